Context: an optimization exercise on an open-source flow, tuned for small area, a short achievable clock period and few clock cycles per item. The choices shown serve that exercise and are no tape-out recipe.
RTL that was checked went through simulation tests only; none was proved equivalent to the original.
Runs are listed by start time; runs that overlapped did not see each other's results, and the first one shown may already differ from the original design.
Not every run is shown, and edits may drop behaviour that the tests do not exercise.
Only the layout flow was run in runs 5 to 10; the RTL was not checked for function there.
Power is estimated from default activity; no workload was simulated.

[flow/run.sh]
#!/bin/bash
# synth_recipe.tcl (not shown) runs the flow's synth.tcl, then flattens the netlist and writes it again
# the make line also repeats each setting of config.mk as NAME=value (left out here)
make -C /OpenROAD-flow-scripts/flow DESIGN_CONFIG=/design/flow/config.mk WORK_HOME=/design/flow/orfs CLKGATE_MAP_FILE= SYNTH_SCRIPT=/design/flow/synth_recipe.tcl finish
[flow/config.mk]
export PLATFORM = sky130hd
export DESIGN_NAME = TopModule
export DESIGN_NICKNAME = TopModule
export VERILOG_FILES = /design/flow/design.v
export SDC_FILE = /design/flow/constraint.sdc
export NUM_CORES = 4
export LEC_CHECK = 0
export CAP_MARGIN = 20
export CORE_MARGIN = 2
export CORE_UTILIZATION = 40
export PLACE_DENSITY = 0.6
export SLEW_MARGIN = 20
[flow/constraint.sdc]
create_clock -name core_clock -period 10.0 [get_ports {Clk}]
set_input_delay 2.0000 -clock core_clock [delete_from_list [all_inputs] [get_ports {Clk}]]
set_output_delay 2.0000 -clock core_clock [all_outputs]
set_load 0.01 [all_outputs]
[flow/design.v]
module vector_multiplier #(
    parameter BITWIDTH = 16,
    parameter MATSIZE  = 8
  )(
    input  logic clk,
    input  logic rstn,
    input  logic valid,
    input  logic [MATSIZE-1:0][BITWIDTH-1:0] k,
    input  logic [MATSIZE-1:0][BITWIDTH-1:0] x,
    output logic Flag,
    output logic [BITWIDTH-1:0] y
  );
  localparam CW = $clog2(MATSIZE/2) + 1;
  logic [MATSIZE-1:0][BITWIDTH-1:0] mul_vector;
  logic [BITWIDTH-1:0] sum1, sum2;
  logic [CW-1:0] counter;
  logic busy;
  always_ff @(posedge clk) begin
    if (valid)
      for (int c = 0; c < MATSIZE; c = c + 1)
        mul_vector[c] <= k[c] * x[c];
  end
  always_ff @(posedge clk) begin
    if (!rstn) begin
      busy <= 1'b0;
      Flag <= 1'b0;
    end else begin
      Flag <= 1'b0;
      if (valid) begin
        busy <= 1'b1;
      end else if (busy && counter == MATSIZE/2) begin
        busy <= 1'b0;
        Flag <= 1'b1;
      end
    end
  end
  always_ff @(posedge clk) begin
    if (valid) begin
      sum1    <= '0;
      sum2    <= '0;
      counter <= '0;
    end else if (busy) begin
      if (counter < MATSIZE/2) begin
        sum1    <= sum1 + mul_vector[counter];
        sum2    <= sum2 + mul_vector[counter + MATSIZE/2];
        counter <= counter + 1'b1;
      end else begin
        y <= sum1 + sum2;
      end
    end
  end
endmodule
module CacheBuffer #(
    parameter BITWIDTH = 16,
    parameter MATSIZE  = 8,
    parameter NPE      = 4
  )(
    input  logic Clk,
    input  logic WriteB,
    input  logic WriteA,
    input  logic [$clog2(MATSIZE)-1:0] Row,
    input  logic [$clog2(MATSIZE)-1:0] Col,
    input  logic [BITWIDTH-1:0] dataIn,
    input  logic [$clog2(MATSIZE/NPE+1)-1:0] Round,
    input  logic WriteOut,
    input  logic [NPE-1:0][BITWIDTH-1:0] PEData_In,
    output logic [MATSIZE-1:0][BITWIDTH-1:0] dataOutA,
    output logic [NPE-1:0][MATSIZE-1:0][BITWIDTH-1:0] dataOutB,
    output logic [MATSIZE-1:0][BITWIDTH-1:0] dataOut
  );
  logic [MATSIZE-1:0][MATSIZE-1:0][BITWIDTH-1:0] CacheB;
  always_ff @(posedge Clk) begin
    if (WriteB) CacheB[Col][Row] <= dataIn;
    if (WriteA) dataOutA[Col] <= dataIn;
    if (WriteOut)
      for (int p = 0; p < NPE; p = p + 1)
        dataOut[Round*NPE + p] <= PEData_In[p];
  end
  always_comb
    for (int p = 0; p < NPE; p = p + 1)
      dataOutB[p] = CacheB[Round*NPE + p];
endmodule
module AXIoutput #(
    parameter BITWIDTH = 16,
    parameter MATSIZE  = 8
  )(
    input  logic clk,
    input  logic rstn,
    input  logic [MATSIZE-1:0][BITWIDTH-1:0] data_in,
    output logic [BITWIDTH-1:0] data_out,
    output logic valid,
    input  logic data_ready,
    input  logic o_ready,
    output logic last_sent
  );
  logic [$clog2(MATSIZE+1)-1:0] counter;
  assign last_sent = valid && o_ready && (counter == MATSIZE);
  always_ff @(posedge clk) begin
    if (!rstn) begin
      valid   <= 1'b0;
      counter <= '0;
    end else begin
      if (!valid) begin
        if (data_ready) begin
          valid    <= 1'b1;
          data_out <= data_in[0];
          counter  <= 1;
        end
      end else if (o_ready) begin
        if (counter < MATSIZE) begin
          data_out <= data_in[counter];
          counter  <= counter + 1'b1;
        end else begin
          valid   <= 1'b0;
          counter <= '0;
        end
      end
    end
  end
endmodule
module PLcontroller #(
    parameter MATSIZE = 8,
    parameter NPE     = 4
  )(
    input  logic clk,
    input  logic rstn,
    input  logic i_valid,
    output logic i_ready,
    output logic WriteB,
    output logic WriteA,
    output logic [$clog2(MATSIZE)-1:0] Row,
    output logic [$clog2(MATSIZE)-1:0] Col,
    output logic [$clog2(MATSIZE/NPE+1)-1:0] Round,
    output logic mul_ready,
    input  logic flag,
    output logic WriteOut,
    output logic AXI_out,
    input  logic last_sent,
    output logic o_intr
  );
  localparam AW = $clog2(MATSIZE);
  localparam ROUNDS = MATSIZE / NPE;
  localparam [1:0] LOAD_B = 2'd0, LOAD_A = 2'd1, COMPUTE = 2'd2, SEND = 2'd3;
  logic [1:0] state;
  logic [AW-1:0] rowA;
  logic started;
  assign i_ready  = (state == LOAD_B) || (state == LOAD_A);
  assign WriteB   = (state == LOAD_B) && i_valid;
  assign WriteA   = (state == LOAD_A) && i_valid;
  assign WriteOut = (state == COMPUTE) && started && flag;
  always_ff @(posedge clk) begin
    if (!rstn) begin
      state     <= LOAD_B;
      Row       <= '0;
      Col       <= '0;
      rowA      <= '0;
      Round     <= '0;
      started   <= 1'b0;
      mul_ready <= 1'b0;
      AXI_out   <= 1'b0;
      o_intr    <= 1'b0;
    end else begin
      mul_ready <= 1'b0;
      AXI_out   <= 1'b0;
      o_intr    <= 1'b0;
      case (state)
        LOAD_B: if (i_valid) begin
          Col <= Col + 1'b1;
          if (Col == AW'(MATSIZE-1)) begin
            Row <= Row + 1'b1;
            if (Row == AW'(MATSIZE-1)) state <= LOAD_A;
          end
        end
        LOAD_A: if (i_valid) begin
          Col <= Col + 1'b1;
          if (Col == AW'(MATSIZE-1)) begin
            state   <= COMPUTE;
            Round   <= '0;
            started <= 1'b0;
          end
        end
        COMPUTE: begin
          if (!started) begin
            mul_ready <= 1'b1;
            started   <= 1'b1;
          end else if (flag) begin
            started <= 1'b0;
            Round   <= Round + 1'b1;
            if (Round == ROUNDS-1) begin
              state   <= SEND;
              AXI_out <= 1'b1;
            end
          end
        end
        SEND: if (last_sent) begin
          rowA <= rowA + 1'b1;
          if (rowA == AW'(MATSIZE-1)) begin
            state  <= LOAD_B;
            o_intr <= 1'b1;
          end else begin
            state <= LOAD_A;
          end
        end
      endcase
    end
  end
endmodule
module TopModule #(
    parameter BITWIDTH = 16,
    parameter MATSIZE  = 8
  )(
    input  logic rstn,
    input  logic [BITWIDTH-1:0] i_data,
    input  logic i_valid,
    output logic i_ready,
    output logic o_valid,
    input  logic o_ready,
    output logic [BITWIDTH-1:0] o_data,
    input  logic Clk,
    output logic o_intr
  );
  localparam NPE = 4;
  localparam AW  = $clog2(MATSIZE);
  logic [MATSIZE-1:0][BITWIDTH-1:0] dataOutA;
  logic [NPE-1:0][MATSIZE-1:0][BITWIDTH-1:0] dataOutB;
  logic [MATSIZE-1:0][BITWIDTH-1:0] outBus;
  logic [NPE-1:0][BITWIDTH-1:0] PEData_In;
  logic [NPE-1:0] flag;
  logic WriteB, WriteA, WriteOut, mul_ready, AXI_out, last_sent;
  logic [AW-1:0] Row, Col;
  logic [$clog2(MATSIZE/NPE+1)-1:0] Round;
  CacheBuffer #(.BITWIDTH(BITWIDTH), .MATSIZE(MATSIZE), .NPE(NPE)) CacheUnit (
    .Clk(Clk),
    .WriteB(WriteB),
    .WriteA(WriteA),
    .Row(Row),
    .Col(Col),
    .dataIn(i_data),
    .Round(Round),
    .WriteOut(WriteOut),
    .PEData_In(PEData_In),
    .dataOutA(dataOutA),
    .dataOutB(dataOutB),
    .dataOut(outBus)
  );
  genvar p;
  generate
    for (p = 0; p < NPE; p = p + 1) begin : PE
      vector_multiplier #(.BITWIDTH(BITWIDTH), .MATSIZE(MATSIZE)) u_pe (
        .clk(Clk),
        .rstn(rstn),
        .valid(mul_ready),
        .k(dataOutA),
        .x(dataOutB[p]),
        .Flag(flag[p]),
        .y(PEData_In[p])
      );
    end
  endgenerate
  PLcontroller #(.MATSIZE(MATSIZE), .NPE(NPE)) contoller (
    .clk(Clk),
    .rstn(rstn),
    .i_valid(i_valid),
    .i_ready(i_ready),
    .WriteB(WriteB),
    .WriteA(WriteA),
    .Row(Row),
    .Col(Col),
    .Round(Round),
    .mul_ready(mul_ready),
    .flag(flag[0]),
    .WriteOut(WriteOut),
    .AXI_out(AXI_out),
    .last_sent(last_sent),
    .o_intr(o_intr)
  );
  AXIoutput #(.BITWIDTH(BITWIDTH), .MATSIZE(MATSIZE)) AXIout (
    .clk(Clk),
    .rstn(rstn),
    .data_in(outBus),
    .data_out(o_data),
    .valid(o_valid),
    .data_ready(AXI_out),
    .o_ready(o_ready),
    .last_sent(last_sent)
  );
endmodule
==> summary.txt, run 1 <==
hold_ws 0.468 ns; grt met3 use 0.0495; H-Tree Depth 5; Reg area 59600 um^2; port bufs 38; Pre-antenna DRT Iters 6; met2 global-route usage 0.385; Area Overhead vs Synth 7.40%; Die Span Y 755 um; Max Cap Viol 0; Synth Flop Type edfxtp_1; total track usage 0.240; CTS Root Cell clkbuf_16; first-pass GRT wire length 1030 mm; Hold Path Origin PE[1].u_pe.counter[2]; Post-Route Setup TNS 0 ns; fin crit period 7.84 ns; post-synthesis cell area 226000 um^2; net count after synthesis 26700; flops & latches, synth 2039; Crit Path Category register to register; final WL 689 mm; Crit. path cell count 22; Final ANT Viol Nets 0; Least-Margin Pin Slew 1.20 ns; WL/cell 23.3 um; CP max FO 59; area occupied by multi-input gates 146000 um^2; buffer and inverter count on the worst path 7; busiest grt layer met2; # fillers 53600; total CTS buffers 268; cell breakdown of the critical path buf_12, buf_12, mux2i_1, nor2_1, nand2_1, fa_1, inv_1, fa_1, inv_1, fa_1, fa_1, inv_1, fa_1, inv_1, fa_1, inv_1, ha_1, and3_1, a21oi_1, o21ai_0, o41ai_1, xnor2_1; Avg Inst Size Synth 10.1 um^2; Critical Path Sink Type register; worst reg-to-reg path cell count 22; RSZ-0062 raised after global routing no; Final setup viols 0; period utilisation layout 0.784; # DRC 0; Yosys warning count 4; final net count 26200; die area 570000 um^2; Worst-Skew Late Latency 1.01 ns; Critical Path Start Type register; Seq/Total Area, Yosys 0.264; Starting Density 0.402; pre-CTS WS 2.25 ns; met1 usage 0.315; CP Launch Point contoller.Round[0]; vias per cell 5.30; slowest stage cell, crit path nor2_1; final worst slack 2.16 ns; max-slew violations 0; main area contributors after synthesis edfxtp_1 (25%), fa_1 (23%), ha_1 (9.8%); fraction of registers with async set/reset 0; Post-CTS Setup Bufs 0; Post-synth EDFFs 1872; GPL Wtd Cong 0.935; CTS tree built; Max Buffers Root-to-Sink 4; Cells after Synth 22300; Resized Gates After CTS 0; hold path cells 2; initial antenna violation count 71; clk slew on worst S/H paths 0.06 ns; R2R Setup Slk 2.16 ns; Highest Clock Rate 128 MHz; vias in the first global route 160000; share of the synthesized area in the top cell type 0.249; largest net degree at the start of global routing 146; Min-Delay Path Class register to register; Floorplan Core Area 562000 um^2; Largest stage delay, worst path 0.81 ns; share of cells above drive strength 1 0.0989; I/O pin count 39; Iter 0 DRT Violations 13400; CP arrival 8.56 ns; final hold viol count 0; cts hold-fix bufs 0; post-layout util 0.432; Worst EP required 10.72 ns; post-detail-place hpwl 502 mm; Die W 755 um; CP dominant cell by count fa_1; Cell Rows 275; status timing/DRC/antenna clean; Slew headroom 0.196; Distinct cells, synth 86; CP delay by family, top adder cells; clk sinks 2039; Fin Clk Skew 0.0883 ns; Via Count 157000; Remaining Overflow, GRT 0; RR Startpoint contoller.Round[0]; Yosys top cell by area edfxtp_1
==> synthesized netlist by cell type (all sizes together), types with 302 or more instances <==
cell type and n:
xor2 302, ha 1776, mux2 1087, inv 4077, and2 1853, clkbuf 903
o21ai 303, nand2 2807, a21oi 385, mux2i 538, nor2 913, xnor2 1025
fa 2572, edfxtp 1872
==> per-layer routing <==
metal  wire [um]  up-vias
met5         212        -
met4       35300       30
met1      284000    80400
met3       55400     1195
li1            -    69600
met2      315000     5482
==> flip-flops by register name (all words and copies together), names as in the netlist <==
name and cells:
PE.u_pe.counter 12, PE.u_pe.sum2 64, PE.u_pe.mul_vector 512, contoller.state 2
contoller.mul_ready 1, contoller.started 1, contoller.o_intr 1, AXIout.counter 4
contoller.rowA 3, CacheUnit.dataOutA 128, PE.u_pe.busy 4, contoller.AXI_out 1
contoller.Row 3, CacheUnit.CacheB 1024, PE.u_pe.Flag 1, contoller.Col 3
CacheUnit.dataOut 128, PE.u_pe.sum1 64, PE.u_pe.y 64, AXIout.data_out 16
AXIout.valid 1, contoller.Round 2
==> through the flow <==
stage / instances / instance area [um^2]
after floorplan: 22300 / 226000
after global placement: 29000 / 233000
after detailed placement: 29000 / 233000
after CTS: 29500 / 242000
after global routing: 29500 / 242000
final: 29600 / 242000
==> cell families after synthesis <==
| kind of cell | share of synthesized area |
|---|---|
| AOI/OAI and AO/OA | 0.0388 |
| xor gates and xnor gates | 0.0548 |
| adders and majority gates | 0.327 |
| buffers and inverters | 0.0892 |
| DFF | 0.264 |
| muxes | 0.0944 |
| and+or+nand+nor | 0.132 |
==> cells in the final DEF, fill, tap and decap left out, drive strengths merged, types with 538 or more instances in the layout <==
master	instances
nand2	2807
edfxtp	1872
mux2	1087
fa	2572
and2	1853
inv	4092
mux2i	538
nor2	913
xnor2	1025
ha	1776
==> worst paths after layout <==
| path | to |
|---|---|
| setup / recovery | PE[3].u_pe.mul_vector[63] |
| hold / removal | PE[1].u_pe.counter[2] |
| setup reg to reg | PE[3].u_pe.mul_vector[63] |
| hold reg to reg | PE[1].u_pe.counter[2] |
==> cell type report <==
cell class | instances | share of cell area
inverters | 4077 | 0.0631
flip-flops and latches | 2039 | 0.246
repair buffers | 369 | 0.0127
multi-input cells | 15100 | 0.603
well taps | 7479 | 0.0386
clock inverters | 152 | 0.00723
clock buffers | 322 | 0.0291
diodes | 48 | 0.000495
==> worst min-delay path, delay by kind of cell (launching register included) <==
family	cells	cell delay, ns
AO/OA/AOI/OAI	1	0.04
flip-flops	1	0.32
AND/OR/NAND/NOR	1	0.07
Testbench counts, summed over its fixed seeds: cycles 7,872, items 1,536.
Power of run 1 is not shown: the default activity estimate is doubtful for this run.
## Run 2: large edit since run 1, in outline
flow/design.v: 287 -> 4262 lines; modules unchanged: 0
  vector_multiplier: edited, 52 -> 4048 lines, shown in part
  CacheBuffer: edited, 30 -> 35 lines
  AXIoutput: edited, 38 -> 32 lines
  PLcontroller: edited, 87 -> 83 lines
  TopModule: edited, 80 -> 64 lines
==> module vector_multiplier, changes in run 2, first 97 of 4094 lines <==
@@ -1,52 +1,4048 @@
-module vector_multiplier #(
-    parameter BITWIDTH = 16,
-    parameter MATSIZE  = 8
-  )(
+module vector_multiplier (
     input  logic clk,
-    input  logic rstn,
-    input  logic valid,
-    input  logic [MATSIZE-1:0][BITWIDTH-1:0] k,
-    input  logic [MATSIZE-1:0][BITWIDTH-1:0] x,
-    output logic Flag,
-    output logic [BITWIDTH-1:0] y
+    input  logic [7:0][15:0] a,
+    input  logic [7:0][15:0] b,
+    output logic [15:0] y
   );
-  localparam CW = $clog2(MATSIZE/2) + 1;
-  logic [MATSIZE-1:0][BITWIDTH-1:0] mul_vector;
-  logic [BITWIDTH-1:0] sum1, sum2;
-  logic [CW-1:0] counter;
-  logic busy;
+  logic one0_0, two0_0, neg0_0;
+  logic p1;
+  logic p2;
+  logic p3;
+  logic p4;
+  logic p5;
+  logic p6;
+  logic p7;
+  logic p8;
+  logic p9;
+  logic p10;
+  logic p11;
+  logic p12;
+  logic p13;
+  logic p14;
+  logic p15;
+  logic p16;
+  logic p17;
+  logic one0_1, two0_1, neg0_1;
+  logic p18;
+  logic p19;
+  logic p20;
+  logic p21;
+  logic p22;
+  logic p23;
+  logic p24;
+  logic p25;
+  logic p26;
+  logic p27;
+  logic p28;
+  logic p29;
+  logic p30;
+  logic p31;
+  logic p32;
+  logic one0_2, two0_2, neg0_2;
+  logic p33;
+  logic p34;
+  logic p35;
+  logic p36;
+  logic p37;
+  logic p38;
+  logic p39;
+  logic p40;
+  logic p41;
+  logic p42;
+  logic p43;
+  logic p44;
+  logic p45;
+  logic one0_3, two0_3, neg0_3;
+  logic p46;
+  logic p47;
+  logic p48;
+  logic p49;
+  logic p50;
+  logic p51;
+  logic p52;
+  logic p53;
+  logic p54;
+  logic p55;
+  logic p56;
+  logic one0_4, two0_4, neg0_4;
+  logic p57;
+  logic p58;
+  logic p59;
+  logic p60;
+  logic p61;
+  logic p62;
+  logic p63;
+  logic p64;
+  logic p65;
+  logic one0_5, two0_5, neg0_5;
+  logic p66;
+  logic p67;
+  logic p68;
+  logic p69;
==> module CacheBuffer as of run 2 <==
module CacheBuffer #(
    parameter BITWIDTH = 16,
    parameter MATSIZE  = 8
  )(
    input  logic Clk,
    input  logic [BITWIDTH-1:0] dataIn,
    input  logic WriteB,
    input  logic [$clog2(MATSIZE)-1:0] RowB,
    input  logic WriteA,
    input  logic LoadCR,
    input  logic LoadDirect,
    output logic [MATSIZE-1:0][BITWIDTH-1:0] rowA,
    output logic [MATSIZE-1:0][BITWIDTH-1:0] colB
  );
  logic [MATSIZE-1:0][MATSIZE-1:0][BITWIDTH-1:0] ringB;
  logic [MATSIZE-1:0][BITWIDTH-1:0] ringA;
  always_ff @(posedge Clk) begin
    for (int k = 0; k < MATSIZE; k++) begin
      for (int m = 0; m < MATSIZE-1; m++)
        ringB[k][m] <= ringB[k][m+1];
      ringB[k][MATSIZE-1] <= (WriteB && RowB == k) ? dataIn : ringB[k][0];
    end
    for (int m = 0; m < MATSIZE-1; m++)
      ringA[m] <= ringA[m+1];
    ringA[MATSIZE-1] <= WriteA ? dataIn : ringA[0];
    if (LoadCR) begin
      for (int k = 0; k < MATSIZE-1; k++)
        rowA[k] <= ringA[k+1];
      rowA[MATSIZE-1] <= LoadDirect ? dataIn : ringA[0];
    end
  end
  always_comb
    for (int k = 0; k < MATSIZE; k++)
      colB[k] = ringB[k][0];
endmodule
==> module AXIoutput as of run 2 <==
module AXIoutput #(
    parameter BITWIDTH = 16,
    parameter DEPTH    = 4
  )(
    input  logic clk,
    input  logic rstn,
    input  logic push,
    input  logic [BITWIDTH-1:0] data_in,
    output logic [BITWIDTH-1:0] data_out,
    output logic valid,
    input  logic o_ready,
    output logic pop
  );
  localparam CW = $clog2(DEPTH+1);
  logic [DEPTH-1:0][BITWIDTH-1:0] q;
  logic [CW-1:0] count;
  assign valid    = (count != 0);
  assign pop      = valid && o_ready;
  assign data_out = q[0];
  always_ff @(posedge clk) begin
    for (int e = 0; e < DEPTH; e++) begin
      if (pop) begin
        if (push && count == CW'(e+1)) q[e] <= data_in;
        else if (e < DEPTH-1)          q[e] <= q[(e < DEPTH-1) ? e+1 : e];
      end else if (push && count == CW'(e)) begin
        q[e] <= data_in;
      end
    end
    if (!rstn) count <= '0;
    else count <= count + CW'(push) - CW'(pop);
  end
endmodule
==> module PLcontroller as of run 2 <==
module PLcontroller #(
    parameter BITWIDTH = 16,
    parameter MATSIZE  = 8,
    parameter LAT      = 2,
    parameter DEPTH    = LAT + 2
  )(
    input  logic clk,
    input  logic rstn,
    input  logic [BITWIDTH-1:0] i_data,
    input  logic i_valid,
    output logic i_ready,
    output logic [BITWIDTH-1:0] word,
    output logic WriteB,
    output logic [$clog2(MATSIZE)-1:0] RowB,
    output logic WriteA,
    output logic LoadCR,
    output logic LoadDirect,
    output logic push,
    input  logic pop,
    output logic o_intr
  );
  localparam AW = $clog2(MATSIZE);
  localparam CW = $clog2(DEPTH+1);
  logic [AW-1:0] ph;
  logic in_v, in_isA;
  logic [AW-1:0] in_hi, in_lo;
  logic [2*AW:0] w;
  logic fr_pend, cr_act;
  logic [AW-1:0] nextcol;
  logic [CW-1:0] resv;
  logic [LAT-1:0] vpipe;
  logic [2*AW-1:0] ocnt;
  logic [AW-1:0] colnow;
  logic commit, phok, colfree, wr, release_cr;
  assign colnow  = ph - 1'b1;
  assign commit  = cr_act && colnow == nextcol && resv < CW'(DEPTH);
  assign phok    = ph == in_lo + 1'b1;
  assign colfree = !cr_act || nextcol > in_lo || (nextcol == in_lo && commit);
  assign WriteB  = in_v && !in_isA && phok && !fr_pend && colfree;
  assign WriteA  = in_v && in_isA && phok && !fr_pend;
  assign wr      = WriteB || WriteA;
  assign RowB    = in_hi;
  assign i_ready = !in_v || wr;
  assign LoadDirect = WriteA && in_lo == AW'(MATSIZE-1);
  assign release_cr = !cr_act || (nextcol == AW'(MATSIZE-1) && commit);
  assign LoadCR  = ph == '0 && (LoadDirect || fr_pend) && release_cr;
  assign push    = vpipe[LAT-1];
  always_ff @(posedge clk) begin
    if (i_ready) begin
      word <= i_data;
      {in_isA, in_hi, in_lo} <= w;
    end
    if (!rstn) begin
      ph      <= '0;
      in_v    <= 1'b0;
      w       <= '0;
      fr_pend <= 1'b0;
      cr_act  <= 1'b0;
      nextcol <= '0;
      resv    <= '0;
      vpipe   <= '0;
      ocnt    <= '0;
      o_intr  <= 1'b0;
    end else begin
      ph <= ph + 1'b1;
      if (i_ready) in_v <= i_valid;
      if (i_valid && i_ready) w <= w + 1'b1;
      if (LoadCR) fr_pend <= 1'b0;
      else if (LoadDirect) fr_pend <= 1'b1;
      if (LoadCR) begin
        cr_act  <= 1'b1;
        nextcol <= '0;
      end else if (commit) begin
        nextcol <= nextcol + 1'b1;
        if (nextcol == AW'(MATSIZE-1)) cr_act <= 1'b0;
      end
      resv  <= resv + CW'(commit) - CW'(pop);
      vpipe <= {vpipe, commit};
      if (pop) ocnt <= ocnt + 1'b1;
      o_intr <= pop && ocnt == '1;
    end
  end
endmodule
==> module TopModule as of run 2 <==
module TopModule #(
    parameter BITWIDTH = 16,
    parameter MATSIZE  = 8
  )(
    input  logic rstn,
    input  logic [BITWIDTH-1:0] i_data,
    input  logic i_valid,
    output logic i_ready,
    output logic o_valid,
    input  logic o_ready,
    output logic [BITWIDTH-1:0] o_data,
    input  logic Clk,
    output logic o_intr
  );
  localparam AW  = $clog2(MATSIZE);
  localparam LAT = 2;    
  logic [BITWIDTH-1:0] word, product;
  logic WriteB, WriteA, LoadCR, LoadDirect, push, pop;
  logic [AW-1:0] RowB;
  logic [MATSIZE-1:0][BITWIDTH-1:0] rowA, colB;
  PLcontroller #(.BITWIDTH(BITWIDTH), .MATSIZE(MATSIZE), .LAT(LAT)) controller (
    .clk(Clk),
    .rstn(rstn),
    .i_data(i_data),
    .i_valid(i_valid),
    .i_ready(i_ready),
    .word(word),
    .WriteB(WriteB),
    .RowB(RowB),
    .WriteA(WriteA),
    .LoadCR(LoadCR),
    .LoadDirect(LoadDirect),
    .push(push),
    .pop(pop),
    .o_intr(o_intr)
  );
  CacheBuffer #(.BITWIDTH(BITWIDTH), .MATSIZE(MATSIZE)) CacheUnit (
    .Clk(Clk),
    .dataIn(word),
    .WriteB(WriteB),
    .RowB(RowB),
    .WriteA(WriteA),
    .LoadCR(LoadCR),
    .LoadDirect(LoadDirect),
    .rowA(rowA),
    .colB(colB)
  );
  vector_multiplier u_mul (
    .clk(Clk),
    .a(rowA),
    .b(colB),
    .y(product)
  );
  AXIoutput #(.BITWIDTH(BITWIDTH), .DEPTH(LAT+2)) AXIout (
    .clk(Clk),
    .rstn(rstn),
    .push(push),
    .data_in(product),
    .data_out(o_data),
    .valid(o_valid),
    .o_ready(o_ready),
    .pop(pop)
  );
endmodule
==> summary.txt, run 2 <==
clk slew on worst S/H paths 0.06 ns (about the same); die area 189000 um^2 (was 570000 um^2); placed cells 9050 (was 29000); final WL 221 mm (was 689 mm); CP delay by family, top simple AND/OR/NAND/NOR gates (was adder cells); R2R Setup Slk 5.45 ns (was 2.16 ns); share of the synthesized area in the top cell type 0.422 (was 0.249); hold path cells 0 (was 2); Seq/Total Area, Yosys 0.495 (was 0.264); CP max FO 17 (was 59); share of cells above drive strength 1 0.0842 (was 0.0989); Top Registers CacheUnit.ringB x1024, u_mul.r1 x287 (was CacheUnit.CacheB x1024, PE.u_pe.mul_vector x512); vias per cell 5.40 (was 5.30); CTS tree built (unchanged); Max Buffers Root-to-Sink 3 (was 4); first-pass GRT wire length 319 mm (was 1030 mm); Max Cap Viol 0 (unchanged); Die Span Y 435 um (was 755 um); Power per Cell Area 242 nW/um^2; Fin Clk Skew 0.0775 ns (was 0.0883 ns); met1 usage 0.321 (was 0.315); Remaining Overflow, GRT 0 (unchanged); clk sinks 1749 (was 2039); Post-synth EDFFs 183 (was 1872); Post-CTS Setup Bufs 0 (unchanged); Cell Rows 158 (was 275); Pre-antenna DRT Iters 8 (was 6); Die W 435 um (was 755 um); Distinct cells, synth 69 (was 86); Synth Flop Type dfxtp_1 (was edfxtp_1); RR Startpoint controller.ph[0] (was contoller.Round[0]); Worst-Skew Late Latency 0.86 ns (was 1.01 ns); fraction of registers with async set/reset 0 (unchanged); cell breakdown of the critical path ha_1, ha_1, xor2_1, nor4_1, nand2_1, nand2_1, a21o_1, clkdlybuf4s50_1 (was buf_12, buf_12, mux2i_1, nor2_1, nand2_1, fa_1, inv_1, fa_1, inv_1, fa_1, fa_1, inv_1, fa_1, inv_1, fa_1, inv_1, ha_1, and3_1, a21oi_1, o21ai_0, o41ai_1, xnor2_1); flops & latches, synth 1749 (was 2039); synth cell count leaders dfxtp_1 (1566), a21oi_1 (615), inv_1 (558) (was inv_1 (4077), nand2_1 (2801), fa_1 (2572)); post-synthesis cell area 74400 um^2 (was 226000 um^2); CTS Root Cell clkbuf_16 (unchanged); # DRC 0 (unchanged); Area Overhead vs Synth 10.9% (was 7.40%); grt met3 use 0.0413 (was 0.0495); port bufs 38 (unchanged); net count after synthesis 7567 (was 26700); slowest stage cell, crit path nand2_1 (was nor2_1); RSZ-0062 raised after global routing no (unchanged); Critical Path Sink Type primary output (was register); Iter 0 DRT Violations 6379 (was 13400); Post-Route Setup TNS 0 ns (unchanged); hold_ws 0.272 ns (was 0.468 ns); Starting Density 0.402 (about the same); Critical Path Start Type register (unchanged); Reg area 36800 um^2 (was 59600 um^2); post-detail-place hpwl 159 mm (was 502 mm); period utilisation layout 0.621 (was 0.784); Avg Inst Size Synth 10.6 um^2 (was 10.1 um^2); area occupied by multi-input gates 33100 um^2 (was 146000 um^2); # fillers 17200 (was 53600); Highest Clock Rate 161 MHz (was 128 MHz); main area contributors after synthesis dfxtp_1 (42%), fa_1 (13%), edfxtp_1 (7.4%) (was edfxtp_1 (25%), fa_1 (23%), ha_1 (9.8%)); busiest grt layer met2 (unchanged); most frequent cells in the layout dfxtp_1 (1566), a21oi_1 (614), inv_1 (558) (was inv_1 (4076), nand2_1 (2801), fa_1 (2572)); met2 global-route usage 0.341 (was 0.385); pre-CTS WS 4.58 ns (was 2.25 ns); placed cell area 76400 um^2 (was 233000 um^2); Cells after Synth 7017 (was 22300); Largest stage delay, worst path 0.76 ns (was 0.81 ns); final net count 7293 (was 26200); final instance area 82500 um^2 (was 242000 um^2); Yosys top cell by area dfxtp_1 (was edfxtp_1); final worst slack 3.79 ns (was 2.16 ns); buffer and inverter count on the worst path 1 (was 7); fin crit period 6.21 ns (was 7.84 ns); I/O pin count 39 (unchanged); vias in the first global route 46600 (was 160000); commonest non-fill, non-tap cell in the layout dfxtp_1 (was inv_1); CP arrival 4.21 ns (was 8.56 ns); Peak VDD IR 0.409 mV; worst reg-to-reg path cell count 8 (was 22); Hold Path Origin CacheUnit.ringB[757] (was PE[1].u_pe.counter[2]); Biggest register CacheUnit.ringB (was CacheUnit.CacheB); max-slew violations 0 (unchanged); Worst EP required 8.00 ns (was 10.72 ns); final hold viol count 0 (unchanged); most frequent cell after synthesis dfxtp_1 (was inv_1); WL/cell 23.5 um (was 23.3 um); Worst R2R End CacheUnit.rowA[96] (was PE[3].u_pe.mul_vector[63]); Final setup viols 0 (unchanged); Least-Margin Pin Slew 1.11 ns (was 1.20 ns); Final ANT Viol Nets 0 (unchanged); Non-Filler Instances 9391 (was 29600); total track usage 0.228 (was 0.240); Resized Gates After CTS 0 (unchanged); Hold Crit Endpoint CacheUnit.ringB[741] (was PE[1].u_pe.counter[2]); initial antenna violation count 29 (was 71); Via Count 50700 (was 157000); cts hold-fix bufs 0 (unchanged); H-Tree Depth 4 (was 5); Slew headroom 0.263 (was 0.196); Min-Delay Path Class register to register (unchanged); total CTS buffers 171 (was 268); status timing/DRC/antenna clean (unchanged); Leakage 31.9 nW; Floorplan Core Area 185000 um^2 (was 562000 um^2); GPL Wtd Cong 0.958 (was 0.935); Crit Path Category register to primary output (was register to register); largest net degree at the start of global routing 69 (was 146); max reg flops 1024 (unchanged); Yosys warning count 4 (unchanged)
run 2: area by class of cell:
| class | instances | share of cell area |
|---|---|---|
| flip-flops and latches | 1749 | 0.447 |
| multi-input cells | 4101 | 0.401 |
| clock buffers | 239 | 0.0606 |
| well taps | 2480 | 0.0376 |
| inverters | 574 | 0.0261 |
| repair buffers | 146 | 0.0144 |
| clock inverters | 78 | 0.0125 |
| diodes | 24 | 0.000728 |
run 2: how the worst max path moves through the flow:
| stage | endpoint | cells after the start | startpoint | slack (ns) |
|---|---|---|---|---|
| after floorplan | controller.nextcol[0] | 8 | controller.in_lo[0] | 0.56 |
| after global placement | i_ready | 8 | controller.in_lo[0] | 4.54 |
| after detailed placement | i_ready | 8 | controller.in_lo[0] | 4.58 |
| after CTS | i_ready | 8 | controller.in_lo[0] | 3.66 |
| after global routing | i_ready | 8 | controller.in_lo[0] | 3.51 |
| final | i_ready | 8 | controller.in_lo[0] | 3.79 |
run 2: power by group:
group	total (mW)	internal [mW]	switching, mW
Clock	6.71	3.84	2.87
Sequential	8.17	7.83	0.339
Combinational	5.09	1.98	3.11
run 2: stage by stage:
step / power [mW] / util
finish: 20.0 / 0.446
global route: 21.0 / 0.445
CTS: 20.1 / 0.445
detailed placement: 13.4 / 0.413
global placement: 13.2 / 0.413
floorplan: 11.7 / -
run 2: kinds of logic after synthesis:
| kind of cell | after synthesis | synth area share |
|---|---|---|
| multiplexers | 202 | 0.0310 |
| buffers and inverters | 1167 | 0.0600 |
| AND/OR/NAND/NOR | 1225 | 0.0768 |
| AO/OA/AOI/OAI | 1665 | 0.141 |
| adder cells (fa/ha/maj) | 623 | 0.150 |
| flip-flops | 1749 | 0.495 |
| XOR/XNOR | 386 | 0.0458 |
run 2: worst reg2reg max path, cell delays in order (launching register included):
cell	delay [ns]
dfxtp_1	0.44
inv_1	0.10
ha_1	0.20
xor3_1	0.39
nor4_4	0.45
a21boi_0	0.32
nor4b_4	0.30
buf_4	0.75
buf_4	1.08
run 2: per-layer routing:
metal,part of all wire,vias to the layer above
met2,0.44,2392
met5,0.00018,-
met4,0.049,6
met1,0.43,24800
li1,-,23100
met3,0.087,406
Testbench counts for the RTL of run 2, summed over its fixed seeds: cycles 3,168, items 1,536.
==> run 3, diff against run 2 <==
--- a/flow/config.mk
+++ b/flow/config.mk
@@ -5,8 +5,10 @@
 export SDC_FILE = /design/flow/constraint.sdc
 export NUM_CORES = 4
 export LEC_CHECK = 0
+export ABC_CLOCK_PERIOD_IN_PS = 3000
 export CAP_MARGIN = 20
 export CORE_MARGIN = 2
 export CORE_UTILIZATION = 40
 export PLACE_DENSITY = 0.6
+export SETUP_SLACK_MARGIN = 5
 export SLEW_MARGIN = 20
==> summary.txt, run 3 <==
Post-Route Setup TNS 0 ns (unchanged); CTS tree built (unchanged); CP max FO 4 (was 17); Clk pwr share 0.331 (was 0.336); period utilisation layout 0.482 (was 0.621); Via Count 50900 (was 50700); CP delay by family, top compound AO/OA/AOI/OAI gates (was simple AND/OR/NAND/NOR gates); Pre-antenna DRT Iters 8 (unchanged); status timing/DRC/antenna clean (unchanged); initial antenna violation count 29 (unchanged); max reg flops 1024 (unchanged); Max Cap Viol 0 (unchanged); Seq/Total Area, Yosys 0.495 (unchanged); Crit Path Category register to primary output (unchanged); port bufs 38 (unchanged); Least-Margin Pin Slew 1.11 ns (about the same); Min-Delay Path Class register to register (unchanged); Slew headroom 0.255 (was 0.263); Logic pwr share 0.258 (was 0.255); GPL Wtd Cong 0.973 (was 0.958); Final setup viols 0 (unchanged); Reg power frac 0.412 (was 0.409); commonest non-fill, non-tap cell in the layout dfxtp_1 (unchanged); synth cell count leaders dfxtp_1 (1566), a21oi_1 (615), inv_1 (558) (unchanged); Critical Path Sink Type primary output (unchanged); Tot Pwr 19.9 mW (was 20.0 mW); Area Overhead vs Synth 10.8% (was 10.9%); Cell Rows 158 (unchanged); Leakage 31.9 nW (about the same); fraction of registers with async set/reset 0 (unchanged); die area 189000 um^2 (unchanged); final hold viol count 0 (unchanged); share of the synthesized area in the top cell type 0.422 (unchanged); first-pass GRT wire length 322 mm (was 319 mm); Distinct cells, synth 69 (unchanged); Iter 0 DRT Violations 6035 (was 6379); CTS Root Cell clkbuf_16 (unchanged); Sw Share 0.317 (about the same); Die Span Y 435 um (unchanged); # DRC 0 (unchanged); main area contributors after synthesis dfxtp_1 (42%), fa_1 (13%), edfxtp_1 (7.4%) (unchanged); Biggest register CacheUnit.ringB (unchanged); Worst-Skew Late Latency 0.83 ns (was 0.86 ns); CP arrival 2.82 ns (was 4.21 ns); Highest Clock Rate 207 MHz (was 161 MHz); Yosys warning count 4 (unchanged); Int Power 13.6 mW (was 13.7 mW); largest net degree at the start of global routing 131 (was 69); most frequent cell after synthesis dfxtp_1 (unchanged); max-slew violations 0 (unchanged); fin crit period 4.82 ns (was 6.21 ns); net count after synthesis 7567 (unchanged); WL/cell 23.7 um (was 23.5 um); Cells after Synth 7017 (unchanged); total track usage 0.230 (was 0.228); final WL 223 mm (was 221 mm); Post-synth EDFFs 183 (unchanged); post-synthesis cell area 74400 um^2 (unchanged); clk sinks 1749 (unchanged); Avg Inst Size Synth 10.6 um^2 (unchanged); RSZ-0062 raised after global routing no (unchanged); vias in the first global route 46800 (was 46600); total CTS buffers 170 (was 171); Top Registers CacheUnit.ringB x1024, u_mul.r1 x287 (unchanged); Final ANT Viol Nets 0 (unchanged); H-Tree Depth 4 (unchanged); final net count 7297 (was 7293); most frequent cells in the layout dfxtp_1 (1563), a21oi_1 (615), inv_1 (556) (was dfxtp_1 (1566), a21oi_1 (614), inv_1 (558)); Starting Density 0.402 (unchanged); clk slew on worst S/H paths 0.07 ns (was 0.06 ns); hold_ws 0.317 ns (was 0.272 ns); I/O pin count 39 (unchanged); switching power 6.32 mW (about the same); Worst EP required 8.00 ns (about the same); Fin Clk Skew 0.0334 ns (was 0.0775 ns); Largest stage delay, worst path 0.39 ns (was 0.76 ns); post-layout util 0.445 (was 0.446); Yosys top cell by area dfxtp_1 (unchanged); Die W 435 um (unchanged); Critical Path Start Type register (unchanged); Power per Cell Area 242 nW/um^2 (about the same); slowest stage cell, crit path edfxtp_1 (was nand2_1); flops & latches, synth 1749 (unchanged); Floorplan Core Area 185000 um^2 (unchanged); cell breakdown of the critical path buf_4, ha_1, nand2b_1, a21o_1, a21oi_1, o21ai_2, a21o_1, buf_12, clkdlybuf4s15_2 (was ha_1, ha_1, xor2_1, nor4_1, nand2_1, nand2_1, a21o_1, clkdlybuf4s50_1); CP dominant cell by count a21o_1; Max Buffers Root-to-Sink 3 (unchanged); post-detail-place hpwl 159 mm (about the same); share of cells above drive strength 1 0.0875 (was 0.0842); Peak VDD IR 0.294 mV (was 0.409 mV); vias per cell 5.42 (was 5.40); buffer and inverter count on the worst path 3 (was 1); Remaining Overflow, GRT 0 (unchanged); Synth Flop Type dfxtp_1 (unchanged)
==> run 3: worst paths after layout <==
path,to,slack [ns],startpoint,depth (start not counted)
hold reg to reg,CacheUnit.ringB[225],0.32,CacheUnit.ringB[241],0
setup reg to reg,u_mul.r1[283],5.67,CacheUnit.rowA[113],15
hold / removal,CacheUnit.ringB[225],0.32,CacheUnit.ringB[241],0
setup / recovery,i_ready,5.18,controller.in_lo[0],9
==> run 3: what timing repair did <==
| action | CTS | global route |
|---|---|---|
| pin swaps | 3 | 1 |
| cloned | 1 | 0 |
| endpoints found under the hold margin | 0 | 0 |
| buffers inserted | 8 | 0 |
| resized for setup | 11 | 0 |
| hold buffers | 0 | 0 |
| endpoints found under the setup margin | 1 | 1 |
==> run 3: layout make-up <==
type / instances / area (um^2)
fill: 17200 / 103000
sequential: 1749 / 36900
multi-input combinational: 4101 / 33200
clock buffer: 235 / 4930
tap: 2480 / 3100
inverter: 574 / 2160
timing repair buffer: 151 / 1280
clock inverter: 81 / 882
antenna: 19 / 47.5
==> run 3: logic make-up after synthesis <==
family,count (synthesis),synth area share
flip-flops,1749,0.495
AO/OA/AOI/OAI,1665,0.141
AND/OR/NAND/NOR,1225,0.0768
buffers and inverters,1167,0.0600
adder cells (fa/ha/maj),623,0.150
XOR/XNOR,386,0.0458
multiplexers,202,0.0310
==> run 3: power groups by stage <==
stage	Clock (mW)	Sequential, mW	Combinational, mW
floorplan	0	8.14	3.52
global placement	0	8.34	4.93
detailed placement	0	8.35	5.05
CTS	6.72	8.20	5.09
global route	6.98	8.24	5.70
finish	6.59	8.20	5.14
==> run 3: per-stage QoR <==
step | std cells | setup slack [ns] | area [um^2]
2_1_floorplan | 7017 | 3.88 | 74500
3_3_place_gp | 9046 | 4.66 | 76400
3_5_place_dp | 9046 | 4.68 | 76400
4_1_cts | 9371 | 5.06 | 82400
5_1_grt | 9376 | 5.03 | 82400
6_report | 9390 | 5.18 | 82400
==> run 3: layer usage <==
metal  routed length [um]  GRT usage  vias up
li1                     -          -    23100
met1                92900      0.312    24900
met2                99100      0.350     2488
met3                19900     0.0492      433
met4                10900      0.113        8
met5                   69          0        -
==> run 4, diff against run 3 <==
--- a/flow/config.mk
+++ b/flow/config.mk
@@ -5,7 +5,6 @@
 export SDC_FILE = /design/flow/constraint.sdc
 export NUM_CORES = 4
 export LEC_CHECK = 0
-export ABC_CLOCK_PERIOD_IN_PS = 3000
 export CAP_MARGIN = 20
 export CORE_MARGIN = 2
 export CORE_UTILIZATION = 40
==> summary.txt, run 4 <==
CP arrival 2.82 ns (about the same); total track usage 0.230 (unchanged); Worst-Skew Late Latency 0.83 ns (about the same); Final ANT Viol Nets 0 (unchanged); Die W 435 um (unchanged); Highest Clock Rate 207 MHz (unchanged); share of the synthesized area in the top cell type 0.422 (unchanged); first-pass GRT wire length 322 mm (unchanged); most frequent cells in the layout dfxtp_1 (1563), a21oi_1 (615), inv_1 (556) (unchanged); most frequent cell after synthesis dfxtp_1 (unchanged); Clk pwr share 0.331 (about the same); die area 189000 um^2 (unchanged); Area Overhead vs Synth 10.8% (unchanged); WL/cell 23.7 um (unchanged); largest net degree at the start of global routing 131 (unchanged); Reg power frac 0.412 (about the same); share of cells above drive strength 1 0.0875 (unchanged); I/O pin count 39 (unchanged); net count after synthesis 7567 (unchanged); final worst slack 5.18 ns (unchanged); clk sinks 1749 (unchanged); CTS tree built (unchanged); Biggest register CacheUnit.ringB (unchanged); Fin Clk Skew 0.0334 ns (unchanged); cts hold-fix bufs 0 (unchanged); Hold Path Origin CacheUnit.ringB[241] (unchanged); period utilisation layout 0.482 (unchanged); Crit Path Category register to primary output (unchanged); pre-CTS WS 4.68 ns (unchanged); Worst EP required 8.00 ns (about the same); commonest non-fill, non-tap cell in the layout dfxtp_1 (unchanged); Starting Density 0.402 (unchanged); Max Buffers Root-to-Sink 3 (unchanged); Die Span Y 435 um (unchanged); vias per cell 5.42 (unchanged); Post-synth EDFFs 183 (unchanged); Slew headroom 0.255 (unchanged); CTS Root Cell clkbuf_16 (unchanged); Min-Delay Path Class register to register (unchanged); worst reg-to-reg path cell count 15 (unchanged); final net count 7297 (unchanged); hold path cells 0 (unchanged); post-synthesis cell area 74400 um^2 (unchanged); Critical Path Sink Type primary output (unchanged); max reg flops 1024 (unchanged); H-Tree Depth 4 (unchanged); R2R Setup Slk 5.67 ns (about the same); fraction of registers with async set/reset 0 (unchanged); Top Registers CacheUnit.ringB x1024, u_mul.r1 x287 (unchanged); Tot Pwr 19.9 mW (unchanged); Post-Route Setup TNS 0 ns (unchanged); Remaining Overflow, GRT 0 (unchanged); Cell Rows 158 (unchanged); Final setup viols 0 (unchanged); Via Count 50900 (unchanged); # DRC 0 (unchanged); RR Startpoint CacheUnit.rowA[113] (unchanged); Max Cap Viol 0 (unchanged); Power per Cell Area 242 nW/um^2 (unchanged); GPL Wtd Cong 0.973 (unchanged); Distinct cells, synth 69 (unchanged); RSZ-0062 raised after global routing no (unchanged); final WL 223 mm (unchanged); clk slew on worst S/H paths 0.07 ns (about the same); hold_ws 0.317 ns (unchanged); Floorplan Core Area 185000 um^2 (unchanged); Least-Margin Pin Slew 1.11 ns (unchanged); status timing/DRC/antenna clean (unchanged); Yosys top cell by area dfxtp_1 (unchanged); Pre-antenna DRT Iters 8 (unchanged); Worst R2R End u_mul.r1[283] (unchanged); max-slew violations 0 (unchanged); Peak VDD IR 0.294 mV (unchanged); vias in the first global route 46800 (unchanged); port bufs 38 (unchanged); post-detail-place hpwl 159 mm (unchanged); Hold Crit Endpoint CacheUnit.ringB[225] (unchanged); Avg Inst Size Synth 10.6 um^2 (unchanged); Critical Path Start Type register (unchanged); Cells after Synth 7017 (unchanged); post-layout util 0.445 (unchanged); final hold viol count 0 (unchanged); Yosys warning count 4 (unchanged); main area contributors after synthesis dfxtp_1 (42%), fa_1 (13%), edfxtp_1 (7.4%) (unchanged); Iter 0 DRT Violations 6035 (unchanged); flops & latches, synth 1749 (unchanged); Synth Flop Type dfxtp_1 (unchanged); CP max FO 4 (unchanged); Logic pwr share 0.258 (about the same); synth cell count leaders dfxtp_1 (1566), a21oi_1 (615), inv_1 (558) (unchanged); switching power 6.32 mW (unchanged); Seq/Total Area, Yosys 0.495 (unchanged); initial antenna violation count 29 (unchanged); Sw Share 0.317 (unchanged); total CTS buffers 170 (unchanged); Leakage 31.9 nW (unchanged); Int Power 13.6 mW (unchanged); fin crit period 4.82 ns (unchanged)
run 4: area by class of cell:
cell class,instances,area (um^2)
Sequential cell,1749,36900
Antenna cell,19,47.5
Timing Repair Buffer,151,1280
Inverter,574,2160
Tap cell,2480,3100
Clock buffer,235,4930
Multi-Input combinational cell,4101,33200
Clock inverter,81,882
Fill cell,17200,103000
run 4: worst max-delay path by stage:
| stage | slack [ns] | end | depth (start not counted) | start |
|---|---|---|---|---|
| global route | 5.03 | i_ready | 9 | controller.in_lo[0] |
| detailed placement | 4.68 | i_ready | 9 | controller.in_lo[0] |
| floorplan | 3.88 | controller.fr_pend | 8 | controller.in_lo[0] |
| finish | 5.18 | i_ready | 9 | controller.in_lo[0] |
| CTS | 5.06 | i_ready | 10 | controller.in_lo[1] |
| global placement | 4.66 | i_ready | 9 | controller.in_lo[0] |
run 4: per-layer routing:
layer | share of wire | global-route usage | wire [um] | vias to the layer above
met3 | 0.089 | 0.0492 | 19900 | 433
met1 | 0.42 | 0.312 | 92900 | 24900
met4 | 0.049 | 0.113 | 10900 | 8
li1 | - | - | - | 23100
met5 | 0.00031 | 0 | 69 | -
met2 | 0.44 | 0.350 | 99100 | 2488
run 4: logic make-up (layout without fill, tap and decap cells):
group,count (synthesis),after routing,synth area share
AO/OA/AOI/OAI,1665,1665,0.141
XOR/XNOR,386,386,0.0458
adder cells (fa/ha/maj),623,623,0.150
buffers and inverters,1167,1041,0.0600
flip-flops,1749,1749,0.495
multiplexers,202,202,0.0310
other,0,19,0
AND/OR/NAND/NOR,1225,1225,0.0768
run 4: power groups by stage:
stage                     combinational [mW]  sequential, mW  clock, mW
after global placement                  4.93            8.34          0
after global routing                    5.70            8.24       6.98
after detailed placement                5.05            8.35          0
final                                   5.14            8.20       6.59
after floorplan                         3.52            8.14          0
after CTS                               5.09            8.20       6.72
run 4: critical path, cell delays in order (launching register included):
cell and delay, ns:
edfxtp_1 0.39, buf_4 0.16, ha_1 0.28, nand2b_1 0.15, a21o_1 0.17, a21oi_1 0.18, o21ai_2 0.12, a21o_1 0.21
buf_12 0.14, clkdlybuf4s15_2 0.21
run 4: what timing repair did:
item / in CTS / in global routing
resized for setup: 11 / 0
gates cloned: 1 / 0
setup endpoints to repair: 1 / 1
pin swaps: 3 / 1
setup buffers: 8 / 0
run 4: through the flow:
step                cell area [um^2]  cells
floorplan                      74500   7017
global placement               76400   9046
detailed placement             76400   9046
CTS                            82400   9371
global route                   82400   9376
finish                         82400   9390
==> run 5, diff against run 4 <==
--- a/flow/design.v
+++ b/flow/design.v
@@ -4094,23 +4094,36 @@
     input  logic o_ready,
     output logic pop
   );
-  localparam CW = $clog2(DEPTH+1);
-  logic [DEPTH-1:0][BITWIDTH-1:0] q;
-  logic [CW-1:0] count;
-  assign valid    = (count != 0);
-  assign pop      = valid && o_ready;
-  assign data_out = q[0];
+  localparam NF = DEPTH - 1;
+  localparam PW = (NF > 1) ? $clog2(NF) : 1;
+  localparam CW = $clog2(NF+1);
+  logic [NF-1:0][BITWIDTH-1:0] fifo;
+  logic [PW-1:0] wp, rp;
+  logic [CW-1:0] fc;
+  logic take, fnext, bypass, fwrite;
+  assign pop    = valid && o_ready;
+  assign take   = !valid || o_ready;         
+  assign fnext  = fc != '0;
+  assign bypass = take && !fnext;            
+  assign fwrite = push && !bypass;
+  function automatic logic [PW-1:0] inc(input logic [PW-1:0] p);
+    inc = p + 1'b1;
+    if (p == PW'(NF-1)) inc = {PW{1'b0}};
+  endfunction
   always_ff @(posedge clk) begin
-    for (int e = 0; e < DEPTH; e++) begin
-      if (pop) begin
-        if (push && count == CW'(e+1)) q[e] <= data_in;
-        else if (e < DEPTH-1)          q[e] <= q[(e < DEPTH-1) ? e+1 : e];
-      end else if (push && count == CW'(e)) begin
-        q[e] <= data_in;
-      end
+    if (push) fifo[wp] <= data_in;
+    if (take) data_out <= fnext ? fifo[rp] : data_in;
+    if (!rstn) begin
+      valid <= 1'b0;
+      wp    <= '0;
+      rp    <= '0;
+      fc    <= '0;
+    end else begin
+      if (take) valid <= fnext || push;
+      if (fwrite) wp <= inc(wp);
+      if (take && fnext) rp <= inc(rp);
+      fc <= fc + CW'(fwrite) - CW'(take && fnext);
     end
-    if (!rstn) count <= '0;
-    else count <= count + CW'(push) - CW'(pop);
   end
 endmodule
 module PLcontroller #(
@@ -4136,60 +4149,90 @@
   );
   localparam AW = $clog2(MATSIZE);
   localparam CW = $clog2(DEPTH+1);
+  typedef struct packed {
+    logic isA;
+    logic [AW-1:0] hi;
+    logic [AW-1:0] lo;
+    logic [AW-1:0] ph;
+  } tag_t;
   logic [AW-1:0] ph;
-  logic in_v, in_isA;
-  logic [AW-1:0] in_hi, in_lo;
-  logic [2*AW:0] w;
+  logic ph0;                        
+  logic h_v, s_v;                   
+  tag_t h_t, s_t, w_t;
+  logic [BITWIDTH-1:0] s_d;
+  logic phok;                       
+  logic [2*AW:0] w;                 
   logic fr_pend, cr_act;
-  logic [AW-1:0] nextcol;
-  logic [CW-1:0] resv;
+  logic [AW-1:0] nextcol, nextph;   
+  logic [CW-1:0] resv;              
+  logic room;                       
   logic [LAT-1:0] vpipe;
   logic [2*AW-1:0] ocnt;
-  logic [AW-1:0] colnow;
-  logic commit, phok, colfree, wr, release_cr;
-  assign colnow  = ph - 1'b1;
-  assign commit  = cr_act && colnow == nextcol && resv < CW'(DEPTH);
-  assign phok    = ph == in_lo + 1'b1;
-  assign colfree = !cr_act || nextcol > in_lo || (nextcol == in_lo && commit);
-  assign WriteB  = in_v && !in_isA && phok && !fr_pend && colfree;
-  assign WriteA  = in_v && in_isA && phok && !fr_pend;
+  logic accept, commit, colfree, wr, hfree, release_cr;
+  logic [CW-1:0] resv_n;
+  tag_t h_t_n;
+  assign w_t     = {w[2*AW], w[2*AW-1:AW], w[AW-1:0], AW'(w[AW-1:0] + 1'b1)};
+  assign accept  = i_valid && i_ready;
+  assign commit  = cr_act && ph == nextph && room;
+  assign colfree = !cr_act || h_t.lo < nextcol || (h_t.lo == nextcol && room);
+  assign WriteB  = h_v && phok && !fr_pend && !h_t.isA && colfree;
+  assign WriteA  = h_v && phok && !fr_pend && h_t.isA;
   assign wr      = WriteB || WriteA;
-  assign RowB    = in_hi;
-  assign i_ready = !in_v || wr;
-  assign LoadDirect = WriteA && in_lo == AW'(MATSIZE-1);
-  assign release_cr = !cr_act || (nextcol == AW'(MATSIZE-1) && commit);
-  assign LoadCR  = ph == '0 && (LoadDirect || fr_pend) && release_cr;
+  assign hfree   = !h_v || wr;
+  assign RowB    = h_t.hi;
+  assign LoadDirect = WriteA && h_t.lo == AW'(MATSIZE-1);
+  assign release_cr = !cr_act || (nextph == '0 && room);
+  assign LoadCR  = ph0 && (LoadDirect || fr_pend) && release_cr;
   assign push    = vpipe[LAT-1];
+  assign resv_n  = resv + CW'(commit) - CW'(pop);
+  assign h_t_n   = !hfree ? h_t : s_v ? s_t : w_t;
   always_ff @(posedge clk) begin
-    if (i_ready) begin
-      word <= i_data;
-      {in_isA, in_hi, in_lo} <= w;
+    if (hfree) begin
+      word <= s_v ? s_d : i_data;
+      h_t  <= h_t_n;
+    end
+    if (!hfree && accept) begin
+      s_d <= i_data;
+      s_t <= w_t;
     end
     if (!rstn) begin
       ph      <= '0;
-      in_v    <= 1'b0;
+      ph0     <= 1'b0;
+      phok    <= 1'b0;
+      h_v     <= 1'b0;
+      s_v     <= 1'b0;
+      i_ready <= 1'b1;
       w       <= '0;
       fr_pend <= 1'b0;
       cr_act  <= 1'b0;
       nextcol <= '0;
+      nextph  <= '0;
       resv    <= '0;
+      room    <= 1'b0;
       vpipe   <= '0;
       ocnt    <= '0;
       o_intr  <= 1'b0;
     end else begin
-      ph <= ph + 1'b1;
-      if (i_ready) in_v <= i_valid;
-      if (i_valid && i_ready) w <= w + 1'b1;
+      ph   <= ph + 1'b1;
+      ph0  <= ph == AW'(MATSIZE-1);
+      phok <= ph + 1'b1 == h_t_n.ph;
+      if (hfree) h_v <= s_v || i_valid;
+      s_v     <= !hfree && (s_v || accept);
+      i_ready <= hfree || !(s_v || accept);
+      if (accept) w <= w + 1'b1;
       if (LoadCR) fr_pend <= 1'b0;
       else if (LoadDirect) fr_pend <= 1'b1;
       if (LoadCR) begin
         cr_act  <= 1'b1;
         nextcol <= '0;
+        nextph  <= AW'(1);
       end else if (commit) begin
         nextcol <= nextcol + 1'b1;
+        nextph  <= nextph + 1'b1;
         if (nextcol == AW'(MATSIZE-1)) cr_act <= 1'b0;
       end
-      resv  <= resv + CW'(commit) - CW'(pop);
+      resv  <= resv_n;
+      room  <= resv_n < CW'(DEPTH);
       vpipe <= {vpipe, commit};
       if (pop) ocnt <= ocnt + 1'b1;
       o_intr <= pop && ocnt == '1;
--- a/flow/config.mk
+++ b/flow/config.mk
@@ -5,9 +5,10 @@
 export SDC_FILE = /design/flow/constraint.sdc
 export NUM_CORES = 4
 export LEC_CHECK = 0
+export ABC_AREA = 1
 export CAP_MARGIN = 20
 export CORE_MARGIN = 2
-export CORE_UTILIZATION = 40
-export PLACE_DENSITY = 0.6
+export CORE_UTILIZATION = 60
+export PLACE_DENSITY = 0.7
 export SETUP_SLACK_MARGIN = 5
 export SLEW_MARGIN = 20
==> summary.txt, run 5 <==
net count after synthesis 6737 (was 7567); first-pass GRT wire length 267 mm (was 322 mm); RSZ-0062 raised after global routing no (unchanged); Reg area 38300 um^2 (was 36900 um^2); placed cell area 69900 um^2 (was 76400 um^2); Yosys warning count 4 (unchanged); Biggest register CacheUnit.ringB (unchanged); Max Buffers Root-to-Sink 3 (unchanged); largest net degree at the start of global routing 64 (was 131); area occupied by multi-input gates 25600 um^2 (was 33200 um^2); final WL 182 mm (was 223 mm); worst reg-to-reg path cell count 11 (was 15); total track usage 0.315 (was 0.230); max-slew violations 0 (unchanged); R2R Setup Slk 5.90 ns (was 5.67 ns); Critical Path Start Type register (unchanged); # fillers 8391 (was 17200); most frequent cell after synthesis dfxtp_1 (unchanged); Leakage 33.1 nW (was 31.9 nW); cts hold-fix bufs 0 (unchanged); Int Power 12.6 mW (was 13.6 mW); total CTS buffers 167 (was 170); CTS Root Cell clkbuf_16 (unchanged); final net count 6773 (was 7297); post-synthesis cell area 68400 um^2 (was 74400 um^2); Post-CTS Setup Bufs 0 (was 8); Fin Clk Skew 0.0270 ns (was 0.0334 ns); Top Registers CacheUnit.ringB x1024, u_mul.r1 x287 (unchanged); hold_ws 0.320 ns (was 0.317 ns); vias in the first global route 41600 (was 46800); Critical Path Sink Type register (was primary output); Cell Rows 123 (was 158); Tot Pwr 17.6 mW (was 19.9 mW); Peak VDD IR 0.283 mV (was 0.294 mV); Remaining Overflow, GRT 0 (unchanged); Min-Delay Path Class register to register (unchanged); H-Tree Depth 4 (unchanged); Logic pwr share 0.185 (was 0.258); pre-CTS WS 5.80 ns (was 4.68 ns); Max Cap Viol 0 (unchanged); clk slew on worst S/H paths 0.06 ns (was 0.07 ns); Final ANT Viol Nets 0 (unchanged); period utilisation layout 0.410 (was 0.482); Reg power frac 0.453 (was 0.412); Iter 0 DRT Violations 4386 (was 6035); fin crit period 4.10 ns (was 4.82 ns); Worst EP required 10.65 ns (was 8.00 ns); GPL Wtd Cong 1.01 (was 0.973); vias per cell 5.50 (was 5.42); placed cells 7552 (was 9046); Slew headroom 0.240 (was 0.255); Cells after Synth 6186 (was 7017); fraction of registers with async set/reset 0 (unchanged); CP arrival 4.76 ns (was 2.82 ns); most frequent cells in the layout dfxtp_1 (1544), nand2_1 (935), inv_1 (872) (was dfxtp_1 (1563), a21oi_1 (615), inv_1 (556)); Resized Gates After CTS 0 (was 11); Yosys top cell by area dfxtp_1 (unchanged); Final setup viols 0 (unchanged); Area Overhead vs Synth 10.5% (was 10.8%); final worst slack 5.90 ns (was 5.18 ns); Avg Inst Size Synth 11.1 um^2 (was 10.6 um^2); Worst-Skew Late Latency 0.78 ns (was 0.83 ns); final instance area 75500 um^2 (was 82400 um^2); Non-Filler Instances 7872 (was 9390); I/O pin count 39 (unchanged); Seq/Total Area, Yosys 0.560 (was 0.495); post-layout util 0.669 (was 0.445); share of cells above drive strength 1 0.0605 (was 0.0875); CTS tree built (unchanged); port bufs 38 (unchanged); Clk pwr share 0.362 (was 0.331); final hold viol count 0 (unchanged); commonest non-fill, non-tap cell in the layout dfxtp_1 (unchanged); die area 117000 um^2 (was 189000 um^2); clk sinks 1790 (was 1749); Hold Crit Endpoint CacheUnit.ringB[440] (was CacheUnit.ringB[225]); Least-Margin Pin Slew 1.14 ns (was 1.11 ns); RR Startpoint CacheUnit.rowA[1] (was CacheUnit.rowA[113]); Sw Share 0.284 (was 0.317); WL/cell 23.2 um (was 23.7 um); max reg flops 1024 (unchanged); Post-Route Setup TNS 0 ns (unchanged); hold path cells 0 (unchanged); # DRC 0 (unchanged); Die Span Y 342 um (was 435 um); main area contributors after synthesis dfxtp_1 (45%), fa_1 (14%), edfxtp_1 (11%) (was dfxtp_1 (42%), fa_1 (13%), edfxtp_1 (7.4%)); post-detail-place hpwl 137 mm (was 159 mm); Crit Path Category register to register (was register to primary output); Die W 342 um (was 435 um); status timing/DRC/antenna clean (unchanged); flops & latches, synth 1790 (was 1749); switching power 5.00 mW (was 6.32 mW); Via Count 43300 (was 50900); Highest Clock Rate 244 MHz (was 207 MHz); Pre-antenna DRT Iters 7 (was 8); initial antenna violation count 27 (was 29); Distinct cells, synth 49 (was 69); synth cell count leaders dfxtp_1 (1546), nand2_1 (935), inv_1 (874) (was dfxtp_1 (1566), a21oi_1 (615), inv_1 (558)); Power per Cell Area 233 nW/um^2 (was 242 nW/um^2); Floorplan Core Area 113000 um^2 (was 185000 um^2); Synth Flop Type dfxtp_1 (unchanged); Hold Path Origin CacheUnit.ringB[456] (was CacheUnit.ringB[241]); CP Launch Point CacheUnit.rowA[1] (was controller.in_lo[0]); Starting Density 0.606 (was 0.402); share of the synthesized area in the top cell type 0.453 (was 0.422); Post-synth EDFFs 244 (was 183); Worst R2R End u_mul.r1[264] (was u_mul.r1[283]); CP max FO 14 (was 4)
[run 5: layout make-up]
class	instances	area share
clock buffers	245	0.0654
multi-input cells	3254	0.339
well taps	1500	0.0249
clock inverters	62	0.00876
inverters	942	0.0471
repair buffers	67	0.00792
diodes	12	0.000398
flip-flops and latches	1790	0.507
[run 5: cells by family after synthesis]
logic type	synth area share
flops	0.560
xor+xnor	0.0709
buf+inv	0.0662
simple gates	0.0783
compound gates	0.0748
fa+ha+maj	0.150
[run 5: routing by layer]
metal,wire length [um],GRT usage,vias to the layer above
met5,53,0,-
met4,8500,0.143,8
met3,15100,0.0490,363
met2,79900,0.471,1933
met1,78700,0.456,21200
li1,-,-,19700
[run 5: power groups by stage]
stage | registers, mW | logic (mW) | clock network [mW]
floorplan | 8.06 | 2.18 | 0
global placement | 8.12 | 3.12 | 0
detailed placement | 8.13 | 3.21 | 0
CTS | 7.98 | 3.23 | 6.44
global route | 8.00 | 3.62 | 6.73
finish | 7.98 | 3.26 | 6.37
[run 5: critical path, stage by stage, from the launching register on]
cell      delay [ns]
edfxtp_1        0.75
inv_2           0.19
nand2_1         0.14
nand2_1         0.06
nand2_1         0.35
o22ai_1         0.15
xor2_1          0.18
fa_1            0.53
inv_1           0.06
fa_1            0.63
fa_1            0.48
fa_1            0.47
[run 5: worst max path at each step]
stage / end
finish: u_mul.r1[264]
global route: u_mul.r1[264]
CTS: u_mul.r1[264]
detailed placement: AXIout.fc[1]
global placement: controller.room
floorplan: controller.nextph[0]
==> run 6, diff against run 5 <==
--- a/flow/config.mk
+++ b/flow/config.mk
@@ -8,7 +8,7 @@
 export ABC_AREA = 1
 export CAP_MARGIN = 20
 export CORE_MARGIN = 2
-export CORE_UTILIZATION = 60
-export PLACE_DENSITY = 0.7
+export CORE_UTILIZATION = 40
+export PLACE_DENSITY = 0.6
 export SETUP_SLACK_MARGIN = 5
 export SLEW_MARGIN = 20
==> summary.txt, run 6 <==
Biggest register CacheUnit.ringB (unchanged); synth cell count leaders dfxtp_1 (1546), nand2_1 (935), inv_1 (874) (unchanged); Crit Path Category register to register (unchanged); CP max FO 14 (unchanged); post-detail-place hpwl 143 mm (was 137 mm); final net count 6784 (was 6773); Worst-Skew Late Latency 0.82 ns (was 0.78 ns); Max Cap Viol 0 (unchanged); # fillers 15600 (was 8391); H-Tree Depth 4 (unchanged); total track usage 0.214 (was 0.315); Largest stage delay, worst path 0.80 ns (was 0.75 ns); share of cells above drive strength 1 0.0663 (was 0.0605); Area Overhead vs Synth 12.6% (was 10.5%); pre-CTS WS 5.21 ns (was 5.80 ns); Synth Flop Type dfxtp_1 (unchanged); Cell Rows 151 (was 123); Floorplan Core Area 170000 um^2 (was 113000 um^2); Seq/Total Area, Yosys 0.560 (unchanged); Fin Clk Skew 0.0585 ns (was 0.0270 ns); RSZ-0062 raised after global routing no (unchanged); clk slew on worst S/H paths 0.07 ns (was 0.06 ns); flops & latches, synth 1790 (unchanged); Highest Clock Rate 235 MHz (was 244 MHz); post-synthesis cell area 68400 um^2 (unchanged); vias per cell 4.91 (was 5.50); Min-Delay Path Class register to register (unchanged); Critical Path Start Type register (unchanged); clk sinks 1790 (unchanged); die area 174000 um^2 (was 117000 um^2); compound-cell area share of the yosys netlist 0.0748 (unchanged); WL/cell 21.8 um (was 23.2 um); Final setup viols 0 (unchanged); Leakage 33.4 nW (was 33.1 nW); met1 wire length 84.0 mm (was 78.7 mm); Avg Inst Size Synth 11.1 um^2 (unchanged); Die Span Y 417 um (was 342 um); most frequent cell after synthesis dfxtp_1 (unchanged); CP Launch Point CacheUnit.rowA[1] (unchanged); CTS Root Cell clkbuf_16 (unchanged); Least-Margin Pin Slew 1.12 ns (was 1.14 ns); Post-Route Setup TNS 0 ns (unchanged); period utilisation layout 0.425 (was 0.410); Iter 0 DRT Violations 4238 (was 4386); Hold Path Origin CacheUnit.ringB[296] (was CacheUnit.ringB[456]); share of the synthesized area in the top cell type 0.453 (unchanged); met3 routed WL 13.4 mm (was 15.1 mm); final worst slack 5.75 ns (was 5.90 ns); Post-CTS Setup Bufs 0 (unchanged); initial antenna violation count 17 (was 27); xor and xnor area share after synthesis 0.0709 (unchanged); Die W 417 um (was 342 um); Crit. path cell count 11 (unchanged); Simple-Gate Fraction of Synth Area 0.0783 (unchanged); Via Count 42200 (was 43300); worst reg-to-reg path cell count 11 (unchanged); most frequent cells in the layout dfxtp_1 (1544), nand2_1 (935), inv_1 (870) (was dfxtp_1 (1544), nand2_1 (935), inv_1 (872)); met2 routed WL 83.4 mm (was 79.9 mm); Cells after Synth 6186 (unchanged); net count after synthesis 6737 (unchanged); Post-synth EDFFs 244 (unchanged); port bufs 38 (unchanged); CP arrival 4.93 ns (was 4.76 ns); CP dominant cell by count fa_1 (unchanged); largest net degree at the start of global routing 73 (was 64); status timing/DRC/antenna clean (unchanged); Yosys top cell by area dfxtp_1 (unchanged); vias in the first global route 40700 (was 41600); Worst EP required 10.67 ns (was 10.65 ns); first-pass GRT wire length 272 mm (was 267 mm); hold_ws 0.294 ns (was 0.320 ns); highest metal used met5 (unchanged); fraction of registers with async set/reset 0 (unchanged); slowest stage cell, crit path edfxtp_1 (unchanged); max reg flops 1024 (unchanged); max-slew violations 0 (unchanged); GPL Wtd Cong 0.959 (was 1.01); CTS tree built (unchanged); Max Buffers Root-to-Sink 3 (unchanged); final hold viol count 0 (unchanged); Distinct cells, synth 49 (unchanged); # DRC 0 (unchanged); cts hold-fix bufs 0 (unchanged); total CTS buffers 175 (was 167); Peak VDD IR 0.195 mV (was 0.283 mV); Slew headroom 0.250 (was 0.240); RR Startpoint CacheUnit.rowA[1] (unchanged); largest family of logic cells by synthesized area adder cells (unchanged); buffer and inverter count on the worst path 2 (unchanged); Critical Path Sink Type register (unchanged); Remaining Overflow, GRT 0 (unchanged); Final ANT Viol Nets 0 (unchanged); cell breakdown of the critical path inv_2, nand2_1, nand2_1, nand2_1, o22ai_1, xor2_1, fa_1, inv_1, fa_1, fa_1, fa_1 (unchanged); fin crit period 4.25 ns (was 4.10 ns); Synth Area in Adders 0.150 (unchanged); Yosys warning count 4 (unchanged); final WL 187 mm (was 182 mm); hold path cells 0 (unchanged); Top Registers CacheUnit.ringB x1024, u_mul.r1 x287 (unchanged); post-layout util 0.454 (was 0.669); Power per Cell Area 235 nW/um^2 (was 233 nW/um^2); main area contributors after synthesis dfxtp_1 (45%), fa_1 (14%), edfxtp_1 (11%) (unchanged); I/O pin count 39 (unchanged); mux contribution to synthesized area 0 (unchanged); Pre-antenna DRT Iters 6 (was 7); CP delay by family, top adder cells (unchanged); Tot Pwr 18.1 mW (was 17.6 mW); Resized Gates After CTS 0 (unchanged); commonest non-fill, non-tap cell in the layout dfxtp_1 (unchanged); Starting Density 0.403 (was 0.606)
[run 6: cell counts after synthesis]
Identical to the previous run, type by type.
[run 6: layer usage]
metal | vias to the layer above | GRT usage
li1 | 19800 | -
met1 | 20700 | 0.302
met2 | 1498 | 0.329
met3 | 287 | 0.0414
met4 | 4 | 0.0755
met5 | - | 0
[run 6: cells by family (layout without fill, tap and decap cells)]
kind of cell | Yosys count | after routing
flip-flops | 1790 | 1790
AND/OR/NAND/NOR | 1305 | 1305
buffers and inverters | 1142 | 1337
AO/OA/AOI/OAI | 866 | 866
XOR/XNOR | 552 | 552
adder cells (fa/ha/maj) | 531 | 531
other | 0 | 5
[run 6: path summary, 6_finish.rpt]
kind	endpoint	slack (ns)
worst max-delay path	u_mul.r1[264]	5.75
worst min-delay path	CacheUnit.ringB[280]	0.29
worst min register to register	CacheUnit.ringB[280]	0.29
worst max register to register	u_mul.r1[264]	5.75
[run 6: layout make-up]
class / count / area (um^2) / area share
timing repair buffer: 70 / 628 / 0.00816
antenna: 5 / 12.5 / 0.000162
tap: 2218 / 2780 / 0.0360
multi-input combinational: 3254 / 25600 / 0.332
sequential: 1790 / 38300 / 0.497
inverter: 942 / 3560 / 0.0462
clock buffer: 247 / 5240 / 0.0681
clock inverter: 78 / 930 / 0.0121
[run 6: per-stage QoR]
stage / cell area [um^2] / std cells
after floorplan: 68400 / 6186
after global placement: 70800 / 8272
after detailed placement: 70800 / 8272
after CTS: 77000 / 8597
after global routing: 77000 / 8599
final: 77000 / 8604
[run 6: report_power, final]
group / leakage [nW] / internal [mW] / total [mW] / switching, mW
registers: 14.9 / 7.79 / 7.97 / 0.182
clock network: 3.02 / 3.97 / 6.84 / 2.88
logic: 15.4 / 1.22 / 3.28 / 2.06
==> run 7, diff against run 6 <==
--- a/flow/design.v
+++ b/flow/design.v
@@ -1091,6 +1091,7 @@
   logic s1021;
   logic s1022;
   logic s1023;
+  logic [395:0] r1;
   logic s1024;
   logic c1025;
   logic s1026;
@@ -1288,7 +1289,6 @@
   logic s1218;
   logic s1219;
   logic s1220;
-  logic [286:0] r1;
   logic s1221;
   logic c1222;
   logic s1223;
@@ -2983,203 +2983,203 @@
   assign s1021 = s796 ^ s797 ^ s798;
   assign s1022 = s799 ^ s800 ^ s801;
   assign s1023 = p637 ^ p639 ^ p640;
-  assign s1024 = p5 ^ p19 ^ p20;
-  assign c1025 = (p5 & p19) | (p5 & p20) | (p19 & p20);
-  assign s1026 = p85 ^ p99 ^ p100;
-  assign c1027 = (p85 & p99) | (p85 & p100) | (p99 & p100);
-  assign s1028 = p165 ^ p179;
-  assign c1029 = p165 & p179;
-  assign s1030 = p6 ^ p21 ^ p33;
-  assign c1031 = (p6 & p21) | (p6 & p33) | (p21 & p33);
-  assign s1032 = p86 ^ p101 ^ p113;
-  assign c1033 = (p86 & p101) | (p86 & p113) | (p101 & p113);
-  assign s1034 = p166 ^ p181 ^ p193;
-  assign c1035 = (p166 & p181) | (p166 & p193) | (p181 & p193);
-  assign s1036 = p246 ^ p261 ^ p273;
-  assign c1037 = (p246 & p261) | (p246 & p273) | (p261 & p273);
-  assign s1038 = s802 ^ s804 ^ p114;
-  assign c1039 = (s802 & s804) | (s802 & p114) | (s804 & p114);
-  assign s1040 = p115 ^ p167 ^ p182;
-  assign c1041 = (p115 & p167) | (p115 & p182) | (p167 & p182);
-  assign s1042 = p194 ^ p195 ^ p247;
-  assign c1043 = (p194 & p195) | (p194 & p247) | (p195 & p247);
-  assign s1044 = p262 ^ p274 ^ p275;
-  assign c1045 = (p262 & p274) | (p262 & p275) | (p274 & p275);
-  assign s1046 = p327 ^ p342 ^ p354;
-  assign c1047 = (p327 & p342) | (p327 & p354) | (p342 & p354);
-  assign s1048 = p355 ^ p407 ^ p422;
-  assign c1049 = (p355 & p407) | (p355 & p422) | (p407 & p422);
-  assign s1050 = p434 ^ p435;
-  assign c1051 = p434 & p435;
-  assign s1052 = c803 ^ c805 ^ s806;
-  assign c1053 = (c803 & c805) | (c803 & s806) | (c805 & s806);
-  assign s1054 = s808 ^ s810 ^ p183;
-  assign c1055 = (s808 & s810) | (s808 & p183) | (s810 & p183);
-  assign s1056 = p196 ^ p206 ^ p248;
-  assign c1057 = (p196 & p206) | (p196 & p248) | (p206 & p248);
-  assign s1058 = p263 ^ p276 ^ p286;
-  assign c1059 = (p263 & p276) | (p263 & p286) | (p276 & p286);
-  assign s1060 = p328 ^ p343 ^ p356;
-  assign c1061 = (p328 & p343) | (p328 & p356) | (p343 & p356);
-  assign s1062 = p366 ^ p408 ^ p423;
-  assign c1063 = (p366 & p408) | (p366 & p423) | (p408 & p423);
-  assign s1064 = p436 ^ p446 ^ p488;
-  assign c1065 = (p436 & p446) | (p436 & p488) | (p446 & p488);
-  assign s1066 = p503 ^ p516 ^ p526;
-  assign c1067 = (p503 & p516) | (p503 & p526) | (p516 & p526);
-  assign s1068 = c807 ^ c809 ^ c811;
-  assign c1069 = (c807 & c809) | (c807 & c811) | (c809 & c811);
-  assign s1070 = s812 ^ s814 ^ s816;
-  assign c1071 = (s812 & s814) | (s812 & s816) | (s814 & s816);
-  assign s1072 = s818 ^ s820 ^ s822;
-  assign c1073 = (s818 & s820) | (s818 & s822) | (s820 & s822);
-  assign s1074 = s824 ^ s826 ^ p367;
-  assign c1075 = (s824 & s826) | (s824 & p367) | (s826 & p367);
-  assign s1076 = p368 ^ p409 ^ p424;
-  assign c1077 = (p368 & p409) | (p368 & p424) | (p409 & p424);
-  assign s1078 = p437 ^ p447 ^ p448;
-  assign c1079 = (p437 & p447) | (p437 & p448) | (p447 & p448);
-  assign s1080 = p489 ^ p504 ^ p517;
-  assign c1081 = (p489 & p504) | (p489 & p517) | (p504 & p517);
-  assign s1082 = p527 ^ p528 ^ p569;
-  assign c1083 = (p527 & p528) | (p527 & p569) | (p528 & p569);
-  assign s1084 = p584 ^ p597;
-  assign c1085 = p584 & p597;
-  assign s1086 = c813 ^ c815 ^ c817;
-  assign c1087 = (c813 & c815) | (c813 & c817) | (c815 & c817);
-  assign s1088 = c819 ^ c821 ^ c823;
-  assign c1089 = (c819 & c821) | (c819 & c823) | (c821 & c823);
-  assign s1090 = c825 ^ c827 ^ s828;
-  assign c1091 = (c825 & c827) | (c825 & s828) | (c827 & s828);
-  assign s1092 = s830 ^ s832 ^ s834;
-  assign c1093 = (s830 & s832) | (s830 & s834) | (s832 & s834);
-  assign s1094 = s836 ^ s838 ^ s840;
-  assign c1095 = (s836 & s838) | (s836 & s840) | (s838 & s840);
-  assign s1096 = s842 ^ s844 ^ s846;
-  assign c1097 = (s842 & s844) | (s842 & s846) | (s844 & s846);
-  assign s1098 = p490 ^ p505 ^ p518;
-  assign c1099 = (p490 & p505) | (p490 & p518) | (p505 & p518);
-  assign s1100 = p529 ^ p537 ^ p570;
-  assign c1101 = (p529 & p537) | (p529 & p570) | (p537 & p570);
-  assign s1102 = p585 ^ p598 ^ p609;
-  assign c1103 = (p585 & p598) | (p585 & p609) | (p598 & p609);
-  assign s1104 = c829 ^ c831 ^ c833;
-  assign c1105 = (c829 & c831) | (c829 & c833) | (c831 & c833);
-  assign s1106 = c835 ^ c837 ^ c839;
-  assign c1107 = (c835 & c837) | (c835 & c839) | (c837 & c839);
-  assign s1108 = c841 ^ c843 ^ c845;
-  assign c1109 = (c841 & c843) | (c841 & c845) | (c843 & c845);
-  assign s1110 = c847 ^ s848 ^ s850;
-  assign c1111 = (c847 & s848) | (c847 & s850) | (s848 & s850);
-  assign s1112 = s852 ^ s854 ^ s856;
-  assign c1113 = (s852 & s854) | (s852 & s856) | (s854 & s856);
-  assign s1114 = s858 ^ s860 ^ s862;
-  assign c1115 = (s858 & s860) | (s858 & s862) | (s860 & s862);
-  assign s1116 = s864 ^ s866 ^ s868;
-  assign c1117 = (s864 & s866) | (s864 & s868) | (s866 & s868);
-  assign s1118 = s870 ^ p571 ^ p586;
-  assign c1119 = (s870 & p571) | (s870 & p586) | (p571 & p586);
-  assign s1120 = p599 ^ p610 ^ p618;
-  assign c1121 = (p599 & p610) | (p599 & p618) | (p610 & p618);
-  assign s1122 = c849 ^ c851 ^ c853;
-  assign c1123 = (c849 & c851) | (c849 & c853) | (c851 & c853);
-  assign s1124 = c855 ^ c857 ^ c859;
-  assign c1125 = (c855 & c857) | (c855 & c859) | (c857 & c859);
-  assign s1126 = c861 ^ c863 ^ c865;
-  assign c1127 = (c861 & c863) | (c861 & c865) | (c863 & c865);
-  assign s1128 = c867 ^ c869 ^ c871;
-  assign c1129 = (c867 & c869) | (c867 & c871) | (c869 & c871);
-  assign s1130 = s872 ^ s874 ^ s876;
-  assign c1131 = (s872 & s874) | (s872 & s876) | (s874 & s876);
-  assign s1132 = s878 ^ s880 ^ s882;
-  assign c1133 = (s878 & s880) | (s878 & s882) | (s880 & s882);
-  assign s1134 = s884 ^ s886 ^ s888;
-  assign c1135 = (s884 & s886) | (s884 & s888) | (s886 & s888);
-  assign s1136 = s890 ^ s892 ^ s894;
-  assign c1137 = (s890 & s892) | (s890 & s894) | (s892 & s894);
-  assign s1138 = s896 ^ p611 ^ p620;
-  assign c1139 = (s896 & p611) | (s896 & p620) | (p611 & p620);
-  assign s1140 = c873 ^ c875 ^ c877;
-  assign c1141 = (c873 & c875) | (c873 & c877) | (c875 & c877);
-  assign s1142 = c879 ^ c881 ^ c883;
-  assign c1143 = (c879 & c881) | (c879 & c883) | (c881 & c883);
-  assign s1144 = c885 ^ c887 ^ c889;
-  assign c1145 = (c885 & c887) | (c885 & c889) | (c887 & c889);
-  assign s1146 = c891 ^ c893 ^ c895;
-  assign c1147 = (c891 & c893) | (c891 & c895) | (c893 & c895);
-  assign s1148 = c897 ^ s898 ^ s900;
-  assign c1149 = (c897 & s898) | (c897 & s900) | (s898 & s900);
-  assign s1150 = s902 ^ s904 ^ s906;
-  assign c1151 = (s902 & s904) | (s902 & s906) | (s904 & s906);
-  assign s1152 = s908 ^ s910 ^ s912;
-  assign c1153 = (s908 & s910) | (s908 & s912) | (s910 & s912);
-  assign s1154 = s914 ^ s916 ^ s918;
-  assign c1155 = (s914 & s916) | (s914 & s918) | (s916 & s918);
-  assign s1156 = s920 ^ s922 ^ s924;
-  assign c1157 = (s920 & s922) | (s920 & s924) | (s922 & s924);
-  assign s1158 = c899 ^ c901 ^ c903;
-  assign c1159 = (c899 & c901) | (c899 & c903) | (c901 & c903);
-  assign s1160 = c905 ^ c907 ^ c909;
-  assign c1161 = (c905 & c907) | (c905 & c909) | (c907 & c909);
-  assign s1162 = c911 ^ c913 ^ c915;
-  assign c1163 = (c911 & c913) | (c911 & c915) | (c913 & c915);
-  assign s1164 = c917 ^ c919 ^ c921;
-  assign c1165 = (c917 & c919) | (c917 & c921) | (c919 & c921);
-  assign s1166 = c923 ^ c925 ^ s926;
-  assign c1167 = (c923 & c925) | (c923 & s926) | (c925 & s926);
-  assign s1168 = s928 ^ s930 ^ s932;
-  assign c1169 = (s928 & s930) | (s928 & s932) | (s930 & s932);
-  assign s1170 = s934 ^ s936 ^ s938;
-  assign c1171 = (s934 & s936) | (s934 & s938) | (s936 & s938);
-  assign s1172 = s940 ^ s942 ^ s944;
-  assign c1173 = (s940 & s942) | (s940 & s944) | (s942 & s944);
-  assign s1174 = s946 ^ s948 ^ s950;
-  assign c1175 = (s946 & s948) | (s946 & s950) | (s948 & s950);
-  assign s1176 = c927 ^ c929 ^ c931;
-  assign c1177 = (c927 & c929) | (c927 & c931) | (c929 & c931);
-  assign s1178 = c933 ^ c935 ^ c937;
-  assign c1179 = (c933 & c935) | (c933 & c937) | (c935 & c937);
-  assign s1180 = c939 ^ c941 ^ c943;
-  assign c1181 = (c939 & c941) | (c939 & c943) | (c941 & c943);
-  assign s1182 = c945 ^ c947 ^ c949;
-  assign c1183 = (c945 & c947) | (c945 & c949) | (c947 & c949);
-  assign s1184 = c951 ^ c953 ^ s954;
-  assign c1185 = (c951 & c953) | (c951 & s954) | (c953 & s954);
-  assign s1186 = s956 ^ s958 ^ s960;
-  assign c1187 = (s956 & s958) | (s956 & s960) | (s958 & s960);
-  assign s1188 = s962 ^ s964 ^ s966;
-  assign c1189 = (s962 & s964) | (s962 & s966) | (s964 & s966);
-  assign s1190 = s968 ^ s970 ^ s972;
-  assign c1191 = (s968 & s970) | (s968 & s972) | (s970 & s972);
-  assign s1192 = s974 ^ s976 ^ s978;
-  assign c1193 = (s974 & s976) | (s974 & s978) | (s976 & s978);
-  assign s1194 = c955 ^ c957 ^ c959;
-  assign c1195 = (c955 & c957) | (c955 & c959) | (c957 & c959);
-  assign s1196 = c961 ^ c963 ^ c965;
-  assign c1197 = (c961 & c963) | (c961 & c965) | (c963 & c965);
-  assign s1198 = c967 ^ c969 ^ c971;
-  assign c1199 = (c967 & c969) | (c967 & c971) | (c969 & c971);
-  assign s1200 = c973 ^ c975 ^ c977;
-  assign c1201 = (c973 & c975) | (c973 & c977) | (c975 & c977);
-  assign s1202 = c979 ^ c981 ^ s982;
-  assign c1203 = (c979 & c981) | (c979 & s982) | (c981 & s982);
-  assign s1204 = s984 ^ s986 ^ s988;
-  assign c1205 = (s984 & s986) | (s984 & s988) | (s986 & s988);
-  assign s1206 = s990 ^ s992 ^ s994;
-  assign c1207 = (s990 & s992) | (s990 & s994) | (s992 & s994);
-  assign s1208 = s996 ^ s998 ^ s1000;
-  assign c1209 = (s996 & s998) | (s996 & s1000) | (s998 & s1000);
-  assign s1210 = s1002 ^ s1004 ^ s1006;
-  assign c1211 = (s1002 & s1004) | (s1002 & s1006) | (s1004 & s1006);
-  assign s1212 = c983 ^ c985 ^ c987;
-  assign s1213 = c989 ^ c991 ^ c993;
-  assign s1214 = c995 ^ c997 ^ c999;
-  assign s1215 = c1001 ^ c1003 ^ c1005;
-  assign s1216 = c1007 ^ c1009 ^ s1010;
-  assign s1217 = s1011 ^ s1012 ^ s1013;
-  assign s1218 = s1014 ^ s1015 ^ s1016;
-  assign s1219 = s1017 ^ s1018 ^ s1019;
-  assign s1220 = s1020 ^ s1021 ^ s1022;
+  assign s1024 = r1[40] ^ r1[41] ^ r1[42];
+  assign c1025 = (r1[40] & r1[41]) | (r1[40] & r1[42]) | (r1[41] & r1[42]);
+  assign s1026 = r1[43] ^ r1[44] ^ r1[45];
+  assign c1027 = (r1[43] & r1[44]) | (r1[43] & r1[45]) | (r1[44] & r1[45]);
+  assign s1028 = r1[46] ^ r1[47];
+  assign c1029 = r1[46] & r1[47];
+  assign s1030 = r1[64] ^ r1[65] ^ r1[66];
+  assign c1031 = (r1[64] & r1[65]) | (r1[64] & r1[66]) | (r1[65] & r1[66]);
+  assign s1032 = r1[67] ^ r1[68] ^ r1[69];
+  assign c1033 = (r1[67] & r1[68]) | (r1[67] & r1[69]) | (r1[68] & r1[69]);
+  assign s1034 = r1[70] ^ r1[71] ^ r1[72];
+  assign c1035 = (r1[70] & r1[71]) | (r1[70] & r1[72]) | (r1[71] & r1[72]);
+  assign s1036 = r1[73] ^ r1[74] ^ r1[75];
+  assign c1037 = (r1[73] & r1[74]) | (r1[73] & r1[75]) | (r1[74] & r1[75]);
+  assign s1038 = r1[88] ^ r1[89] ^ r1[90];
+  assign c1039 = (r1[88] & r1[89]) | (r1[88] & r1[90]) | (r1[89] & r1[90]);
+  assign s1040 = r1[91] ^ r1[92] ^ r1[93];
+  assign c1041 = (r1[91] & r1[92]) | (r1[91] & r1[93]) | (r1[92] & r1[93]);
+  assign s1042 = r1[94] ^ r1[95] ^ r1[96];
+  assign c1043 = (r1[94] & r1[95]) | (r1[94] & r1[96]) | (r1[95] & r1[96]);
+  assign s1044 = r1[97] ^ r1[98] ^ r1[99];
+  assign c1045 = (r1[97] & r1[98]) | (r1[97] & r1[99]) | (r1[98] & r1[99]);
+  assign s1046 = r1[100] ^ r1[101] ^ r1[102];
+  assign c1047 = (r1[100] & r1[101]) | (r1[100] & r1[102]) | (r1[101] & r1[102]);
+  assign s1048 = r1[103] ^ r1[104] ^ r1[105];
+  assign c1049 = (r1[103] & r1[104]) | (r1[103] & r1[105]) | (r1[104] & r1[105]);
+  assign s1050 = r1[106] ^ r1[107];
+  assign c1051 = r1[106] & r1[107];
+  assign s1052 = r1[116] ^ r1[117] ^ r1[118];
+  assign c1053 = (r1[116] & r1[117]) | (r1[116] & r1[118]) | (r1[117] & r1[118]);
+  assign s1054 = r1[119] ^ r1[120] ^ r1[121];
+  assign c1055 = (r1[119] & r1[120]) | (r1[119] & r1[121]) | (r1[120] & r1[121]);
+  assign s1056 = r1[122] ^ r1[123] ^ r1[124];
+  assign c1057 = (r1[122] & r1[123]) | (r1[122] & r1[124]) | (r1[123] & r1[124]);
+  assign s1058 = r1[125] ^ r1[126] ^ r1[127];
+  assign c1059 = (r1[125] & r1[126]) | (r1[125] & r1[127]) | (r1[126] & r1[127]);
+  assign s1060 = r1[128] ^ r1[129] ^ r1[130];
+  assign c1061 = (r1[128] & r1[129]) | (r1[128] & r1[130]) | (r1[129] & r1[130]);
+  assign s1062 = r1[131] ^ r1[132] ^ r1[133];
+  assign c1063 = (r1[131] & r1[132]) | (r1[131] & r1[133]) | (r1[132] & r1[133]);
+  assign s1064 = r1[134] ^ r1[135] ^ r1[136];
+  assign c1065 = (r1[134] & r1[135]) | (r1[134] & r1[136]) | (r1[135] & r1[136]);
+  assign s1066 = r1[137] ^ r1[138] ^ r1[139];
+  assign c1067 = (r1[137] & r1[138]) | (r1[137] & r1[139]) | (r1[138] & r1[139]);
+  assign s1068 = r1[144] ^ r1[145] ^ r1[146];
+  assign c1069 = (r1[144] & r1[145]) | (r1[144] & r1[146]) | (r1[145] & r1[146]);
+  assign s1070 = r1[147] ^ r1[148] ^ r1[149];
+  assign c1071 = (r1[147] & r1[148]) | (r1[147] & r1[149]) | (r1[148] & r1[149]);
+  assign s1072 = r1[150] ^ r1[151] ^ r1[152];
+  assign c1073 = (r1[150] & r1[151]) | (r1[150] & r1[152]) | (r1[151] & r1[152]);
+  assign s1074 = r1[153] ^ r1[154] ^ r1[155];
+  assign c1075 = (r1[153] & r1[154]) | (r1[153] & r1[155]) | (r1[154] & r1[155]);
+  assign s1076 = r1[156] ^ r1[157] ^ r1[158];
+  assign c1077 = (r1[156] & r1[157]) | (r1[156] & r1[158]) | (r1[157] & r1[158]);
+  assign s1078 = r1[159] ^ r1[160] ^ r1[161];
+  assign c1079 = (r1[159] & r1[160]) | (r1[159] & r1[161]) | (r1[160] & r1[161]);
+  assign s1080 = r1[162] ^ r1[163] ^ r1[164];
+  assign c1081 = (r1[162] & r1[163]) | (r1[162] & r1[164]) | (r1[163] & r1[164]);
+  assign s1082 = r1[165] ^ r1[166] ^ r1[167];
+  assign c1083 = (r1[165] & r1[166]) | (r1[165] & r1[167]) | (r1[166] & r1[167]);
+  assign s1084 = r1[168] ^ r1[169];
+  assign c1085 = r1[168] & r1[169];
+  assign s1086 = r1[172] ^ r1[173] ^ r1[174];
+  assign c1087 = (r1[172] & r1[173]) | (r1[172] & r1[174]) | (r1[173] & r1[174]);
+  assign s1088 = r1[175] ^ r1[176] ^ r1[177];
+  assign c1089 = (r1[175] & r1[176]) | (r1[175] & r1[177]) | (r1[176] & r1[177]);
+  assign s1090 = r1[178] ^ r1[179] ^ r1[180];
+  assign c1091 = (r1[178] & r1[179]) | (r1[178] & r1[180]) | (r1[179] & r1[180]);
+  assign s1092 = r1[181] ^ r1[182] ^ r1[183];
+  assign c1093 = (r1[181] & r1[182]) | (r1[181] & r1[183]) | (r1[182] & r1[183]);
+  assign s1094 = r1[184] ^ r1[185] ^ r1[186];
+  assign c1095 = (r1[184] & r1[185]) | (r1[184] & r1[186]) | (r1[185] & r1[186]);
+  assign s1096 = r1[187] ^ r1[188] ^ r1[189];
+  assign c1097 = (r1[187] & r1[188]) | (r1[187] & r1[189]) | (r1[188] & r1[189]);
+  assign s1098 = r1[190] ^ r1[191] ^ r1[192];
+  assign c1099 = (r1[190] & r1[191]) | (r1[190] & r1[192]) | (r1[191] & r1[192]);
+  assign s1100 = r1[193] ^ r1[194] ^ r1[195];
+  assign c1101 = (r1[193] & r1[194]) | (r1[193] & r1[195]) | (r1[194] & r1[195]);
+  assign s1102 = r1[196] ^ r1[197] ^ r1[198];
+  assign c1103 = (r1[196] & r1[197]) | (r1[196] & r1[198]) | (r1[197] & r1[198]);
+  assign s1104 = r1[200] ^ r1[201] ^ r1[202];
+  assign c1105 = (r1[200] & r1[201]) | (r1[200] & r1[202]) | (r1[201] & r1[202]);
+  assign s1106 = r1[203] ^ r1[204] ^ r1[205];
+  assign c1107 = (r1[203] & r1[204]) | (r1[203] & r1[205]) | (r1[204] & r1[205]);
+  assign s1108 = r1[206] ^ r1[207] ^ r1[208];
+  assign c1109 = (r1[206] & r1[207]) | (r1[206] & r1[208]) | (r1[207] & r1[208]);
+  assign s1110 = r1[209] ^ r1[210] ^ r1[211];
+  assign c1111 = (r1[209] & r1[210]) | (r1[209] & r1[211]) | (r1[210] & r1[211]);
+  assign s1112 = r1[212] ^ r1[213] ^ r1[214];
+  assign c1113 = (r1[212] & r1[213]) | (r1[212] & r1[214]) | (r1[213] & r1[214]);
+  assign s1114 = r1[215] ^ r1[216] ^ r1[217];
+  assign c1115 = (r1[215] & r1[216]) | (r1[215] & r1[217]) | (r1[216] & r1[217]);
+  assign s1116 = r1[218] ^ r1[219] ^ r1[220];
+  assign c1117 = (r1[218] & r1[219]) | (r1[218] & r1[220]) | (r1[219] & r1[220]);
+  assign s1118 = r1[221] ^ r1[222] ^ r1[223];
+  assign c1119 = (r1[221] & r1[222]) | (r1[221] & r1[223]) | (r1[222] & r1[223]);
+  assign s1120 = r1[224] ^ r1[225] ^ r1[226];
+  assign c1121 = (r1[224] & r1[225]) | (r1[224] & r1[226]) | (r1[225] & r1[226]);
+  assign s1122 = r1[228] ^ r1[229] ^ r1[230];
+  assign c1123 = (r1[228] & r1[229]) | (r1[228] & r1[230]) | (r1[229] & r1[230]);
+  assign s1124 = r1[231] ^ r1[232] ^ r1[233];
+  assign c1125 = (r1[231] & r1[232]) | (r1[231] & r1[233]) | (r1[232] & r1[233]);
+  assign s1126 = r1[234] ^ r1[235] ^ r1[236];
+  assign c1127 = (r1[234] & r1[235]) | (r1[234] & r1[236]) | (r1[235] & r1[236]);
+  assign s1128 = r1[237] ^ r1[238] ^ r1[239];
+  assign c1129 = (r1[237] & r1[238]) | (r1[237] & r1[239]) | (r1[238] & r1[239]);
+  assign s1130 = r1[240] ^ r1[241] ^ r1[242];
+  assign c1131 = (r1[240] & r1[241]) | (r1[240] & r1[242]) | (r1[241] & r1[242]);
+  assign s1132 = r1[243] ^ r1[244] ^ r1[245];
+  assign c1133 = (r1[243] & r1[244]) | (r1[243] & r1[245]) | (r1[244] & r1[245]);
+  assign s1134 = r1[246] ^ r1[247] ^ r1[248];
+  assign c1135 = (r1[246] & r1[247]) | (r1[246] & r1[248]) | (r1[247] & r1[248]);
+  assign s1136 = r1[249] ^ r1[250] ^ r1[251];
+  assign c1137 = (r1[249] & r1[250]) | (r1[249] & r1[251]) | (r1[250] & r1[251]);
+  assign s1138 = r1[252] ^ r1[253] ^ r1[254];
+  assign c1139 = (r1[252] & r1[253]) | (r1[252] & r1[254]) | (r1[253] & r1[254]);
+  assign s1140 = r1[256] ^ r1[257] ^ r1[258];
+  assign c1141 = (r1[256] & r1[257]) | (r1[256] & r1[258]) | (r1[257] & r1[258]);
+  assign s1142 = r1[259] ^ r1[260] ^ r1[261];
+  assign c1143 = (r1[259] & r1[260]) | (r1[259] & r1[261]) | (r1[260] & r1[261]);
+  assign s1144 = r1[262] ^ r1[263] ^ r1[264];
+  assign c1145 = (r1[262] & r1[263]) | (r1[262] & r1[264]) | (r1[263] & r1[264]);
+  assign s1146 = r1[265] ^ r1[266] ^ r1[267];
+  assign c1147 = (r1[265] & r1[266]) | (r1[265] & r1[267]) | (r1[266] & r1[267]);
+  assign s1148 = r1[268] ^ r1[269] ^ r1[270];
+  assign c1149 = (r1[268] & r1[269]) | (r1[268] & r1[270]) | (r1[269] & r1[270]);
+  assign s1150 = r1[271] ^ r1[272] ^ r1[273];
+  assign c1151 = (r1[271] & r1[272]) | (r1[271] & r1[273]) | (r1[272] & r1[273]);
+  assign s1152 = r1[274] ^ r1[275] ^ r1[276];
+  assign c1153 = (r1[274] & r1[275]) | (r1[274] & r1[276]) | (r1[275] & r1[276]);
+  assign s1154 = r1[277] ^ r1[278] ^ r1[279];
+  assign c1155 = (r1[277] & r1[278]) | (r1[277] & r1[279]) | (r1[278] & r1[279]);
+  assign s1156 = r1[280] ^ r1[281] ^ r1[282];
+  assign c1157 = (r1[280] & r1[281]) | (r1[280] & r1[282]) | (r1[281] & r1[282]);
+  assign s1158 = r1[284] ^ r1[285] ^ r1[286];
+  assign c1159 = (r1[284] & r1[285]) | (r1[284] & r1[286]) | (r1[285] & r1[286]);
+  assign s1160 = r1[287] ^ r1[288] ^ r1[289];
+  assign c1161 = (r1[287] & r1[288]) | (r1[287] & r1[289]) | (r1[288] & r1[289]);
+  assign s1162 = r1[290] ^ r1[291] ^ r1[292];
+  assign c1163 = (r1[290] & r1[291]) | (r1[290] & r1[292]) | (r1[291] & r1[292]);
+  assign s1164 = r1[293] ^ r1[294] ^ r1[295];
+  assign c1165 = (r1[293] & r1[294]) | (r1[293] & r1[295]) | (r1[294] & r1[295]);
+  assign s1166 = r1[296] ^ r1[297] ^ r1[298];
+  assign c1167 = (r1[296] & r1[297]) | (r1[296] & r1[298]) | (r1[297] & r1[298]);
+  assign s1168 = r1[299] ^ r1[300] ^ r1[301];
+  assign c1169 = (r1[299] & r1[300]) | (r1[299] & r1[301]) | (r1[300] & r1[301]);
+  assign s1170 = r1[302] ^ r1[303] ^ r1[304];
+  assign c1171 = (r1[302] & r1[303]) | (r1[302] & r1[304]) | (r1[303] & r1[304]);
+  assign s1172 = r1[305] ^ r1[306] ^ r1[307];
+  assign c1173 = (r1[305] & r1[306]) | (r1[305] & r1[307]) | (r1[306] & r1[307]);
+  assign s1174 = r1[308] ^ r1[309] ^ r1[310];
+  assign c1175 = (r1[308] & r1[309]) | (r1[308] & r1[310]) | (r1[309] & r1[310]);
+  assign s1176 = r1[312] ^ r1[313] ^ r1[314];
+  assign c1177 = (r1[312] & r1[313]) | (r1[312] & r1[314]) | (r1[313] & r1[314]);
+  assign s1178 = r1[315] ^ r1[316] ^ r1[317];
+  assign c1179 = (r1[315] & r1[316]) | (r1[315] & r1[317]) | (r1[316] & r1[317]);
+  assign s1180 = r1[318] ^ r1[319] ^ r1[320];
+  assign c1181 = (r1[318] & r1[319]) | (r1[318] & r1[320]) | (r1[319] & r1[320]);
+  assign s1182 = r1[321] ^ r1[322] ^ r1[323];
+  assign c1183 = (r1[321] & r1[322]) | (r1[321] & r1[323]) | (r1[322] & r1[323]);
+  assign s1184 = r1[324] ^ r1[325] ^ r1[326];
+  assign c1185 = (r1[324] & r1[325]) | (r1[324] & r1[326]) | (r1[325] & r1[326]);
+  assign s1186 = r1[327] ^ r1[328] ^ r1[329];
+  assign c1187 = (r1[327] & r1[328]) | (r1[327] & r1[329]) | (r1[328] & r1[329]);
+  assign s1188 = r1[330] ^ r1[331] ^ r1[332];
+  assign c1189 = (r1[330] & r1[331]) | (r1[330] & r1[332]) | (r1[331] & r1[332]);
+  assign s1190 = r1[333] ^ r1[334] ^ r1[335];
+  assign c1191 = (r1[333] & r1[334]) | (r1[333] & r1[335]) | (r1[334] & r1[335]);
+  assign s1192 = r1[336] ^ r1[337] ^ r1[338];
+  assign c1193 = (r1[336] & r1[337]) | (r1[336] & r1[338]) | (r1[337] & r1[338]);
+  assign s1194 = r1[340] ^ r1[341] ^ r1[342];
+  assign c1195 = (r1[340] & r1[341]) | (r1[340] & r1[342]) | (r1[341] & r1[342]);
+  assign s1196 = r1[343] ^ r1[344] ^ r1[345];
+  assign c1197 = (r1[343] & r1[344]) | (r1[343] & r1[345]) | (r1[344] & r1[345]);
+  assign s1198 = r1[346] ^ r1[347] ^ r1[348];
+  assign c1199 = (r1[346] & r1[347]) | (r1[346] & r1[348]) | (r1[347] & r1[348]);
+  assign s1200 = r1[349] ^ r1[350] ^ r1[351];
+  assign c1201 = (r1[349] & r1[350]) | (r1[349] & r1[351]) | (r1[350] & r1[351]);
+  assign s1202 = r1[352] ^ r1[353] ^ r1[354];
+  assign c1203 = (r1[352] & r1[353]) | (r1[352] & r1[354]) | (r1[353] & r1[354]);
+  assign s1204 = r1[355] ^ r1[356] ^ r1[357];
+  assign c1205 = (r1[355] & r1[356]) | (r1[355] & r1[357]) | (r1[356] & r1[357]);
+  assign s1206 = r1[358] ^ r1[359] ^ r1[360];
+  assign c1207 = (r1[358] & r1[359]) | (r1[358] & r1[360]) | (r1[359] & r1[360]);
+  assign s1208 = r1[361] ^ r1[362] ^ r1[363];
+  assign c1209 = (r1[361] & r1[362]) | (r1[361] & r1[363]) | (r1[362] & r1[363]);
+  assign s1210 = r1[364] ^ r1[365] ^ r1[366];
+  assign c1211 = (r1[364] & r1[365]) | (r1[364] & r1[366]) | (r1[365] & r1[366]);
+  assign s1212 = r1[368] ^ r1[369] ^ r1[370];
+  assign s1213 = r1[371] ^ r1[372] ^ r1[373];
+  assign s1214 = r1[374] ^ r1[375] ^ r1[376];
+  assign s1215 = r1[377] ^ r1[378] ^ r1[379];
+  assign s1216 = r1[380] ^ r1[381] ^ r1[382];
+  assign s1217 = r1[383] ^ r1[384] ^ r1[385];
+  assign s1218 = r1[386] ^ r1[387] ^ r1[388];
+  assign s1219 = r1[389] ^ r1[390] ^ r1[391];
+  assign s1220 = r1[392] ^ r1[393] ^ r1[394];
   assign s1221 = r1[8] ^ r1[9] ^ r1[10];
   assign c1222 = (r1[8] & r1[9]) | (r1[8] & r1[10]) | (r1[9] & r1[10]);
   assign s1223 = r1[11] ^ r1[12];
@@ -3190,154 +3190,154 @@
   assign c1228 = (r1[27] & r1[28]) | (r1[27] & r1[29]) | (r1[28] & r1[29]);
   assign s1229 = r1[30] ^ r1[31];
   assign c1230 = r1[30] & r1[31];
-  assign s1231 = r1[40] ^ r1[41] ^ r1[42];
-  assign c1232 = (r1[40] & r1[41]) | (r1[40] & r1[42]) | (r1[41] & r1[42]);
-  assign s1233 = r1[43] ^ r1[44] ^ r1[45];
-  assign c1234 = (r1[43] & r1[44]) | (r1[43] & r1[45]) | (r1[44] & r1[45]);
-  assign s1235 = r1[46] ^ r1[47] ^ r1[48];
-  assign c1236 = (r1[46] & r1[47]) | (r1[46] & r1[48]) | (r1[47] & r1[48]);
-  assign s1237 = r1[49] ^ r1[50] ^ r1[51];
-  assign c1238 = (r1[49] & r1[50]) | (r1[49] & r1[51]) | (r1[50] & r1[51]);
-  assign s1239 = r1[52] ^ r1[53];
-  assign c1240 = r1[52] & r1[53];
-  assign s1241 = r1[59] ^ r1[60] ^ r1[61];
-  assign c1242 = (r1[59] & r1[60]) | (r1[59] & r1[61]) | (r1[60] & r1[61]);
-  assign s1243 = r1[62] ^ r1[63] ^ r1[64];
-  assign c1244 = (r1[62] & r1[63]) | (r1[62] & r1[64]) | (r1[63] & r1[64]);
-  assign s1245 = r1[65] ^ r1[66] ^ r1[67];
-  assign c1246 = (r1[65] & r1[66]) | (r1[65] & r1[67]) | (r1[66] & r1[67]);
-  assign s1247 = r1[68] ^ r1[69] ^ r1[70];
-  assign c1248 = (r1[68] & r1[69]) | (r1[68] & r1[70]) | (r1[69] & r1[70]);
-  assign s1249 = r1[71] ^ r1[72] ^ r1[73];
-  assign c1250 = (r1[71] & r1[72]) | (r1[71] & r1[73]) | (r1[72] & r1[73]);
-  assign s1251 = r1[74] ^ r1[75];
-  assign c1252 = r1[74] & r1[75];
-  assign s1253 = r1[78] ^ r1[79] ^ r1[80];
-  assign c1254 = (r1[78] & r1[79]) | (r1[78] & r1[80]) | (r1[79] & r1[80]);
-  assign s1255 = r1[81] ^ r1[82] ^ r1[83];
-  assign c1256 = (r1[81] & r1[82]) | (r1[81] & r1[83]) | (r1[82] & r1[83]);
-  assign s1257 = r1[84] ^ r1[85] ^ r1[86];
-  assign c1258 = (r1[84] & r1[85]) | (r1[84] & r1[86]) | (r1[85] & r1[86]);
-  assign s1259 = r1[87] ^ r1[88] ^ r1[89];
-  assign c1260 = (r1[87] & r1[88]) | (r1[87] & r1[89]) | (r1[88] & r1[89]);
-  assign s1261 = r1[90] ^ r1[91] ^ r1[92];
-  assign c1262 = (r1[90] & r1[91]) | (r1[90] & r1[92]) | (r1[91] & r1[92]);
-  assign s1263 = r1[93] ^ r1[94] ^ r1[95];
-  assign c1264 = (r1[93] & r1[94]) | (r1[93] & r1[95]) | (r1[94] & r1[95]);
-  assign s1265 = r1[97] ^ r1[98] ^ r1[99];
-  assign c1266 = (r1[97] & r1[98]) | (r1[97] & r1[99]) | (r1[98] & r1[99]);
-  assign s1267 = r1[100] ^ r1[101] ^ r1[102];
-  assign c1268 = (r1[100] & r1[101]) | (r1[100] & r1[102]) | (r1[101] & r1[102]);
-  assign s1269 = r1[103] ^ r1[104] ^ r1[105];
-  assign c1270 = (r1[103] & r1[104]) | (r1[103] & r1[105]) | (r1[104] & r1[105]);
-  assign s1271 = r1[106] ^ r1[107] ^ r1[108];
-  assign c1272 = (r1[106] & r1[107]) | (r1[106] & r1[108]) | (r1[107] & r1[108]);
-  assign s1273 = r1[109] ^ r1[110] ^ r1[111];
-  assign c1274 = (r1[109] & r1[110]) | (r1[109] & r1[111]) | (r1[110] & r1[111]);
-  assign s1275 = r1[112] ^ r1[113] ^ r1[114];
-  assign c1276 = (r1[112] & r1[113]) | (r1[112] & r1[114]) | (r1[113] & r1[114]);
-  assign s1277 = r1[116] ^ r1[117] ^ r1[118];
-  assign c1278 = (r1[116] & r1[117]) | (r1[116] & r1[118]) | (r1[117] & r1[118]);
-  assign s1279 = r1[119] ^ r1[120] ^ r1[121];
-  assign c1280 = (r1[119] & r1[120]) | (r1[119] & r1[121]) | (r1[120] & r1[121]);
-  assign s1281 = r1[122] ^ r1[123] ^ r1[124];
-  assign c1282 = (r1[122] & r1[123]) | (r1[122] & r1[124]) | (r1[123] & r1[124]);
-  assign s1283 = r1[125] ^ r1[126] ^ r1[127];
-  assign c1284 = (r1[125] & r1[126]) | (r1[125] & r1[127]) | (r1[126] & r1[127]);
-  assign s1285 = r1[128] ^ r1[129] ^ r1[130];
-  assign c1286 = (r1[128] & r1[129]) | (r1[128] & r1[130]) | (r1[129] & r1[130]);
-  assign s1287 = r1[131] ^ r1[132] ^ r1[133];
-  assign c1288 = (r1[131] & r1[132]) | (r1[131] & r1[133]) | (r1[132] & r1[133]);
-  assign s1289 = r1[135] ^ r1[136] ^ r1[137];
-  assign c1290 = (r1[135] & r1[136]) | (r1[135] & r1[137]) | (r1[136] & r1[137]);
-  assign s1291 = r1[138] ^ r1[139] ^ r1[140];
-  assign c1292 = (r1[138] & r1[139]) | (r1[138] & r1[140]) | (r1[139] & r1[140]);
-  assign s1293 = r1[141] ^ r1[142] ^ r1[143];
-  assign c1294 = (r1[141] & r1[142]) | (r1[141] & r1[143]) | (r1[142] & r1[143]);
-  assign s1295 = r1[144] ^ r1[145] ^ r1[146];
-  assign c1296 = (r1[144] & r1[145]) | (r1[144] & r1[146]) | (r1[145] & r1[146]);
-  assign s1297 = r1[147] ^ r1[148] ^ r1[149];
-  assign c1298 = (r1[147] & r1[148]) | (r1[147] & r1[149]) | (r1[148] & r1[149]);
-  assign s1299 = r1[150] ^ r1[151] ^ r1[152];
-  assign c1300 = (r1[150] & r1[151]) | (r1[150] & r1[152]) | (r1[151] & r1[152]);
-  assign s1301 = r1[154] ^ r1[155] ^ r1[156];
-  assign c1302 = (r1[154] & r1[155]) | (r1[154] & r1[156]) | (r1[155] & r1[156]);
-  assign s1303 = r1[157] ^ r1[158] ^ r1[159];
-  assign c1304 = (r1[157] & r1[158]) | (r1[157] & r1[159]) | (r1[158] & r1[159]);
-  assign s1305 = r1[160] ^ r1[161] ^ r1[162];
-  assign c1306 = (r1[160] & r1[161]) | (r1[160] & r1[162]) | (r1[161] & r1[162]);
-  assign s1307 = r1[163] ^ r1[164] ^ r1[165];
-  assign c1308 = (r1[163] & r1[164]) | (r1[163] & r1[165]) | (r1[164] & r1[165]);
-  assign s1309 = r1[166] ^ r1[167] ^ r1[168];
-  assign c1310 = (r1[166] & r1[167]) | (r1[166] & r1[168]) | (r1[167] & r1[168]);
-  assign s1311 = r1[169] ^ r1[170] ^ r1[171];
-  assign c1312 = (r1[169] & r1[170]) | (r1[169] & r1[171]) | (r1[170] & r1[171]);
-  assign s1313 = r1[173] ^ r1[174] ^ r1[175];
-  assign c1314 = (r1[173] & r1[174]) | (r1[173] & r1[175]) | (r1[174] & r1[175]);
-  assign s1315 = r1[176] ^ r1[177] ^ r1[178];
-  assign c1316 = (r1[176] & r1[177]) | (r1[176] & r1[178]) | (r1[177] & r1[178]);
-  assign s1317 = r1[179] ^ r1[180] ^ r1[181];
-  assign c1318 = (r1[179] & r1[180]) | (r1[179] & r1[181]) | (r1[180] & r1[181]);
-  assign s1319 = r1[182] ^ r1[183] ^ r1[184];
-  assign c1320 = (r1[182] & r1[183]) | (r1[182] & r1[184]) | (r1[183] & r1[184]);
-  assign s1321 = r1[185] ^ r1[186] ^ r1[187];
-  assign c1322 = (r1[185] & r1[186]) | (r1[185] & r1[187]) | (r1[186] & r1[187]);
-  assign s1323 = r1[188] ^ r1[189] ^ r1[190];
-  assign c1324 = (r1[188] & r1[189]) | (r1[188] & r1[190]) | (r1[189] & r1[190]);
-  assign s1325 = r1[192] ^ r1[193] ^ r1[194];
-  assign c1326 = (r1[192] & r1[193]) | (r1[192] & r1[194]) | (r1[193] & r1[194]);
-  assign s1327 = r1[195] ^ r1[196] ^ r1[197];
-  assign c1328 = (r1[195] & r1[196]) | (r1[195] & r1[197]) | (r1[196] & r1[197]);
-  assign s1329 = r1[198] ^ r1[199] ^ r1[200];
-  assign c1330 = (r1[198] & r1[199]) | (r1[198] & r1[200]) | (r1[199] & r1[200]);
-  assign s1331 = r1[201] ^ r1[202] ^ r1[203];
-  assign c1332 = (r1[201] & r1[202]) | (r1[201] & r1[203]) | (r1[202] & r1[203]);
-  assign s1333 = r1[204] ^ r1[205] ^ r1[206];
-  assign c1334 = (r1[204] & r1[205]) | (r1[204] & r1[206]) | (r1[205] & r1[206]);
-  assign s1335 = r1[207] ^ r1[208] ^ r1[209];
-  assign c1336 = (r1[207] & r1[208]) | (r1[207] & r1[209]) | (r1[208] & r1[209]);
-  assign s1337 = r1[211] ^ r1[212] ^ r1[213];
-  assign c1338 = (r1[211] & r1[212]) | (r1[211] & r1[213]) | (r1[212] & r1[213]);
-  assign s1339 = r1[214] ^ r1[215] ^ r1[216];
-  assign c1340 = (r1[214] & r1[215]) | (r1[214] & r1[216]) | (r1[215] & r1[216]);
-  assign s1341 = r1[217] ^ r1[218] ^ r1[219];
-  assign c1342 = (r1[217] & r1[218]) | (r1[217] & r1[219]) | (r1[218] & r1[219]);
-  assign s1343 = r1[220] ^ r1[221] ^ r1[222];
-  assign c1344 = (r1[220] & r1[221]) | (r1[220] & r1[222]) | (r1[221] & r1[222]);
-  assign s1345 = r1[223] ^ r1[224] ^ r1[225];
-  assign c1346 = (r1[223] & r1[224]) | (r1[223] & r1[225]) | (r1[224] & r1[225]);
-  assign s1347 = r1[226] ^ r1[227] ^ r1[228];
-  assign c1348 = (r1[226] & r1[227]) | (r1[226] & r1[228]) | (r1[227] & r1[228]);
-  assign s1349 = r1[230] ^ r1[231] ^ r1[232];
-  assign c1350 = (r1[230] & r1[231]) | (r1[230] & r1[232]) | (r1[231] & r1[232]);
-  assign s1351 = r1[233] ^ r1[234] ^ r1[235];
-  assign c1352 = (r1[233] & r1[234]) | (r1[233] & r1[235]) | (r1[234] & r1[235]);
-  assign s1353 = r1[236] ^ r1[237] ^ r1[238];
-  assign c1354 = (r1[236] & r1[237]) | (r1[236] & r1[238]) | (r1[237] & r1[238]);
-  assign s1355 = r1[239] ^ r1[240] ^ r1[241];
-  assign c1356 = (r1[239] & r1[240]) | (r1[239] & r1[241]) | (r1[240] & r1[241]);
-  assign s1357 = r1[242] ^ r1[243] ^ r1[244];
-  assign c1358 = (r1[242] & r1[243]) | (r1[242] & r1[244]) | (r1[243] & r1[244]);
-  assign s1359 = r1[245] ^ r1[246] ^ r1[247];
-  assign c1360 = (r1[245] & r1[246]) | (r1[245] & r1[247]) | (r1[246] & r1[247]);
-  assign s1361 = r1[249] ^ r1[250] ^ r1[251];
-  assign c1362 = (r1[249] & r1[250]) | (r1[249] & r1[251]) | (r1[250] & r1[251]);
-  assign s1363 = r1[252] ^ r1[253] ^ r1[254];
-  assign c1364 = (r1[252] & r1[253]) | (r1[252] & r1[254]) | (r1[253] & r1[254]);
-  assign s1365 = r1[255] ^ r1[256] ^ r1[257];
-  assign c1366 = (r1[255] & r1[256]) | (r1[255] & r1[257]) | (r1[256] & r1[257]);
-  assign s1367 = r1[258] ^ r1[259] ^ r1[260];
-  assign c1368 = (r1[258] & r1[259]) | (r1[258] & r1[260]) | (r1[259] & r1[260]);
-  assign s1369 = r1[261] ^ r1[262] ^ r1[263];
-  assign c1370 = (r1[261] & r1[262]) | (r1[261] & r1[263]) | (r1[262] & r1[263]);
-  assign s1371 = r1[264] ^ r1[265] ^ r1[266];
-  assign c1372 = (r1[264] & r1[265]) | (r1[264] & r1[266]) | (r1[265] & r1[266]);
-  assign s1373 = r1[268] ^ r1[269] ^ r1[270];
-  assign s1374 = r1[271] ^ r1[272] ^ r1[273];
-  assign s1375 = r1[274] ^ r1[275] ^ r1[276];
-  assign s1376 = r1[277] ^ r1[278] ^ r1[279];
-  assign s1377 = r1[280] ^ r1[281] ^ r1[282];
-  assign s1378 = r1[283] ^ r1[284] ^ r1[285];
+  assign s1231 = s1024 ^ s1026 ^ s1028;
+  assign c1232 = (s1024 & s1026) | (s1024 & s1028) | (s1026 & s1028);
+  assign s1233 = r1[48] ^ r1[49] ^ r1[50];
+  assign c1234 = (r1[48] & r1[49]) | (r1[48] & r1[50]) | (r1[49] & r1[50]);
+  assign s1235 = r1[51] ^ r1[52] ^ r1[53];
+  assign c1236 = (r1[51] & r1[52]) | (r1[51] & r1[53]) | (r1[52] & r1[53]);
+  assign s1237 = r1[54] ^ r1[55] ^ r1[56];
+  assign c1238 = (r1[54] & r1[55]) | (r1[54] & r1[56]) | (r1[55] & r1[56]);
+  assign s1239 = r1[57] ^ r1[58];
+  assign c1240 = r1[57] & r1[58];
+  assign s1241 = c1025 ^ c1027 ^ c1029;
+  assign c1242 = (c1025 & c1027) | (c1025 & c1029) | (c1027 & c1029);
+  assign s1243 = s1030 ^ s1032 ^ s1034;
+  assign c1244 = (s1030 & s1032) | (s1030 & s1034) | (s1032 & s1034);
+  assign s1245 = s1036 ^ r1[76] ^ r1[77];
+  assign c1246 = (s1036 & r1[76]) | (s1036 & r1[77]) | (r1[76] & r1[77]);
+  assign s1247 = r1[78] ^ r1[79] ^ r1[80];
+  assign c1248 = (r1[78] & r1[79]) | (r1[78] & r1[80]) | (r1[79] & r1[80]);
+  assign s1249 = r1[81] ^ r1[82] ^ r1[83];
+  assign c1250 = (r1[81] & r1[82]) | (r1[81] & r1[83]) | (r1[82] & r1[83]);
+  assign s1251 = r1[84] ^ r1[85];
+  assign c1252 = r1[84] & r1[85];
+  assign s1253 = c1031 ^ c1033 ^ c1035;
+  assign c1254 = (c1031 & c1033) | (c1031 & c1035) | (c1033 & c1035);
+  assign s1255 = c1037 ^ s1038 ^ s1040;
+  assign c1256 = (c1037 & s1038) | (c1037 & s1040) | (s1038 & s1040);
+  assign s1257 = s1042 ^ s1044 ^ s1046;
+  assign c1258 = (s1042 & s1044) | (s1042 & s1046) | (s1044 & s1046);
+  assign s1259 = s1048 ^ s1050 ^ r1[108];
+  assign c1260 = (s1048 & s1050) | (s1048 & r1[108]) | (s1050 & r1[108]);
+  assign s1261 = r1[109] ^ r1[110] ^ r1[111];
+  assign c1262 = (r1[109] & r1[110]) | (r1[109] & r1[111]) | (r1[110] & r1[111]);
+  assign s1263 = r1[112] ^ r1[113] ^ r1[114];
+  assign c1264 = (r1[112] & r1[113]) | (r1[112] & r1[114]) | (r1[113] & r1[114]);
+  assign s1265 = c1039 ^ c1041 ^ c1043;
+  assign c1266 = (c1039 & c1041) | (c1039 & c1043) | (c1041 & c1043);
+  assign s1267 = c1045 ^ c1047 ^ c1049;
+  assign c1268 = (c1045 & c1047) | (c1045 & c1049) | (c1047 & c1049);
+  assign s1269 = c1051 ^ s1052 ^ s1054;
+  assign c1270 = (c1051 & s1052) | (c1051 & s1054) | (s1052 & s1054);
+  assign s1271 = s1056 ^ s1058 ^ s1060;
+  assign c1272 = (s1056 & s1058) | (s1056 & s1060) | (s1058 & s1060);
+  assign s1273 = s1062 ^ s1064 ^ s1066;
+  assign c1274 = (s1062 & s1064) | (s1062 & s1066) | (s1064 & s1066);
+  assign s1275 = r1[140] ^ r1[141] ^ r1[142];
+  assign c1276 = (r1[140] & r1[141]) | (r1[140] & r1[142]) | (r1[141] & r1[142]);
+  assign s1277 = c1053 ^ c1055 ^ c1057;
+  assign c1278 = (c1053 & c1055) | (c1053 & c1057) | (c1055 & c1057);
+  assign s1279 = c1059 ^ c1061 ^ c1063;
+  assign c1280 = (c1059 & c1061) | (c1059 & c1063) | (c1061 & c1063);
+  assign s1281 = c1065 ^ c1067 ^ s1068;
+  assign c1282 = (c1065 & c1067) | (c1065 & s1068) | (c1067 & s1068);
+  assign s1283 = s1070 ^ s1072 ^ s1074;
+  assign c1284 = (s1070 & s1072) | (s1070 & s1074) | (s1072 & s1074);
+  assign s1285 = s1076 ^ s1078 ^ s1080;
+  assign c1286 = (s1076 & s1078) | (s1076 & s1080) | (s1078 & s1080);
+  assign s1287 = s1082 ^ s1084 ^ r1[170];
+  assign c1288 = (s1082 & s1084) | (s1082 & r1[170]) | (s1084 & r1[170]);
+  assign s1289 = c1069 ^ c1071 ^ c1073;
+  assign c1290 = (c1069 & c1071) | (c1069 & c1073) | (c1071 & c1073);
+  assign s1291 = c1075 ^ c1077 ^ c1079;
+  assign c1292 = (c1075 & c1077) | (c1075 & c1079) | (c1077 & c1079);
+  assign s1293 = c1081 ^ c1083 ^ c1085;
+  assign c1294 = (c1081 & c1083) | (c1081 & c1085) | (c1083 & c1085);
+  assign s1295 = s1086 ^ s1088 ^ s1090;
+  assign c1296 = (s1086 & s1088) | (s1086 & s1090) | (s1088 & s1090);
+  assign s1297 = s1092 ^ s1094 ^ s1096;
+  assign c1298 = (s1092 & s1094) | (s1092 & s1096) | (s1094 & s1096);
+  assign s1299 = s1098 ^ s1100 ^ s1102;
+  assign c1300 = (s1098 & s1100) | (s1098 & s1102) | (s1100 & s1102);
+  assign s1301 = c1087 ^ c1089 ^ c1091;
+  assign c1302 = (c1087 & c1089) | (c1087 & c1091) | (c1089 & c1091);
+  assign s1303 = c1093 ^ c1095 ^ c1097;
+  assign c1304 = (c1093 & c1095) | (c1093 & c1097) | (c1095 & c1097);
+  assign s1305 = c1099 ^ c1101 ^ c1103;
+  assign c1306 = (c1099 & c1101) | (c1099 & c1103) | (c1101 & c1103);
+  assign s1307 = s1104 ^ s1106 ^ s1108;
+  assign c1308 = (s1104 & s1106) | (s1104 & s1108) | (s1106 & s1108);
+  assign s1309 = s1110 ^ s1112 ^ s1114;
+  assign c1310 = (s1110 & s1112) | (s1110 & s1114) | (s1112 & s1114);
+  assign s1311 = s1116 ^ s1118 ^ s1120;
+  assign c1312 = (s1116 & s1118) | (s1116 & s1120) | (s1118 & s1120);
+  assign s1313 = c1105 ^ c1107 ^ c1109;
+  assign c1314 = (c1105 & c1107) | (c1105 & c1109) | (c1107 & c1109);
+  assign s1315 = c1111 ^ c1113 ^ c1115;
+  assign c1316 = (c1111 & c1113) | (c1111 & c1115) | (c1113 & c1115);
+  assign s1317 = c1117 ^ c1119 ^ c1121;
+  assign c1318 = (c1117 & c1119) | (c1117 & c1121) | (c1119 & c1121);
+  assign s1319 = s1122 ^ s1124 ^ s1126;
+  assign c1320 = (s1122 & s1124) | (s1122 & s1126) | (s1124 & s1126);
+  assign s1321 = s1128 ^ s1130 ^ s1132;
+  assign c1322 = (s1128 & s1130) | (s1128 & s1132) | (s1130 & s1132);
+  assign s1323 = s1134 ^ s1136 ^ s1138;
+  assign c1324 = (s1134 & s1136) | (s1134 & s1138) | (s1136 & s1138);
+  assign s1325 = c1123 ^ c1125 ^ c1127;
+  assign c1326 = (c1123 & c1125) | (c1123 & c1127) | (c1125 & c1127);
+  assign s1327 = c1129 ^ c1131 ^ c1133;
+  assign c1328 = (c1129 & c1131) | (c1129 & c1133) | (c1131 & c1133);
+  assign s1329 = c1135 ^ c1137 ^ c1139;
+  assign c1330 = (c1135 & c1137) | (c1135 & c1139) | (c1137 & c1139);
+  assign s1331 = s1140 ^ s1142 ^ s1144;
+  assign c1332 = (s1140 & s1142) | (s1140 & s1144) | (s1142 & s1144);
+  assign s1333 = s1146 ^ s1148 ^ s1150;
+  assign c1334 = (s1146 & s1148) | (s1146 & s1150) | (s1148 & s1150);
+  assign s1335 = s1152 ^ s1154 ^ s1156;
+  assign c1336 = (s1152 & s1154) | (s1152 & s1156) | (s1154 & s1156);
+  assign s1337 = c1141 ^ c1143 ^ c1145;
+  assign c1338 = (c1141 & c1143) | (c1141 & c1145) | (c1143 & c1145);
+  assign s1339 = c1147 ^ c1149 ^ c1151;
+  assign c1340 = (c1147 & c1149) | (c1147 & c1151) | (c1149 & c1151);
+  assign s1341 = c1153 ^ c1155 ^ c1157;
+  assign c1342 = (c1153 & c1155) | (c1153 & c1157) | (c1155 & c1157);
+  assign s1343 = s1158 ^ s1160 ^ s1162;
+  assign c1344 = (s1158 & s1160) | (s1158 & s1162) | (s1160 & s1162);
+  assign s1345 = s1164 ^ s1166 ^ s1168;
+  assign c1346 = (s1164 & s1166) | (s1164 & s1168) | (s1166 & s1168);
+  assign s1347 = s1170 ^ s1172 ^ s1174;
+  assign c1348 = (s1170 & s1172) | (s1170 & s1174) | (s1172 & s1174);
+  assign s1349 = c1159 ^ c1161 ^ c1163;
+  assign c1350 = (c1159 & c1161) | (c1159 & c1163) | (c1161 & c1163);
+  assign s1351 = c1165 ^ c1167 ^ c1169;
+  assign c1352 = (c1165 & c1167) | (c1165 & c1169) | (c1167 & c1169);
+  assign s1353 = c1171 ^ c1173 ^ c1175;
+  assign c1354 = (c1171 & c1173) | (c1171 & c1175) | (c1173 & c1175);
+  assign s1355 = s1176 ^ s1178 ^ s1180;
+  assign c1356 = (s1176 & s1178) | (s1176 & s1180) | (s1178 & s1180);
+  assign s1357 = s1182 ^ s1184 ^ s1186;
+  assign c1358 = (s1182 & s1184) | (s1182 & s1186) | (s1184 & s1186);
+  assign s1359 = s1188 ^ s1190 ^ s1192;
+  assign c1360 = (s1188 & s1190) | (s1188 & s1192) | (s1190 & s1192);
+  assign s1361 = c1177 ^ c1179 ^ c1181;
+  assign c1362 = (c1177 & c1179) | (c1177 & c1181) | (c1179 & c1181);
+  assign s1363 = c1183 ^ c1185 ^ c1187;
+  assign c1364 = (c1183 & c1185) | (c1183 & c1187) | (c1185 & c1187);
+  assign s1365 = c1189 ^ c1191 ^ c1193;
+  assign c1366 = (c1189 & c1191) | (c1189 & c1193) | (c1191 & c1193);
+  assign s1367 = s1194 ^ s1196 ^ s1198;
+  assign c1368 = (s1194 & s1196) | (s1194 & s1198) | (s1196 & s1198);
+  assign s1369 = s1200 ^ s1202 ^ s1204;
+  assign c1370 = (s1200 & s1202) | (s1200 & s1204) | (s1202 & s1204);
+  assign s1371 = s1206 ^ s1208 ^ s1210;
+  assign c1372 = (s1206 & s1208) | (s1206 & s1210) | (s1208 & s1210);
+  assign s1373 = c1195 ^ c1197 ^ c1199;
+  assign s1374 = c1201 ^ c1203 ^ c1205;
+  assign s1375 = c1207 ^ c1209 ^ c1211;
+  assign s1376 = s1212 ^ s1213 ^ s1214;
+  assign s1377 = s1215 ^ s1216 ^ s1217;
+  assign s1378 = s1218 ^ s1219 ^ s1220;
   assign s1379 = s1221 ^ s1223 ^ r1[13];
   assign c1380 = (s1221 & s1223) | (s1221 & r1[13]) | (s1223 & r1[13]);
   assign s1381 = r1[14] ^ r1[15] ^ r1[16];
@@ -3352,18 +3352,18 @@
   assign c1390 = (c1226 & c1228) | (c1226 & c1230) | (c1228 & c1230);
   assign s1391 = s1231 ^ s1233 ^ s1235;
   assign c1392 = (s1231 & s1233) | (s1231 & s1235) | (s1233 & s1235);
-  assign s1393 = s1237 ^ s1239 ^ r1[54];
-  assign c1394 = (s1237 & s1239) | (s1237 & r1[54]) | (s1239 & r1[54]);
-  assign s1395 = r1[55] ^ r1[56];
-  assign c1396 = r1[55] & r1[56];
+  assign s1393 = s1237 ^ s1239 ^ r1[59];
+  assign c1394 = (s1237 & s1239) | (s1237 & r1[59]) | (s1239 & r1[59]);
+  assign s1395 = r1[60] ^ r1[61];
+  assign c1396 = r1[60] & r1[61];
   assign s1397 = c1232 ^ c1234 ^ c1236;
   assign c1398 = (c1232 & c1234) | (c1232 & c1236) | (c1234 & c1236);
   assign s1399 = c1238 ^ c1240 ^ s1241;
   assign c1400 = (c1238 & c1240) | (c1238 & s1241) | (c1240 & s1241);
   assign s1401 = s1243 ^ s1245 ^ s1247;
   assign c1402 = (s1243 & s1245) | (s1243 & s1247) | (s1245 & s1247);
-  assign s1403 = s1249 ^ s1251 ^ r1[76];
-  assign c1404 = (s1249 & s1251) | (s1249 & r1[76]) | (s1251 & r1[76]);
+  assign s1403 = s1249 ^ s1251 ^ r1[86];
+  assign c1404 = (s1249 & s1251) | (s1249 & r1[86]) | (s1251 & r1[86]);
   assign s1405 = c1242 ^ c1244 ^ c1246;
   assign c1406 = (c1242 & c1244) | (c1242 & c1246) | (c1244 & c1246);
   assign s1407 = c1248 ^ c1250 ^ c1252;
@@ -3464,77 +3464,77 @@
   assign c1502 = (c1384 & c1386) | (c1384 & c1388) | (c1386 & c1388);
   assign s1503 = s1389 ^ s1391 ^ s1393;
   assign c1504 = (s1389 & s1391) | (s1389 & s1393) | (s1391 & s1393);
-  assign s1505 = s1395 ^ r1[57] ^ r1[58];
-  assign c1506 = (s1395 & r1[57]) | (s1395 & r1[58]) | (r1[57] & r1[58]);
+  assign s1505 = s1395 ^ r1[62] ^ r1[63];
+  assign c1506 = (s1395 & r1[62]) | (s1395 & r1[63]) | (r1[62] & r1[63]);
   assign s1507 = c1390 ^ c1392 ^ c1394;
   assign c1508 = (c1390 & c1392) | (c1390 & c1394) | (c1392 & c1394);
   assign s1509 = c1396 ^ s1397 ^ s1399;
   assign c1510 = (c1396 & s1397) | (c1396 & s1399) | (s1397 & s1399);
-  assign s1511 = s1401 ^ s1403 ^ r1[77];
-  assign c1512 = (s1401 & s1403) | (s1401 & r1[77]) | (s1403 & r1[77]);
+  assign s1511 = s1401 ^ s1403 ^ r1[87];
+  assign c1512 = (s1401 & s1403) | (s1401 & r1[87]) | (s1403 & r1[87]);
   assign s1513 = c1398 ^ c1400 ^ c1402;
   assign c1514 = (c1398 & c1400) | (c1398 & c1402) | (c1400 & c1402);
   assign s1515 = c1404 ^ s1405 ^ s1407;
   assign c1516 = (c1404 & s1405) | (c1404 & s1407) | (s1405 & s1407);
-  assign s1517 = s1409 ^ s1411 ^ r1[96];
-  assign c1518 = (s1409 & s1411) | (s1409 & r1[96]) | (s1411 & r1[96]);
+  assign s1517 = s1409 ^ s1411 ^ r1[115];
+  assign c1518 = (s1409 & s1411) | (s1409 & r1[115]) | (s1411 & r1[115]);
   assign s1519 = c1406 ^ c1408 ^ c1410;
   assign c1520 = (c1406 & c1408) | (c1406 & c1410) | (c1408 & c1410);
   assign s1521 = c1412 ^ s1413 ^ s1415;
   assign c1522 = (c1412 & s1413) | (c1412 & s1415) | (s1413 & s1415);
-  assign s1523 = s1417 ^ s1419 ^ r1[115];
-  assign c1524 = (s1417 & s1419) | (s1417 & r1[115]) | (s1419 & r1[115]);
+  assign s1523 = s1417 ^ s1419 ^ r1[143];
+  assign c1524 = (s1417 & s1419) | (s1417 & r1[143]) | (s1419 & r1[143]);
   assign s1525 = c1414 ^ c1416 ^ c1418;
   assign c1526 = (c1414 & c1416) | (c1414 & c1418) | (c1416 & c1418);
   assign s1527 = c1420 ^ s1421 ^ s1423;
   assign c1528 = (c1420 & s1421) | (c1420 & s1423) | (s1421 & s1423);
-  assign s1529 = s1425 ^ s1427 ^ r1[134];
-  assign c1530 = (s1425 & s1427) | (s1425 & r1[134]) | (s1427 & r1[134]);
+  assign s1529 = s1425 ^ s1427 ^ r1[171];
+  assign c1530 = (s1425 & s1427) | (s1425 & r1[171]) | (s1427 & r1[171]);
   assign s1531 = c1422 ^ c1424 ^ c1426;
   assign c1532 = (c1422 & c1424) | (c1422 & c1426) | (c1424 & c1426);
   assign s1533 = c1428 ^ s1429 ^ s1431;
   assign c1534 = (c1428 & s1429) | (c1428 & s1431) | (s1429 & s1431);
-  assign s1535 = s1433 ^ s1435 ^ r1[153];
-  assign c1536 = (s1433 & s1435) | (s1433 & r1[153]) | (s1435 & r1[153]);
+  assign s1535 = s1433 ^ s1435 ^ r1[199];
+  assign c1536 = (s1433 & s1435) | (s1433 & r1[199]) | (s1435 & r1[199]);
   assign s1537 = c1430 ^ c1432 ^ c1434;
   assign c1538 = (c1430 & c1432) | (c1430 & c1434) | (c1432 & c1434);
   assign s1539 = c1436 ^ s1437 ^ s1439;
   assign c1540 = (c1436 & s1437) | (c1436 & s1439) | (s1437 & s1439);
-  assign s1541 = s1441 ^ s1443 ^ r1[172];
-  assign c1542 = (s1441 & s1443) | (s1441 & r1[172]) | (s1443 & r1[172]);
+  assign s1541 = s1441 ^ s1443 ^ r1[227];
+  assign c1542 = (s1441 & s1443) | (s1441 & r1[227]) | (s1443 & r1[227]);
   assign s1543 = c1438 ^ c1440 ^ c1442;
   assign c1544 = (c1438 & c1440) | (c1438 & c1442) | (c1440 & c1442);
   assign s1545 = c1444 ^ s1445 ^ s1447;
   assign c1546 = (c1444 & s1445) | (c1444 & s1447) | (s1445 & s1447);
-  assign s1547 = s1449 ^ s1451 ^ r1[191];
-  assign c1548 = (s1449 & s1451) | (s1449 & r1[191]) | (s1451 & r1[191]);
+  assign s1547 = s1449 ^ s1451 ^ r1[255];
+  assign c1548 = (s1449 & s1451) | (s1449 & r1[255]) | (s1451 & r1[255]);
   assign s1549 = c1446 ^ c1448 ^ c1450;
   assign c1550 = (c1446 & c1448) | (c1446 & c1450) | (c1448 & c1450);
   assign s1551 = c1452 ^ s1453 ^ s1455;
   assign c1552 = (c1452 & s1453) | (c1452 & s1455) | (s1453 & s1455);
-  assign s1553 = s1457 ^ s1459 ^ r1[210];
-  assign c1554 = (s1457 & s1459) | (s1457 & r1[210]) | (s1459 & r1[210]);
+  assign s1553 = s1457 ^ s1459 ^ r1[283];
+  assign c1554 = (s1457 & s1459) | (s1457 & r1[283]) | (s1459 & r1[283]);
   assign s1555 = c1454 ^ c1456 ^ c1458;
   assign c1556 = (c1454 & c1456) | (c1454 & c1458) | (c1456 & c1458);
   assign s1557 = c1460 ^ s1461 ^ s1463;
   assign c1558 = (c1460 & s1461) | (c1460 & s1463) | (s1461 & s1463);
-  assign s1559 = s1465 ^ s1467 ^ r1[229];
-  assign c1560 = (s1465 & s1467) | (s1465 & r1[229]) | (s1467 & r1[229]);
+  assign s1559 = s1465 ^ s1467 ^ r1[311];
+  assign c1560 = (s1465 & s1467) | (s1465 & r1[311]) | (s1467 & r1[311]);
   assign s1561 = c1462 ^ c1464 ^ c1466;
   assign c1562 = (c1462 & c1464) | (c1462 & c1466) | (c1464 & c1466);
   assign s1563 = c1468 ^ s1469 ^ s1471;
   assign c1564 = (c1468 & s1469) | (c1468 & s1471) | (s1469 & s1471);
-  assign s1565 = s1473 ^ s1475 ^ r1[248];
-  assign c1566 = (s1473 & s1475) | (s1473 & r1[248]) | (s1475 & r1[248]);
+  assign s1565 = s1473 ^ s1475 ^ r1[339];
+  assign c1566 = (s1473 & s1475) | (s1473 & r1[339]) | (s1475 & r1[339]);
   assign s1567 = c1470 ^ c1472 ^ c1474;
   assign c1568 = (c1470 & c1472) | (c1470 & c1474) | (c1472 & c1474);
   assign s1569 = c1476 ^ s1477 ^ s1479;
   assign c1570 = (c1476 & s1477) | (c1476 & s1479) | (s1477 & s1479);
-  assign s1571 = s1481 ^ s1483 ^ r1[267];
-  assign c1572 = (s1481 & s1483) | (s1481 & r1[267]) | (s1483 & r1[267]);
+  assign s1571 = s1481 ^ s1483 ^ r1[367];
+  assign c1572 = (s1481 & s1483) | (s1481 & r1[367]) | (s1483 & r1[367]);
   assign s1573 = c1478 ^ c1480 ^ c1482;
   assign s1574 = c1484 ^ s1485 ^ s1486;
-  assign s1575 = s1487 ^ s1488 ^ r1[286];
+  assign s1575 = s1487 ^ s1488 ^ r1[395];
   assign s1576 = s1489 ^ r1[3] ^ r1[4];
   assign c1577 = (s1489 & r1[3]) | (s1489 & r1[4]) | (r1[3] & r1[4]);
   assign s1578 = c1490 ^ s1491 ^ s1493;
@@ -3731,253 +3731,362 @@
     r1[37] <= p498;
     r1[38] <= p564;
     r1[39] <= p578;
-    r1[40] <= s1024;
-    r1[41] <= s1026;
-    r1[42] <= s1028;
-    r1[43] <= p180;
-    r1[44] <= p245;
-    r1[45] <= p259;
-    r1[46] <= p260;
-    r1[47] <= p325;
-    r1[48] <= p339;
-    r1[49] <= p340;
-    r1[50] <= p405;
-    r1[51] <= p419;
-    r1[52] <= p420;
-    r1[53] <= p485;
-    r1[54] <= p499;
-    r1[55] <= p500;
-    r1[56] <= p565;
-    r1[57] <= p579;
-    r1[58] <= p580;
-    r1[59] <= c1025;
-    r1[60] <= c1027;
-    r1[61] <= c1029;
-    r1[62] <= s1030;
-    r1[63] <= s1032;
-    r1[64] <= s1034;
-    r1[65] <= s1036;
-    r1[66] <= p326;
-    r1[67] <= p341;
-    r1[68] <= p353;
-    r1[69] <= p406;
-    r1[70] <= p421;
-    r1[71] <= p433;
-    r1[72] <= p486;
-    r1[73] <= p501;
-    r1[74] <= p513;
-    r1[75] <= p566;
-    r1[76] <= p581;
-    r1[77] <= p593;
-    r1[78] <= c1031;
-    r1[79] <= c1033;
-    r1[80] <= c1035;
-    r1[81] <= c1037;
-    r1[82] <= s1038;
-    r1[83] <= s1040;
-    r1[84] <= s1042;
-    r1[85] <= s1044;
-    r1[86] <= s1046;
-    r1[87] <= s1048;
-    r1[88] <= s1050;
-    r1[89] <= p487;
-    r1[90] <= p502;
-    r1[91] <= p514;
-    r1[92] <= p515;
-    r1[93] <= p567;
-    r1[94] <= p582;
-    r1[95] <= p594;
-    r1[96] <= p595;
-    r1[97] <= c1039;
-    r1[98] <= c1041;
-    r1[99] <= c1043;
-    r1[100] <= c1045;
-    r1[101] <= c1047;
-    r1[102] <= c1049;
-    r1[103] <= c1051;
-    r1[104] <= s1052;
-    r1[105] <= s1054;
-    r1[106] <= s1056;
-    r1[107] <= s1058;
-    r1[108] <= s1060;
-    r1[109] <= s1062;
-    r1[110] <= s1064;
-    r1[111] <= s1066;
-    r1[112] <= p568;
-    r1[113] <= p583;
-    r1[114] <= p596;
-    r1[115] <= p606;
-    r1[116] <= c1053;
-    r1[117] <= c1055;
-    r1[118] <= c1057;
-    r1[119] <= c1059;
-    r1[120] <= c1061;
-    r1[121] <= c1063;
-    r1[122] <= c1065;
-    r1[123] <= c1067;
-    r1[124] <= s1068;
-    r1[125] <= s1070;
-    r1[126] <= s1072;
-    r1[127] <= s1074;
-    r1[128] <= s1076;
-    r1[129] <= s1078;
-    r1[130] <= s1080;
-    r1[131] <= s1082;
-    r1[132] <= s1084;
-    r1[133] <= p607;
-    r1[134] <= p608;
-    r1[135] <= c1069;
-    r1[136] <= c1071;
-    r1[137] <= c1073;
-    r1[138] <= c1075;
-    r1[139] <= c1077;
-    r1[140] <= c1079;
-    r1[141] <= c1081;
-    r1[142] <= c1083;
-    r1[143] <= c1085;
-    r1[144] <= s1086;
-    r1[145] <= s1088;
-    r1[146] <= s1090;
-    r1[147] <= s1092;
-    r1[148] <= s1094;
-    r1[149] <= s1096;
-    r1[150] <= s1098;
-    r1[151] <= s1100;
-    r1[152] <= s1102;
-    r1[153] <= p617;
-    r1[154] <= c1087;
-    r1[155] <= c1089;
-    r1[156] <= c1091;
-    r1[157] <= c1093;
-    r1[158] <= c1095;
-    r1[159] <= c1097;
-    r1[160] <= c1099;
-    r1[161] <= c1101;
-    r1[162] <= c1103;
-    r1[163] <= s1104;
-    r1[164] <= s1106;
-    r1[165] <= s1108;
-    r1[166] <= s1110;
-    r1[167] <= s1112;
-    r1[168] <= s1114;
-    r1[169] <= s1116;
-    r1[170] <= s1118;
-    r1[171] <= s1120;
-    r1[172] <= p619;
-    r1[173] <= c1105;
-    r1[174] <= c1107;
-    r1[175] <= c1109;
-    r1[176] <= c1111;
-    r1[177] <= c1113;
-    r1[178] <= c1115;
-    r1[179] <= c1117;
-    r1[180] <= c1119;
-    r1[181] <= c1121;
-    r1[182] <= s1122;
-    r1[183] <= s1124;
-    r1[184] <= s1126;
-    r1[185] <= s1128;
-    r1[186] <= s1130;
-    r1[187] <= s1132;
-    r1[188] <= s1134;
-    r1[189] <= s1136;
-    r1[190] <= s1138;
-    r1[191] <= p626;
-    r1[192] <= c1123;
-    r1[193] <= c1125;
-    r1[194] <= c1127;
-    r1[195] <= c1129;
-    r1[196] <= c1131;
-    r1[197] <= c1133;
-    r1[198] <= c1135;
-    r1[199] <= c1137;
-    r1[200] <= c1139;
-    r1[201] <= s1140;
-    r1[202] <= s1142;
-    r1[203] <= s1144;
-    r1[204] <= s1146;
-    r1[205] <= s1148;
-    r1[206] <= s1150;
-    r1[207] <= s1152;
-    r1[208] <= s1154;
-    r1[209] <= s1156;
-    r1[210] <= p628;
-    r1[211] <= c1141;
-    r1[212] <= c1143;
-    r1[213] <= c1145;
-    r1[214] <= c1147;
-    r1[215] <= c1149;
-    r1[216] <= c1151;
-    r1[217] <= c1153;
-    r1[218] <= c1155;
-    r1[219] <= c1157;
-    r1[220] <= s1158;
-    r1[221] <= s1160;
-    r1[222] <= s1162;
-    r1[223] <= s1164;
-    r1[224] <= s1166;
-    r1[225] <= s1168;
-    r1[226] <= s1170;
-    r1[227] <= s1172;
-    r1[228] <= s1174;
-    r1[229] <= s952;
-    r1[230] <= c1159;
-    r1[231] <= c1161;
-    r1[232] <= c1163;
-    r1[233] <= c1165;
-    r1[234] <= c1167;
-    r1[235] <= c1169;
-    r1[236] <= c1171;
-    r1[237] <= c1173;
-    r1[238] <= c1175;
-    r1[239] <= s1176;
-    r1[240] <= s1178;
-    r1[241] <= s1180;
-    r1[242] <= s1182;
-    r1[243] <= s1184;
-    r1[244] <= s1186;
-    r1[245] <= s1188;
-    r1[246] <= s1190;
-    r1[247] <= s1192;
-    r1[248] <= s980;
-    r1[249] <= c1177;
-    r1[250] <= c1179;
-    r1[251] <= c1181;
-    r1[252] <= c1183;
-    r1[253] <= c1185;
-    r1[254] <= c1187;
-    r1[255] <= c1189;
-    r1[256] <= c1191;
-    r1[257] <= c1193;
-    r1[258] <= s1194;
-    r1[259] <= s1196;
-    r1[260] <= s1198;
-    r1[261] <= s1200;
-    r1[262] <= s1202;
-    r1[263] <= s1204;
-    r1[264] <= s1206;
-    r1[265] <= s1208;
-    r1[266] <= s1210;
-    r1[267] <= s1008;
-    r1[268] <= c1195;
-    r1[269] <= c1197;
-    r1[270] <= c1199;
-    r1[271] <= c1201;
-    r1[272] <= c1203;
-    r1[273] <= c1205;
-    r1[274] <= c1207;
-    r1[275] <= c1209;
-    r1[276] <= c1211;
-    r1[277] <= s1212;
-    r1[278] <= s1213;
-    r1[279] <= s1214;
-    r1[280] <= s1215;
-    r1[281] <= s1216;
-    r1[282] <= s1217;
-    r1[283] <= s1218;
-    r1[284] <= s1219;
-    r1[285] <= s1220;
-    r1[286] <= s1023;
+    r1[40] <= p5;
+    r1[41] <= p19;
+    r1[42] <= p20;
+    r1[43] <= p85;
+    r1[44] <= p99;
+    r1[45] <= p100;
+    r1[46] <= p165;
+    r1[47] <= p179;
+    r1[48] <= p180;
+    r1[49] <= p245;
+    r1[50] <= p259;
+    r1[51] <= p260;
+    r1[52] <= p325;
+    r1[53] <= p339;
+    r1[54] <= p340;
+    r1[55] <= p405;
+    r1[56] <= p419;
+    r1[57] <= p420;
+    r1[58] <= p485;
+    r1[59] <= p499;
+    r1[60] <= p500;
+    r1[61] <= p565;
+    r1[62] <= p579;
+    r1[63] <= p580;
+    r1[64] <= p6;
+    r1[65] <= p21;
+    r1[66] <= p33;
+    r1[67] <= p86;
+    r1[68] <= p101;
+    r1[69] <= p113;
+    r1[70] <= p166;
+    r1[71] <= p181;
+    r1[72] <= p193;
+    r1[73] <= p246;
+    r1[74] <= p261;
+    r1[75] <= p273;
+    r1[76] <= p326;
+    r1[77] <= p341;
+    r1[78] <= p353;
+    r1[79] <= p406;
+    r1[80] <= p421;
+    r1[81] <= p433;
+    r1[82] <= p486;
+    r1[83] <= p501;
+    r1[84] <= p513;
+    r1[85] <= p566;
+    r1[86] <= p581;
+    r1[87] <= p593;
+    r1[88] <= s802;
+    r1[89] <= s804;
+    r1[90] <= p114;
+    r1[91] <= p115;
+    r1[92] <= p167;
+    r1[93] <= p182;
+    r1[94] <= p194;
+    r1[95] <= p195;
+    r1[96] <= p247;
+    r1[97] <= p262;
+    r1[98] <= p274;
+    r1[99] <= p275;
+    r1[100] <= p327;
+    r1[101] <= p342;
+    r1[102] <= p354;
+    r1[103] <= p355;
+    r1[104] <= p407;
+    r1[105] <= p422;
+    r1[106] <= p434;
+    r1[107] <= p435;
+    r1[108] <= p487;
+    r1[109] <= p502;
+    r1[110] <= p514;
+    r1[111] <= p515;
+    r1[112] <= p567;
+    r1[113] <= p582;
+    r1[114] <= p594;
+    r1[115] <= p595;
+    r1[116] <= c803;
+    r1[117] <= c805;
+    r1[118] <= s806;
+    r1[119] <= s808;
+    r1[120] <= s810;
+    r1[121] <= p183;
+    r1[122] <= p196;
+    r1[123] <= p206;
+    r1[124] <= p248;
+    r1[125] <= p263;
+    r1[126] <= p276;
+    r1[127] <= p286;
+    r1[128] <= p328;
+    r1[129] <= p343;
+    r1[130] <= p356;
+    r1[131] <= p366;
+    r1[132] <= p408;
+    r1[133] <= p423;
+    r1[134] <= p436;
+    r1[135] <= p446;
+    r1[136] <= p488;
+    r1[137] <= p503;
+    r1[138] <= p516;
+    r1[139] <= p526;
+    r1[140] <= p568;
+    r1[141] <= p583;
+    r1[142] <= p596;
+    r1[143] <= p606;
+    r1[144] <= c807;
+    r1[145] <= c809;
+    r1[146] <= c811;
+    r1[147] <= s812;
+    r1[148] <= s814;
+    r1[149] <= s816;
+    r1[150] <= s818;
+    r1[151] <= s820;
+    r1[152] <= s822;
+    r1[153] <= s824;
+    r1[154] <= s826;
+    r1[155] <= p367;
+    r1[156] <= p368;
+    r1[157] <= p409;
+    r1[158] <= p424;
+    r1[159] <= p437;
+    r1[160] <= p447;
+    r1[161] <= p448;
+    r1[162] <= p489;
+    r1[163] <= p504;
+    r1[164] <= p517;
+    r1[165] <= p527;
+    r1[166] <= p528;
+    r1[167] <= p569;
+    r1[168] <= p584;
+    r1[169] <= p597;
+    r1[170] <= p607;
+    r1[171] <= p608;
+    r1[172] <= c813;
+    r1[173] <= c815;
+    r1[174] <= c817;
+    r1[175] <= c819;
+    r1[176] <= c821;
+    r1[177] <= c823;
+    r1[178] <= c825;
+    r1[179] <= c827;
+    r1[180] <= s828;
+    r1[181] <= s830;
+    r1[182] <= s832;
+    r1[183] <= s834;
+    r1[184] <= s836;
+    r1[185] <= s838;
+    r1[186] <= s840;
+    r1[187] <= s842;
+    r1[188] <= s844;
+    r1[189] <= s846;
+    r1[190] <= p490;
+    r1[191] <= p505;
+    r1[192] <= p518;
+    r1[193] <= p529;
+    r1[194] <= p537;
+    r1[195] <= p570;
+    r1[196] <= p585;
+    r1[197] <= p598;
+    r1[198] <= p609;
+    r1[199] <= p617;
+    r1[200] <= c829;
+    r1[201] <= c831;
+    r1[202] <= c833;
+    r1[203] <= c835;
+    r1[204] <= c837;
+    r1[205] <= c839;
+    r1[206] <= c841;
+    r1[207] <= c843;
+    r1[208] <= c845;
+    r1[209] <= c847;
+    r1[210] <= s848;
+    r1[211] <= s850;
+    r1[212] <= s852;
+    r1[213] <= s854;
+    r1[214] <= s856;
+    r1[215] <= s858;
+    r1[216] <= s860;
+    r1[217] <= s862;
+    r1[218] <= s864;
+    r1[219] <= s866;
+    r1[220] <= s868;
+    r1[221] <= s870;
+    r1[222] <= p571;
+    r1[223] <= p586;
+    r1[224] <= p599;
+    r1[225] <= p610;
+    r1[226] <= p618;
+    r1[227] <= p619;
+    r1[228] <= c849;
+    r1[229] <= c851;
+    r1[230] <= c853;
+    r1[231] <= c855;
+    r1[232] <= c857;
+    r1[233] <= c859;
+    r1[234] <= c861;
+    r1[235] <= c863;
+    r1[236] <= c865;
+    r1[237] <= c867;
+    r1[238] <= c869;
+    r1[239] <= c871;
+    r1[240] <= s872;
+    r1[241] <= s874;
+    r1[242] <= s876;
+    r1[243] <= s878;
+    r1[244] <= s880;
+    r1[245] <= s882;
+    r1[246] <= s884;
+    r1[247] <= s886;
+    r1[248] <= s888;
+    r1[249] <= s890;
+    r1[250] <= s892;
+    r1[251] <= s894;
+    r1[252] <= s896;
+    r1[253] <= p611;
+    r1[254] <= p620;
+    r1[255] <= p626;
+    r1[256] <= c873;
+    r1[257] <= c875;
+    r1[258] <= c877;
+    r1[259] <= c879;
+    r1[260] <= c881;
+    r1[261] <= c883;
+    r1[262] <= c885;
+    r1[263] <= c887;
+    r1[264] <= c889;
+    r1[265] <= c891;
+    r1[266] <= c893;
+    r1[267] <= c895;
+    r1[268] <= c897;
+    r1[269] <= s898;
+    r1[270] <= s900;
+    r1[271] <= s902;
+    r1[272] <= s904;
+    r1[273] <= s906;
+    r1[274] <= s908;
+    r1[275] <= s910;
+    r1[276] <= s912;
+    r1[277] <= s914;
+    r1[278] <= s916;
+    r1[279] <= s918;
+    r1[280] <= s920;
+    r1[281] <= s922;
+    r1[282] <= s924;
+    r1[283] <= p628;
+    r1[284] <= c899;
+    r1[285] <= c901;
+    r1[286] <= c903;
+    r1[287] <= c905;
+    r1[288] <= c907;
+    r1[289] <= c909;
+    r1[290] <= c911;
+    r1[291] <= c913;
+    r1[292] <= c915;
+    r1[293] <= c917;
+    r1[294] <= c919;
+    r1[295] <= c921;
+    r1[296] <= c923;
+    r1[297] <= c925;
+    r1[298] <= s926;
+    r1[299] <= s928;
+    r1[300] <= s930;
+    r1[301] <= s932;
+    r1[302] <= s934;
+    r1[303] <= s936;
+    r1[304] <= s938;
+    r1[305] <= s940;
+    r1[306] <= s942;
+    r1[307] <= s944;
+    r1[308] <= s946;
+    r1[309] <= s948;
+    r1[310] <= s950;
+    r1[311] <= s952;
+    r1[312] <= c927;
+    r1[313] <= c929;
+    r1[314] <= c931;
+    r1[315] <= c933;
+    r1[316] <= c935;
+    r1[317] <= c937;
+    r1[318] <= c939;
+    r1[319] <= c941;
+    r1[320] <= c943;
+    r1[321] <= c945;
+    r1[322] <= c947;
+    r1[323] <= c949;
+    r1[324] <= c951;
+    r1[325] <= c953;
+    r1[326] <= s954;
+    r1[327] <= s956;
+    r1[328] <= s958;
+    r1[329] <= s960;
+    r1[330] <= s962;
+    r1[331] <= s964;
+    r1[332] <= s966;
+    r1[333] <= s968;
+    r1[334] <= s970;
+    r1[335] <= s972;
+    r1[336] <= s974;
+    r1[337] <= s976;
+    r1[338] <= s978;
+    r1[339] <= s980;
+    r1[340] <= c955;
+    r1[341] <= c957;
+    r1[342] <= c959;
+    r1[343] <= c961;
+    r1[344] <= c963;
+    r1[345] <= c965;
+    r1[346] <= c967;
+    r1[347] <= c969;
+    r1[348] <= c971;
+    r1[349] <= c973;
+    r1[350] <= c975;
+    r1[351] <= c977;
+    r1[352] <= c979;
+    r1[353] <= c981;
+    r1[354] <= s982;
+    r1[355] <= s984;
+    r1[356] <= s986;
+    r1[357] <= s988;
+    r1[358] <= s990;
+    r1[359] <= s992;
+    r1[360] <= s994;
+    r1[361] <= s996;
+    r1[362] <= s998;
+    r1[363] <= s1000;
+    r1[364] <= s1002;
+    r1[365] <= s1004;
+    r1[366] <= s1006;
+    r1[367] <= s1008;
+    r1[368] <= c983;
+    r1[369] <= c985;
+    r1[370] <= c987;
+    r1[371] <= c989;
+    r1[372] <= c991;
+    r1[373] <= c993;
+    r1[374] <= c995;
+    r1[375] <= c997;
+    r1[376] <= c999;
+    r1[377] <= c1001;
+    r1[378] <= c1003;
+    r1[379] <= c1005;
+    r1[380] <= c1007;
+    r1[381] <= c1009;
+    r1[382] <= s1010;
+    r1[383] <= s1011;
+    r1[384] <= s1012;
+    r1[385] <= s1013;
+    r1[386] <= s1014;
+    r1[387] <= s1015;
+    r1[388] <= s1016;
+    r1[389] <= s1017;
+    r1[390] <= s1018;
+    r1[391] <= s1019;
+    r1[392] <= s1020;
+    r1[393] <= s1021;
+    r1[394] <= s1022;
+    r1[395] <= s1023;
   end
   always_ff @(posedge clk) begin
     r2[0] <= s1576;
--- a/flow/config.mk
+++ b/flow/config.mk
@@ -8,7 +8,7 @@
 export ABC_AREA = 1
 export CAP_MARGIN = 20
 export CORE_MARGIN = 2
-export CORE_UTILIZATION = 40
-export PLACE_DENSITY = 0.6
+export CORE_UTILIZATION = 60
+export PLACE_DENSITY = 0.7
 export SETUP_SLACK_MARGIN = 5
 export SLEW_MARGIN = 20
==> summary.txt, run 7 <==
status timing/DRC/antenna clean (unchanged); Power per Cell Area 245 nW/um^2 (was 235 nW/um^2); cell breakdown of the critical path clkdlybuf4s50_1 (was inv_2, nand2_1, nand2_1, nand2_1, o22ai_1, xor2_1, fa_1, inv_1, fa_1, fa_1, fa_1); clk sinks 1899 (was 1790); synth cell count leaders dfxtp_1 (1655), nand2_1 (940), inv_1 (932) (was dfxtp_1 (1546), nand2_1 (935), inv_1 (874)); Worst-Skew Late Latency 0.85 ns (was 0.82 ns); hold path cells 0 (unchanged); Die Span Y 347 um (was 417 um); period utilisation layout 0.373 (was 0.425); first-pass GRT wire length 265 mm (was 272 mm); # DRC 0 (unchanged); flops & latches, synth 1899 (was 1790); Cell Rows 125 (was 151); cts hold-fix bufs 0 (unchanged); Final ANT Viol Nets 0 (unchanged); Hold Path Origin CacheUnit.ringB[765] (was CacheUnit.ringB[296]); max reg flops 1024 (unchanged); CTS Root Cell clkbuf_16 (unchanged); total track usage 0.299 (was 0.214); worst reg-to-reg path cell count 9 (was 11); CP max FO 2 (was 14); Post-CTS Setup Bufs 0 (unchanged); Biggest register CacheUnit.ringB (unchanged); max-slew violations 0 (unchanged); Remaining Overflow, GRT 0 (unchanged); vias in the first global route 42700 (was 40700); Max Cap Viol 0 (unchanged); most frequent cell after synthesis dfxtp_1 (unchanged); final WL 178 mm (was 187 mm); GPL Wtd Cong 1.01 (was 0.959); Post-synth EDFFs 244 (unchanged); CP arrival 1.73 ns (was 4.93 ns); R2R Setup Slk 6.41 ns (was 5.75 ns); Die W 347 um (was 417 um); Fin Clk Skew 0.0475 ns (was 0.0585 ns); Starting Density 0.607 (was 0.403); RSZ-0062 raised after global routing no (unchanged); slowest stage cell, crit path clkdlybuf4s50_1 (was edfxtp_1); Hold Crit Endpoint CacheUnit.ringB[749] (was CacheUnit.ringB[280]); placed cells 7729 (was 8272); Cells after Synth 6350 (was 6186); largest net degree at the start of global routing 57 (was 73); post-synthesis cell area 70700 um^2 (was 68400 um^2); H-Tree Depth 4 (unchanged); Resized Gates After CTS 0 (unchanged); Via Count 43700 (was 42200); port bufs 38 (unchanged); WL/cell 22.1 um (was 21.8 um); most frequent cells in the layout dfxtp_1 (1654), nand2_1 (938), inv_1 (931) (was dfxtp_1 (1544), nand2_1 (935), inv_1 (870)); Slew headroom 0.237 (was 0.250); Worst EP required 8.00 ns (was 10.67 ns); Seq/Total Area, Yosys 0.572 (was 0.560); Least-Margin Pin Slew 1.14 ns (was 1.12 ns); final hold viol count 0 (unchanged); main area contributors after synthesis dfxtp_1 (47%), fa_1 (14%), edfxtp_1 (10%) (was dfxtp_1 (45%), fa_1 (14%), edfxtp_1 (11%)); final net count 6934 (was 6784); Worst R2R End u_mul.r1[359] (was u_mul.r1[264]); Distinct cells, synth 55 (was 49); Yosys warning count 4 (unchanged); commonest non-fill, non-tap cell in the layout dfxtp_1 (unchanged); Top Registers CacheUnit.ringB x1024, u_mul.r1 x396 (was CacheUnit.ringB x1024, u_mul.r1 x287); Yosys top cell by area dfxtp_1 (unchanged); Avg Inst Size Synth 11.1 um^2 (about the same); Final setup viols 0 (unchanged); Highest Clock Rate 268 MHz (was 235 MHz); Floorplan Core Area 117000 um^2 (was 170000 um^2); hold_ws 0.298 ns (was 0.294 ns); die area 121000 um^2 (was 174000 um^2); Largest stage delay, worst path 0.55 ns (was 0.80 ns); share of the synthesized area in the top cell type 0.468 (was 0.453); CTS tree built (unchanged); Critical Path Sink Type primary output (was register); buffer and inverter count on the worst path 1 (was 2); share of cells above drive strength 1 0.0632 (was 0.0663); I/O pin count 39 (unchanged); fin crit period 3.73 ns (was 4.25 ns); clk slew on worst S/H paths 0.06 ns (was 0.07 ns); vias per cell 5.42 (was 4.91); Post-Route Setup TNS 0 ns (unchanged); Non-Filler Instances 8069 (was 8604); Max Buffers Root-to-Sink 3 (unchanged); Synth Flop Type dfxtp_1 (unchanged); Crit Path Category register to primary output (was register to register); Area Overhead vs Synth 11.2% (was 12.6%); CP delay by family, top buffers and inverters (was adder cells); fraction of registers with async set/reset 0 (unchanged); net count after synthesis 6901 (was 6737); Pre-antenna DRT Iters 8 (was 6); post-detail-place hpwl 131 mm (was 143 mm); Critical Path Start Type register (unchanged); initial antenna violation count 22 (was 17); Peak VDD IR 0.304 mV (was 0.195 mV); Leakage 34.3 nW (was 33.4 nW); Min-Delay Path Class register to register (unchanged); Iter 0 DRT Violations 4368 (was 4238); RR Startpoint CacheUnit.rowA[3] (was CacheUnit.rowA[1]); total CTS buffers 175 (unchanged)
[run 7: layout make-up]
class | count | area, um^2
diodes | 10 | 25.0
clock buffers | 249 | 5290
clock inverters | 80 | 1020
fillers | 8521 | 37900
inverters | 987 | 3710
multi-input cells | 3253 | 25600
flip-flops and latches | 1899 | 40500
well taps | 1524 | 1910
repair buffers | 67 | 602
[run 7: cell families (layout without fill, tap and decap cells)]
family | after synthesis | count (layout) | synth area share
other | 0 | 10 | 0
AO/OA/AOI/OAI | 862 | 862 | 0.0727
AND/OR/NAND/NOR | 1298 | 1298 | 0.0747
buffers and inverters | 1198 | 1383 | 0.0659
adder cells (fa/ha/maj) | 531 | 531 | 0.145
XOR/XNOR | 562 | 562 | 0.0699
flip-flops | 1899 | 1899 | 0.572
[run 7: worst max path at each step]
stage / cells after the start / slack [ns] / end / startpoint
finish: 1 / 6.27 / i_ready / controller.i_ready
global route: 12 / 6.10 / controller.room / o_ready
detailed placement: 12 / 5.50 / controller.room / o_ready
CTS: 1 / 6.20 / i_ready / controller.i_ready
global placement: 12 / 5.42 / controller.room / o_ready
floorplan: 7 / 5.26 / controller.cr_act / controller.fr_pend
[run 7: metal layers]
metal  vias up  global-route usage  routed length (um)
met2      1928               0.446               78000
li1      20100                   -                   -
met1     21300               0.419               75400
met3       392              0.0587               15500
met4         4               0.152                9170
met5         -                   0                  26
[run 7: stage by stage]
stage	utilization	area, um^2	power (mW)	setup slack [ns]
final	0.675	78700	19.3	6.27
after global routing	0.675	78600	20.2	6.10
after CTS	0.675	78600	19.4	6.20
after detailed placement	0.621	72300	12.4	5.50
after global placement	0.621	72300	12.3	5.42
after floorplan	-	70700	11.1	5.26
[run 7: where the power goes]
group / switching (mW) / leakage (nW) / internal [mW]
Clock: 3.01 / 3.08 / 3.99
Combinational: 2.37 / 15.4 / 1.42
Sequential: 0.197 / 15.8 / 8.29
Total: 5.58 / 34.3 / 13.7
==> run 8, diff against run 7 <==
==> flow/flow/run.sh (new file) <==
#!/bin/bash
set -euo pipefail
bash standard.sh SETUP_SLACK_MARGIN=6.6 finish > standard.log 2>&1
==> flow/standard.sh (new file) <==
#!/bin/bash
# synth_recipe.tcl (not shown) runs the flow's synth.tcl, then flattens the netlist and writes it again
# the make line also repeats each setting of config.mk as NAME=value (left out here)
make -C /OpenROAD-flow-scripts/flow DESIGN_CONFIG=/design/flow/config.mk WORK_HOME=/design/flow/orfs CLKGATE_MAP_FILE= SYNTH_SCRIPT=/design/flow/synth_recipe.tcl "${@:-finish}"
removed: flow/run.sh
==> summary.txt, run 8 <==
status timing/DRC/antenna clean (unchanged); Fin Clk Skew 0.0538 ns (was 0.0475 ns); vias in the first global route 42700 (about the same); Final setup viols 0 (unchanged); Biggest register CacheUnit.ringB (unchanged); final hold viol count 0 (unchanged); Area Overhead vs Synth 11.4% (was 11.2%); net count after synthesis 6901 (unchanged); Final ANT Viol Nets 0 (unchanged); Max Buffers Root-to-Sink 3 (unchanged); commonest non-fill, non-tap cell in the layout dfxtp_1 (unchanged); Slew headroom 0.197 (was 0.237); final WL 186 mm (was 178 mm); CTS Root Cell clkbuf_16 (unchanged); Synth Flop Type dfxtp_1 (unchanged); share of the synthesized area in the top cell type 0.468 (unchanged); Max Cap Viol 0 (unchanged); Remaining Overflow, GRT 0 (unchanged); Avg Inst Size Synth 11.1 um^2 (unchanged); Post-Route Setup TNS 0 ns (unchanged); Yosys top cell by area dfxtp_1 (unchanged); Iter 0 DRT Violations 4970 (was 4368); most frequent cell after synthesis dfxtp_1 (unchanged); CP max FO 1 (was 2); I/O pin count 39 (unchanged); GPL Wtd Cong 0.971 (was 1.01); Min-Delay Path Class register to register (unchanged); fin crit period 3.36 ns (was 3.73 ns); fraction of registers with async set/reset 0 (unchanged); Top Registers CacheUnit.ringB x1024, u_mul.r1 x396 (unchanged); Largest stage delay, worst path 0.70 ns (was 0.55 ns); final instance area 78800 um^2 (was 78700 um^2); Distinct cells, synth 55 (unchanged); port bufs 38 (unchanged); share of cells above drive strength 1 0.0740 (was 0.0632); cts hold-fix bufs 0 (unchanged); post-detail-place hpwl 136 mm (was 131 mm); CP dominant cell by count fa_1; Leakage 34.4 nW (was 34.3 nW); vias per cell 5.44 (was 5.42); Highest Clock Rate 298 MHz (was 268 MHz); Critical Path Start Type register (unchanged); initial antenna violation count 23 (was 22); Die Span Y 347 um (unchanged); Pre-antenna DRT Iters 6 (was 8); total track usage 0.309 (was 0.299); CP arrival 4.05 ns (was 1.73 ns); Seq/Total Area, Yosys 0.572 (unchanged); hold_ws 0.300 ns (was 0.298 ns); clk slew on worst S/H paths 0.07 ns (was 0.06 ns); buffer and inverter count on the worst path 2 (was 1); final net count 6962 (was 6934); CP delay by family, top adder cells (was buffers and inverters); Worst-Skew Late Latency 0.84 ns (was 0.85 ns); Peak VDD IR 0.277 mV (was 0.304 mV); Worst EP required 10.70 ns (was 8.00 ns); Cell Rows 125 (unchanged); main area contributors after synthesis dfxtp_1 (47%), fa_1 (14%), edfxtp_1 (10%) (unchanged); Least-Margin Pin Slew 1.20 ns (was 1.14 ns); Via Count 44000 (was 43700); Tot Pwr 19.4 mW (was 19.3 mW); clk sinks 1899 (unchanged); Yosys warning count 4 (unchanged); period utilisation layout 0.336 (was 0.373); max-slew violations 0 (unchanged); # DRC 0 (unchanged); WL/cell 22.9 um (was 22.1 um); most frequent cells in the layout dfxtp_1 (1652), nand2_1 (935), inv_1 (925) (was dfxtp_1 (1654), nand2_1 (938), inv_1 (931)); Cells after Synth 6350 (unchanged); placed cell area 72300 um^2 (about the same); CTS tree built (unchanged); RSZ-0062 raised after global routing yes (was no); largest net degree at the start of global routing 131 (was 57); Starting Density 0.607 (unchanged); total CTS buffers 175 (unchanged); first-pass GRT wire length 272 mm (was 265 mm); H-Tree Depth 4 (unchanged); post-synthesis cell area 70700 um^2 (unchanged); Critical Path Sink Type register (was primary output); Crit Path Category register to register (was register to primary output); die area 121000 um^2 (unchanged); Power per Cell Area 247 nW/um^2 (was 245 nW/um^2); Floorplan Core Area 117000 um^2 (unchanged); Post-synth EDFFs 244 (unchanged); Die W 347 um (unchanged); cell breakdown of the critical path fa_1, inv_1, fa_1, inv_1, fa_1, fa_1, fa_1 (was clkdlybuf4s50_1); synth cell count leaders dfxtp_1 (1655), nand2_1 (940), inv_1 (932) (unchanged); flops & latches, synth 1899 (unchanged); max reg flops 1024 (unchanged); slowest stage cell, crit path fa_1 (was clkdlybuf4s50_1)
[run 8: logic make-up (layout without fill, tap and decap cells)]
logic type      after synthesis  in the layout  synth area share
buf+inv                    1198           1412            0.0659
other cells                   0             11                 0
xor+xnor                    562            562            0.0699
compound gates              862            862            0.0727
flops                      1899           1899             0.572
fa+ha+maj                   531            531             0.145
simple gates               1298           1298            0.0747
[run 8: repair_timing]
action	CTS	global route
resized for setup	77	28
setup buffers	9	21
setup endpoints to repair	22	60
pin swaps	0	6
[run 8: power by group]
| part | leakage, nW | internal (mW) | total [mW] | switching (mW) |
|---|---|---|---|---|
| sequential | 15.8 | 8.29 | 8.49 | 0.194 |
| clock | 3.04 | 3.98 | 6.98 | 3.00 |
| combinational | 15.6 | 1.47 | 3.98 | 2.51 |
[run 8: worst register-to-register path, delay by kind of cell (launching register included)]
family	cells	cell delay, ns
fa+ha+maj	5	2.72
buf+inv	2	0.18
flops	1	0.33
[run 8: worst paths after layout]
kind,slack [ns],from,to,cells past startpoint
worst max register to register,6.64,u_mul.r1[131],u_mul.r2[31],7
worst min-delay path,0.30,CacheUnit.ringB[183],CacheUnit.ringB[167],0
worst max-delay path,6.64,u_mul.r1[131],u_mul.r2[31],7
worst min register to register,0.30,CacheUnit.ringB[183],CacheUnit.ringB[167],0
[run 8: per-stage QoR]
step	instances	setup slack, ns	util
2_1_floorplan	6350	6.61	-
3_3_place_gp	7728	5.80	0.621
3_5_place_dp	7728	5.82	0.621
4_1_cts	8067	6.54	0.674
5_1_grt	8090	6.51	0.676
6_report	8099	6.64	0.677
[run 8: layer usage]
metal | wire length [um] | vias to the layer above | global-route usage | share of wire
met5 | 76 | - | 0 | 0.00041
met4 | 8610 | 10 | 0.140 | 0.046
met3 | 15900 | 384 | 0.0597 | 0.086
met2 | 82400 | 1992 | 0.468 | 0.44
met1 | 78800 | 21500 | 0.435 | 0.42
li1 | - | 20200 | - | -
[run 8: area by class of cell]
type	count	area [um^2]
antenna	11	27.5
multi-input combinational	3253	25800
sequential	1899	40500
clock inverter	74	908
inverter	987	3720
tap	1524	1910
clock buffer	256	5300
fill	8543	37700
timing repair buffer	95	741
--- run 9: outline of the changes from run 8 ---
flow/design.v: 4414 -> 4119 lines; modules unchanged: 2
  vector_multiplier: edited, 4157 -> 3861 lines, shown in part
  AXIoutput: edited, 45 -> 46 lines
  PLcontroller: edited, 113 -> 113 lines
==> module vector_multiplier as of run 9, first 119 of 3861 lines <==
module vector_multiplier (
    input  logic clk,
    input  logic [7:0][15:0] a,
    input  logic [7:0][15:0] b,
    output logic [15:0] y
  );
  logic one0_0, two0_0, neg0_0;
  logic p1;
  logic p2;
  logic p3;
  logic p4;
  logic p5;
  logic p6;
  logic p7;
  logic p8;
  logic p9;
  logic p10;
  logic p11;
  logic p12;
  logic p13;
  logic p14;
  logic p15;
  logic p16;
  logic p17;
  logic one0_1, two0_1, neg0_1;
  logic p18;
  logic p19;
  logic p20;
  logic p21;
  logic p22;
  logic p23;
  logic p24;
  logic p25;
  logic p26;
  logic p27;
  logic p28;
  logic p29;
  logic p30;
  logic p31;
  logic p32;
  logic one0_2, two0_2, neg0_2;
  logic p33;
  logic p34;
  logic p35;
  logic p36;
  logic p37;
  logic p38;
  logic p39;
  logic p40;
  logic p41;
  logic p42;
  logic p43;
  logic p44;
  logic p45;
  logic one0_3, two0_3, neg0_3;
  logic p46;
  logic p47;
  logic p48;
  logic p49;
  logic p50;
  logic p51;
  logic p52;
  logic p53;
  logic p54;
  logic p55;
  logic p56;
  logic one0_4, two0_4, neg0_4;
  logic p57;
  logic p58;
  logic p59;
  logic p60;
  logic p61;
  logic p62;
  logic p63;
  logic p64;
  logic p65;
  logic one0_5, two0_5, neg0_5;
  logic p66;
  logic p67;
  logic p68;
  logic p69;
  logic p70;
  logic p71;
  logic p72;
  logic one0_6, two0_6, neg0_6;
  logic p73;
  logic p74;
  logic p75;
  logic p76;
  logic p77;
  logic one0_7, two0_7, neg0_7;
  logic p78;
  logic p79;
  logic p80;
  logic one1_0, two1_0, neg1_0;
  logic p81;
  logic p82;
  logic p83;
  logic p84;
  logic p85;
  logic p86;
  logic p87;
  logic p88;
  logic p89;
  logic p90;
  logic p91;
  logic p92;
  logic p93;
  logic p94;
  logic p95;
  logic p96;
  logic p97;
  logic one1_1, two1_1, neg1_1;
  logic p98;
  logic p99;
  logic p100;
  logic p101;
  logic p102;
  logic p103;
==> module AXIoutput, changes in run 9 <==
@@ -39,7 +39,8 @@
       if (take) valid <= fnext || push;
       if (fwrite) wp <= inc(wp);
       if (take && fnext) rp <= inc(rp);
-      fc <= fc + CW'(fwrite) - CW'(take && fnext);
+      if (!valid || o_ready) fc <= fc + CW'(push && fnext) - CW'(fnext);
+      else                   fc <= fc + CW'(push);
     end
   end
 endmodule
==> module PLcontroller, changes in run 9 <==
@@ -41,7 +41,7 @@
   logic [LAT-1:0] vpipe;
   logic [2*AW-1:0] ocnt;
   logic accept, commit, colfree, wr, hfree, release_cr;
-  logic [CW-1:0] resv_n;
+  logic [CW-1:0] resv_c;            
   tag_t h_t_n;
   assign w_t     = {w[2*AW], w[2*AW-1:AW], w[AW-1:0], AW'(w[AW-1:0] + 1'b1)};
   assign accept  = i_valid && i_ready;
@@ -56,7 +56,7 @@
   assign release_cr = !cr_act || (nextph == '0 && room);
   assign LoadCR  = ph0 && (LoadDirect || fr_pend) && release_cr;
   assign push    = vpipe[LAT-1];
-  assign resv_n  = resv + CW'(commit) - CW'(pop);
+  assign resv_c  = resv + CW'(commit);
   assign h_t_n   = !hfree ? h_t : s_v ? s_t : w_t;
   always_ff @(posedge clk) begin
     if (hfree) begin
@@ -103,8 +103,8 @@
         nextph  <= nextph + 1'b1;
         if (nextcol == AW'(MATSIZE-1)) cr_act <= 1'b0;
       end
-      resv  <= resv_n;
-      room  <= resv_n < CW'(DEPTH);
+      resv  <= pop ? resv_c - 1'b1 : resv_c;
+      room  <= pop ? resv_c <= CW'(DEPTH) : resv_c < CW'(DEPTH);
       vpipe <= {vpipe, commit};
       if (pop) ocnt <= ocnt + 1'b1;
       o_intr <= pop && ocnt == '1;
==> flow/flow/run.sh (replaced) <==
#!/bin/bash
set -euo pipefail
bash standard.sh SETUP_SLACK_MARGIN=6.6 CTS_CLUSTER_SIZE=24 CTS_CLUSTER_DIAMETER=100 finish > standard.log 2>&1
==> summary.txt, run 9 <==
cell breakdown of the critical path buf_4, inv_2, nand2_1, nand2_2, o22ai_1, xor2_1, fa_1, fa_1, inv_1, fa_1 (was fa_1, inv_1, fa_1, inv_1, fa_1, fa_1, fa_1); final net count 6576 (was 6962); max reg flops 1024 (unchanged); post-detail-place hpwl 129 mm (was 136 mm); R2R Setup Slk 6.59 ns (was 6.64 ns); Remaining Overflow, GRT 0 (unchanged); max-slew violations 0 (unchanged); Leakage 30.2 nW (was 34.4 nW); Worst R2R End u_mul.r1[57] (was u_mul.r2[31]); Distinct cells, synth 47 (was 55); Least-Margin Pin Slew 1.02 ns (was 1.20 ns); die area 111000 um^2 (was 121000 um^2); CP Launch Point CacheUnit.rowA[117] (was u_mul.r1[131]); Power per Cell Area 203 nW/um^2 (was 247 nW/um^2); Hold Crit Endpoint CacheUnit.ringB[860] (was CacheUnit.ringB[167]); CP max FO 11 (was 1); cts hold-fix bufs 0 (unchanged); port bufs 38 (unchanged); Cells after Synth 5971 (was 6350); Final setup viols 0 (unchanged); Highest Clock Rate 293 MHz (was 298 MHz); fraction of registers with async set/reset 0 (unchanged); worst reg-to-reg path cell count 10 (was 7); Slew headroom 0.318 (was 0.197); Tot Pwr 14.2 mW (was 19.4 mW); slowest stage cell, crit path fa_1 (unchanged); Avg Inst Size Synth 10.9 um^2 (was 11.1 um^2); RR Startpoint CacheUnit.rowA[117] (was u_mul.r1[131]); Starting Density 0.606 (was 0.607); flops & latches, synth 1643 (was 1899); I/O pin count 39 (unchanged); highest metal used met5 (unchanged); Max Buffers Root-to-Sink 3 (unchanged); Worst-Skew Late Latency 0.74 ns (was 0.84 ns); most frequent cells in the layout dfxtp_1 (1394), nand2_1 (850), inv_1 (831) (was dfxtp_1 (1652), nand2_1 (935), inv_1 (925)); status timing/DRC/antenna clean (unchanged); net count after synthesis 6505 (was 6901); Final ANT Viol Nets 0 (unchanged); # DRC 0 (unchanged); Cell Rows 120 (was 125); Worst EP required 10.60 ns (was 10.70 ns); Fin Clk Skew 0.0452 ns (was 0.0538 ns); GPL Wtd Cong 1.01 (was 0.971); first-pass GRT wire length 253 mm (was 272 mm); clk slew on worst S/H paths 0.10 ns (was 0.07 ns); placed cell area 66400 um^2 (was 72300 um^2); most frequent cell after synthesis dfxtp_1 (unchanged); Synth Flop Type dfxtp_1 (unchanged); period utilisation layout 0.341 (was 0.336); Critical Path Sink Type register (unchanged); Die W 333 um (was 347 um); synth cell count leaders dfxtp_1 (1399), nand2_1 (892), inv_1 (852) (was dfxtp_1 (1655), nand2_1 (940), inv_1 (932)); Critical Path Start Type register (unchanged); WL/cell 23.0 um (was 22.9 um); final hold viol count 0 (unchanged); Post-Route Setup TNS 0 ns (unchanged); CP arrival 4.01 ns (was 4.05 ns); post-synthesis cell area 65000 um^2 (was 70700 um^2); main area contributors after synthesis dfxtp_1 (43%), fa_1 (15%), edfxtp_1 (11%) (was dfxtp_1 (47%), fa_1 (14%), edfxtp_1 (10%)); Top Registers CacheUnit.ringB x1024, u_mul.r1 x174 (was CacheUnit.ringB x1024, u_mul.r1 x396); initial antenna violation count 14 (was 23); H-Tree Depth 3 (was 4); Post-synth EDFFs 244 (unchanged); commonest non-fill, non-tap cell in the layout dfxtp_1 (unchanged); pre-CTS WS 6.20 ns (was 5.82 ns); final instance area 70100 um^2 (was 78800 um^2); CTS tree built (unchanged); Iter 0 DRT Violations 4800 (was 4970); hold path cells 0 (unchanged); CTS Root Cell clkbuf_16 (unchanged); Max Cap Viol 0 (unchanged); Via Count 41900 (was 44000); Yosys warning count 4 (unchanged); Peak VDD IR 0.203 mV (was 0.277 mV); Pre-antenna DRT Iters 6 (unchanged); Floorplan Core Area 107000 um^2 (was 117000 um^2); vias per cell 5.58 (was 5.44); met3 routed WL 16.6 mm (was 15.9 mm); fin crit period 3.41 ns (was 3.36 ns); Hold Path Origin CacheUnit.ringB[876] (was CacheUnit.ringB[183]); share of the synthesized area in the top cell type 0.431 (was 0.468); met2 routed WL 74.4 mm (was 82.4 mm); vias in the first global route 39800 (was 42700); Yosys top cell by area dfxtp_1 (unchanged); total CTS buffers 81 (was 175); final WL 172 mm (was 186 mm); Min-Delay Path Class register to register (unchanged); total track usage 0.310 (was 0.309); Die Span Y 333 um (was 347 um); CP dominant cell by count fa_1 (unchanged); share of cells above drive strength 1 0.0675 (was 0.0740); Area Overhead vs Synth 7.86% (was 11.4%); Seq/Total Area, Yosys 0.544 (was 0.572); Biggest register CacheUnit.ringB (unchanged); Crit Path Category register to register (unchanged); RSZ-0062 raised after global routing yes (unchanged); Largest stage delay, worst path 0.64 ns (was 0.70 ns); clk sinks 1643 (was 1899); met1 wire length 72.7 mm (was 78.8 mm); largest net degree at the start of global routing 71 (was 131); final worst slack 6.59 ns (was 6.64 ns)
## run 9: cell types whose count changed in the layout (fill, tap and decap cells not counted), moves of 17 or more
cell       delta
buf_4        +82
nand3_1      +26
inv_1        -94
ha_1         -21
nand2_1      -85
o21ai_0      +17
nand2_2      +32
clkbuf_8     -34
clkbuf_16   -106
clkinv_2     -22
dfxtp_1     -258
## run 9: cell families after synthesis
| logic type | Yosys count | share of synthesized area |
|---|---|---|
| adder cells (fa/ha/maj) | 514 | 0.155 |
| flip-flops | 1643 | 0.544 |
| XOR/XNOR | 558 | 0.0754 |
| AND/OR/NAND/NOR | 1275 | 0.0801 |
| AO/OA/AOI/OAI | 865 | 0.0781 |
| buffers and inverters | 1116 | 0.0674 |
## run 9: per-layer routing
layer,track usage,vias up
met3,0.0614,400
met2,0.459,2137
met5,0,-
li1,-,19100
met1,0.441,20300
met4,0.146,2
## run 9: power by group
part / switching (mW) / leakage, nW / internal (mW) / total [mW]
clock: 2.10 / 1.15 / 1.56 / 3.66
combinational: 1.91 / 15.3 / 1.16 / 3.08
sequential: 0.259 / 13.7 / 7.22 / 7.48
total: 4.27 / 30.2 / 9.95 / 14.2
## run 9: worst max path at each step
| stage | cells past startpoint | slack, ns | to |
|---|---|---|---|
| finish | 10 | 6.59 | u_mul.r1[57] |
| CTS | 12 | 6.58 | u_mul.r1[57] |
| global route | 8 | 6.49 | u_mul.r1[26] |
| global placement | 7 | 6.17 | AXIout.wp[1] |
| floorplan | 11 | 6.67 | controller.nextph[2] |
| detailed placement | 7 | 6.20 | AXIout.wp[0] |
## run 9: cell type report
class	instances	area, um^2
fillers	8331	37100
multi-input cells	3213	25500
repair inverters	2	12.5
clock inverters	14	226
flip-flops and latches	1643	35300
repair buffers	181	1470
clock buffers	114	2170
well taps	1403	1760
diodes	21	52.6
inverters	920	3560
## run 9: critical path, delay by kind of cell (launching register included)
family | cells | cell delay (ns)
fa+ha+maj | 3 | 1.58
compound gates | 1 | 0.14
xor+xnor | 1 | 0.20
simple gates | 2 | 0.35
buf+inv | 3 | 0.48
flops | 1 | 0.53
## run 9: what timing repair did
action / CTS / global route
gates cloned: 0 / 3
endpoints found under the setup margin: 140 / 163
buffers inserted: 61 / 51
gates resized for setup: 67 / 95
pin swaps: 0 / 12
## run 9: metrics by stage
step                       util  instances  hold slack [ns]
after floorplan               -       5971            0.310
after CTS                 0.647       7436            0.313
after global routing      0.653       7490            0.329
final                     0.654       7511            0.304
after global placement    0.620       7247            0.309
after detailed placement  0.620       7247            0.312
==> run 10, diff against run 9 <==
==> flow/flow/run.sh (replaced) <==
#!/bin/bash
set -euo pipefail
bash standard.sh SETUP_SLACK_MARGIN=6.6 finish > standard.log 2>&1
==> summary.txt, run 10 <==
Synth Flop Type dfxtp_1 (unchanged); Cells after Synth 5971 (unchanged); Pre-antenna DRT Iters 10 (was 6); met2 global-route usage 0.469 (was 0.459); Tot Pwr 16.5 mW (was 14.2 mW); Max Buffers Root-to-Sink 3 (unchanged); net count after synthesis 6505 (unchanged); commonest non-fill, non-tap cell in the layout dfxtp_1 (unchanged); die area 111000 um^2 (unchanged); clk sinks 1643 (unchanged); busiest grt layer met2 (unchanged); Peak VDD IR 0.228 mV (was 0.203 mV); synth cell count leaders dfxtp_1 (1399), nand2_1 (892), inv_1 (852) (unchanged); max-slew violations 0 (unchanged); first-pass GRT wire length 258 mm (was 253 mm); CP arrival 4.03 ns (was 4.01 ns); I/O pin count 39 (unchanged); Die Span Y 333 um (unchanged); CTS tree built (unchanged); Critical Path Start Type register (unchanged); R2R Setup Slk 6.60 ns (was 6.59 ns); Post-synth EDFFs 244 (unchanged); Die W 333 um (unchanged); initial antenna violation count 13 (was 14); Highest Clock Rate 294 MHz (was 293 MHz); largest net degree at the start of global routing 71 (unchanged); GPL Wtd Cong 1.01 (unchanged); clk slew on worst S/H paths 0.06 ns (was 0.10 ns); final net count 6644 (was 6576); total CTS buffers 154 (was 81); status timing/DRC/antenna clean (unchanged); Yosys top cell by area dfxtp_1 (unchanged); Crit Path Category register to register (unchanged); flops & latches, synth 1643 (unchanged); Yosys warning count 4 (unchanged); max reg flops 1024 (unchanged); most frequent cell after synthesis dfxtp_1 (unchanged); Biggest register CacheUnit.ringB (unchanged); Final ANT Viol Nets 0 (unchanged); fin crit period 3.40 ns (was 3.41 ns); most frequent cells in the layout dfxtp_1 (1393), nand2_1 (852), inv_1 (830) (was dfxtp_1 (1394), nand2_1 (850), inv_1 (831)); met1 usage 0.447 (was 0.441); Min-Delay Path Class register to register (unchanged); Remaining Overflow, GRT 0 (unchanged); Starting Density 0.606 (unchanged); Max Cap Viol 0 (unchanged); port bufs 38 (unchanged); Critical Path Sink Type register (unchanged); CP max FO 9 (was 11); CTS Root Cell clkbuf_16 (unchanged); Fin Clk Skew 0.0496 ns (was 0.0452 ns); Distinct cells, synth 47 (unchanged); main area contributors after synthesis dfxtp_1 (43%), fa_1 (15%), edfxtp_1 (11%) (unchanged); Top Registers CacheUnit.ringB x1024, u_mul.r1 x174 (unchanged); grt met3 use 0.0653 (was 0.0614); Worst-Skew Late Latency 0.81 ns (was 0.74 ns); post-detail-place hpwl 129 mm (unchanged); Slew headroom 0.305 (was 0.318); post-synthesis cell area 65000 um^2 (unchanged); Worst EP required 10.63 ns (was 10.60 ns); Least-Margin Pin Slew 1.04 ns (was 1.02 ns); vias per cell 5.55 (was 5.58); total track usage 0.318 (was 0.310); Seq/Total Area, Yosys 0.544 (unchanged); WL/cell 22.9 um (was 23.0 um); share of cells above drive strength 1 0.0904 (was 0.0675); Leakage 31.6 nW (was 30.2 nW); Cell Rows 120 (unchanged); Area Overhead vs Synth 12.1% (was 7.86%); Via Count 42500 (was 41900); Post-Route Setup TNS 0 ns (unchanged); final hold viol count 0 (unchanged); fraction of registers with async set/reset 0 (unchanged); RSZ-0062 raised after global routing yes (unchanged); share of the synthesized area in the top cell type 0.431 (unchanged); Iter 0 DRT Violations 4928 (was 4800); # DRC 0 (unchanged); H-Tree Depth 4 (was 3); Floorplan Core Area 107000 um^2 (unchanged); Final setup viols 0 (unchanged); Avg Inst Size Synth 10.9 um^2 (unchanged); vias in the first global route 41100 (was 39800); final WL 175 mm (was 172 mm); Power per Cell Area 227 nW/um^2 (was 203 nW/um^2); period utilisation layout 0.340 (was 0.341); cts hold-fix bufs 0 (unchanged)
## run 10: cell type report
class                           instances  area (um^2)
Clock inverter                         60          686
Timing Repair inverter                  2         12.5
Clock buffer                          225         4590
Fill cell                            7978        34400
Inverter                              920         3570
Tap cell                             1403         1760
Sequential cell                      1643        35300
Antenna cell                           22         55.1
Multi-Input combinational cell       3213        25500
Timing Repair Buffer                  176         1390
## run 10: cells by family (layout without fill, tap and decap cells)
family	after synthesis	after routing	synth area share
flops	1643	1643	0.544
simple gates	1275	1276	0.0801
buf+inv	1116	1383	0.0674
compound gates	865	865	0.0781
xor+xnor	558	558	0.0754
fa+ha+maj	514	514	0.155
other cells	0	22	0
## run 10: metrics by stage
stage | setup slack [ns] | area, um^2 | hold WS, ns | instances | utilization
finish | 6.60 | 72800 | 0.318 | 7664 | 0.679
global route | 6.54 | 72800 | 0.316 | 7642 | 0.679
CTS | 6.54 | 72200 | 0.309 | 7587 | 0.673
detailed placement | 6.20 | 66400 | 0.312 | 7247 | 0.620
global placement | 6.17 | 66400 | 0.309 | 7247 | 0.620
floorplan | 6.67 | 65000 | 0.310 | 5971 | -
## run 10: metal layers
layer / up-vias / wire length, um
li1: 19300 / -
met3: 436 / 17700
met5: - / 17
met1: 20500 / 72400
met2: 2284 / 75500
met4: 2 / 9600
## run 10: power breakdown
part           switching [mW]  internal [mW]
Combinational            1.90           1.15
Sequential              0.260           7.23
Clock                    2.53           3.43
## run 10: worst paths after layout
kind	from	to	cells past startpoint
worst min-delay path	CacheUnit.ringB[735]	CacheUnit.ringB[719]	0
worst min register to register	CacheUnit.ringB[735]	CacheUnit.ringB[719]	0
worst max-delay path	CacheUnit.rowA[69]	u_mul.r1[99]	10
worst max register to register	CacheUnit.rowA[69]	u_mul.r1[99]	10
## run 10: critical path, stage by stage (launching register included)
cell and delay, ns:
edfxtp_1 0.46, buf_4 0.18, nand2_1 0.06, and2_1 0.19, clkinvlp_4 0.20, o22ai_1 0.20
xor2_1 0.21, fa_1 0.49, fa_1 0.58, inv_1 0.15, fa_1 0.51
## run 10: timing repair
action                     4_1_cts  5_1_grt
setup buffers                   55       52
gates resized for setup        110       80
cloned                           0        3
setup endpoints to repair      164       83
pin swaps                        0       11
==> run 11, diff against run 10 <==
--- a/flow/design.v
+++ b/flow/design.v
@@ -3967,7 +3967,6 @@
     logic isA;
     logic [AW-1:0] hi;
     logic [AW-1:0] lo;
-    logic [AW-1:0] ph;
   } tag_t;
   logic [AW-1:0] ph;
   logic ph0;                        
@@ -3985,7 +3984,7 @@
   logic accept, commit, colfree, wr, hfree, release_cr;
   logic [CW-1:0] resv_c;            
   tag_t h_t_n;
-  assign w_t     = {w[2*AW], w[2*AW-1:AW], w[AW-1:0], AW'(w[AW-1:0] + 1'b1)};
+  assign w_t     = w;
   assign accept  = i_valid && i_ready;
   assign commit  = cr_act && ph == nextph && room;
   assign colfree = !cr_act || h_t.lo < nextcol || (h_t.lo == nextcol && room);
@@ -4029,7 +4028,7 @@
     end else begin
       ph   <= ph + 1'b1;
       ph0  <= ph == AW'(MATSIZE-1);
-      phok <= ph + 1'b1 == h_t_n.ph;
+      phok <= ph == h_t_n.lo;
       if (hfree) h_v <= s_v || i_valid;
       s_v     <= !hfree && (s_v || accept);
       i_ready <= hfree || !(s_v || accept);
==> flow/flow/run.sh (replaced) <==
#!/bin/bash
set -euo pipefail
bash standard.sh SETUP_SLACK_MARGIN=6.6 CTS_CLUSTER_SIZE=24 CTS_CLUSTER_DIAMETER=100 finish > standard.log 2>&1
==> summary.txt, run 11 <==
slowest stage cell, crit path edfxtp_1 (was fa_1); CP arrival 1.37 ns (was 4.03 ns); clk slew on worst S/H paths 0.10 ns (was 0.06 ns); fraction of registers with async set/reset 0 (unchanged); Max Cap Viol 0 (unchanged); Least-Margin Pin Slew 0.991 ns (was 1.04 ns); final net count 6585 (was 6644); post-detail-place hpwl 131 mm (was 129 mm); Remaining Overflow, GRT 0 (unchanged); total CTS buffers 80 (was 154); max-slew violations 0 (unchanged); Highest Clock Rate 297 MHz (was 294 MHz); CTS Root Cell clkbuf_16 (unchanged); post-synthesis cell area 64900 um^2 (was 65000 um^2); Synth Flop Type dfxtp_1 (unchanged); final WL 173 mm (was 175 mm); fin crit period 3.37 ns (was 3.40 ns); placed cells 7244 (was 7247); Final setup viols 0 (unchanged); Min-Delay Path Class register to register (unchanged); RR Startpoint CacheUnit.rowA[17] (was CacheUnit.rowA[69]); Yosys top cell by area dfxtp_1 (unchanged); Worst-Skew Late Latency 0.71 ns (was 0.81 ns); die area 111000 um^2 (about the same); Largest stage delay, worst path 0.37 ns (was 0.58 ns); Distinct cells, synth 50 (was 47); Post-synth EDFFs 238 (was 244); Power per Cell Area 202 nW/um^2 (was 227 nW/um^2); CP max FO 1 (was 9); buffer and inverter count on the worst path 1 (was 3); most frequent cells in the layout dfxtp_1 (1394), nand2_1 (877), inv_1 (830) (was dfxtp_1 (1393), nand2_1 (852), inv_1 (830)); flops & latches, synth 1637 (was 1643); final hold viol count 0 (unchanged); H-Tree Depth 3 (was 4); net count after synthesis 6508 (was 6505); Iter 0 DRT Violations 5366 (was 4928); Critical Path Start Type register (unchanged); Fin Clk Skew 0.0416 ns (was 0.0496 ns); Crit Path Category register to primary output (was register to register); clk sinks 1637 (was 1643); share of the synthesized area in the top cell type 0.431 (about the same); most frequent cell after synthesis dfxtp_1 (unchanged); max reg flops 1024 (unchanged); port bufs 38 (unchanged); placed cell area 66300 um^2 (was 66400 um^2); Die Span Y 333 um (about the same); CTS tree built (unchanged); Avg Inst Size Synth 10.9 um^2 (about the same); vias per cell 5.53 (was 5.55); Max Buffers Root-to-Sink 3 (unchanged); Final ANT Viol Nets 0 (unchanged); Peak VDD IR 0.177 mV (was 0.228 mV); final instance area 70000 um^2 (was 72800 um^2); WL/cell 23.1 um (was 22.9 um); initial antenna violation count 14 (was 13); synth cell count leaders dfxtp_1 (1399), nand2_1 (910), inv_1 (851) (was dfxtp_1 (1399), nand2_1 (892), inv_1 (852)); Top Registers CacheUnit.ringB x1024, u_mul.r1 x174 (unchanged); RSZ-0062 raised after global routing yes (unchanged); status timing/DRC/antenna clean (unchanged); cell breakdown of the critical path dlygate4sd2_1 (was buf_4, nand2_1, and2_1, clkinvlp_4, o22ai_1, xor2_1, fa_1, fa_1, inv_1, fa_1); vias in the first global route 39000 (was 41100); GPL Wtd Cong 1.01 (about the same); first-pass GRT wire length 251 mm (was 258 mm); Leakage 30.5 nW (was 31.6 nW); Worst EP required 8.00 ns (was 10.63 ns); Pre-antenna DRT Iters 6 (was 10); Post-Route Setup TNS 0 ns (unchanged); share of cells above drive strength 1 0.0715 (was 0.0904); Via Count 41500 (was 42500); main area contributors after synthesis dfxtp_1 (43%), fa_1 (15%), edfxtp_1 (11%) (unchanged); Area Overhead vs Synth 7.82% (was 12.1%); Die W 333 um (about the same); total track usage 0.311 (was 0.318); Hold Path Origin CacheUnit.ringB[553] (was CacheUnit.ringB[735]); period utilisation layout 0.337 (was 0.340); CP delay by family, top flip-flops (was adder cells); Seq/Total Area, Yosys 0.541 (was 0.544); Starting Density 0.606 (about the same); # DRC 0 (unchanged); hold_ws 0.304 ns (was 0.318 ns); Biggest register CacheUnit.ringB (unchanged); largest net degree at the start of global routing 54 (was 71); Slew headroom 0.337 (was 0.305); Cell Rows 120 (unchanged); Non-Filler Instances 7499 (was 7664); Critical Path Sink Type primary output (was register); I/O pin count 39 (unchanged); Cells after Synth 5974 (was 5971); Floorplan Core Area 107000 um^2 (unchanged); CP Launch Point AXIout.data_out[15] (was CacheUnit.rowA[69]); commonest non-fill, non-tap cell in the layout dfxtp_1 (unchanged); Yosys warning count 4 (unchanged)
[run 11: final timing paths]
kind / endpoint / slack, ns / cells after the start
worst max register to register: u_mul.r1[151] / 6.64 / 12
worst max-delay path: o_data[15] / 6.63 / 1
worst min-delay path: CacheUnit.ringB[537] / 0.30 / 0
worst min register to register: CacheUnit.ringB[537] / 0.30 / 0
[run 11: cell families after synthesis]
group,share of synthesized area
AND/OR/NAND/NOR,0.0835
XOR/XNOR,0.0740
AO/OA/AOI/OAI,0.0767
flip-flops,0.541
buffers and inverters,0.0693
adder cells (fa/ha/maj),0.155
[run 11: power breakdown]
| part | switching, mW | leakage (nW) | total, mW | internal, mW |
|---|---|---|---|---|
| clock | 2.05 | 1.13 | 3.61 | 1.56 |
| sequential | 0.242 | 13.7 | 7.45 | 7.21 |
| combinational | 1.86 | 15.7 | 3.07 | 1.21 |
[run 11: metrics by stage]
step / util / setup WS, ns / total power [mW]
floorplan: - / 6.64 / 9.54
global placement: 0.618 / 5.71 / 10.6
detailed placement: 0.618 / 5.70 / 10.7
CTS: 0.646 / 6.60 / 14.2
global route: 0.653 / 6.57 / 14.9
finish: 0.653 / 6.63 / 14.1
[run 11: timing repair]
item	in CTS	in global routing
gates resized for setup	71	76
hold buffers	0	0
setup buffers	61	63
pin swaps	2	9
endpoints found under the setup margin	267	84
hold endpoints to repair	0	0
gates cloned	1	3
[run 11: routing by layer]
metal / vias up / part of all wire / routed length, um / GRT usage
li1: 19000 / - / - / -
met1: 20100 / 0.42 / 73400 / 0.455
met2: 2033 / 0.43 / 74600 / 0.459
met3: 334 / 0.094 / 16300 / 0.0498
met4: 2 / 0.049 / 8470 / 0.137
met5: - / 0.000075 / 13 / 0
[run 11: area by class of cell]
type | count | area [um^2]
Antenna cell | 8 | 20.0
Clock buffer | 110 | 2180
Clock inverter | 9 | 160
Fill cell | 8389 | 37200
Inverter | 926 | 3640
Multi-Input combinational cell | 3219 | 25500
Sequential cell | 1637 | 35200
Tap cell | 1403 | 1760
Timing Repair Buffer | 185 | 1570
Timing Repair inverter | 2 | 12.5
Testbench counts for the RTL of run 11, summed over its fixed seeds: cycles 3,168, items 1,536.
==> run 12, diff against run 11 <==
==> flow/flow/run.sh (replaced) <==
#!/bin/bash
set -euo pipefail
bash standard.sh SETUP_SLACK_MARGIN=6.8 CTS_CLUSTER_SIZE=20 CTS_CLUSTER_DIAMETER=100 finish > standard.log 2>&1
==> summary.txt, run 12 <==
max reg flops 1024 (unchanged); net count after synthesis 6508 (unchanged); Starting Density 0.606 (unchanged); cts hold-fix bufs 0 (unchanged); clk sinks 1637 (unchanged); Power per Cell Area 203 nW/um^2 (was 202 nW/um^2); post-synthesis cell area 64900 um^2 (unchanged); final net count 6695 (was 6585); largest net degree at the start of global routing 53 (was 54); most frequent cells in the layout dfxtp_1 (1386), nand2_1 (839), inv_1 (798) (was dfxtp_1 (1394), nand2_1 (877), inv_1 (830)); busiest grt layer met2 (unchanged); clk slew on worst S/H paths 0.10 ns (about the same); xor and xnor area share after synthesis 0.0740 (unchanged); Die Span Y 333 um (unchanged); Fin Clk Skew 0.0384 ns (was 0.0416 ns); RSZ-0062 raised after global routing yes (unchanged); Non-Filler Instances 7635 (was 7499); Cells after Synth 5974 (unchanged); Slew headroom 0.302 (was 0.337); Crit Path Category register to register (was register to primary output); post-detail-place hpwl 138 mm (was 131 mm); Max Buffers Root-to-Sink 3 (unchanged); final WL 184 mm (was 173 mm); Pre-antenna DRT Iters 6 (unchanged); met1 usage 0.480 (was 0.455); Largest stage delay, worst path 0.54 ns (was 0.37 ns); CP arrival 3.94 ns (was 1.37 ns); share of cells above drive strength 1 0.131 (was 0.0715); Final ANT Viol Nets 0 (unchanged); fraction of registers with async set/reset 0 (unchanged); vias per cell 5.59 (was 5.53); synth cell count leaders dfxtp_1 (1399), nand2_1 (910), inv_1 (851) (unchanged); Die W 333 um (unchanged); GPL Wtd Cong 0.993 (was 1.01); CP max FO 7 (was 1); WL/cell 24.2 um (was 23.1 um); cell breakdown of the critical path buf_6, nand2_4, and2_4, clkinvlp_4, buf_6, o22ai_4, xor2_2, fa_1, fa_2, inv_2, fa_2 (was dlygate4sd2_1); Critical Path Sink Type register (was primary output); Min-Delay Path Class register to register (unchanged); initial antenna violation count 13 (was 14); Synth Flop Type dfxtp_1 (unchanged); main area contributors after synthesis dfxtp_1 (43%), fa_1 (15%), edfxtp_1 (11%) (unchanged); Peak VDD IR 0.251 mV (was 0.177 mV); Floorplan Core Area 107000 um^2 (unchanged); max-slew violations 0 (unchanged); Post-Route Setup TNS 0 ns (unchanged); Leakage 31.3 nW (was 30.5 nW); Highest Clock Rate 302 MHz (was 297 MHz); first-pass GRT wire length 265 mm (was 251 mm); placed cells 7247 (was 7244); flops & latches, synth 1637 (unchanged); Area Overhead vs Synth 11.6% (was 7.82%); largest family of logic cells by synthesized area adder cells (unchanged); # fillers 8220 (was 8389); Iter 0 DRT Violations 5026 (was 5366); CTS tree built (unchanged); Max Cap Viol 0 (unchanged); status timing/DRC/antenna clean (unchanged); Seq/Total Area, Yosys 0.541 (unchanged); CTS Root Cell clkbuf_16 (unchanged); compound-cell area share of the yosys netlist 0.0767 (unchanged); total CTS buffers 93 (was 80); Remaining Overflow, GRT 0 (unchanged); Distinct cells, synth 50 (unchanged); Post-synth EDFFs 238 (unchanged); H-Tree Depth 3 (unchanged); Worst EP required 10.63 ns (was 8.00 ns); Critical Path Start Type register (unchanged); Biggest register CacheUnit.ringB (unchanged); # DRC 0 (unchanged); Avg Inst Size Synth 10.9 um^2 (unchanged); Top Registers CacheUnit.ringB x1024, u_mul.r1 x174 (unchanged); vias in the first global route 40100 (was 39000); share of the synthesized area in the top cell type 0.431 (unchanged); period utilisation layout 0.331 (was 0.337); Yosys warning count 4 (unchanged); total track usage 0.328 (was 0.311); met2 global-route usage 0.489 (was 0.459); I/O pin count 39 (unchanged); commonest non-fill, non-tap cell in the layout dfxtp_1 (unchanged); Least-Margin Pin Slew 1.05 ns (was 0.991 ns); fin crit period 3.31 ns (was 3.37 ns); die area 111000 um^2 (unchanged); Cell Rows 120 (unchanged); port bufs 38 (unchanged); Synth Area in Adders 0.155 (unchanged); slowest stage cell, crit path fa_2 (was edfxtp_1); R2R Setup Slk 6.69 ns (was 6.64 ns); most frequent cell after synthesis dfxtp_1 (unchanged); Worst-Skew Late Latency 0.72 ns (was 0.71 ns); Via Count 42700 (was 41500); Yosys top cell by area dfxtp_1 (unchanged); grt met3 use 0.0594 (was 0.0498); final hold viol count 0 (unchanged); Simple-Gate Fraction of Synth Area 0.0835 (unchanged); Final setup viols 0 (unchanged); mux contribution to synthesized area 0 (unchanged)
==> run 12: cell families (layout without fill, tap and decap cells) <==
group / Yosys count / count (layout)
fa+ha+maj: 514 / 514
xor+xnor: 549 / 549
other cells: 0 / 23
compound gates: 844 / 844
simple gates: 1310 / 1320
buf+inv: 1120 / 1345
flops: 1637 / 1637
==> run 12: per-layer routing <==
| metal | vias to the layer above | share of wire | wire length, um |
|---|---|---|---|
| met5 | - | 0 | 0 |
| met4 | 0 | 0.043 | 7870 |
| met3 | 345 | 0.096 | 17700 |
| met2 | 2136 | 0.44 | 80800 |
| met1 | 20900 | 0.42 | 78100 |
| li1 | 19300 | - | - |
==> run 12: layout make-up <==
class                           count  area, um^2  area share
Inverter                          926        3720      0.0513
Clock buffer                      134        2580      0.0356
Antenna cell                       23        57.6    0.000794
Timing Repair Buffer              274        2230      0.0308
Sequential cell                  1637       35200       0.485
Multi-Input combinational cell   3227       26800       0.370
Timing Repair inverter              2        11.3    0.000155
Clock inverter                      9         136     0.00188
Tap cell                         1403        1760      0.0242
==> run 12: critical path: cells and delay by family, from the launching register on <==
family,cells,cell delay [ns]
compound gates,1,0.13
xor+xnor,1,0.19
fa+ha+maj,3,1.53
buf+inv,4,0.67
flops,1,0.48
simple gates,2,0.23
==> run 12: per-stage QoR <==
step            util  power, mW  setup WS [ns]  area [um^2]  hold WS, ns
5_1_grt        0.675       15.4           6.63        72400        0.312
3_3_place_gp   0.619       10.7           6.05        66300        0.310
4_1_cts        0.656       14.7           6.65        70400        0.307
6_report       0.676       14.7           6.69        72400        0.301
2_1_floorplan      -       9.54           6.75        65000        0.310
3_5_place_dp   0.619       10.9           6.17        66300        0.312
==> run 12: path summary, 6_finish.rpt <==
kind	start	cells after the start	to
worst max-delay path	CacheUnit.rowA[65]	11	u_mul.r1[70]
worst min-delay path	CacheUnit.ringB[364]	0	CacheUnit.ringB[348]
worst max register to register	CacheUnit.rowA[65]	11	u_mul.r1[70]
worst min register to register	CacheUnit.ringB[364]	0	CacheUnit.ringB[348]
==> run 12: report_power, final <==
part,switching (mW),internal [mW]
combinational,2.03,1.27
clock,2.11,1.81
sequential,0.261,7.21
total,4.41,10.3
==> run 12: timing repair <==
| item | 4_1_cts | 5_1_grt |
|---|---|---|
| setup buffers | 126 | 84 |
| hold endpoints to repair | 0 | 0 |
| pin swaps | 22 | 177 |
| gates cloned | 3 | 9 |
| resized for setup | 214 | 332 |
| endpoints found under the setup margin | 168 | 272 |
==> run 13, diff against run 12 <==
--- a/flow/design.v
+++ b/flow/design.v
@@ -3948,10 +3948,8 @@
   )(
     input  logic clk,
     input  logic rstn,
-    input  logic [BITWIDTH-1:0] i_data,
     input  logic i_valid,
     output logic i_ready,
-    output logic [BITWIDTH-1:0] word,
     output logic WriteB,
     output logic [$clog2(MATSIZE)-1:0] RowB,
     output logic WriteA,
@@ -3963,17 +3961,8 @@
   );
   localparam AW = $clog2(MATSIZE);
   localparam CW = $clog2(DEPTH+1);
-  typedef struct packed {
-    logic isA;
-    logic [AW-1:0] hi;
-    logic [AW-1:0] lo;
-  } tag_t;
   logic [AW-1:0] ph;
   logic ph0;                        
-  logic h_v, s_v;                   
-  tag_t h_t, s_t, w_t;
-  logic [BITWIDTH-1:0] s_d;
-  logic phok;                       
   logic [2*AW:0] w;                 
   logic fr_pend, cr_act;
   logic [AW-1:0] nextcol, nextph;   
@@ -3981,39 +3970,63 @@
   logic room;                       
   logic [LAT-1:0] vpipe;
   logic [2*AW-1:0] ocnt;
-  logic accept, commit, colfree, wr, hfree, release_cr;
+  logic accept, commit, release_cr, idle;
+  logic [AW-1:0] lo;
   logic [CW-1:0] resv_c;            
-  tag_t h_t_n;
-  assign w_t     = w;
+  logic fr_pend_n, cr_act_n;
+  logic [AW-1:0] nextcol_n, nextph_n;
+  logic [2*AW:0] w_inc;
+  logic [AW-1:0] ph_inc;
+  assign lo      = w[AW-1:0];
+  assign idle    = w == '0 && !cr_act && !fr_pend;
   assign accept  = i_valid && i_ready;
   assign commit  = cr_act && ph == nextph && room;
-  assign colfree = !cr_act || h_t.lo < nextcol || (h_t.lo == nextcol && room);
-  assign WriteB  = h_v && phok && !fr_pend && !h_t.isA && colfree;
-  assign WriteA  = h_v && phok && !fr_pend && h_t.isA;
-  assign wr      = WriteB || WriteA;
-  assign hfree   = !h_v || wr;
-  assign RowB    = h_t.hi;
-  assign LoadDirect = WriteA && h_t.lo == AW'(MATSIZE-1);
+  assign WriteB  = accept && !w[2*AW];
+  assign WriteA  = accept && w[2*AW];
+  assign RowB    = w[2*AW-1:AW];
+  assign LoadDirect = WriteA && lo == AW'(MATSIZE-1);
   assign release_cr = !cr_act || (nextph == '0 && room);
   assign LoadCR  = ph0 && (LoadDirect || fr_pend) && release_cr;
   assign push    = vpipe[LAT-1];
   assign resv_c  = resv + CW'(commit);
-  assign h_t_n   = !hfree ? h_t : s_v ? s_t : w_t;
-  always_ff @(posedge clk) begin
-    if (hfree) begin
-      word <= s_v ? s_d : i_data;
-      h_t  <= h_t_n;
-    end
-    if (!hfree && accept) begin
-      s_d <= i_data;
-      s_t <= w_t;
+  assign w_inc   = w + 1'b1;
+  assign ph_inc  = ph + 1'b1;
+  always_comb begin
+    fr_pend_n = fr_pend;
+    cr_act_n  = cr_act;
+    nextcol_n = nextcol;
+    nextph_n  = nextph;
+    if (LoadCR) begin
+      fr_pend_n = 1'b0;
+      cr_act_n  = 1'b1;
+      nextcol_n = '0;
+      nextph_n  = AW'(1);
+    end else begin
+      if (LoadDirect) fr_pend_n = 1'b1;
+      if (commit) begin
+        nextcol_n = nextcol + 1'b1;
+        nextph_n  = nextph + 1'b1;
+        if (nextcol == AW'(MATSIZE-1)) cr_act_n = 1'b0;
+      end
     end
+  end
+  function automatic logic ready_next(input logic acc, input logic pp);
+    logic [2*AW:0] wn;
+    logic [AW-1:0] phn, lon;
+    logic roomn, colfree, idlen;
+    wn    = acc ? w_inc : w;
+    phn   = (acc && idle) ? AW'(2) : ph_inc;
+    lon   = wn[AW-1:0];
+    roomn = pp ? resv_c <= CW'(DEPTH) : resv_c < CW'(DEPTH);
+    idlen = wn == '0 && !cr_act_n && !fr_pend_n;
+    colfree = !cr_act_n || lon < nextcol_n || (lon == nextcol_n && roomn);
+    ready_next = idlen ||
+                 (phn == lon + 1'b1 && !fr_pend_n && (wn[2*AW] || colfree));
+  endfunction
+  always_ff @(posedge clk) begin
     if (!rstn) begin
       ph      <= '0;
       ph0     <= 1'b0;
-      phok    <= 1'b0;
-      h_v     <= 1'b0;
-      s_v     <= 1'b0;
       i_ready <= 1'b1;
       w       <= '0;
       fr_pend <= 1'b0;
@@ -4026,24 +4039,19 @@
       ocnt    <= '0;
       o_intr  <= 1'b0;
     end else begin
-      ph   <= ph + 1'b1;
-      ph0  <= ph == AW'(MATSIZE-1);
-      phok <= ph == h_t_n.lo;
-      if (hfree) h_v <= s_v || i_valid;
-      s_v     <= !hfree && (s_v || accept);
-      i_ready <= hfree || !(s_v || accept);
-      if (accept) w <= w + 1'b1;
-      if (LoadCR) fr_pend <= 1'b0;
-      else if (LoadDirect) fr_pend <= 1'b1;
-      if (LoadCR) begin
-        cr_act  <= 1'b1;
-        nextcol <= '0;
-        nextph  <= AW'(1);
-      end else if (commit) begin
-        nextcol <= nextcol + 1'b1;
-        nextph  <= nextph + 1'b1;
-        if (nextcol == AW'(MATSIZE-1)) cr_act <= 1'b0;
-      end
+      ph  <= (accept && idle) ? AW'(2) : ph_inc;
+      ph0 <= (accept && idle) ? 1'b0 : ph == AW'(MATSIZE-1);
+      case ({accept, pop})
+        2'b00: i_ready <= ready_next(1'b0, 1'b0);
+        2'b01: i_ready <= ready_next(1'b0, 1'b1);
+        2'b10: i_ready <= ready_next(1'b1, 1'b0);
+        default: i_ready <= ready_next(1'b1, 1'b1);
+      endcase
+      if (accept) w <= w_inc;
+      fr_pend <= fr_pend_n;
+      cr_act  <= cr_act_n;
+      nextcol <= nextcol_n;
+      nextph  <= nextph_n;
       resv  <= pop ? resv_c - 1'b1 : resv_c;
       room  <= pop ? resv_c <= CW'(DEPTH) : resv_c < CW'(DEPTH);
       vpipe <= {vpipe, commit};
@@ -4068,17 +4076,15 @@
   );
   localparam AW  = $clog2(MATSIZE);
   localparam LAT = 2;    
-  logic [BITWIDTH-1:0] word, product;
+  logic [BITWIDTH-1:0] product;
   logic WriteB, WriteA, LoadCR, LoadDirect, push, pop;
   logic [AW-1:0] RowB;
   logic [MATSIZE-1:0][BITWIDTH-1:0] rowA, colB;
   PLcontroller #(.BITWIDTH(BITWIDTH), .MATSIZE(MATSIZE), .LAT(LAT)) controller (
     .clk(Clk),
     .rstn(rstn),
-    .i_data(i_data),
     .i_valid(i_valid),
     .i_ready(i_ready),
-    .word(word),
     .WriteB(WriteB),
     .RowB(RowB),
     .WriteA(WriteA),
@@ -4090,7 +4096,7 @@
   );
   CacheBuffer #(.BITWIDTH(BITWIDTH), .MATSIZE(MATSIZE)) CacheUnit (
     .Clk(Clk),
-    .dataIn(word),
+    .dataIn(i_data),
     .WriteB(WriteB),
     .RowB(RowB),
     .WriteA(WriteA),
==> flow/flow/run.sh (replaced) <==
#!/bin/bash
set -euo pipefail
bash standard.sh SETUP_SLACK_MARGIN=6.6 CTS_CLUSTER_SIZE=24 CTS_CLUSTER_DIAMETER=100 finish > standard.log 2>&1
==> summary.txt, run 13 <==
I/O pin count 39 (unchanged); Highest Clock Rate 296 MHz (was 302 MHz); WL/cell 23.9 um (was 24.2 um); Min-Delay Path Class register to register (unchanged); RSZ-0062 raised after global routing yes (unchanged); max-slew violations 0 (unchanged); largest net degree at the start of global routing 66 (was 53); post-synthesis cell area 63300 um^2 (was 64900 um^2); Pre-antenna DRT Iters 7 (was 6); CP delay by family, top adder cells (unchanged); Final ANT Viol Nets 0 (unchanged); R2R Setup Slk 6.62 ns (was 6.69 ns); Starting Density 0.603 (was 0.606); Sw Share 0.385 (was 0.300); Floorplan Core Area 105000 um^2 (was 107000 um^2); Synth Flop Type dfxtp_1 (unchanged); GPL Wtd Cong 0.999 (was 0.993); Clk pwr share 0.161 (was 0.267); net count after synthesis 6412 (was 6508); Fin Clk Skew 0.0397 ns (was 0.0384 ns); Yosys top cell by area dfxtp_1 (unchanged); main area contributors after synthesis dfxtp_1 (44%), fa_1 (15%), edfxtp_1 (9.1%) (was dfxtp_1 (43%), fa_1 (15%), edfxtp_1 (11%)); Power per Cell Area 317 nW/um^2 (was 203 nW/um^2); switching power 8.40 mW (was 4.41 mW); total CTS buffers 78 (was 93); Slew headroom 0.286 (was 0.302); Yosys warning count 4 (unchanged); die area 108000 um^2 (was 111000 um^2); Critical Path Start Type register (unchanged); Max Buffers Root-to-Sink 3 (unchanged); most frequent cell after synthesis dfxtp_1 (unchanged); post-detail-place hpwl 130 mm (was 138 mm); most frequent cells in the layout dfxtp_1 (1393), inv_1 (820), nand2_1 (796) (was dfxtp_1 (1386), nand2_1 (839), inv_1 (798)); commonest non-fill, non-tap cell in the layout dfxtp_1 (unchanged); cell breakdown of the critical path buf_4, nand2_2, inv_1, nor2_2, bufinv_8, o22ai_1, xor2_1, fa_1, fa_2, inv_1, fa_1 (was buf_6, nand2_4, and2_4, clkinvlp_4, buf_6, o22ai_4, xor2_2, fa_1, fa_2, inv_2, fa_2); first-pass GRT wire length 257 mm (was 265 mm); Leakage 30.4 nW (was 31.3 nW); Cells after Synth 5874 (was 5974); area occupied by multi-input gates 25800 um^2 (was 26800 um^2); slowest stage cell, crit path fa_2 (unchanged); Via Count 41300 (was 42700); Die Span Y 329 um (was 333 um); fraction of registers with async set/reset 0 (unchanged); # fillers 8245 (was 8220); Crit Path Category register to register (unchanged); Crit. path cell count 11 (unchanged); placed cells 7132 (was 7247); Post-synth EDFFs 192 (was 238); final net count 6525 (was 6695); clk slew on worst S/H paths 0.11 ns (was 0.10 ns); vias in the first global route 39200 (was 40100); Worst-Skew Late Latency 0.71 ns (was 0.72 ns); Peak VDD IR 0.503 mV (was 0.251 mV); final WL 178 mm (was 184 mm); CP Launch Point CacheUnit.rowA[69] (was CacheUnit.rowA[65]); buffer and inverter count on the worst path 4 (unchanged); Seq/Total Area, Yosys 0.532 (was 0.541); clk sinks 1588 (was 1637); Final setup viols 0 (unchanged); port bufs 38 (unchanged); status timing/DRC/antenna clean (unchanged); CTS tree built (unchanged); period utilisation layout 0.338 (was 0.331); Critical Path End u_mul.r1[57] (was u_mul.r1[70]); Cell Rows 119 (was 120); Max Cap Viol 0 (unchanged); share of cells above drive strength 1 0.0854 (was 0.131); Biggest register CacheUnit.ringB (unchanged); Worst EP required 10.58 ns (was 10.63 ns); H-Tree Depth 3 (unchanged); Avg Inst Size Synth 10.8 um^2 (was 10.9 um^2); vias per cell 5.57 (was 5.59); Reg power frac 0.422 (was 0.508); flops & latches, synth 1588 (was 1637); Post-Route Setup TNS 0 ns (unchanged); Area Overhead vs Synth 8.98% (was 11.6%); Remaining Overflow, GRT 0 (unchanged); Int Power 13.4 mW (was 10.3 mW); RR Startpoint CacheUnit.rowA[69] (was CacheUnit.rowA[65]); max reg flops 1024 (unchanged); Reg area 33700 um^2 (was 35200 um^2); CP arrival 3.96 ns (was 3.94 ns); CTS Root Cell clkbuf_16 (unchanged); worst reg-to-reg path cell count 11 (unchanged); CP max FO 10 (was 7); Non-Filler Instances 7425 (was 7635); Iter 0 DRT Violations 4796 (was 5026); Die W 329 um (was 333 um); initial antenna violation count 14 (was 13); Top Registers CacheUnit.ringB x1024, u_mul.r1 x174 (unchanged); Distinct cells, synth 54 (was 50); Logic pwr share 0.417 (was 0.225); Least-Margin Pin Slew 1.07 ns (was 1.05 ns); synth cell count leaders dfxtp_1 (1396), inv_1 (847), nand2_1 (842) (was dfxtp_1 (1399), nand2_1 (910), inv_1 (851)); total track usage 0.328 (about the same); Critical Path Sink Type register (unchanged); # DRC 0 (unchanged); Largest stage delay, worst path 0.69 ns (was 0.54 ns); share of the synthesized area in the top cell type 0.441 (was 0.431); fin crit period 3.38 ns (was 3.31 ns); Worst R2R End u_mul.r1[57] (was u_mul.r1[70]); final hold viol count 0 (unchanged)
## run 13: worst min path at each step
stage,start,to,cells after the start
after floorplan,CacheUnit.ringB[16],CacheUnit.ringB[0],0
after global placement,CacheUnit.ringB[993],CacheUnit.ringB[977],0
after detailed placement,CacheUnit.ringB[637],CacheUnit.ringB[621],0
after CTS,CacheUnit.ringB[306],CacheUnit.ringB[290],0
after global routing,CacheUnit.ringB[306],CacheUnit.ringB[290],0
final,CacheUnit.ringB[306],CacheUnit.ringB[290],0
## run 13: what timing repair did
action                     in CTS  in global routing
pin swaps                       7                 42
setup endpoints to repair     331                223
cloned                          4                  2
setup buffers                  71                 89
gates resized for setup       106                110
hold buffers                    0                  0
## run 13: power groups by stage
| stage | Combinational, mW | Sequential (mW) | Clock, mW |
|---|---|---|---|
| floorplan | 5.91 | 8.83 | 0 |
| global placement | 8.64 | 9.30 | 0 |
| detailed placement | 8.97 | 9.34 | 0 |
| CTS | 9.01 | 9.21 | 3.58 |
| global route | 10.3 | 9.32 | 3.80 |
| finish | 9.11 | 9.22 | 3.52 |
## run 13: cell type report
| class | count | area share |
|---|---|---|
| sequential | 1588 | 0.488 |
| multi-input combinational | 3177 | 0.373 |
| inverter | 912 | 0.0519 |
| clock buffer | 108 | 0.0305 |
| timing repair buffer | 229 | 0.0277 |
| tap | 1391 | 0.0252 |
| clock inverter | 12 | 0.00261 |
| antenna | 7 | 0.000254 |
| timing repair inverter | 1 | 0.000109 |
## run 13: cell families (layout without fill, tap and decap cells)
logic type / after synthesis / count (layout) / share of synthesized area
adder cells (fa/ha/maj): 518 / 518 / 0.160
flip-flops: 1588 / 1588 / 0.532
buffers and inverters: 1113 / 1262 / 0.0693
XOR/XNOR: 560 / 560 / 0.0775
other: 0 / 7 / 0
AND/OR/NAND/NOR: 1234 / 1238 / 0.0803
AO/OA/AOI/OAI: 861 / 861 / 0.0808
## run 13: layer usage
| layer | wire, um | vias up | track usage |
|---|---|---|---|
| li1 | - | 18800 | - |
| met1 | 74100 | 20200 | 0.464 |
| met2 | 78100 | 1997 | 0.495 |
| met3 | 16400 | 360 | 0.0603 |
| met4 | 9170 | 0 | 0.151 |
| met5 | 0 | - | 0 |
## run 13: stage by stage
| stage | utilization | hold WS (ns) | cell area, um^2 | setup WS, ns | total power [mW] |
|---|---|---|---|---|---|
| 2_1_floorplan | - | 0.310 | 63400 | 5.07 | 14.7 |
| 3_3_place_gp | 0.617 | 0.309 | 64800 | 4.23 | 17.9 |
| 3_5_place_dp | 0.617 | 0.312 | 64800 | 4.21 | 18.3 |
| 4_1_cts | 0.647 | 0.309 | 67900 | 6.35 | 21.8 |
| 5_1_grt | 0.657 | 0.313 | 69000 | 6.47 | 23.4 |
| 6_report | 0.658 | 0.314 | 69000 | 6.62 | 21.8 |
Testbench counts for the RTL of run 13, summed over its fixed seeds: cycles 3,160, items 1,536.
==> run 14, diff against run 13 <==
--- a/flow/config.mk
+++ b/flow/config.mk
@@ -8,7 +8,7 @@
 export ABC_AREA = 1
 export CAP_MARGIN = 20
 export CORE_MARGIN = 2
-export CORE_UTILIZATION = 60
-export PLACE_DENSITY = 0.7
+export CORE_UTILIZATION = 70
+export PLACE_DENSITY = 0.78
 export SETUP_SLACK_MARGIN = 5
 export SLEW_MARGIN = 20
==> summary.txt, run 14 <==
Yosys top cell by area dfxtp_1 (unchanged); I/O pin count 39 (unchanged); Largest stage delay, worst path 0.37 ns (was 0.69 ns); Post-synth EDFFs 192 (unchanged); die area 92900 um^2 (was 108000 um^2); fraction of registers with async set/reset 0 (unchanged); pre-CTS WS 4.19 ns (was 4.21 ns); GPL Wtd Cong 1.00 (was 0.999); Worst EP required 8.00 ns (was 10.58 ns); RSZ-0062 raised after global routing yes (unchanged); final worst slack 6.62 ns (about the same); WL/cell 23.5 um (was 23.9 um); R2R Setup Slk 6.63 ns (was 6.62 ns); CP delay by family, top flip-flops (was adder cells); status timing/DRC/antenna clean (unchanged); slowest stage cell, crit path edfxtp_1 (was fa_2); Area Overhead vs Synth 7.83% (was 8.98%); final hold viol count 0 (unchanged); vias per cell 5.82 (was 5.57); Die Span Y 305 um (was 329 um); Pre-antenna DRT Iters 7 (unchanged); net count after synthesis 6412 (unchanged); total CTS buffers 78 (unchanged); Simple-Gate Fraction of Synth Area 0.0803 (unchanged); Seq/Total Area, Yosys 0.532 (unchanged); CP arrival 1.38 ns (was 3.96 ns); total track usage 0.364 (was 0.328); Highest Clock Rate 296 MHz (about the same); fin crit period 3.38 ns (about the same); Critical Path Start Type register (unchanged); xor and xnor area share after synthesis 0.0775 (unchanged); Crit Path Category register to primary output (was register to register); cell breakdown of the critical path dlygate4sd2_1 (was buf_4, nand2_2, inv_1, nor2_2, bufinv_8, o22ai_1, xor2_1, fa_1, fa_2, inv_1, fa_1); Die W 305 um (was 329 um); commonest non-fill, non-tap cell in the layout dfxtp_1 (unchanged); Power per Cell Area 329 nW/um^2 (was 317 nW/um^2); share of cells above drive strength 1 0.0723 (was 0.0854); CTS Root Cell clkbuf_16 (unchanged); clk sinks 1588 (unchanged); CTS tree built (unchanged); mux contribution to synthesized area 0 (unchanged); most frequent cells in the layout dfxtp_1 (1394), inv_1 (828), nand2_1 (806) (was dfxtp_1 (1393), inv_1 (820), nand2_1 (796)); Remaining Overflow, GRT 0 (unchanged); # DRC 0 (unchanged); Worst-Skew Late Latency 0.71 ns (about the same); H-Tree Depth 3 (unchanged); final WL 169 mm (was 178 mm); Synth Area in Adders 0.160 (unchanged); Hold Path Origin CacheUnit.ringB[752] (was CacheUnit.ringB[306]); RR Startpoint CacheUnit.rowA[67] (was CacheUnit.rowA[69]); max reg flops 1024 (unchanged); main area contributors after synthesis dfxtp_1 (44%), fa_1 (15%), edfxtp_1 (9.1%) (unchanged); synth cell count leaders dfxtp_1 (1396), inv_1 (847), nand2_1 (842) (unchanged); vias in the first global route 40000 (was 39200); Distinct cells, synth 54 (unchanged); CP max FO 1 (was 10); Cell Rows 110 (was 119); buffer and inverter count on the worst path 1 (was 4); Final setup viols 0 (unchanged); clk slew on worst S/H paths 0.11 ns (about the same); Avg Inst Size Synth 10.8 um^2 (unchanged); Max Cap Viol 0 (unchanged); most frequent cell after synthesis dfxtp_1 (unchanged); Critical Path Sink Type primary output (was register); hold_ws 0.314 ns (about the same); max-slew violations 0 (unchanged); largest family of logic cells by synthesized area adder cells (unchanged); Least-Margin Pin Slew 0.929 ns (was 1.07 ns); compound-cell area share of the yosys netlist 0.0808 (unchanged); Biggest register CacheUnit.ringB (unchanged); port bufs 38 (unchanged); largest net degree at the start of global routing 55 (was 66); post-detail-place hpwl 121 mm (was 130 mm); # fillers 5962 (was 8245); flops & latches, synth 1588 (unchanged); Peak VDD IR 0.613 mV (was 0.503 mV); Final ANT Viol Nets 0 (unchanged); Min-Delay Path Class register to register (unchanged); Slew headroom 0.379 (was 0.286); Cells after Synth 5874 (unchanged); Top Registers CacheUnit.ringB x1024, u_mul.r1 x174 (unchanged); first-pass GRT wire length 249 mm (was 257 mm); initial antenna violation count 12 (was 14); Post-Route Setup TNS 0 ns (unchanged); share of the synthesized area in the top cell type 0.441 (unchanged); Floorplan Core Area 89900 um^2 (was 105000 um^2); Max Buffers Root-to-Sink 3 (unchanged); Synth Flop Type dfxtp_1 (unchanged); Via Count 41900 (was 41300); Yosys warning count 4 (unchanged); Iter 0 DRT Violations 5227 (was 4796); Fin Clk Skew 0.0377 ns (was 0.0397 ns); Leakage 30.2 nW (was 30.4 nW); post-synthesis cell area 63300 um^2 (unchanged); period utilisation layout 0.338 (about the same); CP Launch Point AXIout.data_out[2] (was CacheUnit.rowA[69]); Starting Density 0.705 (was 0.603); final net count 6497 (was 6525)
-- run 14: area by class of cell --
type,instances,area (um^2),area share
diodes,30,75.1,0.00110
clock buffers,105,2070,0.0304
clock inverters,15,198,0.00289
inverters,912,3550,0.0520
multi-input cells,3176,25500,0.374
flip-flops and latches,1588,33700,0.494
well taps,1176,1470,0.0215
repair buffers,201,1660,0.0244
repair inverters,2,12.5,0.000183
-- run 14: cells by family (layout without fill, tap and decap cells) --
family / count (synthesis) / count (layout)
AO/OA/AOI/OAI: 861 / 861
other: 0 / 30
adder cells (fa/ha/maj): 518 / 518
buffers and inverters: 1113 / 1235
flip-flops: 1588 / 1588
AND/OR/NAND/NOR: 1234 / 1237
XOR/XNOR: 560 / 560
-- run 14: routing by layer --
| layer | vias up | GRT usage | part of all wire |
|---|---|---|---|
| met1 | 20300 | 0.497 | 0.40 |
| li1 | 18700 | - | - |
| met3 | 499 | 0.0754 | 0.099 |
| met5 | - | 0 | 0.00010 |
| met4 | 2 | 0.198 | 0.061 |
| met2 | 2368 | 0.549 | 0.45 |
-- run 14: worst reg2reg max path, delay by kind of cell (launching register included) --
family                   cells  cell delay, ns
AO/OA/AOI/OAI                1            0.12
AND/OR/NAND/NOR              3            0.42
flip-flops                   1            0.52
adder cells (fa/ha/maj)      3            1.60
buffers and inverters        3            0.39
XOR/XNOR                     1            0.19
-- run 14: what timing repair did --
item                                    CTS  global route
hold buffers                              0             0
resized for setup                        82            71
pin swaps                                 3            12
setup buffers                            54            79
cloned                                    5             1
endpoints found under the setup margin  348           102
-- run 14: stage by stage --
stage / utilization / cell area (um^2) / std cells / power, mW
after floorplan: - / 63400 / 5874 / 14.7
after detailed placement: 0.718 / 64500 / 6916 / 18.7
after CTS: 0.750 / 67400 / 7095 / 22.2
final: 0.760 / 68300 / 7205 / 22.5
after global routing: 0.759 / 68200 / 7176 / 23.7
after global placement: 0.718 / 64500 / 6916 / 18.4
-- run 14: final timing paths --
path | end | depth (start not counted)
worst min-delay path | CacheUnit.ringB[736] | 0
worst min register to register | CacheUnit.ringB[736] | 0
worst max register to register | u_mul.r1[36] | 11
worst max-delay path | o_data[2] | 1
-- run 14: power by group --
group	total, mW	internal, mW	switching, mW
Combinational	9.66	3.78	5.88
Sequential	9.27	8.30	0.968
Clock	3.56	1.52	2.04
==> run 15, diff against run 14 <==
==> flow/flow/run.sh (replaced) <==
#!/bin/bash
set -euo pipefail
bash standard.sh SETUP_SLACK_MARGIN=6.7 CTS_CLUSTER_SIZE=24 CTS_CLUSTER_DIAMETER=100 "BUFFER_PORTS_ARGS=-buffer_cell sky130_fd_sc_hd__buf_2" finish > standard.log 2>&1
--- a/flow/config.mk
+++ b/flow/config.mk
@@ -8,7 +8,7 @@
 export ABC_AREA = 1
 export CAP_MARGIN = 20
 export CORE_MARGIN = 2
-export CORE_UTILIZATION = 70
-export PLACE_DENSITY = 0.78
+export CORE_UTILIZATION = 60
+export PLACE_DENSITY = 0.7
 export SETUP_SLACK_MARGIN = 5
 export SLEW_MARGIN = 20
==> summary.txt, run 15 <==
status timing/DRC/antenna clean (unchanged); final hold viol count 0 (unchanged); most frequent cell after synthesis dfxtp_1 (unchanged); final WL 170 mm (was 169 mm); Clk pwr share 0.157 (was 0.158); clk slew on worst S/H paths 0.10 ns (was 0.11 ns); Post-synth EDFFs 192 (unchanged); Final setup viols 0 (unchanged); Remaining Overflow, GRT 0 (unchanged); fraction of registers with async set/reset 0 (unchanged); placed cells 7129 (was 6916); first-pass GRT wire length 248 mm (was 249 mm); share of cells above drive strength 1 0.0988 (was 0.0723); main area contributors after synthesis dfxtp_1 (44%), fa_1 (15%), edfxtp_1 (9.1%) (unchanged); Die Span Y 329 um (was 305 um); pre-CTS WS 4.26 ns (was 4.19 ns); CP arrival 3.91 ns (was 1.38 ns); Highest Clock Rate 301 MHz (was 296 MHz); Synth Flop Type dfxtp_1 (unchanged); Worst EP required 10.59 ns (was 8.00 ns); Critical Path Sink Type register (was primary output); Die W 329 um (was 305 um); switching power 8.56 mW (was 8.89 mW); worst reg-to-reg path cell count 11 (unchanged); Floorplan Core Area 105000 um^2 (was 89900 um^2); commonest non-fill, non-tap cell in the layout dfxtp_1 (unchanged); port bufs 38 (unchanged); CTS Root Cell clkbuf_16 (unchanged); die area 108000 um^2 (was 92900 um^2); cts hold-fix bufs 0 (unchanged); final net count 6561 (was 6497); Seq/Total Area, Yosys 0.532 (unchanged); Cells after Synth 5874 (unchanged); total CTS buffers 77 (was 78); WL/cell 22.8 um (was 23.5 um); placed cell area 64600 um^2 (was 64500 um^2); H-Tree Depth 3 (unchanged); Yosys top cell by area dfxtp_1 (unchanged); flops & latches, synth 1588 (unchanged); CTS tree built (unchanged); # DRC 0 (unchanged); slowest stage cell, crit path fa_2 (was edfxtp_1); Iter 0 DRT Violations 4750 (was 5227); period utilisation layout 0.332 (was 0.338); Critical Path Start Type register (unchanged); post-synthesis cell area 63300 um^2 (unchanged); Min-Delay Path Class register to register (unchanged); hold path cells 0 (unchanged); fin crit period 3.32 ns (was 3.38 ns); final instance area 69200 um^2 (was 68300 um^2); Power per Cell Area 319 nW/um^2 (was 329 nW/um^2); Avg Inst Size Synth 10.8 um^2 (unchanged); I/O pin count 39 (unchanged); GPL Wtd Cong 0.964 (was 1.00); Leakage 30.5 nW (was 30.2 nW); CP max FO 6 (was 1); Post-Route Setup TNS 0 ns (unchanged); Largest stage delay, worst path 0.66 ns (was 0.37 ns); post-detail-place hpwl 123 mm (was 121 mm); share of the synthesized area in the top cell type 0.441 (unchanged); Top Registers CacheUnit.ringB x1024, u_mul.r1 x174 (unchanged); Final ANT Viol Nets 0 (unchanged); Starting Density 0.603 (was 0.705); Distinct cells, synth 54 (unchanged); Tot Pwr 22.1 mW (was 22.5 mW); Reg power frac 0.415 (was 0.412); Via Count 41300 (was 41900); max-slew violations 0 (unchanged); vias in the first global route 38700 (was 40000); Biggest register CacheUnit.ringB (unchanged); Fin Clk Skew 0.0333 ns (was 0.0377 ns); Non-Filler Instances 7461 (was 7205); Yosys warning count 4 (unchanged); Max Cap Viol 0 (unchanged); most frequent cells in the layout dfxtp_1 (1389), inv_1 (821), nand2_1 (794) (was dfxtp_1 (1394), inv_1 (828), nand2_1 (806)); final worst slack 6.68 ns (was 6.62 ns); Worst-Skew Late Latency 0.71 ns (about the same); Max Buffers Root-to-Sink 3 (unchanged); clk sinks 1588 (unchanged); initial antenna violation count 15 (was 12); total track usage 0.314 (was 0.364); Peak VDD IR 0.492 mV (was 0.613 mV); synth cell count leaders dfxtp_1 (1396), inv_1 (847), nand2_1 (842) (unchanged); largest net degree at the start of global routing 56 (was 55); Crit Path Category register to register (was register to primary output); vias per cell 5.54 (was 5.82); # fillers 8178 (was 5962); Int Power 13.5 mW (was 13.6 mW); Sw Share 0.387 (was 0.395); Pre-antenna DRT Iters 5 (was 7); Area Overhead vs Synth 9.17% (was 7.83%); cell breakdown of the critical path buf_4, nand2_1, inv_1, nor2_4, inv_2, o22ai_2, xor2_2, fa_2, fa_2, inv_1, fa_1 (was dlygate4sd2_1); Least-Margin Pin Slew 0.972 ns (was 0.929 ns); Cell Rows 119 (was 110); net count after synthesis 6412 (unchanged); RSZ-0062 raised after global routing yes (unchanged); max reg flops 1024 (unchanged); Logic pwr share 0.428 (was 0.429); Slew headroom 0.350 (was 0.379)
## run 15: layout make-up
class                           instances  area, um^2  share of cell area
Clock inverter                          9        95.1             0.00137
Inverter                              912        3570              0.0517
Timing Repair Buffer                  261        1980              0.0287
Multi-Input combinational cell       3179       25900               0.374
Timing Repair inverter                  4        23.8            0.000344
Tap cell                             1391        1740              0.0252
Sequential cell                      1588       33700               0.488
Antenna cell                            9        22.5            0.000326
Clock buffer                          108        2120              0.0306
## run 15: logic make-up after synthesis
kind of cell	Yosys count	synth area share
XOR/XNOR	560	0.0775
AO/OA/AOI/OAI	861	0.0808
adder cells (fa/ha/maj)	518	0.160
AND/OR/NAND/NOR	1234	0.0803
buffers and inverters	1113	0.0693
flip-flops	1588	0.532
## run 15: path summary, 6_finish.rpt
path / to / startpoint / slack [ns]
worst max-delay path: u_mul.r1[150] / CacheUnit.rowA[3] / 6.68
worst max register to register: u_mul.r1[150] / CacheUnit.rowA[3] / 6.68
worst min-delay path: CacheUnit.ringB[512] / CacheUnit.ringB[528] / 0.32
worst min register to register: CacheUnit.ringB[512] / CacheUnit.ringB[528] / 0.32
## run 15: through the flow
stage	hold WS, ns	util
2_1_floorplan	0.310	-
3_3_place_gp	0.310	0.615
3_5_place_dp	0.312	0.615
4_1_cts	0.318	0.648
5_1_grt	0.330	0.659
6_report	0.318	0.659
## run 15: critical path: cells and delay by family, from the launching register on
kind | cells | cell delay, ns
AO/OA/AOI/OAI | 1 | 0.20
flip-flops | 1 | 0.47
adder cells (fa/ha/maj) | 3 | 1.62
buffers and inverters | 4 | 0.48
XOR/XNOR | 1 | 0.21
AND/OR/NAND/NOR | 2 | 0.25
## run 15: routing by layer
| layer | up-vias | routed length (um) | global-route usage |
|---|---|---|---|
| li1 | 18800 | - | - |
| met1 | 20100 | 70200 | 0.445 |
| met2 | 1946 | 74200 | 0.472 |
| met3 | 383 | 15500 | 0.0483 |
| met4 | 6 | 10000 | 0.158 |
| met5 | - | 65 | 0 |
## run 15: repair_timing
item	4_1_cts	5_1_grt
gates resized for setup	97	114
pin swaps	10	51
setup buffers	110	86
gates cloned	5	5
endpoints found under the setup margin	288	102
## run 15: power groups by stage
stage / Clock [mW] / Sequential [mW] / Combinational [mW]
finish: 3.46 / 9.17 / 9.46
floorplan: 0 / 8.83 / 5.91
global placement: 0 / 9.26 / 8.94
detailed placement: 0 / 9.30 / 9.17
global route: 3.74 / 9.29 / 10.5
CTS: 3.52 / 9.17 / 9.27
==> run 16, diff against run 15 <==
==> flow/flow/run.sh (replaced) <==
#!/bin/bash
set -euo pipefail
bash standard.sh SETUP_SLACK_MARGIN=6.85 CTS_CLUSTER_SIZE=24 CTS_CLUSTER_DIAMETER=100 "BUFFER_PORTS_ARGS=-buffer_cell sky130_fd_sc_hd__buf_2" finish > standard.log 2>&1
==> summary.txt, run 16 <==
status timing/DRC/antenna clean (unchanged); Hold Path Origin CacheUnit.ringB[528] (unchanged); hold path cells 0 (unchanged); Synth Flop Type dfxtp_1 (unchanged); final net count 6664 (was 6561); max-slew violations 0 (unchanged); CTS Root Cell clkbuf_16 (unchanged); max reg flops 1024 (unchanged); synth cell count leaders dfxtp_1 (1396), inv_1 (847), nand2_1 (842) (unchanged); # DRC 0 (unchanged); I/O pin count 39 (unchanged); CTS tree built (unchanged); Slew headroom 0.346 (was 0.350); port bufs 38 (unchanged); share of the synthesized area in the top cell type 0.441 (unchanged); fraction of registers with async set/reset 0 (unchanged); Worst EP required 10.58 ns (was 10.59 ns); Final ANT Viol Nets 0 (unchanged); R2R Setup Slk 6.58 ns (was 6.68 ns); final worst slack 6.58 ns (was 6.68 ns); largest net degree at the start of global routing 56 (unchanged); Highest Clock Rate 293 MHz (was 301 MHz); Cells after Synth 5874 (unchanged); post-synthesis cell area 63300 um^2 (unchanged); Critical Path Start Type register (unchanged); CP arrival 4.00 ns (was 3.91 ns); switching power 8.74 mW (was 8.56 mW); total CTS buffers 77 (unchanged); Seq/Total Area, Yosys 0.532 (unchanged); pre-CTS WS 4.26 ns (unchanged); Worst-Skew Late Latency 0.71 ns (about the same); Largest stage delay, worst path 0.56 ns (was 0.66 ns); Post-synth EDFFs 192 (unchanged); CP max FO 8 (was 6); H-Tree Depth 3 (unchanged); Clk pwr share 0.154 (was 0.157); share of cells above drive strength 1 0.164 (was 0.0988); initial antenna violation count 14 (was 15); Distinct cells, synth 54 (unchanged); Hold Crit Endpoint CacheUnit.ringB[512] (unchanged); Leakage 31.2 nW (was 30.5 nW); area occupied by multi-input gates 27600 um^2 (was 25900 um^2); vias in the first global route 39500 (was 38700); final instance area 71800 um^2 (was 69200 um^2); Biggest register CacheUnit.ringB (unchanged); Yosys top cell by area dfxtp_1 (unchanged); first-pass GRT wire length 252 mm (was 248 mm); Critical Path Sink Type register (unchanged); placed cell area 64600 um^2 (unchanged); net count after synthesis 6412 (unchanged); Remaining Overflow, GRT 0 (unchanged); GPL Wtd Cong 0.964 (unchanged); Reg power frac 0.408 (was 0.415); fin crit period 3.42 ns (was 3.32 ns); Post-Route Setup TNS 0 ns (unchanged); RR Startpoint CacheUnit.rowA[3] (unchanged); most frequent cell after synthesis dfxtp_1 (unchanged); # fillers 7711 (was 8178); Area Overhead vs Synth 13.3% (was 9.17%); RSZ-0062 raised after global routing yes (unchanged); final hold viol count 0 (unchanged); Floorplan Core Area 105000 um^2 (unchanged); Iter 0 DRT Violations 5111 (was 4750); Pre-antenna DRT Iters 8 (was 5); slowest stage cell, crit path fa_2 (unchanged); commonest non-fill, non-tap cell in the layout dfxtp_1 (unchanged); Least-Margin Pin Slew 0.978 ns (was 0.972 ns); Die W 329 um (unchanged); Int Power 13.7 mW (was 13.5 mW); Final setup viols 0 (unchanged); Min-Delay Path Class register to register (unchanged); Cell Rows 119 (unchanged); Tot Pwr 22.5 mW (was 22.1 mW); Peak VDD IR 0.508 mV (was 0.492 mV); Crit Path Category register to register (unchanged); clk slew on worst S/H paths 0.10 ns (about the same); WL/cell 23.2 um (was 22.8 um); flops & latches, synth 1588 (unchanged); Fin Clk Skew 0.0371 ns (was 0.0333 ns); Starting Density 0.603 (unchanged); Logic pwr share 0.437 (was 0.428); main area contributors after synthesis dfxtp_1 (44%), fa_1 (15%), edfxtp_1 (9.1%) (unchanged); worst reg-to-reg path cell count 10 (was 11); post-detail-place hpwl 123 mm (unchanged); final WL 176 mm (was 170 mm); Worst R2R End u_mul.r1[36] (was u_mul.r1[150]); Die Span Y 329 um (unchanged); cell breakdown of the critical path buf_6, buf_4, o21ai_4, nand2_8, buf_6, o22ai_1, xor2_1, fa_1, fa_2, fa_2 (was buf_4, nand2_1, inv_1, nor2_4, inv_2, o22ai_2, xor2_2, fa_2, fa_2, inv_1, fa_1); Yosys warning count 4 (unchanged); die area 108000 um^2 (unchanged); Reg area 33700 um^2 (about the same); Max Cap Viol 0 (unchanged); Top Registers CacheUnit.ringB x1024, u_mul.r1 x174 (unchanged); Avg Inst Size Synth 10.8 um^2 (unchanged); period utilisation layout 0.342 (was 0.332); Via Count 42300 (was 41300); total track usage 0.319 (was 0.314); Sw Share 0.389 (was 0.387); Power per Cell Area 313 nW/um^2 (was 319 nW/um^2); most frequent cells in the layout dfxtp_1 (1385), inv_1 (764), nand2_1 (749) (was dfxtp_1 (1389), inv_1 (821), nand2_1 (794)); clk sinks 1588 (unchanged); vias per cell 5.59 (was 5.54); Max Buffers Root-to-Sink 3 (unchanged)
-- run 16: cell counts after synthesis --
Identical to the previous run, type by type.
-- run 16: stage by stage --
stage / cells / hold slack, ns / utilization
5_1_grt: 7556 / 0.329 / 0.684
3_5_place_dp: 7129 / 0.312 / 0.615
2_1_floorplan: 5874 / 0.310 / -
3_3_place_gp: 7129 / 0.310 / 0.615
6_report: 7567 / 0.317 / 0.684
4_1_cts: 7461 / 0.318 / 0.661
-- run 16: power groups by stage --
stage | clock [mW] | combinational (mW) | sequential, mW
2_1_floorplan | 0 | 5.91 | 8.83
4_1_cts | 3.52 | 9.34 | 9.17
6_report | 3.47 | 9.84 | 9.18
3_3_place_gp | 0 | 8.94 | 9.26
3_5_place_dp | 0 | 9.17 | 9.30
5_1_grt | 3.74 | 10.9 | 9.30
-- run 16: kinds of logic (layout without fill, tap and decap cells) --
group | count (synthesis) | after routing | share of synthesized area
adders and majority gates | 518 | 518 | 0.160
xor gates and xnor gates | 560 | 560 | 0.0775
DFF | 1588 | 1588 | 0.532
AOI/OAI and AO/OA | 861 | 861 | 0.0808
other | 0 | 12 | 0
buffers and inverters | 1113 | 1392 | 0.0693
and+or+nand+nor | 1234 | 1245 | 0.0803
-- run 16: critical path: cells and delay by family (launching register included) --
kind | cells | cell delay, ns
adders and majority gates | 3 | 1.48
DFF | 1 | 0.49
buffers and inverters | 3 | 0.46
AOI/OAI and AO/OA | 2 | 0.44
xor gates and xnor gates | 1 | 0.29
and+or+nand+nor | 1 | 0.13
-- run 16: layout make-up --
| type | count | share of cell area |
|---|---|---|
| multi-input cells | 3184 | 0.384 |
| diodes | 12 | 0.000418 |
| well taps | 1391 | 0.0242 |
| inverters | 912 | 0.0503 |
| repair inverters | 4 | 0.000331 |
| flip-flops and latches | 1588 | 0.470 |
| repair buffers | 359 | 0.0402 |
| clock inverters | 9 | 0.00132 |
| clock buffers | 108 | 0.0295 |
-- run 16: repair_timing --
action,in CTS,in global routing
cloned,10,6
hold buffers,0,0
resized for setup,264,414
buffers inserted,205,88
endpoints found under the setup margin,331,217
pin swaps,105,233
-- run 16: worst max path at each step --
stage | from | depth (start not counted) | endpoint
2_1_floorplan | i_valid | 13 | controller.i_ready
3_3_place_gp | i_valid | 8 | CacheUnit.rowA[71]
3_5_place_dp | i_valid | 8 | CacheUnit.rowA[73]
4_1_cts | AXIout.data_out[13] | 1 | o_data[13]
5_1_grt | CacheUnit.rowA[3] | 10 | u_mul.r1[36]
6_report | CacheUnit.rowA[3] | 10 | u_mul.r1[36]
-- run 16: metal layers --
metal	track usage	part of all wire	wire (um)	vias up
li1	-	-	-	19000
met1	0.451	0.40	71100	20600
met2	0.484	0.44	78100	2224
met3	0.0461	0.091	16000	465
met4	0.161	0.059	10400	0
met5	0	0	0	-

==> what the ideal ports hide <==
The results above use ideal ports. As a check the final layouts listed here were re-extracted and re-timed, cells and wires unchanged.
Step 1 assumes that a clkbuf_16 drives the clock port and a buf_2 every other input.
Step 2 times the ports against the registers' clock, not the clock port: input delays grow and output delays shrink by t, the midpoint of the rising clock arrivals with the driver on.
a / b / c = no drivers / after step 1 / after step 2; a / b = the first two.
| run | t (ns) | setup WS [ns] | worst setup path after step 2 | latest minus earliest clock arrival (ns) |
|---|---|---|---|---|
| run 1 | 1.108 | 2.163 / 2.163 / 2.163 | register to register | 0.090 / 0.090 |
| run 2 | 0.904 | 3.785 / 3.696 / 4.600 | register to output | 0.081 / 0.081 |
| run 3 | 0.903 | 5.177 / 5.091 / 5.672 | register to register | 0.037 / 0.037 |
| run 4 | 0.903 | 5.177 / 5.091 / 5.672 | register to register | 0.037 / 0.037 |
| run 5 | 0.847 | 5.895 / 5.895 / 5.726 | input to register | 0.028 / 0.028 |
| run 6 | 0.871 | 5.747 / 5.747 / 5.747 | register to register | 0.063 / 0.063 |
| run 7 | 0.897 | 6.267 / 6.191 / 5.460 | input to register | 0.048 / 0.049 |
| run 8 | 0.895 | 6.643 / 6.581 / 6.154 | input to register | 0.060 / 0.060 |
| run 9 | 0.789 | 6.587 / 6.562 / 6.200 | input to register | 0.047 / 0.047 |
| run 10 | 0.857 | 6.601 / 6.548 / 6.182 | input to register | 0.051 / 0.050 |
| run 11 | 0.764 | 6.633 / 6.561 / 6.117 | input to register | 0.052 / 0.053 |
| run 12 | 0.772 | 6.689 / 6.628 / 6.359 | input to register | 0.042 / 0.042 |
| run 13 | 0.764 | 6.625 / 6.571 / 5.972 | input to register | 0.044 / 0.045 |
| run 14 | 0.768 | 6.624 / 6.553 / 5.996 | input to register | 0.045 / 0.045 |
| run 15 | 0.765 | 6.678 / 6.678 / 6.041 | input to register | 0.036 / 0.036 |
| run 16 | 0.762 | 6.584 / 6.584 / 6.191 | input to register | 0.040 / 0.040 |
After both steps every run listed still meets setup and hold. For run 7, which loses most, drivers alone change the setup slack by -0.076 ns; drivers and shift together by -0.807 ns.
